Source: an optimization exercise on an open RTL-to-GDS flow (aim: small area, a short achievable clock period and few clock cycles per item). Production flows keep margins and buffers that such runs may drop.
RTL that was checked went through simulation tests only; none was proved equivalent to the original.
The runs stand in the order in which they began. Some may have run side by side, so a run need not build on the results above it, and the first need not be the original design.
Some runs may be left out. An edit can pass the tests and still lose a function that they never use.
Function not checked in runs 2 to 6: the RTL went through the layout flow alone.
Power and IR drop assume default switching activity.

==> design.v <==
module PCinc(
	input 		      [3:0]  		PC_out,
	output		[3:0]					PC_next
);
assign PC_next = PC_out + 1;
endmodule
module mux_x(
	input 			[31:0]			in_1, 		 
	input 			[31:0]         in_2,			 
	input									select,
	output		[31:0]				Rd_data
);
assign Rd_data = select ? in_2 : in_1;  
endmodule
module mux_y(
	input 		      [3:0]   		in_1, 		 
	input 		      [3:0]    	in_2,			 
	input									select,
	output		[3:0]					out
);
assign out = select ? in_2 : in_1;  
endmodule
module mux_src1(
	input 		      [31:0]    	Rn, 				 
	input 		      [31:0]   	Rs, 				 
	input 		      [3:0]  		PC_out,			 
	input					[1:0]			select,
	output		reg	[31:0]		src1
);
always @(*)
begin
	case (select)
		2'b01 :  src1 = Rs;
		2'b10 :  src1 = {28'b0, PC_out};
		default: src1 = Rn;
	endcase
end
endmodule
module flags_register(
	input 		          			CLOCK_50,
	input									rst,
	input 		      [3:0]  		NZCV,
	input									CNTRL_update_en,
	output		reg	[3:0]			flags 		 
);
always @(posedge CLOCK_50)
	begin
		if (rst) flags <= 0;
		else if(CNTRL_update_en == 1) flags <= NZCV;
	end
endmodule
module data_memory(
	input 		          			CLOCK_50,
	input									rst,
	input 		      [3:0]    	Mem_addr,
	input 		      [31:0]   	RF_Rd_data,
	input 		        				CNTRL_write_en,
	output		[31:0]				Mem_data
);
logic [31:0] memory [15:0];
integer i;
always @(posedge CLOCK_50)
	begin
		if (rst) begin
			for (i=0; i<16; i=i+1) memory[i] <= 0;
		end
		else if(CNTRL_write_en == 1) memory[Mem_addr] <= RF_Rd_data;
	end
assign Mem_data = memory[Mem_addr];
endmodule
module reg_file(
	input 		          			CLOCK_50,
	input									rst,
	input					[2:0]			stage,
	input 		      [3:0]		   IR_ARn,
	input 		      [3:0]   		IR_ARs,
	input 		      [3:0]  		IR_ARm,
	input 		      [3:0]  		IR_ARd,				 
	input 		      [3:0]  		mux_ARd_or_15,
	input 		        				CNTRL_write_en_ARd,
	input 		      [3:0]  		PC_next,
	input 		      [31:0]  		mux_ALU_result_or_DMEM_data,
	output		reg	[31:0]		Rn,
	output		reg	[31:0]		Rs,
	output		reg	[31:0]		Rm,
	output		reg	[31:0]		Rd,
	output		reg	[3:0]			PC_out  
);
logic [31:0] memory [14:0];
integer i;
function [31:0] read_reg(input [3:0] a);
	read_reg = (a == 4'd15) ? {28'b0, PC_next} : memory[a];
endfunction
always @(posedge CLOCK_50)
	begin
		if (rst) begin
			for (i=0; i<15; i=i+1) memory[i] <= 0;
			PC_out <= 0;
			Rn <= 0;
			Rs <= 0;
			Rm <= 0;
			Rd <= 0;
		end
		else begin
			if (stage == 3'd1) begin
				Rn <= read_reg(IR_ARn);
				Rs <= read_reg(IR_ARs);
				Rm <= read_reg(IR_ARm);
				Rd <= read_reg(IR_ARd);
			end
			if (stage == 3'd4) begin
				if (CNTRL_write_en_ARd == 1 && mux_ARd_or_15 != 4'd15)
					memory[mux_ARd_or_15] <= mux_ALU_result_or_DMEM_data;
				if (CNTRL_write_en_ARd == 1 && mux_ARd_or_15 == 4'd15)
					PC_out <= mux_ALU_result_or_DMEM_data[3:0];
				else
					PC_out <= PC_next;
			end
		end
	end
endmodule
module src2shift(
	input 		          			CLOCK_50,
	input					[2:0]			stage,
	input					[2:0]			CTRL_select,  
	input 		      [4:0]  		IR_shamt5,			
	input					[1:0]			IR_sh,
	input									IR_4th,
	input					[23:0]		IR_imm,
	input					[31:0]		RF_Rm,
	input					[31:0]		RF_Rs,
	input									C_in,		 
	output 		reg   [31:0]  		src2,
	output 		reg			  		carryBit
);
logic [31:0] sh_out;
logic        sh_c;
logic [7:0]  amount;
logic [63:0] rot;
logic [32:0] wide;
always @(*)
	begin
		sh_out = RF_Rm;
		sh_c = C_in;
		rot = 64'b0;
		wide = 33'b0;
		if (amount != 0) begin
			case (IR_sh)
			2'b00: begin														 
				if (amount > 32) begin sh_out = 0; sh_c = 0; end
				else begin
					wide = {1'b0, RF_Rm} << amount;
					sh_out = wide[31:0];
					sh_c = wide[32];
				end
			end
			2'b01: begin														 
				if (amount > 32) begin sh_out = 0; sh_c = 0; end
				else begin
					wide = {RF_Rm, 1'b0} >> amount;
					sh_out = wide[32:1];
					sh_c = wide[0];
				end
			end
			2'b10: begin														 
				if (amount >= 32) begin sh_out = {32{RF_Rm[31]}}; sh_c = RF_Rm[31]; end
				else begin
					wide = $signed({RF_Rm, 1'b0}) >>> amount;
					sh_out = wide[32:1];
					sh_c = wide[0];
				end
			end
			2'b11: begin														 
				rot = {RF_Rm, RF_Rm} >> amount[4:0];
				sh_out = rot[31:0];
				sh_c = rot[31];
			end
			endcase
		end
	end
always @(*)
	begin
		if (CTRL_select == 3'b000 && IR_4th == 1)
			amount = RF_Rs[7:0];				 
		else
			amount = {3'b0, IR_shamt5};	 
	end
logic [63:0] imm_rot;
assign imm_rot = {24'b0, IR_imm[7:0], 24'b0, IR_imm[7:0]} >> {IR_imm[11:8], 1'b0};
always @(posedge CLOCK_50)
	begin
		if (stage == 3'd2) begin
			case (CTRL_select)
			3'b001 :								 
				begin
					src2 <= imm_rot[31:0];
					carryBit <= (IR_imm[11:8] != 0) ? imm_rot[31] : C_in;
				end
			3'b010 :								 
				begin
					src2 <= {20'b0, IR_imm[11:0]};
					carryBit <= C_in;
				end
			3'b100, 3'b101 :					 
				begin
					src2 <= {8'b0, IR_imm[23:0]};
					carryBit <= C_in;
				end
			default :							 
				begin
					src2 <= sh_out;
					carryBit <= sh_c;
				end
			endcase
		end
	end
endmodule
module ALU(
	input 		          			CLOCK_50,
	input					[2:0]			stage,
	input					[31:0]		src1,
	input 		      [31:0]  		src2,
	input									src2shift_carry,
	input					[3:0]			flags, 		 
	input					[4:0]			CTRL_cmd,
	output 		reg   [3:0]  		NZCV,
	output 		reg   [31:0]  		ALU_output
);
logic [31:0] a, b, out;
logic        cin, arith, logical_c;
logic [32:0] sum;
always @(*)
	begin
		a = src1;
		b = src2;
		cin = 0;
		arith = 1;
		case (CTRL_cmd[3:0])
		4'b0010, 4'b1010: begin b = ~src2; cin = 1; end				 
		4'b0011: begin a = src2; b = ~src1; cin = 1; end				 
		4'b0100, 4'b1011: ;														 
		4'b0101: cin = flags[1];												 
		4'b0110: begin b = ~src2; cin = flags[1]; end					 
		4'b0111: begin a = src2; b = ~src1; cin = flags[1]; end		 
		default: arith = 0;
		endcase
		if (CTRL_cmd[4]) arith = 0;
		sum = {1'b0, a} + {1'b0, b} + {32'b0, cin};
	end
always @(*)
	begin
		case(CTRL_cmd)
		5'b00000: out = src1 & src2; 						 
		5'b00001: out = src1 ^ src2; 						 
		5'b01000: out = src1 & src2;						 
		5'b01001: out = src1 ^ src2;						 
		5'b01100: out = src1 | src2;						 
		5'b01101: out = src2;								 
		5'b01110: out = src1 & ~src2;						 
		5'b01111: out = ~src2;								 
		5'b10000: out = src1 * src2;						 
		default:  out = sum[31:0];							 
		endcase
	end
always @(posedge CLOCK_50)
	begin
		if (stage == 3'd3) begin
			ALU_output <= out;
			NZCV[3] <= out[31];
			NZCV[2] <= (out == 0);
			if (arith) begin
				NZCV[1] <= sum[32];
				NZCV[0] <= (a[31] == b[31]) && (sum[31] != a[31]);
			end
			else begin
				NZCV[1] <= src2shift_carry;
				NZCV[0] <= flags[0];
			end
		end
	end
endmodule
module controller(
	input 		          			CLOCK_50,
	input									rst,
	input				[31:0]			IR_in,
	input				[3:0]				Flags_in,  
	output	reg	[31:0]			IR,
	output	reg	[2:0]				stage,
	output	reg						Wen_ARd,
	output	reg						Wen_Dmem,
	output	reg						Wen_Flags,
	output	reg	[4:0]				cmd,
	output	reg						select_X,
	output	reg						select_Y,
	output	reg	[1:0]				select_src1,
	output	reg	[2:0]				select_src2shift
);
logic [1:0] op;
logic [3:0] cond;
logic enable;
assign op = IR[27:26];
assign cond = IR[31:28];
always @(*)
	begin
		case(cond)
		4'b0000: enable = Flags_in[2];									 
		4'b0001: enable = !Flags_in[2];									 
		4'b0010: enable = Flags_in[1];									 
		4'b0011: enable = !Flags_in[1];									 
		4'b0100: enable = Flags_in[3];									 
		4'b0101: enable = !Flags_in[3];									 
		4'b0110: enable = Flags_in[0];									 
		4'b0111: enable = !Flags_in[0];									 
		4'b1000: enable = Flags_in[1] && !Flags_in[2];				 
		4'b1001: enable = !Flags_in[1] || Flags_in[2];				 
		4'b1010: enable = !(Flags_in[0] ^ Flags_in[1]);				 
		4'b1011: enable = Flags_in[0] ^ Flags_in[1];					 
		4'b1100: enable = !(Flags_in[0] ^ Flags_in[1]) && !Flags_in[2];	 
		4'b1101: enable = (Flags_in[0] ^ Flags_in[1]) || Flags_in[2];		 
		default: enable = 1;													 
		endcase
	end
always @(posedge CLOCK_50)
	begin
		if (rst) begin
			stage <= 0;
			IR <= 0;
			Wen_ARd <= 0;
			Wen_Dmem <= 0;
			Wen_Flags <= 0;
			cmd <= 0;
			select_X <= 0;
			select_Y <= 0;
			select_src1 <= 0;
			select_src2shift <= 0;
		end
		else begin
			stage <= (stage == 3'd4) ? 3'd0 : stage + 3'd1;
			if (stage == 3'd0) IR <= IR_in;	 
			if (stage == 3'd1) begin			 
				Wen_ARd <= 0;
				Wen_Dmem <= 0;
				Wen_Flags <= 0;
				select_X <= 0;
				select_Y <= 0;
				select_src1 <= 2'b00;
				cmd <= 5'b01101;
				select_src2shift <= IR[27:25];	 
				case (op)
				2'b00 :
					begin
						Wen_ARd <= enable && !(IR[24:23] == 2'b10);
						Wen_Flags <= enable && IR[20];
						if(IR[25:21] == 5'b00000 && IR[7:4] == 4'b1001)
							cmd <= 5'b10000;
						else
							cmd <= {1'b0, IR[24:21]};
					end
				2'b01 :
					begin
						Wen_ARd <= enable && IR[20];
						Wen_Dmem <= enable && !IR[20];
						select_X <= IR[20];		 
						cmd <= 5'b00100;			 
					end
				2'b10 :
					begin
						Wen_ARd <= enable;
						select_Y <= 1; 			 
						select_src1 <= 2'b10; 	 
						cmd <= 5'b00100;			 
					end
				default : ;
				endcase
			end
		end
	end
endmodule
module Processor(
	input 		          			CLOCK_50,
	input									rst,
	output		[3:0]					imem_addr,
	input			[31:0]				imem_data,
	output	reg						retire,
	output	reg	[3:0]				flags_out,
	output	reg	[31:0]			result_out
);
logic [3:0]  	PC_out;
logic [31:0] 	instruction;
logic [2:0]		stage;
logic [3:0] 	flags;
logic				Wen_ARd;
logic				Wen_Dmem;
logic				Wen_Flags;
logic	[4:0]		cmd;
logic				select_X;
logic				select_Y;
logic	[1:0]		select_src1;
logic	[2:0]		select_src2shift;
logic [3:0] 	mux_Y_out;
logic [3:0]  	PC_next;
logic	[31:0]	Rn;
logic	[31:0]	Rs;
logic	[31:0]	Rm;
logic	[31:0]	Rd;
logic [31:0]	mux_src1_out;
logic [31:0]  	src2shift_out;
logic		  		carryBit;
logic [3:0]		NZCV;
logic [31:0]  	ALU_output;
logic [31:0] 	DMEM_output;
logic [31:0] 	mux_X_out;
logic				wb;
logic [3:0]		ARd_decode;
logic				write_pc;
logic [31:0]	dest_after;
assign imem_addr = PC_out;
assign wb = (stage == 3'd4);
assign ARd_decode = (instruction[27:26] == 2'b10) ? 4'd15 : instruction[15:12];
controller inst1 (CLOCK_50, rst, imem_data, flags, instruction, stage, Wen_ARd, Wen_Dmem, Wen_Flags, cmd, select_X, select_Y, select_src1, select_src2shift);
mux_y inst2 (instruction[15:12], 4'b1111, select_Y, mux_Y_out);
PCinc inst3 (PC_out, PC_next);
reg_file inst4 (CLOCK_50, rst, stage, instruction[19:16], instruction[11:8], instruction[3:0], ARd_decode, mux_Y_out, Wen_ARd & wb, PC_next, mux_X_out, Rn, Rs, Rm, Rd, PC_out);
mux_src1 inst5 (Rn, Rs, PC_out, select_src1, mux_src1_out);
src2shift inst6 (CLOCK_50, stage, select_src2shift, instruction[11:7], instruction[6:5], instruction[4], instruction[23:0], Rm, Rs, flags[1], src2shift_out, carryBit);
ALU inst7 (CLOCK_50, stage, mux_src1_out, src2shift_out, carryBit, flags, cmd, NZCV, ALU_output);
flags_register inst8 (CLOCK_50, rst, NZCV, Wen_Flags & wb, flags);
data_memory inst9 (CLOCK_50, rst, ALU_output[3:0], Rd, Wen_Dmem & wb, DMEM_output);
mux_x inst10 (ALU_output, DMEM_output, select_X, mux_X_out);
assign write_pc = Wen_ARd && (mux_Y_out == 4'd15);
always @(*)
	begin
		if (mux_Y_out == 4'd15)
			dest_after = {28'b0, write_pc ? mux_X_out[3:0] : PC_next};
		else if (Wen_ARd)
			dest_after = mux_X_out;
		else
			dest_after = Rd;
	end
always @(posedge CLOCK_50)
	begin
		if (rst) begin
			retire <= 0;
			result_out <= 0;
			flags_out <= 0;
		end
		else begin
			retire <= wb;
			if (wb) begin
				result_out <= dest_after;
				flags_out <= Wen_Flags ? NZCV : flags;
			end
		end
	end
endmodule
==> run.sh <==
#!/bin/bash
# synth_recipe.tcl (not shown) runs the flow's synth.tcl, then flattens the netlist and writes it again
# the make line also repeats each setting of config.mk as NAME=value (left out here)
make -C /OpenROAD-flow-scripts/flow DESIGN_CONFIG=/design/flow/config.mk WORK_HOME=/design/flow/orfs CLKGATE_MAP_FILE= SYNTH_SCRIPT=/design/flow/synth_recipe.tcl finish
==> config.mk <==
export PLATFORM = sky130hd
export DESIGN_NAME = Processor
export DESIGN_NICKNAME = Processor
export VERILOG_FILES = /design/flow/design.v
export SDC_FILE = /design/flow/constraint.sdc
export NUM_CORES = 4
export LEC_CHECK = 0
export CAP_MARGIN = 20
export CORE_MARGIN = 2
export CORE_UTILIZATION = 30
export SLEW_MARGIN = 20
==> constraint.sdc <==
create_clock -name core_clock -period 11.0 [get_ports {CLOCK_50}]
set_input_delay 2.2000 -clock core_clock [delete_from_list [all_inputs] [get_ports {CLOCK_50}]]
set_output_delay 2.2000 -clock core_clock [all_outputs]
set_load 0.01 [all_outputs]
==> impl_metrics.csv, run 1 <==
group,metric,value,unit
cts,htreeDepth,4,
timing,finClkSkew,58.8,ps
worst_setup_path,end_kind,"flip-flop",
routing,vias,70100,
timing,finalSetupViolations,0,
cts,hold_buffers,0,
timing,hold_viol,0,
logic_synthesis,ys_warn_count,8,
pwr,leakagePower,37.0,nW
pwr,powerDensity,170,nW/µm²
routing,first_iter_violations,9769,
worst_setup_path,worst-path-buf-inv,7,
routing,via_per_inst,5.82,
die,fp-row-count,201,
cts,insertion_delay,840,ps
die,pin_count,75,
routing,wl_per_cell,29.8,µm
global_route,grt_overflow,0,
global_route,grt_antenna_before_repair,12,
cts,cts_buffer_depth,3,
place,hpwl,237000,µm
worst_setup_path,cp.arrival,10510,ps
global_route,grt_pass1_wl,511000,µm
logic_synthesis,synth_edf_count,1092,
global_route,grt_pass1_vias,69300,
place,place_congestion,0.982,
run,cap_violations,0,
routing,ant_nets,0,
cts,cts_sinks,1305,
worst_setup_path,critPathMaxFanout,40,
global_route,grtUsageTotal,0.229,
die,fp.dieArea,306000,µm²
worst_setup_path,slowest_stage,"clkinv_1",
timing,fmax,0.102,GHz
logic_synthesis,async_reset_ff_frac,0,
outcome,status,"timing/DRC/antenna clean",
cts,post-cts-setup-buffers,0,
die,fp.coreArea,300000,µm²
logic_synthesis,ys.flop_type,"edfxtp_1",
cts,numCtsBuffers,135,
worst_setup_path,slowest_delay,790,ps
pwr,p_total,17.1,mW
pwr,peakVddDrop,0.000174,V
worst_setup_path,rrSetupSlack,1200,ps
cts,path_clk_slew,70,ps
final_layout,fillers,29700,
logic_synthesis,ys_ff_latch,1305,
logic_synthesis,postSynthAreaPerCell,11.0,µm²
die,fp.dieW,554,µm
final_layout,drive_gt1_frac,0.149,
logic_synthesis,synth.yosys.seq_area_share,0.409,
global_route,grt_max_degree,151,
worst_setup_path,worstSetupPathType,"reg -> reg",
hold_path,hp-class,"reg -> reg",
worst_setup_path,crit_required,11710,ps
logic_synthesis,synth_cells,8213,
timing,slew_headroom,0.187,
logic_synthesis,synth_area,90600,µm²
timing,setup_tns,0,ps
routing,firstDrtPassIters,8,
cts,cts_tree,"built",
die,die_h,554,µm
timing,fin_crit,9800,ps
worst_setup_path,crit_top_cell,"fa_1",
worst_setup_path,critPathLaunchType,"flip-flop",
final_layout,syn2layout_area_growth,11.2,%
final_layout,final_nets,8624,
place,pre_cts_slack,1360,ps
timing,setup_ws,1200,ps
routing,drcViolationCount,0,
timing,worstMarginPinSlew,1190,ps
worst_setup_path,path_delay_family,"adder cells",
routing,routed_wl,359000,µm
timing,slew_violations,0,
timing,rsz0062_at_grt,"false",
logic_synthesis,ys_types,83,
cts,post_cts_resized,0,
place,portBuffers,74,
timing,final.period_utilization,0.891,
cts,cts_root_buffer,"clkbuf_16",
die,start_util,0.302,
-- final timing paths --
kind	from	cells past startpoint	endpoint
worst min register to register	result_out[23]$_SDFFE_PP0P_	2	result_out[23]$_SDFFE_PP0P_
worst min-delay path	result_out[23]$_SDFFE_PP0P_	2	result_out[23]$_SDFFE_PP0P_
worst max register to register	inst1.select_Y$_SDFFE_PP0N_	29	inst7.NZCV[2]$_DFFE_PN_
worst max-delay path	inst1.select_Y$_SDFFE_PP0N_	29	inst7.NZCV[2]$_DFFE_PN_
-- where the power goes --
group	internal, mW	switching, mW	total [mW]
clock	2.66	2.11	4.78
combinational	2.30	4.11	6.41
sequential	5.60	0.358	5.96
total	10.6	6.58	17.1
-- layout make-up --
cell class                      count  area (µm²)  area share
Clock inverter                     73         891     0.00884
Inverter                          505        1900      0.0188
Sequential cell                  1305       37100       0.368
Clock buffer                      177        3670      0.0364
Timing Repair Buffer              299        2490      0.0248
Tap cell                         3958        4950      0.0492
Multi-Input combinational cell   5722       49700       0.493
Antenna cell                        6        15.0    0.000149
-- logic make-up after synthesis --
group | after synthesis | share of synthesized area
buffers and inverters | 1217 | 0.0511
multiplexers | 920 | 0.181
AO/OA/AOI/OAI | 1281 | 0.0884
other | 1 | 0.0000414
adder cells (fa/ha/maj) | 622 | 0.120
AND/OR/NAND/NOR | 2757 | 0.139
XOR/XNOR | 110 | 0.0112
flip-flops | 1305 | 0.409
-- through the flow --
step                 util  cells  area [µm²]  hold WS, ps
floorplan               -   8244       90700          445
global placement    0.320  11800       96000          444
detailed placement  0.320  11800       96000          446
CTS                 0.335  12000      101000          461
global route        0.336  12000      101000          484
finish              0.336  12000      101000          455
-- cells in the final DEF (no fill, tap or decap), types with 46 or more instances in the layout --
master              n
edfxtp_1         1092
nand2_1           625
a21oi_1           314
a211oi_1           60
inv_1             488
nor2_1           1168
xnor2_1            82
clkdlybuf4s50_1    73
clkbuf_16         138
mux2i_1           271
and2_1            530
a22oi_1           125
nor3_1             88
o211ai_1           63
nor2b_1            46
mux4_2            574
o21ai_0           395
nand3_1            77
ha_1              211
buf_4             220
fa_1              410
dfxtp_1           193
-- tightest hold or removal path, stage by stage, from the launching register on --
cell and delay (ps):
dfxtp_1 330, nand2_1 50, o21ai_0 50
-- flip-flops by register name (all words and copies together), names as in the netlist, 4 cells and up, named ones only --
name              cells
flags_out             4
inst1.IR             32
inst1.cmd             5
inst4.PC_out          4
inst4.Rd             32
inst4.Rm             32
inst4.Rn             32
inst4.Rs              8
inst4.memory        512
inst6.src2           32
inst7.ALU_output     32
inst8.flags           4
inst9.memory        512
result_out           32
-- per-layer routing --
layer  vias up  GRT usage  part of all wire
met5         -          0           0.00020
met4        10      0.126             0.066
met3      1010     0.0598              0.12
met1     35400      0.288              0.36
li1      28800          -                 -
met2      4822      0.359              0.45
-- synth_stat cells, types with 40 or more instances --
library cell  number  area, µm²
a221oi_1          40        350
nand3_1           77        385
dfxtp_1          213       4260
and2_1           532       3330
o21ai_0          397       1990
buf_1             94        353
fa_1             410       8210
nor2_1          1186       4450
o211ai_1          63        473
nor3_1            94        470
xnor2_1           82        718
nor2b_1           50        313
a211oi_1          60        450
a22oi_1          125        938
a21oi_1          314       1570
mux2i_1          310       3100
inv_1            488       1830
edfxtp_1        1092      32800
nand2_1          642       2410
nand2b_1          45        282
mux4_2           574      12900
clkbuf_1         581       2180
ha_1             212       2650
Testbench counts, summed over its fixed seeds: cycles 15,552, instrs 3,072.
==> inputs of run 2 (changes only) <==
==> design.v (replaced) <==
module Processor(
	input					CLOCK_50,
	input					rst,
	output	[3:0]			imem_addr,
	input	[31:0]			imem_data,
	output	reg				retire,
	output	[3:0]			flags_out,
	output	reg	[31:0]		result_out
);
reg  [3:0]   pc;			 
reg  [31:0]  ir;			 
reg  [3:0]   ir_pc;			 
reg          ir_v;			 
reg          fN, fZ, fC, fV;
reg  [31:0]  rf [0:14];		 
reg  [14:0]  rf_v;			 
reg  [31:0]  dm [0:15];		 
reg  [15:0]  dm_v;			 
reg          mbusy;			 
reg  [30:0]  mplier;		 
reg  [5:0]   mamt;			 
reg          msc;			 
assign imem_addr = pc;
assign flags_out = {fN, fZ, fC, fV};
wire [3:0] cond = ir[31:28];
wire [1:0] op   = ir[27:26];
wire       I    = ir[25];
wire [3:0] cmd  = ir[24:21];
wire       S    = ir[20];
wire [3:0] a_n  = ir[19:16];
wire [3:0] a_d  = ir[15:12];
wire [3:0] a_s  = ir[11:8];
wire [3:0] a_m  = ir[3:0];
wire is_dp  = (op == 2'b00);
wire is_ls  = (op == 2'b01);
wire is_br  = (op == 2'b10);
wire is_mul = is_dp && ir[25:21] == 5'b00000 && ir[7:4] == 4'b1001;
reg pass;
always @(*) begin
	case (cond)
	4'h0: pass = fZ;
	4'h1: pass = !fZ;
	4'h2: pass = fC;
	4'h3: pass = !fC;
	4'h4: pass = fN;
	4'h5: pass = !fN;
	4'h6: pass = fV;
	4'h7: pass = !fV;
	4'h8: pass = fC && !fZ;
	4'h9: pass = !fC || fZ;
	4'ha: pass = fC == fV;
	4'hb: pass = fC != fV;
	4'hc: pass = (fC == fV) && !fZ;
	4'hd: pass = (fC != fV) || fZ;
	default: pass = 1'b1;
	endcase
end
wire [3:0] pc_inc = ir_pc + 4'd1;
reg [31:0] vn, vm, vs, vd;
always @(*) begin
	vn = (a_n == 4'd15) ? {28'b0, pc_inc} : (rf_v[a_n] ? rf[a_n] : 32'b0);
	vm = (a_m == 4'd15) ? {28'b0, pc_inc} : (rf_v[a_m] ? rf[a_m] : 32'b0);
	vs = (a_s == 4'd15) ? {28'b0, pc_inc} : (rf_v[a_s] ? rf[a_s] : 32'b0);
	vd = (a_d == 4'd15) ? {28'b0, pc_inc} : (rf_v[a_d] ? rf[a_d] : 32'b0);
end
wire       reg_amt = is_dp && !I && ir[4];
wire [7:0] amount  = mbusy ? {2'b0, mamt} : (reg_amt ? vs[7:0] : {3'b0, ir[11:7]});
wire [1:0] sh_type = ir[6:5];
reg [31:0] sh;
reg        shc;
always @(*) begin
	sh  = vm;
	shc = fC;
	if (amount != 8'd0) begin
		case (sh_type)
		2'b00: begin
			if (amount < 8'd32) begin sh = vm << amount[4:0]; shc = vm[6'd32 - {1'b0, amount[4:0]}]; end
			else if (amount == 8'd32) begin sh = 32'b0; shc = vm[0]; end
			else begin sh = 32'b0; shc = 1'b0; end
		end
		2'b01: begin
			if (amount < 8'd32) begin sh = vm >> amount[4:0]; shc = vm[amount[4:0] - 5'd1]; end
			else if (amount == 8'd32) begin sh = 32'b0; shc = vm[31]; end
			else begin sh = 32'b0; shc = 1'b0; end
		end
		2'b10: begin
			if (amount < 8'd32) begin sh = $signed(vm) >>> amount[4:0]; shc = vm[amount[4:0] - 5'd1]; end
			else begin sh = {32{vm[31]}}; shc = vm[31]; end
		end
		2'b11: begin
			sh  = (vm >> amount[4:0]) | (vm << (6'd32 - {1'b0, amount[4:0]}));
			shc = sh[31];
		end
		endcase
	end
end
wire [3:0]  rot     = ir[11:8];
wire [63:0] imm_dbl = {24'b0, ir[7:0], 24'b0, ir[7:0]} >> {rot, 1'b0};
wire [31:0] imm_rot = imm_dbl[31:0];
wire        imm_c   = (rot != 4'd0) ? imm_rot[31] : fC;
wire mul_term = mbusy ? mplier[0] : vn[0];	 
reg [31:0] op2;
reg        sc;
always @(*) begin
	if (is_dp && I) begin op2 = imm_rot; sc = imm_c; end
	else if (is_ls && !I) begin op2 = {20'b0, ir[11:0]}; sc = shc; end
	else if (is_mul) begin op2 = mul_term ? sh : 32'b0; sc = shc; end
	else begin op2 = sh; sc = shc; end
end
wire [31:0] src1 = is_mul ? (mbusy ? result_out : 32'b0) : vn;
reg  [31:0] x, y;
reg         cin, arith;
always @(*) begin
	x = src1;
	y = op2;
	cin = 1'b0;
	arith = 1'b1;
	if (is_mul) arith = 1'b0;
	else case (cmd)
	4'h2, 4'ha: begin y = ~op2; cin = 1'b1; end
	4'h3:       begin x = op2; y = ~src1; cin = 1'b1; end
	4'h4, 4'hb: ;
	4'h5:       cin = fC;
	4'h6:       begin y = ~op2; cin = fC; end
	4'h7:       begin x = op2; y = ~src1; cin = fC; end
	default:    arith = 1'b0;
	endcase
end
wire [32:0] sum = {1'b0, x} + {1'b0, y} + {32'b0, cin};
reg [31:0] res;
always @(*) begin
	if (is_mul) res = sum[31:0];
	else case (cmd)
	4'h0, 4'h8: res = src1 & op2;
	4'h1, 4'h9: res = src1 ^ op2;
	4'hc:       res = src1 | op2;
	4'hd:       res = op2;
	4'he:       res = src1 & ~op2;
	4'hf:       res = ~op2;
	default:    res = sum[31:0];
	endcase
end
wire newN = res[31];
wire newZ = (res == 32'b0);
wire newC = arith ? sum[32] : ((is_mul && mbusy) ? msc : sc);
wire newV = arith ? ((x[31] == y[31]) && (sum[31] != x[31])) : fV;
wire mul_last = mbusy ? ((mplier[30:1] == 30'b0) || (sh == 32'b0))
                      : ((vn[31:1] == 31'b0) || (sh == 32'b0));
wire mul_more = ir_v && is_mul && pass && !mul_last;	 
wire done     = ir_v && !mul_more;						 
wire [3:0]  maddr = vn[3:0] + op2[3:0];
wire [31:0] mdata = dm_v[maddr] ? dm[maddr] : 32'b0;
wire wr_rd   = pass && ((is_dp && cmd[3:2] != 2'b10) || is_mul || (is_ls && S));
wire wr_mem  = pass && is_ls && !S;
wire wr_flag = pass && is_dp && S;
wire [31:0] wdata = is_ls ? mdata : res;
wire [3:0]  br_tgt = ir_pc + ir[3:0];
reg  [3:0]  npc;
always @(*) begin
	if (is_br) npc = pass ? br_tgt : pc_inc;
	else if (wr_rd && a_d == 4'd15) npc = wdata[3:0];
	else npc = pc_inc;
end
wire [3:0] predicted = is_br ? br_tgt : pc_inc;
wire       redirect  = done && (npc != predicted);
wire        f_br   = (imem_data[27:26] == 2'b10);
wire [3:0]  f_next = f_br ? (pc + imem_data[3:0]) : (pc + 4'd1);
always @(posedge CLOCK_50) begin
	if (rst) begin
		pc     <= 4'd0;
		ir_v   <= 1'b0;
		retire <= 1'b0;
		mbusy  <= 1'b0;
		fN <= 1'b0; fZ <= 1'b0; fC <= 1'b0; fV <= 1'b0;
		rf_v   <= 15'b0;
		dm_v   <= 16'b0;
	end
	else begin
		retire <= done;
		if (!ir_v || done) begin
			if (redirect) begin
				pc   <= npc;
				ir_v <= 1'b0;
			end
			else begin
				pc    <= f_next;
				ir    <= imem_data;
				ir_pc <= pc;
				ir_v  <= 1'b1;
			end
		end
		if (done) begin
			if (wr_flag) begin fN <= newN; fZ <= newZ; fC <= newC; fV <= newV; end
			if (wr_rd && a_d != 4'd15) rf_v[a_d] <= 1'b1;
			if (wr_mem) dm_v[maddr] <= 1'b1;
			mbusy <= 1'b0;
		end
		else if (mul_more) begin
			mbusy <= 1'b1;
		end
	end
end
always @(posedge CLOCK_50) begin
	if (!rst && done) begin
		if (wr_rd && a_d != 4'd15) rf[a_d] <= wdata;
		if (wr_mem) dm[maddr] <= vd;
	end
end
always @(posedge CLOCK_50) begin
	if (done) begin
		if (is_br) result_out <= {28'b0, npc};
		else if (wr_rd) result_out <= (a_d == 4'd15) ? {28'b0, wdata[3:0]} : wdata;
		else result_out <= vd;
	end
	else if (mul_more) begin
		result_out <= sum[31:0];	 
	end
end
always @(posedge CLOCK_50) begin
	if (mul_more) begin
		mplier <= mbusy ? {1'b0, mplier[30:1]} : vn[31:1];
		mamt   <= amount[5:0] + 6'd1;
		if (!mbusy) msc <= shc;
	end
end
endmodule
==> impl_metrics.csv, run 2 <==
group,metric,value,unit
routing,vias,53700,
pwr,switchingPower,11.5,mW
worst_setup_path,crit_top_cell,"o21ai_0",
logic_synthesis,synthTopCellsByArea,"edfxtp_1 (48%), mux4_2 (18%), mux2i_1 (3.2%), o21ai_0 (2.3%), nand2_1 (2.3%)",
place,hpwl,215000,µm
global_route,grt_antenna_before_repair,17,
worst_setup_path,crit_required,11460,ps
run,cap_violations,0,
logic_synthesis,ys_types,114,
cts,cts_root_buffer,"clkbuf_16",
global_route,grtUsageTotal,0.254,
timing,slew_headroom,0.133,
cts,htreeDepth,3,
cts,cts_tree,"built",
logic_synthesis,ys.flop_type,"edfxtp_1",
outcome,status,"timing/DRC/antenna clean",
worst_setup_path,cp.arrival,10930,ps
die,pin_count,75,
pwr,leakagePower,26.5,nW
place,pre_cts_slack,915,ps
timing,fin_crit,10470,ps
routing,drcViolationCount,0,
final_layout,top_regs,"dm (512), rf (480)",
worst_setup_path,worstSetupPathType,"reg -> reg",
final_layout,layout_commonest_cell,"edfxtp_1",
logic_synthesis,synth_cells,5322,
pwr,swShare,0.466,
routing,ant_nets,0,
logic_synthesis,synth_top_area_share,0.481,
timing,rsz0062_at_grt,"false",
timing,finalSetupViolations,0,
logic_synthesis,synth.yosys.seq_area_share,0.498,
timing,worstMarginPinSlew,1290,ps
global_route,grt_max_degree,92,
place,portBuffers,74,
place,place_congestion,1.02,
cts,numCtsBuffers,117,
die,fp-row-count,175,
routing,routed_wl,303000,µm
timing,setup_tns,0,ps
worst_setup_path,slowest_delay,790,ps
final_layout,final_util,0.347,
pwr,peakVddDrop,0.000191,V
timing,finClkSkew,134,ps
global_route,grt_pass1_wl,416000,µm
logic_synthesis,yosysMostFrequentCell,"edfxtp_1",
cts,insertion_delay,840,ps
final_layout,fillers,22000,
logic_synthesis,async_reset_ff_frac,0,
cts,hold_buffers,0,
routing,via_per_inst,6.26,
final_layout,top_register,"dm",
timing,setup_ws,534,ps
timing,slew_violations,0,
logic_synthesis,postSynthAreaPerCell,12.9,µm²
logic_synthesis,ys_warn_count,1,
worst_setup_path,end_kind,"flip-flop",
worst_setup_path,slowest_stage,"or2_0",
place,dp.cells,8351,
routing,wl_per_cell,35.3,µm
global_route,grt_overflow,0,
final_layout,drive_gt1_frac,0.235,
pwr,p_int,13.2,mW
hold_path,hp-class,"reg -> reg",
pwr,powerDensity,313,nW/µm²
cts,cts_buffer_depth,3,
timing,holdWs,462,ps
routing,first_iter_violations,7953,
logic_synthesis,ys_ff_latch,1156,
pwr,p_comb_frac,0.581,
timing,final.period_utilization,0.951,
die,fp.coreArea,227000,µm²
worst_setup_path,critPathMaxFanout,25,
global_route,grt_pass1_vias,51500,
pwr,pwr-share-seq,0.250,
routing,firstDrtPassIters,6,
die,die_h,482,µm
cts,post-cts-setup-buffers,0,
final_layout,syn2layout_area_growth,15.3,%
timing,hold_viol,0,
worst_setup_path,critPathLaunchType,"flip-flop",
cts,post_cts_resized,0,
cts,path_clk_slew,70,ps
logic_synthesis,synth_area,68500,µm²
final_layout,stdcell_count,8580,
logic_synthesis,synth_common_cells,"edfxtp_1 (1098), mux4_2 (545), nand2_1 (412)",
pwr,clock_power_share,0.168,
logic_synthesis,yosysTopAreaCell,"edfxtp_1",
die,fp.dieW,482,µm
timing,fmax,0.0956,GHz
final_layout,final_nets,5590,
final_layout,largest_reg_flops,512,
logic_synthesis,synth_edf_count,1098,
die,fp.dieArea,232000,µm²
die,start_util,0.301,
cts,cts_sinks,1156,
final_layout,final_cell_mix,"edfxtp_1 (1098), mux4_2 (545), nand2_1 (412)",
==> run 2: cell type report <==
cell class	count	area, µm²	share of cell area
Clock inverter	77	948	0.0120
Sequential cell	1156	34200	0.433
Multi-Input combinational cell	3658	32700	0.415
Inverter	80	300	0.00380
Timing Repair Buffer	451	3960	0.0502
Clock buffer	143	3070	0.0388
Antenna cell	6	15.0	0.000190
Tap cell	3009	3760	0.0477
==> run 2: per-layer routing <==
| metal | vias to the layer above | global-route usage | part of all wire |
|---|---|---|---|
| li1 | 21800 | - | - |
| met1 | 27500 | 0.325 | 0.38 |
| met2 | 3556 | 0.391 | 0.45 |
| met3 | 822 | 0.0546 | 0.10 |
| met4 | 10 | 0.162 | 0.078 |
| met5 | - | 0 | 0.00019 |
==> run 2: final timing paths <==
check,startpoint,end,slack (ps),cells past startpoint
setup / recovery,flip-flop,rf[7][30]$_DFFE_PP_,530,37
hold / removal,dm_v[2]$_SDFFE_PP0P_,dm_v[2]$_SDFFE_PP0P_,460,2
setup reg to reg,flip-flop,rf[7][30]$_DFFE_PP_,530,37
hold reg to reg,dm_v[2]$_SDFFE_PP0P_,dm_v[2]$_SDFFE_PP0P_,460,2
==> run 2: cells by family (layout without fill, tap and decap cells) <==
logic type | count (synthesis) | in the layout | synth area share
multiplexers | 822 | 822 | 0.222
AO/OA/AOI/OAI | 1337 | 1337 | 0.129
XOR/XNOR | 63 | 63 | 0.00816
flip-flops | 1156 | 1156 | 0.498
adder cells (fa/ha/maj) | 92 | 92 | 0.0174
buffers and inverters | 508 | 751 | 0.0324
AND/OR/NAND/NOR | 1344 | 1344 | 0.0927
other | 0 | 6 | 0
==> run 2: power groups by stage <==
stage               clock (mW)  sequential, mW  combinational [mW]
finish                    4.17            6.19                14.4
detailed placement           0            6.27                14.0
floorplan                    0            5.85                8.47
global route              4.39            6.21                14.9
CTS                       4.22            6.18                14.0
global placement             0            6.27                14.0
==> run 2: critical path, delay by kind of cell, from the launching register on <==
family,cells,cell delay [ps]
compound gates,20,4900
xor+xnor,1,140
fa+ha+maj,2,940
buf+inv,4,920
flops,1,750
mux,1,520
simple gates,9,1900
==> run 2: stage by stage <==
stage	area, µm²	power, mW
global route	79000	25.5
floorplan	68500	14.3
finish	79000	24.7
CTS	78900	24.4
detailed placement	74900	20.3
global placement	74900	20.3
==> inputs of run 3 (changes only) <==
--- a/design.v
+++ b/design.v
@@ -11,6 +11,9 @@
 reg  [31:0]  ir;			 
 reg  [3:0]   ir_pc;			 
 reg          ir_v;			 
+reg  [31:0]  opn, opm, opd;	 
+reg  [7:0]   ops;
+reg          fwn, fwm, fws, fwd;	 
 reg          fN, fZ, fC, fV;
 reg  [31:0]  rf [0:14];		 
 reg  [14:0]  rf_v;			 
@@ -56,13 +59,23 @@
 	endcase
 end
 wire [3:0] pc_inc = ir_pc + 4'd1;
-reg [31:0] vn, vm, vs, vd;
-always @(*) begin
-	vn = (a_n == 4'd15) ? {28'b0, pc_inc} : (rf_v[a_n] ? rf[a_n] : 32'b0);
-	vm = (a_m == 4'd15) ? {28'b0, pc_inc} : (rf_v[a_m] ? rf[a_m] : 32'b0);
-	vs = (a_s == 4'd15) ? {28'b0, pc_inc} : (rf_v[a_s] ? rf[a_s] : 32'b0);
-	vd = (a_d == 4'd15) ? {28'b0, pc_inc} : (rf_v[a_d] ? rf[a_d] : 32'b0);
-end
+wire [3:0] f_n = imem_data[19:16];
+wire [3:0] f_m = imem_data[3:0];
+wire [3:0] f_s = imem_data[11:8];
+wire [3:0] f_d = imem_data[15:12];
+wire [3:0] f_pc_inc = pc + 4'd1;
+reg [31:0] rn_f, rm_f, rd_f;
+reg [7:0]  rs_f;
+always @(*) begin
+	rn_f = (f_n == 4'd15) ? {28'b0, f_pc_inc} : (rf_v[f_n] ? rf[f_n] : 32'b0);
+	rm_f = (f_m == 4'd15) ? {28'b0, f_pc_inc} : (rf_v[f_m] ? rf[f_m] : 32'b0);
+	rs_f = (f_s == 4'd15) ? {4'b0, f_pc_inc} : (rf_v[f_s] ? rf[f_s][7:0] : 8'b0);
+	rd_f = (f_d == 4'd15) ? {28'b0, f_pc_inc} : (rf_v[f_d] ? rf[f_d] : 32'b0);
+end
+wire [31:0] vn = fwn ? result_out : opn;
+wire [31:0] vm = fwm ? result_out : opm;
+wire [7:0]  vs = fws ? result_out[7:0] : ops;
+wire [31:0] vd = fwd ? result_out : opd;
 wire       reg_amt = is_dp && !I && ir[4];
 wire [7:0] amount  = mbusy ? {2'b0, mamt} : (reg_amt ? vs[7:0] : {3'b0, ir[11:7]});
 wire [1:0] sh_type = ir[6:5];
@@ -154,6 +167,7 @@
 wire wr_mem  = pass && is_ls && !S;
 wire wr_flag = pass && is_dp && S;
 wire [31:0] wdata = is_ls ? mdata : res;
+wire        wr_reg = done && wr_rd && a_d != 4'd15;	 
 wire [3:0]  br_tgt = ir_pc + ir[3:0];
 reg  [3:0]  npc;
 always @(*) begin
@@ -187,6 +201,14 @@
 				ir    <= imem_data;
 				ir_pc <= pc;
 				ir_v  <= 1'b1;
+				opn   <= rn_f;
+				opm   <= rm_f;
+				ops   <= rs_f;
+				opd   <= rd_f;
+				fwn   <= wr_reg && (f_n == a_d);
+				fwm   <= wr_reg && (f_m == a_d);
+				fws   <= wr_reg && (f_s == a_d);
+				fwd   <= wr_reg && (f_d == a_d);
 			end
 		end
 		if (done) begin
@@ -197,6 +219,8 @@
 		end
 		else if (mul_more) begin
 			mbusy <= 1'b1;
+			opm <= vm;
+			fwm <= 1'b0;
 		end
 	end
 end
--- a/config.mk
+++ b/config.mk
@@ -7,5 +7,6 @@
 export LEC_CHECK = 0
 export CAP_MARGIN = 20
 export CORE_MARGIN = 2
-export CORE_UTILIZATION = 30
+export CORE_UTILIZATION = 40
+export SETUP_SLACK_MARGIN = 3
 export SLEW_MARGIN = 20
==> impl_metrics.csv, run 3 <==
group,metric,value,unit
die,pin_count,75,
worst_setup_path,cp.arrival,8490,ps
cts,cts_buffer_depth,3,
global_route,grt_pass1_wl,466000,µm
cts,cts_tree,"built",
place,portBuffers,74,
final_layout,drive_gt1_frac,0.269,
timing,worstMarginPinSlew,1380,ps
cts,htreeDepth,4,
logic_synthesis,synthTopCellsByArea,"edfxtp_1 (48%), mux4_2 (17%), mux2i_1 (4.1%), o21ai_0 (2.3%), nand2_1 (2.1%)",
logic_synthesis,synth.yosys.seq_area_share,0.496,
final_layout,syn2layout_area_growth,16.9,%
routing,via_per_inst,7.09,
logic_synthesis,ys.flop_type,"edfxtp_1",
cts,cts_root_buffer,"clkbuf_16",
worst_setup_path,crit_top_cell,"buf_4",
timing,final.period_utilization,0.728,
pwr,powerDensity,216,nW/µm²
worst_setup_path,worstSetupPathType,"reg -> reg",
cts,numCtsBuffers,134,
worst_setup_path,slowest_delay,650,ps
place,hpwl,230000,µm
timing,fin_crit,8010,ps
logic_synthesis,synth_area,74500,µm²
global_route,grt_pass1_vias,56800,
logic_synthesis,ys_ff_latch,1244,
timing,finClkSkew,39.8,ps
die,fp.coreArea,185000,µm²
pwr,peakVddDrop,0.000142,V
routing,firstDrtPassIters,7,
die,start_util,0.402,
routing,vias,60900,
routing,routed_wl,342000,µm
cts,path_clk_slew,60,ps
run,cap_violations,0,
routing,wl_per_cell,39.8,µm
logic_synthesis,yosysTopAreaCell,"edfxtp_1",
cts,insertion_delay,810,ps
logic_synthesis,synth_edf_count,1202,
final_layout,final_cell_mix,"edfxtp_1 (1202), mux4_2 (559), nand2_1 (417)",
final_layout,top_register,"dm",
logic_synthesis,synth_cells,5834,
logic_synthesis,postSynthAreaPerCell,12.8,µm²
logic_synthesis,synth_top_area_share,0.485,
die,fp.dieW,435,µm
routing,drcViolationCount,0,
global_route,grtUsageTotal,0.349,
cts,hold_buffers,0,
timing,fmax,0.125,GHz
routing,ant_nets,0,
outcome,status,"timing/DRC/antenna clean",
logic_synthesis,yosysMostFrequentCell,"edfxtp_1",
logic_synthesis,synth_common_cells,"edfxtp_1 (1202), mux4_2 (559), nand2_1 (426)",
final_layout,layout_commonest_cell,"edfxtp_1",
global_route,grt_antenna_before_repair,26,
final_layout,largest_reg_flops,512,
pwr,leakagePower,28.8,nW
place,place_congestion,1.08,
cts,cts_sinks,1244,
worst_setup_path,slowest_stage,"nor3_1",
global_route,grt_overflow,0,
timing,setup_tns,0,ps
die,fp-row-count,158,
pwr,p_total,18.8,mW
timing,rsz0062_at_grt,"true",
timing,slew_violations,0,
logic_synthesis,async_reset_ff_frac,0,
routing,first_iter_violations,9050,
die,fp.dieArea,190000,µm²
final_layout,final_nets,6107,
timing,slew_headroom,0.0706,
hold_path,hp-class,"reg -> reg",
logic_synthesis,ys_warn_count,1,
final_layout,top_regs,"dm (512), rf (480)",
logic_synthesis,ys_types,103,
timing,hold_viol,0,
worst_setup_path,critPathMaxFanout,20,
worst_setup_path,critPathLaunchType,"flip-flop",
worst_setup_path,end_kind,"flip-flop",
die,die_h,435,µm
global_route,grt_max_degree,123,
worst_setup_path,crit_required,11490,ps
timing,finalSetupViolations,0,
-- run 3: cell types whose count changed after synthesis, moves of 35 or more --
cell	change
nand2b_1	-40
o211ai_1	+50
nor2b_1	+35
mux2_2	+49
o32ai_1	+35
clkbuf_1	+53
o22ai_1	+94
edfxtp_1	+104
mux2i_1	+84
-- run 3: worst paths after layout --
check	slack (ps)	from	endpoint	cells past startpoint
setup / recovery	2990	ir[27]$_DFFE_PP_	ops[6]$_SDFFCE_PP0P_	28
setup reg to reg	2990	ir[27]$_DFFE_PP_	ops[6]$_SDFFCE_PP0P_	28
hold / removal	470	dm_v[9]$_SDFFE_PP0P_	dm_v[9]$_SDFFE_PP0P_	2
hold reg to reg	470	dm_v[9]$_SDFFE_PP0P_	dm_v[9]$_SDFFE_PP0P_	2
-- run 3: timing repair --
item / 4_1_cts / 5_1_grt
pin swaps: 21 / 35
cloned: 13 / 9
endpoints found under the hold margin: 0 / 0
setup buffers: 59 / 34
gates resized for setup: 171 / 170
setup endpoints to repair: 1726 / 1176
-- run 3: cell families (layout without fill, tap and decap cells) --
kind of cell               Yosys count  after routing  share of synthesized area
and+or+nand+nor                   1313           1322                     0.0821
buffers and inverters              578            828                     0.0313
adders and majority gates           92             92                     0.0159
AOI/OAI and AO/OA                 1578           1578                      0.142
DFF                               1244           1244                      0.496
other                                0             12                          0
muxes                              952            952                      0.223
xor gates and xnor gates            77             77                    0.00906
-- run 3: through the flow --
| step | hold WS (ps) | setup slack, ps | util | std cells | cell area (µm²) |
|---|---|---|---|---|---|
| 2_1_floorplan | 427 | 3010 | - | 5834 | 74600 |
| 3_3_place_gp | 444 | 934 | 0.430 | 8212 | 79600 |
| 3_5_place_dp | 458 | 930 | 0.430 | 8212 | 79600 |
| 4_1_cts | 472 | 3000 | 0.463 | 8530 | 85800 |
| 5_1_grt | 486 | 2860 | 0.470 | 8574 | 87000 |
| 6_report | 470 | 2990 | 0.470 | 8585 | 87100 |
-- run 3: layout make-up --
cell class              count  area, µm²
well taps                2480       3100
fillers                 16300      98200
flip-flops and latches   1244      36900
repair buffers            500       4840
clock inverters            82       1080
inverters                  82        310
diodes                     12       30.0
multi-input cells        4021      37200
clock buffers             164       3530
-- run 3: power breakdown --
group	total [mW]	internal (mW)	switching, mW
combinational	7.98	2.71	5.27
clock	4.76	2.77	1.99
sequential	6.06	5.85	0.210
total	18.8	11.3	7.48
-- run 3: routing by layer --
layer / up-vias / share of wire / GRT usage
met2: 4576 / 0.43 / 0.517
met1: 31000 / 0.37 / 0.459
li1: 24100 / - / -
met3: 1147 / 0.12 / 0.0929
met5: - / 0.00048 / 0
met4: 26 / 0.076 / 0.214
-- run 3: worst max-delay path, delay by kind of cell (launching register included) --
family / cells / cell delay, ps
adders and majority gates: 1 / 330
buffers and inverters: 6 / 1090
DFF: 1 / 440
xor gates and xnor gates: 1 / 160
muxes: 2 / 600
and+or+nand+nor: 11 / 3510
AOI/OAI and AO/OA: 7 / 1510
==> inputs of run 4 (changes only) <==
==> design.v (replaced) <==
module Processor(
	input					CLOCK_50,
	input					rst,
	output	[3:0]			imem_addr,
	input	[31:0]			imem_data,
	output	reg				retire,
	output	[3:0]			flags_out,
	output	reg	[31:0]		result_out
);
reg  [31:0]  rf [0:14];		 
reg  [14:0]  rf_v;			 
reg  [31:0]  dm [0:15];		 
reg  [15:0]  dm_v;			 
reg          fN, fZ, fC, fV;
assign flags_out = {fN, fZ, fC, fV};
reg          ir_v;			 
reg  [3:0]   ir_pc;			 
reg  [3:0]   ir_cond;
reg  [3:0]   ir_rd;			 
reg  [3:0]   ir_off;		 
reg          k_dp;			 
reg          k_mul;			 
reg          k_ld, k_st, k_br;
reg          k_wr;			 
reg          k_fl;			 
reg          k_arith;		 
reg          k_acv;			 
reg          k_inva, k_invb;	 
reg          k_cinc;		 
reg          k_cin1;		 
reg  [3:0]   k_tt;			 
reg          k_lsl, k_asr, k_ror;	 
reg          k_immc;		 
reg          imm_cv;
reg  [31:0]  opn, opm, opd;	 
reg  [7:0]   ops;			 
reg          fwn, fwm, fws, fwd;	 
reg          mbusy;			 
reg  [30:0]  mplier;		 
reg          msc;			 
reg  [3:0]   pc_r;			 
reg pass;
always @(*) begin
	case (ir_cond)
	4'h0: pass = fZ;
	4'h1: pass = !fZ;
	4'h2: pass = fC;
	4'h3: pass = !fC;
	4'h4: pass = fN;
	4'h5: pass = !fN;
	4'h6: pass = fV;
	4'h7: pass = !fV;
	4'h8: pass = fC && !fZ;
	4'h9: pass = !fC || fZ;
	4'ha: pass = fC == fV;
	4'hb: pass = fC != fV;
	4'hc: pass = (fC == fV) && !fZ;
	4'hd: pass = (fC != fV) || fZ;
	default: pass = 1'b1;
	endcase
end
wire [3:0]  pc_inc = ir_pc + 4'd1;
wire [31:0] vn = fwn ? result_out : opn;
wire [31:0] vm = fwm ? result_out : opm;
wire [7:0]  vs = fws ? result_out[7:0] : ops;
wire [31:0] vd = fwd ? result_out : opd;
wire [4:0]  n5  = vs[4:0];
wire        big = |vs[7:5];					 
wire        nz  = |vs;						 
wire [31:0] r0 = k_lsl ? {vm[0], vm[31:1]} : vm;
wire [4:0]  rs = n5 ^ {5{k_lsl}};
wire [31:0] r1 = rs[0] ? {r0[0],     r0[31:1]}  : r0;
wire [31:0] r2 = rs[1] ? {r1[1:0],   r1[31:2]}  : r1;
wire [31:0] r3 = rs[2] ? {r2[3:0],   r2[31:4]}  : r2;
wire [31:0] r4 = rs[3] ? {r3[7:0],   r3[31:8]}  : r3;
wire [31:0] rot = rs[4] ? {r4[15:0], r4[31:16]} : r4;
reg  [31:0] therm;
integer k;
always @(*) for (k = 0; k < 32; k = k + 1) therm[k] = (n5 > k);
reg  [31:0] sh;
reg         shc;
wire        fill = k_asr & vm[31];
always @(*) begin
	for (k = 0; k < 32; k = k + 1) begin
		if (k_ror) sh[k] = rot[k];
		else if (big || (k_lsl ? therm[k] : therm[31 - k])) sh[k] = fill;
		else sh[k] = rot[k];
	end
	if (!nz) shc = fC;
	else if (k_lsl) shc = big ? (vs == 8'd32 ? vm[0] : 1'b0) : rot[0];
	else if (k_asr) shc = big ? vm[31] : rot[31];
	else if (k_ror) shc = rot[31];
	else shc = big ? (vs == 8'd32 ? vm[31] : 1'b0) : rot[31];
end
wire        sc = k_immc ? imm_cv : shc;
wire        mterm = mbusy ? mplier[0] : vn[0];		 
wire        selr  = k_mul ? mbusy : fwn;			 
wire        seln  = !k_mul && !fwn;					 
wire [31:0] src1  = ({32{selr}} & result_out) | ({32{seln}} & opn);
wire        en_b  = !(k_mul && !mterm);
wire [31:0] ax = src1 ^ {32{k_inva}};
wire [31:0] ay = (sh & {32{en_b}}) ^ {32{k_invb}};
wire        cin = k_cinc ? fC : k_cin1;
wire [31:0] p0 = ax ^ ay;
wire [31:0] g0 = {ax[31:1] & ay[31:1], (ax[0] & ay[0]) | (p0[0] & cin)};
wire [31:0] g1, p1, g2, p2, g3, p3, g4, p4, g5, p5;
genvar gi;
generate
	for (gi = 0; gi < 32; gi = gi + 1) begin : pfx
		if (gi >= 1)  begin assign g1[gi] = g0[gi] | (p0[gi] & g0[gi-1]);  assign p1[gi] = p0[gi] & ((gi == 1) ? 1'b0 : p0[gi-1]); end
		else          begin assign g1[gi] = g0[gi];                         assign p1[gi] = 1'b0; end
		if (gi >= 2)  begin assign g2[gi] = g1[gi] | (p1[gi] & g1[gi-2]);  assign p2[gi] = p1[gi] & p1[gi-2];  end
		else          begin assign g2[gi] = g1[gi];                         assign p2[gi] = 1'b0; end
		if (gi >= 4)  begin assign g3[gi] = g2[gi] | (p2[gi] & g2[gi-4]);  assign p3[gi] = p2[gi] & p2[gi-4];  end
		else          begin assign g3[gi] = g2[gi];                         assign p3[gi] = 1'b0; end
		if (gi >= 8)  begin assign g4[gi] = g3[gi] | (p3[gi] & g3[gi-8]);  assign p4[gi] = p3[gi] & p3[gi-8];  end
		else          begin assign g4[gi] = g3[gi];                         assign p4[gi] = 1'b0; end
		if (gi >= 16) begin assign g5[gi] = g4[gi] | (p4[gi] & g4[gi-16]); assign p5[gi] = p4[gi] & p4[gi-16]; end
		else          begin assign g5[gi] = g4[gi];                         assign p5[gi] = 1'b0; end
	end
endgenerate
wire [31:0] carries = {g5[30:0], cin};
wire [31:0] sum  = p0 ^ carries;
wire        cout = g5[31];
reg  [31:0] logic_r;
always @(*) for (k = 0; k < 32; k = k + 1) logic_r[k] = k_tt[{src1[k], sh[k]}];
wire [31:0] res = k_arith ? sum : logic_r;
wire newN = res[31];
wire newZ = (res == 32'b0);
wire newC = k_acv ? cout : (mbusy ? msc : sc);
wire newV = k_acv ? ((ax[31] == ay[31]) && (sum[31] != ax[31])) : fV;
wire mul_last = mbusy ? ((mplier[30:1] == 30'b0) || (sh == 32'b0))
                      : ((vn[31:1] == 31'b0) || (sh == 32'b0));
wire mul_more = ir_v && k_mul && pass && !mul_last;	 
wire done     = ir_v && !mul_more;					 
wire [3:0]  maddr = src1[3:0] + sh[3:0];
reg  [31:0] mdata;
always @(*) begin
	mdata = 32'b0;
	for (k = 0; k < 16; k = k + 1)
		if (maddr == k && dm_v[k]) mdata = mdata | dm[k];
end
wire [31:0] wdata = k_ld ? mdata : res;
wire wr_rd   = pass && k_wr;
wire wr_reg  = done && wr_rd && ir_rd != 4'd15;		 
wire wr_pc   = done && wr_rd && ir_rd == 4'd15;		 
wire wr_mem  = done && pass && k_st;
wire wr_flag = done && pass && k_fl;
wire [3:0]  br_tgt = ir_pc + ir_off;
wire [3:0]  npc_fast = (k_br && pass) ? br_tgt : pc_inc;
assign imem_addr = rst ? 4'd0 : (ir_v ? npc_fast : pc_r);
wire [31:0] f   = imem_data;
wire [3:0]  f_n = f[19:16];
wire [3:0]  f_d = f[15:12];
wire [3:0]  f_s = f[11:8];
wire [3:0]  f_m = f[3:0];
wire [3:0]  f_pc_inc = imem_addr + 4'd1;
wire        f_dp  = f[27:26] == 2'b00;
wire        f_ls  = f[27:26] == 2'b01;
wire        f_br  = f[27:26] == 2'b10;
wire        f_I   = f[25];
wire [3:0]  f_cmd = f[24:21];
wire        f_mul = f_dp && f[25:21] == 5'b00000 && f[7:4] == 4'b1001;
wire        f_ramt = f_dp && !f_I && f[4];		 
wire        f_immop = (f_dp && f_I) || (f_ls && !f_I);
wire [14:0] rv = rst ? 15'b0 : rf_v;
reg  [31:0] rn_f, rm_f, rd_f;
reg  [7:0]  rs_f;
always @(*) begin
	rn_f = (f_n == 4'd15) ? {28'b0, f_pc_inc} : 32'b0;
	rm_f = (f_m == 4'd15) ? {28'b0, f_pc_inc} : 32'b0;
	rd_f = (f_d == 4'd15) ? {28'b0, f_pc_inc} : 32'b0;
	rs_f = (f_s == 4'd15) ? {4'b0, f_pc_inc} : 8'b0;
	for (k = 0; k < 15; k = k + 1) begin
		if (f_n == k && rv[k]) rn_f = rn_f | rf[k];
		if (f_m == k && rv[k]) rm_f = rm_f | rf[k];
		if (f_d == k && rv[k]) rd_f = rd_f | rf[k];
		if (f_s == k && rv[k]) rs_f = rs_f | rf[k][7:0];
	end
end
wire [63:0] imm_dbl = {24'b0, f[7:0], 24'b0, f[7:0]} >> {f[11:8], 1'b0};
wire [31:0] imm_rot = imm_dbl[31:0];
reg [3:0] f_tt;
always @(*) begin
	case (f_cmd)
	4'h0, 4'h8: f_tt = 4'b1000;		 
	4'h1, 4'h9: f_tt = 4'b0110;		 
	4'hc:       f_tt = 4'b1110;		 
	4'hd:       f_tt = 4'b1010;		 
	4'he:       f_tt = 4'b0100;		 
	default:    f_tt = 4'b0101;		 
	endcase
end
wire f_arith = f_mul || (f_dp && (f_cmd[3:1] == 3'b001 || f_cmd[3:1] == 3'b010 || f_cmd[3:1] == 3'b011 || f_cmd[3:1] == 3'b101));
wire fwd_ok = !rst && wr_reg;	 
always @(posedge CLOCK_50) begin
	if (rst || !mul_more) begin
		ir_v    <= rst || !wr_pc;
		ir_pc   <= imem_addr;
		ir_cond <= f[31:28];
		ir_rd   <= f_d;
		ir_off  <= f[3:0];
		k_dp    <= f_dp;
		k_mul   <= f_mul;
		k_ld    <= f_ls && f[20];
		k_st    <= f_ls && !f[20];
		k_br    <= f_br;
		k_wr    <= f_mul || (f_dp && f_cmd[3:2] != 2'b10) || (f_ls && f[20]);
		k_fl    <= f_dp && f[20];
		k_arith <= f_arith;
		k_acv   <= f_arith && !f_mul;
		k_inva  <= !f_mul && (f_cmd == 4'h3 || f_cmd == 4'h7);
		k_invb  <= !f_mul && (f_cmd == 4'h2 || f_cmd == 4'h6 || f_cmd == 4'ha);
		k_cinc  <= !f_mul && (f_cmd == 4'h5 || f_cmd == 4'h6 || f_cmd == 4'h7);
		k_cin1  <= !f_mul && (f_cmd == 4'h2 || f_cmd == 4'h3 || f_cmd == 4'ha);
		k_tt    <= f_tt;
		k_lsl   <= !f_immop && f[6:5] == 2'b00;
		k_asr   <= !f_immop && f[6:5] == 2'b10;
		k_ror   <= !f_immop && f[6:5] == 2'b11;
		k_immc  <= f_dp && f_I && f[11:8] != 4'd0;
		imm_cv  <= imm_rot[31];
		opn     <= rn_f;
		opm     <= (f_dp && f_I) ? imm_rot : ((f_ls && !f_I) ? {20'b0, f[11:0]} : rm_f);
		ops     <= f_ramt ? rs_f : (f_immop ? 8'd0 : {3'b0, f[11:7]});
		opd     <= rd_f;
		fwn     <= fwd_ok && f_n == ir_rd;
		fwm     <= fwd_ok && !f_immop && f_m == ir_rd;
		fws     <= fwd_ok && f_ramt && f_s == ir_rd;
		fwd     <= fwd_ok && f_d == ir_rd;
	end
	else if (mul_more) begin
		opm <= vm;
		fwm <= 1'b0;
		ops <= vs + 8'd1;
		fws <= 1'b0;
	end
end
always @(posedge CLOCK_50) begin
	if (rst) begin
		retire <= 1'b0;
		mbusy  <= 1'b0;
		fN <= 1'b0; fZ <= 1'b0; fC <= 1'b0; fV <= 1'b0;
		rf_v   <= 15'b0;
		dm_v   <= 16'b0;
	end
	else begin
		retire <= done;
		mbusy  <= mul_more;
		if (wr_flag) begin fN <= newN; fZ <= newZ; fC <= newC; fV <= newV; end
		if (wr_reg) rf_v[ir_rd] <= 1'b1;
		if (wr_mem) dm_v[maddr] <= 1'b1;
	end
end
always @(posedge CLOCK_50) begin
	if (!rst && wr_reg) rf[ir_rd] <= wdata;
	if (!rst && wr_mem) dm[maddr] <= vd;
	if (wr_pc) pc_r <= wdata[3:0];
end
always @(posedge CLOCK_50) begin
	if (done) begin
		if (k_br) result_out <= {28'b0, npc_fast};
		else if (wr_rd) result_out <= (ir_rd == 4'd15) ? {28'b0, wdata[3:0]} : wdata;
		else result_out <= vd;
	end
	else if (mul_more) begin
		result_out <= sum;			 
	end
end
always @(posedge CLOCK_50) begin
	if (mul_more) begin
		mplier <= mbusy ? {1'b0, mplier[30:1]} : vn[31:1];
		if (!mbusy) msc <= shc;
	end
end
endmodule
--- a/config.mk
+++ b/config.mk
@@ -8,5 +8,5 @@
 export CAP_MARGIN = 20
 export CORE_MARGIN = 2
 export CORE_UTILIZATION = 40
-export SETUP_SLACK_MARGIN = 3
+export SETUP_SLACK_MARGIN = 4
 export SLEW_MARGIN = 20
==> impl_metrics.csv, run 4 <==
group,metric,value,unit
outcome,status,"timing/DRC/antenna clean",
logic_synthesis,synth_area,66800,µm²
final_layout,top_regs,"dm (512), rf (480)",
routing,drcViolationCount,0,
global_route,grt_overflow,0,
routing,routed_wl,322000,µm
timing,hold_viol,0,
global_route,grt_use_met3,0.143,
cts,cts_sinks,1243,
die,pin_count,75,
timing,slew_violations,0,
global_route,grt.busiest_layer,"met2",
place,portBuffers,74,
routing,ant_nets,0,
worst_setup_path,crit_top_cell,"a21o_1",
final_layout,largest_reg_flops,512,
logic_synthesis,async_reset_ff_frac,0,
routing,first_iter_violations,13900,
worst_setup_path,end_kind,"flip-flop",
logic_synthesis,ys.flop_type,"edfxtp_1",
pwr,powerDensity,161,nW/µm²
logic_synthesis,synth_cells,5511,
final_layout,final_cell_mix,"edfxtp_1 (1206), a22oi_1 (552), nand2_1 (312)",
die,die_h,413,µm
worst_setup_path,worst-path-buf-inv,1,
pwr,leakagePower,25.3,nW
worst_setup_path,slowest_stage,"edfxtp_1",
routing,firstDrtPassIters,13,
routing,wl_per_cell,40.5,µm
worst_setup_path,critPathMaxFanout,8,
cts,cts_buffer_depth,3,
global_route,grtUsageMet1,0.475,
worst_setup_path,cp.arrival,7800,ps
timing,finClkSkew,47.1,ps
worst_setup_path,path_delay_family,"compound AO/OA/AOI/OAI gates",
timing,slew_headroom,0.106,
logic_synthesis,ys_types,101,
global_route,grt_pass1_wl,436000,µm
worst_setup_path,critPathLaunchType,"flip-flop",
routing,vias,59500,
timing,finalSetupViolations,0,
logic_synthesis,synth_top_area_share,0.542,
logic_synthesis,synth_common_cells,"edfxtp_1 (1206), a22oi_1 (554), clkbuf_1 (323)",
logic_synthesis,yosysMostFrequentCell,"edfxtp_1",
die,start_util,0.404,
logic_synthesis,ys_warn_count,1,
worst_setup_path,cp_cell_sequence,"mux2i_2 > mux2i_1 > mux4_2 > mux4_2 > nor3b_1 > a211oi_2 > nor2_1 > xor2_1 > ha_1 > a21o_1 > a21o_1 > a21oi_2 > and3_2 > a21o_1 > buf_4 > a21oi_1 > o31a_1 > o31a_1 > or4b_2 > nand3_2 > a21o_4 > o32a_4",
place,pre_cts_slack,1850,ps
timing,setup_ws,3820,ps
global_route,met2_usage,0.511,
cts,htreeDepth,4,
global_route,grt_antenna_before_repair,25,
cts,cts_tree,"built",
die,fp.dieW,413,µm
timing,fmax,0.139,GHz
worst_setup_path,worstSetupPathType,"reg -> reg",
die,fp.coreArea,165000,µm²
final_layout,drive_gt1_frac,0.182,
cts,cts_root_buffer,"clkbuf_16",
die,fp.dieArea,170000,µm²
global_route,grtUsageTotal,0.365,
timing,fin_crit,7180,ps
logic_synthesis,synthTopCellsByArea,"edfxtp_1 (54%), a22oi_1 (6.2%), mux2i_1 (3.4%), mux4_2 (3.1%), a221oi_1 (2.1%)",
logic_synthesis,postSynthAreaPerCell,12.1,µm²
final_layout,syn2layout_area_growth,16.2,%
timing,rsz0062_at_grt,"true",
cts,hold_buffers,0,
logic_synthesis,ys_ff_latch,1243,
timing,worstMarginPinSlew,1330,ps
logic_synthesis,synth.yosys.seq_area_share,0.553,
cts,numCtsBuffers,135,
logic_synthesis,yosysTopAreaCell,"edfxtp_1",
logic_synthesis,synth_edf_count,1206,
place,hpwl,199000,µm
cts,insertion_delay,830,ps
place,place_congestion,1.01,
global_route,grt_pass1_vias,54000,
final_layout,final_nets,5740,
die,fp-row-count,149,
run,cap_violations,0,
final_layout,fillers,14600,
worst_setup_path,slowest_delay,730,ps
final_layout,layout_commonest_cell,"edfxtp_1",
global_route,grt_max_degree,89,
timing,setup_tns,0,ps
timing,final.period_utilization,0.653,
pwr,peakVddDrop,0.000184,V
routing,via_per_inst,7.48,
worst_setup_path,crit_required,11620,ps
hold_path,hp-class,"reg -> reg",
final_layout,top_register,"dm",
cts,path_clk_slew,60,ps
-- run 4: cell types whose count changed in the layout (fill, tap and decap cells not counted), sizes merged, moves of 112 or more --
cell	before	now
a221oi	20	161
a22oi	61	554
and3	16	134
mux4	559	91
nand2	429	317
o21ai	365	188
o22ai	166	32
-- run 4: repair_timing --
item	CTS	global route
endpoints found under the setup margin	1564	654
resized for setup	181	89
gates cloned	11	6
pin swaps	33	25
hold endpoints to repair	0	0
buffers inserted	65	46
-- run 4: area by class of cell --
class	count	area, µm²	area share
Inverter	57	253	0.00326
Tap cell	2189	2740	0.0353
Clock buffer	164	3560	0.0458
Timing Repair Buffer	405	3700	0.0476
Multi-Input combinational cell	3805	29700	0.382
Antenna cell	17	42.5	0.000548
Clock inverter	72	682	0.00878
Sequential cell	1243	37000	0.476
Timing Repair inverter	1	8.76	0.000113
-- run 4: per-stage QoR --
stage	cell area (µm²)	std cells	util	power (mW)	hold WS (ps)
after floorplan	67000	5552	-	6.76	435
final	77600	7953	0.470	12.5	471
after CTS	76600	7884	0.463	12.3	473
after global placement	70800	7572	0.428	7.68	452
after detailed placement	70800	7572	0.428	7.68	462
after global routing	77600	7938	0.469	12.7	490
-- run 4: worst paths after layout --
kind                             from                   end  slack [ps]  depth (start not counted)
max          result_out[27]$_DFFE_PP_  rf[11][28]$_DFFE_PP_        3820                         22
min              dm_v[3]$_SDFFE_PP0P_  dm_v[3]$_SDFFE_PP0P_         470                          2
max reg2reg  result_out[27]$_DFFE_PP_  rf[11][28]$_DFFE_PP_        3820                         22
min reg2reg      dm_v[3]$_SDFFE_PP0P_  dm_v[3]$_SDFFE_PP0P_         470                          2
-- run 4: worst reg2reg max path, cell delays in order, from the launching register on --
cell and delay, ps:
edfxtp_1 730, mux2i_2 530, mux2i_1 290, mux4_2 600, mux4_2 510, nor3b_1 160, a211oi_2 320, nor2_1 90
xor2_1 150, ha_1 350, a21o_1 210, a21o_1 210, a21oi_2 190, and3_2 250, a21o_1 210, buf_4 130
a21oi_1 80, o31a_1 300, o31a_1 300, or4b_2 630, nand3_2 140, a21o_4 250, o32a_4 330
-- run 4: kinds of logic (layout without fill, tap and decap cells) --
family                   count (synthesis)  after routing  synth area share
buffers and inverters                  513            699            0.0319
AO/OA/AOI/OAI                         1752           1754             0.196
adder cells (fa/ha/maj)                 59             59            0.0113
XOR/XNOR                               140            142            0.0190
other                                    1             59         0.0000561
AND/OR/NAND/NOR                       1368           1373             0.104
flip-flops                            1243           1243             0.553
multiplexers                           435            435            0.0845
-- run 4: per-layer routing --
metal	vias up	routed length, µm
met3	1493	52800
met4	20	25000
met1	29000	114000
met5	-	188
li1	22900	-
met2	6014	130000
-- run 4: power breakdown --
part	total (mW)	internal [mW]	switching, mW
Clock	4.50	2.49	2.01
Sequential	5.40	5.34	0.0572
Combinational	2.58	0.831	1.75
==> inputs of run 5 (changes only) <==
==> design.v (replaced) <==
module Processor(
	input					CLOCK_50,
	input					rst,
	output	[3:0]			imem_addr,
	input	[31:0]			imem_data,
	output	reg				retire,
	output	[3:0]			flags_out,
	output	reg	[31:0]		result_out
);
integer k;
reg  [31:0]  rf [0:14];		 
reg  [14:0]  rf_v;			 
reg  [31:0]  dm [0:15];		 
reg  [15:0]  dm_v;			 
reg          fN, fZ, fC, fV;
assign flags_out = {fN, fZ, fC, fV};
reg          ir_v;			 
reg  [3:0]   ir_pc;			 
reg  [3:0]   ir_cond;
reg  [3:0]   ir_rd;			 
reg  [3:0]   ir_off;		 
reg          k_mul;			 
reg          k_ld, k_st, k_br;
reg          k_wr;			 
reg          k_fl;			 
reg          k_arith;		 
reg          k_acv;			 
reg          k_inva, k_invb;	 
reg          k_cinc;		 
reg          k_cin1;		 
reg  [3:0]   k_tt;			 
reg  [31:0]  opn;			 
reg  [31:0]  op2;			 
reg  [31:0]  opd;			 
reg          sc_c;			 
reg          sc_v;			 
reg          mbusy;			 
reg  [30:0]  mplier;		 
reg  [3:0]   pc_r;			 
reg pass;
always @(*) begin
	case (ir_cond)
	4'h0: pass = fZ;
	4'h1: pass = !fZ;
	4'h2: pass = fC;
	4'h3: pass = !fC;
	4'h4: pass = fN;
	4'h5: pass = !fN;
	4'h6: pass = fV;
	4'h7: pass = !fV;
	4'h8: pass = fC && !fZ;
	4'h9: pass = !fC || fZ;
	4'ha: pass = fC == fV;
	4'hb: pass = fC != fV;
	4'hc: pass = (fC == fV) && !fZ;
	4'hd: pass = (fC != fV) || fZ;
	default: pass = 1'b1;
	endcase
end
wire [3:0]  pc_inc = ir_pc + 4'd1;
wire        sc = sc_c ? fC : sc_v;
wire        mterm = mbusy ? mplier[0] : opn[0];		 
wire        selr  = k_mul && mbusy;					 
wire        seln  = !k_mul;							 
wire [31:0] src1  = ({32{selr}} & result_out) | ({32{seln}} & opn);
wire        en_b  = !(k_mul && !mterm);
wire [31:0] ax = src1 ^ {32{k_inva}};
wire [31:0] ay = (op2 & {32{en_b}}) ^ {32{k_invb}};
wire        cin = k_cinc ? fC : k_cin1;
wire [31:0] p0 = ax ^ ay;
wire [31:0] g0 = {ax[31:1] & ay[31:1], (ax[0] & ay[0]) | (p0[0] & cin)};
wire [31:0] g1, p1, g2, p2, g3, p3, g4, p4, g5;
genvar gi;
generate
	for (gi = 0; gi < 32; gi = gi + 1) begin : pfx
		if (gi >= 1)  begin assign g1[gi] = g0[gi] | (p0[gi] & g0[gi-1]);  assign p1[gi] = p0[gi] & ((gi == 1) ? 1'b0 : p0[gi-1]); end
		else          begin assign g1[gi] = g0[gi];                         assign p1[gi] = 1'b0; end
		if (gi >= 2)  begin assign g2[gi] = g1[gi] | (p1[gi] & g1[gi-2]);  assign p2[gi] = p1[gi] & p1[gi-2];  end
		else          begin assign g2[gi] = g1[gi];                         assign p2[gi] = 1'b0; end
		if (gi >= 4)  begin assign g3[gi] = g2[gi] | (p2[gi] & g2[gi-4]);  assign p3[gi] = p2[gi] & p2[gi-4];  end
		else          begin assign g3[gi] = g2[gi];                         assign p3[gi] = 1'b0; end
		if (gi >= 8)  begin assign g4[gi] = g3[gi] | (p3[gi] & g3[gi-8]);  assign p4[gi] = p3[gi] & p3[gi-8];  end
		else          begin assign g4[gi] = g3[gi];                         assign p4[gi] = 1'b0; end
		if (gi >= 16) begin assign g5[gi] = g4[gi] | (p4[gi] & g4[gi-16]); end
		else          begin assign g5[gi] = g4[gi];                         end
	end
endgenerate
wire [31:0] carries = {g5[30:0], cin};
wire [31:0] sum  = p0 ^ carries;
wire        cout = g5[31];
reg  [31:0] logic_r;
always @(*) for (k = 0; k < 32; k = k + 1) logic_r[k] = k_tt[{src1[k], op2[k]}];
wire [31:0] res = k_arith ? sum : logic_r;
wire newN = res[31];
wire newZ = (res == 32'b0);
wire newC = k_acv ? cout : sc;
wire newV = k_acv ? ((ax[31] == ay[31]) && (sum[31] != ax[31])) : fV;
wire mul_last = ((mbusy ? mplier[30:1] : opn[31:1]) == 31'b0) || (op2[30:0] == 31'b0);
wire mul_more = ir_v && k_mul && pass && !mul_last;	 
wire done     = ir_v && !mul_more;					 
wire [3:0]  maddr = opn[3:0] + op2[3:0];
reg  [31:0] mdata;
always @(*) begin
	mdata = 32'b0;
	for (k = 0; k < 16; k = k + 1)
		if (maddr == k && dm_v[k]) mdata = mdata | dm[k];
end
wire [31:0] wdata = k_ld ? mdata : res;
wire wr_rd   = pass && k_wr;
wire wr_reg  = done && wr_rd && ir_rd != 4'd15;		 
wire wr_pc   = done && wr_rd && ir_rd == 4'd15;		 
wire wr_mem  = done && pass && k_st;
wire wr_flag = done && pass && k_fl;
wire [3:0]  br_tgt = ir_pc + ir_off;
wire [3:0]  npc_fast = (k_br && pass) ? br_tgt : pc_inc;
assign imem_addr = rst ? 4'd0 : (ir_v ? npc_fast : pc_r);
wire [31:0] f   = imem_data;
wire [3:0]  f_n = f[19:16];
wire [3:0]  f_d = f[15:12];
wire [3:0]  f_s = f[11:8];
wire [3:0]  f_m = f[3:0];
wire [3:0]  f_pc_inc = imem_addr + 4'd1;
wire        f_dp  = f[27:26] == 2'b00;
wire        f_ls  = f[27:26] == 2'b01;
wire        f_br  = f[27:26] == 2'b10;
wire        f_I   = f[25];
wire [3:0]  f_cmd = f[24:21];
wire        f_mul = f_dp && f[25:21] == 5'b00000 && f[7:4] == 4'b1001;
wire        f_ramt = f_dp && !f_I && f[4];		 
wire        f_dpi  = f_dp && f_I;				 
wire        f_lsi  = f_ls && !f_I;				 
wire        fwd_ok = !rst && wr_reg;
wire [14:0] rv = rst ? 15'b0 : rf_v;
reg  [31:0] rn_f, rm_f, rd_f;
reg  [7:0]  rs_f;
always @(*) begin
	rn_f = (f_n == 4'd15) ? {28'b0, f_pc_inc} : 32'b0;
	rm_f = (f_m == 4'd15) ? {28'b0, f_pc_inc} : 32'b0;
	rd_f = (f_d == 4'd15) ? {28'b0, f_pc_inc} : 32'b0;
	rs_f = (f_s == 4'd15) ? {4'b0, f_pc_inc} : 8'b0;
	for (k = 0; k < 15; k = k + 1) begin
		if (f_n == k && rv[k]) rn_f = rn_f | rf[k];
		if (f_m == k && rv[k]) rm_f = rm_f | rf[k];
		if (f_d == k && rv[k]) rd_f = rd_f | rf[k];
		if (f_s == k && rv[k]) rs_f = rs_f | rf[k][7:0];
	end
end
wire        fw_n = fwd_ok && f_n == ir_rd;
wire        fw_m = fwd_ok && f_m == ir_rd;
wire        fw_s = fwd_ok && f_s == ir_rd;
wire        fw_d = fwd_ok && f_d == ir_rd;
wire [31:0] vn_f = fw_n ? wdata : rn_f;
wire [31:0] vd_f = fw_d ? wdata : rd_f;
wire [7:0]  vs_f = fw_s ? wdata[7:0] : rs_f;
wire [63:0] imm_dbl = {24'b0, f[7:0], 24'b0, f[7:0]} >> {f[11:8], 1'b0};
wire [31:0] imm_rot = imm_dbl[31:0];
wire        sel_imm = f_dpi;
wire        sel_off = f_lsi;
wire        sel_fw  = !f_dpi && !f_lsi && fw_m;
wire        sel_rm  = !f_dpi && !f_lsi && !fw_m;
wire [31:0] vm = ({32{sel_imm}} & imm_rot) | ({32{sel_off}} & {20'b0, f[11:0]}) |
                 ({32{sel_fw}} & wdata) | ({32{sel_rm}} & rm_f);
wire [7:0]  vs = f_ramt ? vs_f : ((f_dpi || f_lsi) ? 8'd0 : {3'b0, f[11:7]});
wire        t_lsl = f[6:5] == 2'b00;
wire        t_asr = f[6:5] == 2'b10;
wire        t_ror = f[6:5] == 2'b11;
wire [4:0]  n5  = vs[4:0];
wire        big = |vs[7:5];					 
wire        nz  = |vs;						 
wire [31:0] r0 = t_lsl ? {vm[0], vm[31:1]} : vm;
wire [4:0]  rsel = n5 ^ {5{t_lsl}};
wire [31:0] r1 = rsel[0] ? {r0[0],     r0[31:1]}  : r0;
wire [31:0] r2 = rsel[1] ? {r1[1:0],   r1[31:2]}  : r1;
wire [31:0] r3 = rsel[2] ? {r2[3:0],   r2[31:4]}  : r2;
wire [31:0] r4 = rsel[3] ? {r3[7:0],   r3[31:8]}  : r3;
wire [31:0] rot = rsel[4] ? {r4[15:0], r4[31:16]} : r4;
reg  [31:0] therm;
always @(*) for (k = 0; k < 32; k = k + 1) therm[k] = (n5 > k);
reg  [31:0] sh;
reg         shc;
wire        fill = t_asr & vm[31];
always @(*) begin
	for (k = 0; k < 32; k = k + 1) begin
		if (t_ror) sh[k] = rot[k];
		else if (big || (t_lsl ? therm[k] : therm[31 - k])) sh[k] = fill;
		else sh[k] = rot[k];
	end
	if (t_lsl) shc = big ? (vs == 8'd32 ? vm[0] : 1'b0) : rot[0];
	else if (t_asr) shc = big ? vm[31] : rot[31];
	else if (t_ror) shc = rot[31];
	else shc = big ? (vs == 8'd32 ? vm[31] : 1'b0) : rot[31];
end
reg [3:0] f_tt;
always @(*) begin
	case (f_cmd)
	4'h0, 4'h8: f_tt = 4'b1000;		 
	4'h1, 4'h9: f_tt = 4'b0110;		 
	4'hc:       f_tt = 4'b1110;		 
	4'hd:       f_tt = 4'b1010;		 
	4'he:       f_tt = 4'b0100;		 
	default:    f_tt = 4'b0101;		 
	endcase
end
wire f_arith = f_mul || (f_dp && (f_cmd[3:1] == 3'b001 || f_cmd[3:1] == 3'b010 || f_cmd[3:1] == 3'b011 || f_cmd[3:1] == 3'b101));
wire f_immc  = f_dpi && f[11:8] != 4'd0;	 
always @(posedge CLOCK_50) begin
	if (rst || !mul_more) begin
		ir_v    <= rst || !wr_pc;
		ir_pc   <= imem_addr;
		ir_cond <= f[31:28];
		ir_rd   <= f_d;
		ir_off  <= f[3:0];
		k_mul   <= f_mul;
		k_ld    <= f_ls && f[20];
		k_st    <= f_ls && !f[20];
		k_br    <= f_br;
		k_wr    <= f_mul || (f_dp && f_cmd[3:2] != 2'b10) || (f_ls && f[20]);
		k_fl    <= f_dp && f[20];
		k_arith <= f_arith;
		k_acv   <= f_arith && !f_mul;
		k_inva  <= !f_mul && (f_cmd == 4'h3 || f_cmd == 4'h7);
		k_invb  <= !f_mul && (f_cmd == 4'h2 || f_cmd == 4'h6 || f_cmd == 4'ha);
		k_cinc  <= !f_mul && (f_cmd == 4'h5 || f_cmd == 4'h6 || f_cmd == 4'h7);
		k_cin1  <= !f_mul && (f_cmd == 4'h2 || f_cmd == 4'h3 || f_cmd == 4'ha);
		k_tt    <= f_tt;
		opn     <= vn_f;
		opd     <= vd_f;
		op2     <= sh;
		sc_c    <= !f_immc && !nz;
		sc_v    <= f_immc ? imm_rot[31] : shc;
	end
	else begin
		op2     <= {op2[30:0], 1'b0};
	end
end
always @(posedge CLOCK_50) begin
	if (rst) begin
		retire <= 1'b0;
		mbusy  <= 1'b0;
		fN <= 1'b0; fZ <= 1'b0; fC <= 1'b0; fV <= 1'b0;
		rf_v   <= 15'b0;
		dm_v   <= 16'b0;
	end
	else begin
		retire <= done;
		mbusy  <= mul_more;
		if (wr_flag) begin fN <= newN; fZ <= newZ; fC <= newC; fV <= newV; end
		if (wr_reg) rf_v[ir_rd] <= 1'b1;
		if (wr_mem) dm_v[maddr] <= 1'b1;
	end
end
always @(posedge CLOCK_50) begin
	if (!rst && wr_reg) rf[ir_rd] <= wdata;
	if (!rst && wr_mem) dm[maddr] <= opd;
	if (wr_pc) pc_r <= wdata[3:0];
end
always @(posedge CLOCK_50) begin
	if (done) begin
		if (k_br) result_out <= {28'b0, npc_fast};
		else if (wr_rd) result_out <= (ir_rd == 4'd15) ? {28'b0, wdata[3:0]} : wdata;
		else result_out <= opd;
	end
	else if (mul_more) begin
		result_out <= sum;			 
	end
end
always @(posedge CLOCK_50) begin
	if (mul_more) mplier <= mbusy ? {1'b0, mplier[30:1]} : opn[31:1];
end
endmodule
--- a/config.mk
+++ b/config.mk
@@ -7,6 +7,6 @@
 export LEC_CHECK = 0
 export CAP_MARGIN = 20
 export CORE_MARGIN = 2
-export CORE_UTILIZATION = 40
-export SETUP_SLACK_MARGIN = 4
+export CORE_UTILIZATION = 30
+export SETUP_SLACK_MARGIN = 5
 export SLEW_MARGIN = 20
==> impl_metrics.csv, run 5 <==
group,metric,value,unit
final_layout,top_regs,"dm (512), rf (480)",
logic_synthesis,ys_types,117,
final_layout,top_register,"dm",
place,hpwl,195000,µm
worst_setup_path,rr_endpoint,"sc_v$_DFFE_PN_",
worst_setup_path,r2r_start,"op2[2]$_DFF_P_",
hold_path,min_to,"dm_v[3]$_SDFFE_PP0P_",
worst_setup_path,critPathMaxFanout,31,
place,pre_cts_slack,2880,ps
worst_setup_path,critPathLaunchType,"input pin",
pwr,leakagePower,24.2,nW
place,dp.cells,8072,
logic_synthesis,synth_top_family_by_area,"compound AO/OA/AOI/OAI gates",
pwr,peakVddDrop,0.000167,V
routing,first_iter_violations,11200,
global_route,grt_max_degree,88,
global_route,grtUsageTotal,0.272,
die,pin_count,75,
logic_synthesis,synthTopCellsByArea,"edfxtp_1 (54%), a22oi_1 (7.0%), dfxtp_1 (2.2%), a21oi_1 (2.0%), a222oi_1 (1.9%)",
cts,numCtsBuffers,131,
timing,slew_headroom,0.100,
logic_synthesis,synth_edf_count,1158,
logic_synthesis,synth_area,63900,µm²
timing,rsz0062_at_grt,"true",
pwr,powerDensity,164,nW/µm²
place,place_congestion,1.03,
logic_synthesis,synth-compound-area-share,0.221,
timing,finClkSkew,46.6,ps
die,fp.dieW,466,µm
logic_synthesis,ys_warn_count,1,
logic_synthesis,synth.yosys.seq_area_share,0.566,
final_layout,largest_reg_flops,512,
logic_synthesis,async_reset_ff_frac,0,
final_layout,drive_gt1_frac,0.166,
logic_synthesis,synthAdderAreaFrac,0.0106,
routing,wl_per_cell,36.9,µm
final_layout,final_nets,5553,
cts,insertion_delay,810,ps
logic_synthesis,yosysTopAreaCell,"edfxtp_1",
logic_synthesis,synth_common_cells,"edfxtp_1 (1158), a22oi_1 (595), nand2_1 (313)",
cts,path_clk_slew,60,ps
die,start_util,0.302,
timing,final.period_utilization,0.567,
place,portBuffers,74,
worst_setup_path,rrSetupSlack,4860,ps
timing,fin_crit,6240,ps
worst_setup_path,cp_cell_sequence,"clkdlybuf4s50_1 > buf_8 > and3_1 > and2_1 > buf_4 > a222oi_1 > and3_1 > nand4_1 > a31oi_2 > o21ai_2 > or3_1 > o221ai_2 > a222oi_1 > buf_4 > mux2_2 > mux2_4 > a32oi_2 > a32oi_2",
worst_setup_path,crit_required,11520,ps
routing,routed_wl,310000,µm
cts,htreeDepth,4,
timing,worstMarginPinSlew,1340,ps
cts,cts_buffer_depth,3,
final_layout,syn2layout_area_growth,17.2,%
timing,setup_ws,4760,ps
worst_setup_path,cp.arrival,6760,ps
logic_synthesis,ys.flop_type,"edfxtp_1",
routing,drcViolationCount,0,
routing,vias,57000,
final_layout,multi_input_area,27600,µm²
timing,fmax,0.160,GHz
cts,cts_sinks,1227,
logic_synthesis,yosys.area_share.simple,0.120,
final_layout,final_cell_mix,"edfxtp_1 (1158), a22oi_1 (591), nand2_1 (305)",
routing,via_per_inst,6.79,
global_route,grt_overflow,0,
die,fp.coreArea,212000,µm²
timing,hold_viol,0,
logic_synthesis,synth_top_area_share,0.544,
die,fp-row-count,169,
global_route,grt_pass1_wl,422000,µm
hold_path,hp-class,"reg -> reg",
logic_synthesis,synthXorXnorAreaFrac,0.0170,
global_route,grt_pass1_vias,53500,
hold_path,holdCritStartpoint,"dm_v[3]$_SDFFE_PP0P_",
run,cap_violations,0,
worst_setup_path,worstSetupPathType,"in -> reg",
timing,setup_tns,0,ps
hold_path,min_path_cells,1,
logic_synthesis,yosysMostFrequentCell,"edfxtp_1",
outcome,status,"timing/DRC/antenna clean",
worst_setup_path,slowest_delay,440,ps
timing,slew_violations,0,
die,fp.dieArea,217000,µm²
cts,cts_tree,"built",
cts,cts_root_buffer,"clkbuf_16",
worst_setup_path,end_kind,"flip-flop",
global_route,grt_antenna_before_repair,16,
final_layout,seq_area,36200,µm²
routing,ant_nets,0,
logic_synthesis,yosys-mux-area-fraction,0.0325,
logic_synthesis,synth_cells,5452,
timing,finalSetupViolations,0,
final_layout,layout_commonest_cell,"edfxtp_1",
final_layout,stdcell_count,8397,
die,die_h,466,µm
worst_setup_path,slowest_stage,"clkdlybuf4s50_1",
logic_synthesis,ys_ff_latch,1227,
worst_setup_path,r2r_cells,17,
final_layout,fillers,20700,
logic_synthesis,postSynthAreaPerCell,11.7,µm²
pwr,p_total,12.3,mW
routing,firstDrtPassIters,11,
run 5: cell types whose count changed in the layout (fill, tap and decap cells not counted), moves of 44 or more:
cell / change
mux4_2: -62
nor3_1: +44
edfxtp_1: -48
mux2i_1: -124
a21oi_1: +51
mux2_2: -52
buf_4: -76
run 5: critical path: cells and delay by family:
| family | cells | cell delay (ps) |
|---|---|---|
| AOI/OAI and AO/OA | 7 | 1410 |
| and+or+nand+nor | 5 | 1330 |
| buffers and inverters | 4 | 1150 |
| muxes | 2 | 590 |
run 5: power breakdown:
part	switching, mW	internal, mW
logic	1.64	0.754
registers	0.153	5.30
clock network	1.94	2.52
run 5: layout make-up:
class,count,share of cell area
well taps,2821,0.0471
diodes,8,0.000267
clock buffers,165,0.0477
repair buffers,342,0.0421
inverters,47,0.00252
multi-input cells,3718,0.369
flip-flops and latches,1227,0.483
clock inverters,69,0.00870
run 5: worst max path at each step:
stage                                    start             end  cells after the start
after floorplan                            rst  sc_v$_DFFE_PN_                     20
after global placement           imem_data[10]  sc_v$_DFFE_PN_                     16
after detailed placement          imem_data[9]  sc_v$_DFFE_PN_                     15
after CTS                     opn[0]$_DFFE_PN_  sc_v$_DFFE_PN_                     23
after global routing      ir_cond[2]$_DFFE_PN_  sc_v$_DFFE_PN_                     26
final                             imem_data[0]  sc_v$_DFFE_PN_                     18
run 5: routing by layer:
layer	global-route usage	vias to the layer above	part of all wire
met4	0.169	10	0.078
met3	0.0910	1351	0.14
met5	0.00132	-	0.00089
met2	0.396	5176	0.42
met1	0.346	28100	0.36
li1	-	22400	-
run 5: cell families after synthesis:
group / Yosys count
buffers and inverters: 513
AO/OA/AOI/OAI: 1895
flip-flops: 1227
adder cells (fa/ha/maj): 52
multiplexers: 162
XOR/XNOR: 123
AND/OR/NAND/NOR: 1480
run 5: what timing repair did:
| action | 4_1_cts | 5_1_grt |
|---|---|---|
| buffers inserted | 35 | 39 |
| cloned | 4 | 4 |
| resized for setup | 231 | 180 |
| hold endpoints to repair | 0 | 0 |
| hold buffers | 0 | 0 |
| pin swaps | 33 | 48 |
| endpoints found under the setup margin | 44 | 35 |
run 5: per-stage QoR:
step,hold slack (ps),utilization,instance area [µm²]
6_report,514,0.353,74900
5_1_grt,538,0.353,74900
4_1_cts,500,0.348,73700
3_5_place_dp,486,0.322,68300
3_3_place_gp,479,0.322,68300
2_1_floorplan,452,-,63900
==> inputs of run 6 (changes only) <==
--- a/config.mk
+++ b/config.mk
@@ -7,6 +7,7 @@
 export LEC_CHECK = 0
 export CAP_MARGIN = 20
 export CORE_MARGIN = 2
-export CORE_UTILIZATION = 30
+export CORE_UTILIZATION = 25
 export SETUP_SLACK_MARGIN = 5
 export SLEW_MARGIN = 20
+export TNS_END_PERCENT = 100
==> impl_metrics.csv, run 6 <==
group,metric,value,unit
outcome,status,"timing/DRC/antenna clean",
timing,hold_viol,0,
final_layout,final_util,0.302,
global_route,met2_usage,0.339,
routing,vias,57500,
timing,slew_headroom,0.0782,
pwr,powerDensity,164,nW/µm²
timing,final.period_utilization,0.559,
routing,wl_per_cell,35.3,µm
worst_setup_path,crit_required,8800,ps
logic_synthesis,synth_edf_count,1158,
worst_setup_path,cp_cell_sequence,"nor2b_4 > mux2i_2 > mux2_4 > a32o_2 > buf_6 > and3_4 > ha_4 > a21o_1 > a21oi_2 > xor2_2 > nand4_1 > a31o_4 > nor2_4 > buf_6",
pwr,peakVddDrop,0.000182,V
timing,finClkSkew,53.5,ps
final_layout,design_area,76900,µm²
cts,cts_tree,"built",
pwr,leakagePower,24.7,nW
routing,drcViolationCount,0,
place,portBuffers,74,
place,postPlaceCellArea,69200,µm²
hold_path,hp-class,"reg -> reg",
worst_setup_path,crit_top_cell,"buf_6",
cts,htreeDepth,4,
place,place_congestion,1.00,
run,cap_violations,0,
worst_setup_path,slowest_stage,"edfxtp_1",
logic_synthesis,yosysTopAreaCell,"edfxtp_1",
timing,worstMarginPinSlew,1370,ps
logic_synthesis,synth.yosys.seq_area_share,0.566,
cts,insertion_delay,830,ps
timing,setup_tns,0,ps
routing,ant_nets,0,
logic_synthesis,yosysMostFrequentCell,"edfxtp_1",
cts,cts_sinks,1227,
die,fp.dieW,510,µm
timing,fin_crit,6150,ps
final_layout,syn2layout_area_growth,20.2,%
cts,cts_root_buffer,"clkbuf_16",
final_layout,layout_commonest_cell,"edfxtp_1",
worst_setup_path,end_kind,"output pin",
final_layout,final_cell_mix,"edfxtp_1 (1158), a22oi_1 (589), nand2_1 (299)",
routing,firstDrtPassIters,14,
global_route,grt_overflow,0,
logic_synthesis,synth_top_area_share,0.544,
die,fp.coreArea,254000,µm²
worst_setup_path,worstSetupPathType,"reg -> out",
logic_synthesis,synthTopCellsByArea,"edfxtp_1 (54%), a22oi_1 (7.0%), dfxtp_1 (2.2%), a21oi_1 (2.0%), a222oi_1 (1.9%)",
final_layout,final_nets,5636,
logic_synthesis,ys.flop_type,"edfxtp_1",
global_route,grt.busiest_layer,"met2",
die,start_util,0.251,
global_route,grt_pass1_wl,429000,µm
cts,path_clk_slew,60,ps
routing,first_iter_violations,12300,
routing,via_per_inst,6.38,
cts,numCtsBuffers,130,
global_route,grt_antenna_before_repair,19,
die,pin_count,75,
die,fp-row-count,185,
final_layout,top_regs,"dm (512), rf (480)",
routing,routed_wl,319000,µm
final_layout,top_register,"dm",
logic_synthesis,ys_warn_count,1,
cts,hold_buffers,0,
worst_setup_path,critPathLaunchType,"flip-flop",
worst_setup_path,critPathMaxFanout,4,
cts,cts_buffer_depth,3,
global_route,grt_max_degree,120,
timing,slew_violations,0,
global_route,grtUsageTotal,0.232,
worst_setup_path,slowest_delay,360,ps
worst_setup_path,cp.arrival,3950,ps
timing,finalSetupViolations,0,
final_layout,largest_reg_flops,512,
final_layout,fillers,25700,
die,die_h,510,µm
timing,rsz0062_at_grt,"true",
timing,fmax,0.163,GHz
logic_synthesis,postSynthAreaPerCell,11.7,µm²
logic_synthesis,ys_types,117,
die,fp.dieArea,260000,µm²
logic_synthesis,ys_ff_latch,1227,
logic_synthesis,synth_area,63900,µm²
timing,holdWs,500,ps
global_route,grt_use_met3,0.0880,
logic_synthesis,synth_common_cells,"edfxtp_1 (1158), a22oi_1 (595), nand2_1 (313)",
global_route,grt_pass1_vias,53500,
global_route,grtUsageMet1,0.288,
final_layout,drive_gt1_frac,0.190,
logic_synthesis,async_reset_ff_frac,0,
place,hpwl,198000,µm
logic_synthesis,synth_cells,5452,
-- run 6: metal layers --
metal  vias up  wire length, µm
li1      22600                -
met1     28200           114000
met2      5276           134000
met3      1445            45200
met4        20            25300
met5         -              436
-- run 6: what timing repair did --
action,CTS,global route
gates resized for setup,272,243
pin swaps,57,87
hold endpoints to repair,0,0
buffers inserted,64,61
endpoints found under the setup margin,39,37
gates cloned,1,14
-- run 6: worst max-delay path, delay by kind of cell, from the launching register on --
family                   cells  cell delay (ps)
AND/OR/NAND/NOR              4              620
XOR/XNOR                     1              190
adder cells (fa/ha/maj)      1              210
flip-flops                   1              360
buffers and inverters        2              290
AO/OA/AOI/OAI                4              890
multiplexers                 2              580
-- run 6: per-stage QoR --
stage | instances | total power [mW] | worst slack, ps
floorplan | 5452 | 6.69 | 4990
global placement | 8643 | 7.68 | 2640
detailed placement | 8643 | 7.68 | 2650
CTS | 8937 | 12.3 | 4830
global route | 9016 | 12.8 | 4740
finish | 9021 | 12.6 | 4850
-- run 6: kinds of logic after synthesis --
group | share of synthesized area
buf+inv | 0.0337
xor+xnor | 0.0170
fa+ha+maj | 0.0106
mux | 0.0325
compound gates | 0.221
flops | 0.566
simple gates | 0.120
-- run 6: power breakdown --
group / switching, mW / internal (mW)
Sequential: 0.172 / 5.29
Clock: 2.00 / 2.57
Combinational: 1.73 / 0.811
Total: 3.90 / 8.68
-- run 6: cell type report --
class,count,area (µm²),area share
inverters,47,189,0.00246
repair buffers,427,3950,0.0514
flip-flops and latches,1227,36200,0.471
clock buffers,159,3430,0.0446
diodes,8,20.0,0.000260
well taps,3366,4210,0.0548
multi-input cells,3717,28000,0.365
clock inverters,70,870,0.0113
-- run 6: final timing paths --
path | from | endpoint | slack [ps] | cells past startpoint
max | ir_cond[2]$_DFFE_PN_ | imem_addr[3] | 4850 | 14
min | dm_v[3]$_SDFFE_PP0P_ | dm_v[3]$_SDFFE_PP0P_ | 500 | 1
max reg2reg | opn[0]$_DFFE_PN_ | sc_v$_DFFE_PN_ | 4950 | 21
min reg2reg | dm_v[3]$_SDFFE_PP0P_ | dm_v[3]$_SDFFE_PP0P_ | 500 | 1
==> inputs of run 7 (changes only) <==
--- a/design.v
+++ b/design.v
@@ -14,7 +14,6 @@
 reg  [15:0]  dm_v;			 
 reg          fN, fZ, fC, fV;
 assign flags_out = {fN, fZ, fC, fV};
-reg          ir_v;			 
 reg  [3:0]   ir_pc;			 
 reg  [3:0]   ir_cond;
 reg  [3:0]   ir_rd;			 
@@ -35,8 +34,8 @@
 reg          sc_c;			 
 reg          sc_v;			 
 reg          mbusy;			 
-reg  [30:0]  mplier;		 
-reg  [3:0]   pc_r;			 
+reg  [31:0]  mplier;		 
+reg          mprev;			 
 reg pass;
 always @(*) begin
 	case (ir_cond)
@@ -59,14 +58,17 @@
 end
 wire [3:0]  pc_inc = ir_pc + 4'd1;
 wire        sc = sc_c ? fC : sc_v;
-wire        mterm = mbusy ? mplier[0] : opn[0];		 
+wire        mcur  = mbusy ? mplier[0] : opn[0];		 
+wire        mlow  = mbusy ? mprev : 1'b0;			 
+wire        mneg  = k_mul && !mlow && mcur;			 
 wire        selr  = k_mul && mbusy;					 
 wire        seln  = !k_mul;							 
 wire [31:0] src1  = ({32{selr}} & result_out) | ({32{seln}} & opn);
-wire        en_b  = !(k_mul && !mterm);
+wire        en_b  = !(k_mul && (mlow == mcur));		 
+wire        invb  = k_invb || mneg;
 wire [31:0] ax = src1 ^ {32{k_inva}};
-wire [31:0] ay = (op2 & {32{en_b}}) ^ {32{k_invb}};
-wire        cin = k_cinc ? fC : k_cin1;
+wire [31:0] ay = (op2 & {32{en_b}}) ^ {32{invb}};
+wire        cin = k_cinc ? fC : (k_cin1 || mneg);
 wire [31:0] p0 = ax ^ ay;
 wire [31:0] g0 = {ax[31:1] & ay[31:1], (ax[0] & ay[0]) | (p0[0] & cin)};
 wire [31:0] g1, p1, g2, p2, g3, p3, g4, p4, g5;
@@ -95,9 +97,10 @@
 wire newZ = (res == 32'b0);
 wire newC = k_acv ? cout : sc;
 wire newV = k_acv ? ((ax[31] == ay[31]) && (sum[31] != ax[31])) : fV;
-wire mul_last = ((mbusy ? mplier[30:1] : opn[31:1]) == 31'b0) || (op2[30:0] == 31'b0);
-wire mul_more = ir_v && k_mul && pass && !mul_last;	 
-wire done     = ir_v && !mul_more;					 
+wire [31:0] mrest = mbusy ? mplier : opn;
+wire mul_last = (mrest == 32'b0) || (mrest == 32'hffffffff) || (op2[30:0] == 31'b0);
+wire mul_more = k_mul && pass && !mul_last;	 
+wire done     = !mul_more;					 
 wire [3:0]  maddr = opn[3:0] + op2[3:0];
 reg  [31:0] mdata;
 always @(*) begin
@@ -108,12 +111,16 @@
 wire [31:0] wdata = k_ld ? mdata : res;
 wire wr_rd   = pass && k_wr;
 wire wr_reg  = done && wr_rd && ir_rd != 4'd15;		 
-wire wr_pc   = done && wr_rd && ir_rd == 4'd15;		 
 wire wr_mem  = done && pass && k_st;
 wire wr_flag = done && pass && k_fl;
 wire [3:0]  br_tgt = ir_pc + ir_off;
-wire [3:0]  npc_fast = (k_br && pass) ? br_tgt : pc_inc;
-assign imem_addr = rst ? 4'd0 : (ir_v ? npc_fast : pc_r);
+reg  [3:0]  npc;
+always @(*) begin
+	if (k_br) npc = pass ? br_tgt : pc_inc;
+	else if (wr_rd && ir_rd == 4'd15) npc = wdata[3:0];
+	else npc = pc_inc;
+end
+assign imem_addr = rst ? 4'd0 : npc;
 wire [31:0] f   = imem_data;
 wire [3:0]  f_n = f[19:16];
 wire [3:0]  f_d = f[15:12];
@@ -205,7 +212,6 @@
 wire f_immc  = f_dpi && f[11:8] != 4'd0;	 
 always @(posedge CLOCK_50) begin
 	if (rst || !mul_more) begin
-		ir_v    <= rst || !wr_pc;
 		ir_pc   <= imem_addr;
 		ir_cond <= f[31:28];
 		ir_rd   <= f_d;
@@ -252,11 +258,10 @@
 always @(posedge CLOCK_50) begin
 	if (!rst && wr_reg) rf[ir_rd] <= wdata;
 	if (!rst && wr_mem) dm[maddr] <= opd;
-	if (wr_pc) pc_r <= wdata[3:0];
 end
 always @(posedge CLOCK_50) begin
 	if (done) begin
-		if (k_br) result_out <= {28'b0, npc_fast};
+		if (k_br) result_out <= {28'b0, npc};
 		else if (wr_rd) result_out <= (ir_rd == 4'd15) ? {28'b0, wdata[3:0]} : wdata;
 		else result_out <= opd;
 	end
@@ -265,6 +270,9 @@
 	end
 end
 always @(posedge CLOCK_50) begin
-	if (mul_more) mplier <= mbusy ? {1'b0, mplier[30:1]} : opn[31:1];
+	if (mul_more) begin
+		mplier <= {mrest[31], mrest[31:1]};
+		mprev  <= mrest[0];
+	end
 end
 endmodule
--- a/config.mk
+++ b/config.mk
@@ -7,7 +7,6 @@
 export LEC_CHECK = 0
 export CAP_MARGIN = 20
 export CORE_MARGIN = 2
-export CORE_UTILIZATION = 25
+export CORE_UTILIZATION = 30
 export SETUP_SLACK_MARGIN = 5
 export SLEW_MARGIN = 20
-export TNS_END_PERCENT = 100
==> impl_metrics.csv, run 7 <==
group,metric,value,unit
routing,via_per_inst,6.79,
die,start_util,0.301,
cts,path_clk_slew,60,ps
place,portBuffers,74,
routing,routed_wl,324000,µm
global_route,grt_use_met3,0.0948,
timing,fmax,0.146,GHz
logic_synthesis,ys_ff_latch,1223,
worst_setup_path,critPathLaunchType,"flip-flop",
final_layout,drive_gt1_frac,0.184,
final_layout,syn2layout_area_growth,19.7,%
logic_synthesis,synth_common_cells,"edfxtp_1 (1122), a22oi_1 (507), clkbuf_1 (351)",
worst_setup_path,r2r_cells,33,
logic_synthesis,async_reset_ff_frac,0,
final_layout,final_nets,5775,
logic_synthesis,synthAdderAreaFrac,0.0109,
logic_synthesis,yosysMostFrequentCell,"edfxtp_1",
timing,worstMarginPinSlew,1190,ps
pwr,powerDensity,167,nW/µm²
logic_synthesis,yosysTopAreaCell,"edfxtp_1",
timing,fin_crit,6840,ps
die,pin_count,75,
logic_synthesis,synth.yosys.seq_area_share,0.555,
logic_synthesis,synth_cells,5559,
routing,firstDrtPassIters,13,
timing,finalSetupViolations,0,
pwr,peakVddDrop,0.000171,V
logic_synthesis,ys_warn_count,1,
final_layout,multi_input_area,28600,µm²
timing,rsz0062_at_grt,"true",
worst_setup_path,cp_cell_sequence,"ha_2 > fa_2 > buf_6 > ha_4 > and2_4 > buf_12 > buf_12 > a221oi_4 > nor2_2 > o31ai_4 > o32a_4 > clkinvlp_4 > a221oi_4 > nor2_4 > buf_6",
timing,final.period_utilization,0.622,
die,die_h,467,µm
logic_synthesis,ys.flop_type,"edfxtp_1",
global_route,grt_antenna_before_repair,6,
global_route,grt_overflow,0,
cts,cts_root_buffer,"clkbuf_16",
cts,cts_buffer_depth,3,
final_layout,fillers,20700,
global_route,grt_pass1_vias,55100,
global_route,grt.busiest_layer,"met2",
final_layout,top_regs,"dm (512), rf (480)",
worst_setup_path,worstSetupPathType,"reg -> out",
worst_setup_path,crit_required,8800,ps
logic_synthesis,yosys-mux-area-fraction,0.0340,
timing,hold_viol,0,
cts,htreeDepth,4,
logic_synthesis,synthTopCellsByArea,"edfxtp_1 (52%), a22oi_1 (5.9%), dfxtp_1 (3.1%), a221oi_1 (2.5%), clkbuf_1 (2.0%)",
global_route,grtUsageTotal,0.285,
logic_synthesis,synth_top_area_share,0.523,
worst_setup_path,end_kind,"output pin",
place,place_congestion,1.01,
place,dp.cells,8231,
die,fp-row-count,170,
routing,wl_per_cell,37.5,µm
die,fp.dieW,467,µm
global_route,grtUsageMet1,0.361,
cts,hold_buffers,0,
final_layout,stdcell_count,8635,
logic_synthesis,synth_edf_count,1122,
final_layout,seq_area,35700,µm²
worst_setup_path,cp.arrival,4640,ps
cts,numCtsBuffers,133,
worst_setup_path,slowest_delay,520,ps
timing,setup_tns,0,ps
outcome,status,"timing/DRC/antenna clean",
die,fp.dieArea,218000,µm²
logic_synthesis,postSynthAreaPerCell,11.6,µm²
logic_synthesis,synth_area,64400,µm²
hold_path,min_path_cells,1,
die,fp.coreArea,214000,µm²
logic_synthesis,synthXorXnorAreaFrac,0.0177,
global_route,met2_usage,0.417,
routing,ant_nets,0,
final_layout,layout_commonest_cell,"edfxtp_1",
cts,cts_tree,"built",
global_route,grt_pass1_wl,443000,µm
routing,first_iter_violations,12600,
timing,slew_violations,0,
timing,slew_headroom,0.201,
logic_synthesis,synth-compound-area-share,0.228,
logic_synthesis,synth_top_family_by_area,"compound AO/OA/AOI/OAI gates",
logic_synthesis,yosys.area_share.simple,0.120,
worst_setup_path,critPathMaxFanout,6,
global_route,grt_max_degree,89,
final_layout,final_cell_mix,"edfxtp_1 (1122), a22oi_1 (504), buf_4 (325)",
pwr,leakagePower,25.2,nW
routing,drcViolationCount,0,
hold_path,hp-class,"reg -> reg",
cts,cts_sinks,1223,
run,cap_violations,0,
final_layout,top_register,"dm",
final_layout,largest_reg_flops,512,
routing,vias,58600,
place,hpwl,202000,µm
cts,insertion_delay,830,ps
worst_setup_path,slowest_stage,"fa_2",
timing,finClkSkew,45.8,ps
logic_synthesis,ys_types,116,
[run 7: changes by cell type after synthesis, sizes merged, moves of 34 or more]
cell	previous run	this run
nor2	237	338
a221oi	135	188
mux2i	66	105
xor2	27	63
a21oi	256	214
edfxtp	1158	1122
buf	173	132
nand2	314	278
xnor2	96	62
a22oi	595	507
clkbuf	293	352
[run 7: power by group]
group | leakage (nW) | switching (mW) | internal (mW)
Clock | 2.21 | 2.03 | 2.70
Combinational | 11.6 | 1.87 | 0.911
Sequential | 11.4 | 0.130 | 5.27
Total | 25.2 | 4.02 | 8.87
[run 7: stage by stage]
stage / hold WS, ps / utilization / setup WS [ps] / instance area [µm²] / power (mW)
after floorplan: 448 / - / 4700 / 64700 / 6.82
after global placement: 474 / 0.324 / 2030 / 69200 / 7.84
after detailed placement: 471 / 0.324 / 1890 / 69200 / 7.85
after CTS: 492 / 0.356 / 4220 / 76300 / 12.7
after global routing: 530 / 0.360 / 4080 / 77100 / 13.2
final: 503 / 0.360 / 4160 / 77100 / 12.9
[run 7: final timing paths]
| path | endpoint | slack (ps) | from |
|---|---|---|---|
| worst max register to register | op2[14]$_DFF_P_ | 4210 | opn[0]$_DFFE_PN_ |
| worst min register to register | dm_v[6]$_SDFFE_PP0P_ | 500 | dm_v[6]$_SDFFE_PP0P_ |
| worst max-delay path | imem_addr[3] | 4160 | opn[0]$_DFFE_PN_ |
| worst min-delay path | dm_v[6]$_SDFFE_PP0P_ | 500 | dm_v[6]$_SDFFE_PP0P_ |
[run 7: final cells by class]
class,count,share of cell area
Antenna cell,3,0.0000974
Clock buffer,155,0.0455
Clock inverter,86,0.0132
Inverter,52,0.00273
Multi-Input combinational cell,3806,0.371
Sequential cell,1223,0.463
Tap cell,2838,0.0461
Timing Repair Buffer,471,0.0577
Timing Repair inverter,1,0.0000649
[run 7: kinds of logic (layout without fill, tap and decap cells)]
group | count (synthesis) | count (layout)
buf+inv | 536 | 765
other cells | 0 | 3
xor+xnor | 125 | 127
flops | 1223 | 1223
fa+ha+maj | 54 | 54
mux | 177 | 177
compound gates | 1930 | 1932
simple gates | 1514 | 1516
[run 7: critical path, delay by kind of cell (launching register included)]
kind / cells / cell delay, ps
DFF: 1 / 430
buffers and inverters: 5 / 730
and+or+nand+nor: 3 / 340
adders and majority gates: 3 / 920
AOI/OAI and AO/OA: 4 / 1380
[run 7: metal layers]
metal | wire length [µm] | vias up
met2 | 135000 | 5402
met3 | 46300 | 1460
met4 | 27200 | 6
li1 | - | 23100
met1 | 115000 | 28600
met5 | 55 | -
[run 7: timing repair]
item	4_1_cts	5_1_grt
endpoints found under the setup margin	95	38
gates cloned	17	2
pin swaps	92	61
buffers inserted	95	45
gates resized for setup	349	80
Testbench counts for the RTL of run 7, summed over its fixed seeds: cycles 3,358, instrs 3,072.
==> inputs of run 8 (changes only) <==
==> flow/run.sh (new file) <==
#!/bin/bash
set -euo pipefail
bash standard.sh SETUP_SLACK_MARGIN=6.5 finish > make_finish.log 2>&1
==> standard.sh (new file) <==
#!/bin/bash
# synth_recipe.tcl (not shown) runs the flow's synth.tcl, then flattens the netlist and writes it again
# the make line also repeats each setting of config.mk as NAME=value (left out here)
make -C /OpenROAD-flow-scripts/flow DESIGN_CONFIG=/design/flow/config.mk WORK_HOME=/design/flow/orfs CLKGATE_MAP_FILE= SYNTH_SCRIPT=/design/flow/synth_recipe.tcl "${@:-finish}"
--- a/config.mk
+++ b/config.mk
@@ -8,5 +8,4 @@
 export CAP_MARGIN = 20
 export CORE_MARGIN = 2
 export CORE_UTILIZATION = 30
-export SETUP_SLACK_MARGIN = 5
 export SLEW_MARGIN = 20
removed: run.sh
==> impl_metrics.csv, run 8 <==
group,metric,value,unit
logic_synthesis,synth_edf_count,1122,
cts,cts_sinks,1223,
final_layout,layout_commonest_cell,"edfxtp_1",
hold_path,hp-class,"reg -> reg",
logic_synthesis,yosysMostFrequentCell,"edfxtp_1",
logic_synthesis,ys_ff_latch,1223,
place,portBuffers,74,
worst_setup_path,worstSetupPathType,"reg -> out",
logic_synthesis,synth.yosys.seq_area_share,0.555,
routing,routed_wl,328000,µm
worst_setup_path,critPathLaunchType,"flip-flop",
place,hpwl,204000,µm
global_route,grt_overflow,0,
cts,path_clk_slew,60,ps
global_route,grtUsageTotal,0.287,
routing,vias,60100,
global_route,grt_pass1_vias,55200,
timing,fmax,0.145,GHz
logic_synthesis,synthTopCellsByArea,"edfxtp_1 (52%), a22oi_1 (5.9%), dfxtp_1 (3.1%), a221oi_1 (2.5%), clkbuf_1 (2.0%)",
logic_synthesis,ys_types,116,
global_route,grt_antenna_before_repair,15,
run,cap_violations,0,
logic_synthesis,ys.flop_type,"edfxtp_1",
logic_synthesis,yosys.area_share.simple,0.120,
timing,finalSetupViolations,0,
cts,htreeDepth,4,
routing,wl_per_cell,37.5,µm
pwr,powerDensity,165,nW/µm²
worst_setup_path,critPathMaxFanout,14,
logic_synthesis,synth_top_area_share,0.523,
final_layout,largest_reg_flops,512,
cts,numCtsBuffers,134,
logic_synthesis,postSynthAreaPerCell,11.6,µm²
die,fp.coreArea,214000,µm²
timing,setup_tns,0,ps
routing,firstDrtPassIters,13,
final_layout,top_regs,"dm (512), rf (480)",
cts,cts_buffer_depth,3,
die,fp-row-count,170,
die,die_h,467,µm
routing,drcViolationCount,0,
outcome,status,"timing/DRC/antenna clean",
final_layout,final_nets,5886,
routing,via_per_inst,6.86,
die,pin_count,75,
place,place_congestion,1.02,
final_layout,stdcell_count,8758,
logic_synthesis,synthAdderAreaFrac,0.0109,
timing,worstMarginPinSlew,1210,ps
cts,cts_tree,"built",
cts,cts_root_buffer,"clkbuf_16",
logic_synthesis,synth_cells,5559,
final_layout,final_cell_mix,"edfxtp_1 (1122), a22oi_1 (490), buf_4 (351)",
timing,finClkSkew,38.8,ps
die,fp.dieArea,218000,µm²
final_layout,syn2layout_area_growth,25.2,%
timing,slew_violations,0,
pwr,peakVddDrop,0.000160,V
logic_synthesis,yosys-mux-area-fraction,0.0340,
timing,rsz0062_at_grt,"true",
worst_setup_path,crit_required,8800,ps
logic_synthesis,synthXorXnorAreaFrac,0.0177,
logic_synthesis,yosysTopAreaCell,"edfxtp_1",
global_route,grt_max_degree,71,
place,dp.cells,8215,
logic_synthesis,synth_common_cells,"edfxtp_1 (1122), a22oi_1 (507), clkbuf_1 (351)",
final_layout,drive_gt1_frac,0.236,
logic_synthesis,synth_top_family_by_area,"compound AO/OA/AOI/OAI gates",
worst_setup_path,cp.arrival,4700,ps
final_layout,fillers,20500,
final_layout,top_register,"dm",
timing,hold_viol,0,
timing,slew_headroom,0.190,
pwr,leakagePower,26.3,nW
global_route,grt_pass1_wl,447000,µm
worst_setup_path,end_kind,"output pin",
logic_synthesis,ys_warn_count,1,
die,fp.dieW,467,µm
die,start_util,0.301,
cts,hold_buffers,0,
logic_synthesis,synth-compound-area-share,0.228,
timing,holdWs,493,ps
logic_synthesis,synth_area,64400,µm²
routing,ant_nets,0,
logic_synthesis,async_reset_ff_frac,0,
cts,insertion_delay,830,ps
routing,first_iter_violations,12200,
timing,fin_crit,6900,ps
timing,final.period_utilization,0.627,
[run 8: cell counts after synthesis]
Identical to the previous run, type by type.
[run 8: layout make-up]
class | count | area (µm²) | share of cell area
sequential | 1223 | 35700 | 0.443
multi-input combinational | 3806 | 30800 | 0.382
timing repair buffer | 581 | 5840 | 0.0724
tap | 2838 | 3550 | 0.0440
clock buffer | 167 | 3540 | 0.0439
clock inverter | 77 | 942 | 0.0117
inverter | 52 | 235 | 0.00292
antenna | 13 | 32.5 | 0.000403
timing repair inverter | 1 | 6.26 | 0.0000776
[run 8: final timing paths]
check | start | end | slack, ps | depth (start not counted)
setup / recovery | opn[0]$_DFFE_PN_ | imem_addr[3] | 4100 | 14
hold reg to reg | dm_v[6]$_SDFFE_PP0P_ | dm_v[6]$_SDFFE_PP0P_ | 490 | 1
hold / removal | dm_v[6]$_SDFFE_PP0P_ | dm_v[6]$_SDFFE_PP0P_ | 490 | 1
setup reg to reg | opn[0]$_DFFE_PN_ | sc_v$_DFFE_PN_ | 4150 | 31
[run 8: logic make-up after synthesis]
kind of cell             Yosys count
AO/OA/AOI/OAI                   1930
flip-flops                      1223
adder cells (fa/ha/maj)           54
multiplexers                     177
buffers and inverters            536
AND/OR/NAND/NOR                 1514
XOR/XNOR                         125
[run 8: stage by stage]
stage | setup slack (ps) | utilization | cell area (µm²) | power, mW
finish | 4100 | 0.377 | 80600 | 13.3
global route | 4050 | 0.377 | 80600 | 13.6
CTS | 4090 | 0.365 | 78100 | 12.9
detailed placement | 2340 | 0.324 | 69400 | 7.86
global placement | 2430 | 0.324 | 69400 | 7.86
floorplan | 4730 | - | 65200 | 6.86
[run 8: per-layer routing]
layer,vias to the layer above,track usage,routed length [µm]
met5,-,0,454
met4,20,0.168,26600
met3,1516,0.105,48500
met2,5774,0.415,135000
met1,29400,0.367,118000
li1,23400,-,-
[run 8: critical path: stages, from the launching register on]
cell        delay, ps
edfxtp_1          440
ha_4              200
fa_2              720
inv_4              80
ha_4              210
and2_4            160
buf_6             160
a221oi_2          310
nor2_4            100
a2111oi_4         470
o32a_4            350
clkinvlp_4        140
a221oi_4          310
nor2_2             90
buf_6             140
[run 8: repair_timing]
item | in CTS | in global routing
gates cloned | 19 | 5
endpoints found under the setup margin | 1685 | 698
buffers inserted | 149 | 113
resized for setup | 586 | 307
pin swaps | 130 | 76
[run 8: power breakdown]
part	switching, mW	total (mW)	internal, mW
Sequential	0.179	5.44	5.27
Clock	2.04	4.65	2.61
Combinational	2.04	3.23	1.20
Total	4.26	13.3	9.08
==> inputs of run 9 (changes only) <==
--- a/design.v
+++ b/design.v
@@ -14,7 +14,9 @@
 reg  [15:0]  dm_v;			 
 reg          fN, fZ, fC, fV;
 assign flags_out = {fN, fZ, fC, fV};
+reg          ir_v;			 
 reg  [3:0]   ir_pc;			 
+reg  [3:0]   pc_r;			 
 reg  [3:0]   ir_cond;
 reg  [3:0]   ir_rd;			 
 reg  [3:0]   ir_off;		 
@@ -58,16 +60,18 @@
 end
 wire [3:0]  pc_inc = ir_pc + 4'd1;
 wire        sc = sc_c ? fC : sc_v;
-wire        mcur  = mbusy ? mplier[0] : opn[0];		 
-wire        mlow  = mbusy ? mprev : 1'b0;			 
-wire        mneg  = k_mul && !mlow && mcur;			 
+wire [31:0] mrest = mbusy ? mplier : opn;			 
+wire        mlow  = mbusy && mprev;					 
+wire        m_one = k_mul && (mrest[0] ^ mlow);		 
+wire        m_two = k_mul && ((mrest[1] && !mrest[0] && !mlow) || (!mrest[1] && mrest[0] && mlow));	 
+wire        mneg  = k_mul && mrest[1];				 
 wire        selr  = k_mul && mbusy;					 
 wire        seln  = !k_mul;							 
 wire [31:0] src1  = ({32{selr}} & result_out) | ({32{seln}} & opn);
-wire        en_b  = !(k_mul && (mlow == mcur));		 
+wire        sel1  = !k_mul || m_one;
 wire        invb  = k_invb || mneg;
 wire [31:0] ax = src1 ^ {32{k_inva}};
-wire [31:0] ay = (op2 & {32{en_b}}) ^ {32{invb}};
+wire [31:0] ay = ((op2 & {32{sel1}}) | ({op2[30:0], 1'b0} & {32{m_two}})) ^ {32{invb}};
 wire        cin = k_cinc ? fC : (k_cin1 || mneg);
 wire [31:0] p0 = ax ^ ay;
 wire [31:0] g0 = {ax[31:1] & ay[31:1], (ax[0] & ay[0]) | (p0[0] & cin)};
@@ -97,10 +101,9 @@
 wire newZ = (res == 32'b0);
 wire newC = k_acv ? cout : sc;
 wire newV = k_acv ? ((ax[31] == ay[31]) && (sum[31] != ax[31])) : fV;
-wire [31:0] mrest = mbusy ? mplier : opn;
-wire mul_last = (mrest == 32'b0) || (mrest == 32'hffffffff) || (op2[30:0] == 31'b0);
-wire mul_more = k_mul && pass && !mul_last;	 
-wire done     = !mul_more;					 
+wire mul_last = (mrest[31:1] == 31'b0) || (mrest[31:1] == 31'h7fffffff) || (op2[29:0] == 30'b0);
+wire mul_more = ir_v && k_mul && pass && !mul_last;	 
+wire done     = ir_v && !mul_more;					 
 wire [3:0]  maddr = opn[3:0] + op2[3:0];
 reg  [31:0] mdata;
 always @(*) begin
@@ -114,19 +117,18 @@
 wire wr_mem  = done && pass && k_st;
 wire wr_flag = done && pass && k_fl;
 wire [3:0]  br_tgt = ir_pc + ir_off;
-reg  [3:0]  npc;
-always @(*) begin
-	if (k_br) npc = pass ? br_tgt : pc_inc;
-	else if (wr_rd && ir_rd == 4'd15) npc = wdata[3:0];
-	else npc = pc_inc;
-end
-assign imem_addr = rst ? 4'd0 : npc;
+wire wr_r15  = done && wr_rd && ir_rd == 4'd15;		 
+wire r15_dp  = wr_r15 && !k_ld;						 
+wire [3:0]  npc_fast = (k_br && pass) ? br_tgt : pc_inc;
+wire [3:0]  f_pc = rst ? 4'd0 : (ir_v ? npc_fast : pc_r);
+assign imem_addr = (r15_dp && !rst) ? wdata[3:0] : f_pc;
 wire [31:0] f   = imem_data;
 wire [3:0]  f_n = f[19:16];
 wire [3:0]  f_d = f[15:12];
 wire [3:0]  f_s = f[11:8];
 wire [3:0]  f_m = f[3:0];
-wire [3:0]  f_pc_inc = imem_addr + 4'd1;
+wire [3:0]  f_pc_inc = imem_addr + 4'd1;	 
+wire [3:0]  f_pc_inc_s = f_pc + 4'd1;		 
 wire        f_dp  = f[27:26] == 2'b00;
 wire        f_ls  = f[27:26] == 2'b01;
 wire        f_br  = f[27:26] == 2'b10;
@@ -142,9 +144,9 @@
 reg  [7:0]  rs_f;
 always @(*) begin
 	rn_f = (f_n == 4'd15) ? {28'b0, f_pc_inc} : 32'b0;
-	rm_f = (f_m == 4'd15) ? {28'b0, f_pc_inc} : 32'b0;
+	rm_f = (f_m == 4'd15) ? {28'b0, f_pc_inc_s} : 32'b0;
 	rd_f = (f_d == 4'd15) ? {28'b0, f_pc_inc} : 32'b0;
-	rs_f = (f_s == 4'd15) ? {4'b0, f_pc_inc} : 8'b0;
+	rs_f = (f_s == 4'd15) ? {4'b0, f_pc_inc_s} : 8'b0;
 	for (k = 0; k < 15; k = k + 1) begin
 		if (f_n == k && rv[k]) rn_f = rn_f | rf[k];
 		if (f_m == k && rv[k]) rm_f = rm_f | rf[k];
@@ -210,8 +212,11 @@
 end
 wire f_arith = f_mul || (f_dp && (f_cmd[3:1] == 3'b001 || f_cmd[3:1] == 3'b010 || f_cmd[3:1] == 3'b011 || f_cmd[3:1] == 3'b101));
 wire f_immc  = f_dpi && f[11:8] != 4'd0;	 
+wire f_r15   = !f_br && ((f_m == 4'd15 && !f_dpi && !f_lsi) || (f_s == 4'd15 && f_ramt));	 
+wire bubble  = !rst && wr_r15 && (k_ld || f_r15);
 always @(posedge CLOCK_50) begin
 	if (rst || !mul_more) begin
+		ir_v    <= !bubble;
 		ir_pc   <= imem_addr;
 		ir_cond <= f[31:28];
 		ir_rd   <= f_d;
@@ -236,7 +241,7 @@
 		sc_v    <= f_immc ? imm_rot[31] : shc;
 	end
 	else begin
-		op2     <= {op2[30:0], 1'b0};
+		op2     <= {op2[29:0], 2'b0};
 	end
 end
 always @(posedge CLOCK_50) begin
@@ -258,10 +263,11 @@
 always @(posedge CLOCK_50) begin
 	if (!rst && wr_reg) rf[ir_rd] <= wdata;
 	if (!rst && wr_mem) dm[maddr] <= opd;
+	if (wr_r15) pc_r <= wdata[3:0];
 end
 always @(posedge CLOCK_50) begin
 	if (done) begin
-		if (k_br) result_out <= {28'b0, npc};
+		if (k_br) result_out <= {28'b0, npc_fast};
 		else if (wr_rd) result_out <= (ir_rd == 4'd15) ? {28'b0, wdata[3:0]} : wdata;
 		else result_out <= opd;
 	end
@@ -271,8 +277,8 @@
 end
 always @(posedge CLOCK_50) begin
 	if (mul_more) begin
-		mplier <= {mrest[31], mrest[31:1]};
-		mprev  <= mrest[0];
+		mplier <= {{2{mrest[31]}}, mrest[31:2]};
+		mprev  <= mrest[1];
 	end
 end
 endmodule
==> run.sh (new file) <==
#!/bin/bash
# synth_recipe.tcl (not shown) runs the flow's synth.tcl, then flattens the netlist and writes it again
# the make line also repeats each setting of config.mk as NAME=value (left out here)
make -C /OpenROAD-flow-scripts/flow DESIGN_CONFIG=/design/flow/config.mk WORK_HOME=/design/flow/orfs CLKGATE_MAP_FILE= SYNTH_SCRIPT=/design/flow/synth_recipe.tcl finish
--- a/config.mk
+++ b/config.mk
@@ -5,7 +5,9 @@
 export SDC_FILE = /design/flow/constraint.sdc
 export NUM_CORES = 4
 export LEC_CHECK = 0
+export ABC_AREA = 1
 export CAP_MARGIN = 20
 export CORE_MARGIN = 2
 export CORE_UTILIZATION = 30
+export SETUP_SLACK_MARGIN = 5
 export SLEW_MARGIN = 20
removed: flow/run.sh
removed: standard.sh
==> impl_metrics.csv, run 9 <==
group,metric,value,unit
outcome,status,"timing/DRC/antenna clean",
place,postPlaceCellArea,70100,µm²
run,cap_violations,0,
timing,slew_headroom,0.184,
die,fp-row-count,171,
routing,wl_per_cell,32.4,µm
place,hpwl,213000,µm
routing,via_per_inst,6.05,
timing,slew_violations,0,
routing,ant_nets,0,
global_route,grt_overflow,0,
final_layout,syn2layout_area_growth,19.1,%
die,fp.dieArea,222000,µm²
routing,firstDrtPassIters,9,
logic_synthesis,synth_top_area_share,0.531,
die,fp.dieW,471,µm
pwr,peakVddDrop,0.000146,V
timing,fmax,0.160,GHz
logic_synthesis,synth_area,65500,µm²
timing,final.period_utilization,0.567,
final_layout,layout_commonest_cell,"nand2_1",
cts,path_clk_slew,60,ps
cts,hold_buffers,0,
timing,rsz0062_at_grt,"true",
final_layout,final_nets,7573,
logic_synthesis,yosysMostFrequentCell,"nand2_1",
pwr,p_comb_frac,0.164,
logic_synthesis,ys_warn_count,1,
cts,cts_sinks,1227,
cts,htreeDepth,4,
timing,finalSetupViolations,0,
timing,fin_crit,6240,ps
place,portBuffers,74,
pwr,leakagePower,30.2,nW
pwr,powerDensity,154,nW/µm²
pwr,pwr-share-seq,0.449,
place,place_congestion,1.02,
logic_synthesis,yosysTopAreaCell,"edfxtp_1",
die,fp.coreArea,217000,µm²
final_layout,top_register,"dm",
worst_setup_path,cp.arrival,4040,ps
routing,drcViolationCount,0,
die,pin_count,75,
timing,setup_tns,0,ps
worst_setup_path,worstSetupPathType,"reg -> out",
die,die_h,471,µm
logic_synthesis,ys_types,75,
pwr,p_int,8.41,mW
final_layout,drive_gt1_frac,0.125,
cts,cts_tree,"built",
die,start_util,0.302,
cts,numCtsBuffers,139,
pwr,swShare,0.300,
global_route,grt_pass1_vias,58200,
global_route,grtUsageTotal,0.294,
global_route,grt_max_degree,69,
pwr,switchingPower,3.61,mW
logic_synthesis,synthTopCellsByArea,"edfxtp_1 (53%), nand2_1 (11%), nand3_1 (4.4%), inv_1 (3.9%), nor2_1 (3.2%)",
worst_setup_path,crit_required,8800,ps
final_layout,final_cell_mix,"nand2_1 (1910), edfxtp_1 (1158), inv_1 (647)",
logic_synthesis,synth_common_cells,"nand2_1 (1954), edfxtp_1 (1158), inv_1 (684)",
global_route,grt_antenna_before_repair,32,
cts,insertion_delay,820,ps
timing,hold_viol,0,
logic_synthesis,ys.flop_type,"edfxtp_1",
logic_synthesis,synth.yosys.seq_area_share,0.552,
timing,worstMarginPinSlew,1220,ps
cts,cts_buffer_depth,3,
worst_setup_path,critPathMaxFanout,7,
hold_path,hp-class,"reg -> reg",
logic_synthesis,postSynthAreaPerCell,9.06,µm²
final_layout,top_regs,"dm (512), rf (480)",
routing,vias,63300,
worst_setup_path,end_kind,"output pin",
final_layout,largest_reg_flops,512,
logic_synthesis,synth_edf_count,1158,
timing,finClkSkew,48.0,ps
logic_synthesis,ys_ff_latch,1227,
pwr,clock_power_share,0.387,
logic_synthesis,synth_cells,7236,
worst_setup_path,critPathLaunchType,"flip-flop",
global_route,grt_pass1_wl,463000,µm
routing,first_iter_violations,11300,
logic_synthesis,async_reset_ff_frac,0,
cts,cts_root_buffer,"clkbuf_16",
final_layout,design_area,78000,µm²
routing,routed_wl,339000,µm
-- run 9: power by group through the flow --
| stage | combinational (mW) | sequential, mW | clock, mW |
|---|---|---|---|
| floorplan | 0.934 | 5.41 | 0 |
| global route | 2.05 | 5.39 | 4.87 |
| finish | 1.97 | 5.39 | 4.66 |
| global placement | 1.59 | 5.49 | 0 |
| detailed placement | 1.59 | 5.49 | 0 |
| CTS | 1.81 | 5.39 | 4.68 |
-- run 9: worst paths after layout --
check        slack [ps]                    to  cells past startpoint                 start
min                 490  dm_v[3]$_SDFFE_PP0P_                      2  dm_v[3]$_SDFFE_PP0P_
max reg2reg        4980        sc_v$_DFFE_PN_                     31      opn[0]$_DFFE_PN_
max                4760          imem_addr[3]                     17      opn[0]$_DFFE_PN_
min reg2reg         490  dm_v[3]$_SDFFE_PP0P_                      2  dm_v[3]$_SDFFE_PP0P_
-- run 9: area by class of cell --
type / count / area [µm²]
Inverter: 716 / 2830
Multi-Input combinational cell: 4939 / 26500
Antenna cell: 14 / 35.0
Timing Repair Buffer: 458 / 4440
Timing Repair inverter: 5 / 36.3
Sequential cell: 1227 / 36200
Clock buffer: 181 / 3690
Tap cell: 2854 / 3570
Fill cell: 21700 / 139000
Clock inverter: 69 / 798
-- run 9: per-layer routing --
layer  part of all wire  wire [µm]  up-vias  global-route usage
li1                   -          -    26100                   -
met1               0.37     126000    30600               0.378
met2               0.42     142000     5275               0.430
met3               0.14      47100     1302              0.0958
met4              0.071      24100       24               0.171
met5            0.00073        249        -             0.00281
-- run 9: through the flow --
stage / util / power (mW) / worst slack, ps / cells / hold WS [ps]
global route: 0.359 / 12.3 / 4730 / 10500 / 512
finish: 0.359 / 12.0 / 4760 / 10500 / 492
detailed placement: 0.323 / 7.08 / 2450 / 10000 / 451
floorplan: - / 6.34 / 5060 / 7236 / 431
CTS: 0.355 / 11.9 / 4720 / 10400 / 472
global placement: 0.323 / 7.08 / 2420 / 10000 / 454
-- run 9: cell families (layout without fill, tap and decap cells) --
kind of cell,Yosys count,in the layout,synth area share
fa+ha+maj,53,53,0.0106
simple gates,3430,3435,0.222
other cells,0,14,0
xor+xnor,100,100,0.0135
flops,1227,1227,0.552
buf+inv,1075,1429,0.0676
compound gates,1351,1351,0.135
-- run 9: worst max-delay path: stages, from the launching register on --
cell        delay (ps)
edfxtp_1           470
ha_2               240
fa_2               630
inv_4               80
ha_4               210
nand3_4            110
clkinvlp_4         220
buf_12             210
nand2_1             50
nand4_1            110
nor2_2             150
nand2_4            100
nand2_4            110
clkinvlp_4         120
buf_12             140
nand2_4             50
o21ai_4             70
buf_6              120
-- run 9: what timing repair did --
item	CTS	global route
pin swaps	52	73
endpoints found under the setup margin	481	41
resized for setup	279	140
setup buffers	109	51
gates cloned	24	6
Testbench counts for the RTL of run 9, summed over its fixed seeds: cycles 3,368, instrs 3,072.
==> inputs of run 10 (changes only) <==
--- a/config.mk
+++ b/config.mk
@@ -5,7 +5,6 @@
 export SDC_FILE = /design/flow/constraint.sdc
 export NUM_CORES = 4
 export LEC_CHECK = 0
-export ABC_AREA = 1
 export CAP_MARGIN = 20
 export CORE_MARGIN = 2
 export CORE_UTILIZATION = 30
==> impl_metrics.csv, run 10 <==
group,metric,value,unit
outcome,status,"timing/DRC/antenna clean",
routing,firstDrtPassIters,15,
worst_setup_path,worst-path-buf-inv,4,
logic_synthesis,synth.yosys.seq_area_share,0.565,
timing,slew_violations,0,
routing,first_iter_violations,13400,
routing,vias,59600,
timing,slew_headroom,0.168,
cts,cts_sinks,1227,
pwr,leakagePower,24.8,nW
final_layout,largest_reg_flops,512,
global_route,grt_pass1_wl,441000,µm
logic_synthesis,synthTopCellsByArea,"edfxtp_1 (54%), a22oi_1 (6.6%), a221oi_1 (2.8%), dfxtp_1 (2.2%), nor2_1 (2.2%)",
routing,drcViolationCount,0,
die,fp.coreArea,212000,µm²
hold_path,hp-class,"reg -> reg",
pwr,p_total,12.5,mW
final_layout,syn2layout_area_growth,21.5,%
cts,cts_tree,"built",
place,postPlaceCellArea,68500,µm²
cts,hold_buffers,0,
logic_synthesis,postSynthAreaPerCell,11.6,µm²
final_layout,design_area,77700,µm²
routing,ant_nets,0,
worst_setup_path,critPathMaxFanout,8,
pwr,powerDensity,161,nW/µm²
hold_path,min_path_cells,1,
worst_setup_path,path_delay_family,"adder cells",
logic_synthesis,ys_ff_latch,1227,
place,hpwl,200000,µm
logic_synthesis,yosysMostFrequentCell,"edfxtp_1",
die,pin_count,75,
logic_synthesis,synth_edf_count,1158,
worst_setup_path,slowest_delay,700,ps
routing,wl_per_cell,38.1,µm
die,fp-row-count,169,
worst_setup_path,rr_endpoint,"op2[13]$_DFF_P_",
timing,setup_tns,0,ps
timing,hold_viol,0,
die,start_util,0.302,
routing,routed_wl,327000,µm
cts,cts_buffer_depth,3,
final_layout,top_regs,"dm (512), rf (480)",
logic_synthesis,ys_types,108,
hold_path,holdCritStartpoint,"dm_v[10]$_SDFFE_PP0P_",
routing,via_per_inst,6.95,
worst_setup_path,rrSetupSlack,4760,ps
global_route,grt_antenna_before_repair,22,
cts,path_clk_slew,60,ps
cts,cts_root_buffer,"clkbuf_16",
logic_synthesis,ys_warn_count,1,
place,place_congestion,1.03,
timing,fmax,0.152,GHz
timing,finalSetupViolations,0,
logic_synthesis,synth_cells,5490,
logic_synthesis,async_reset_ff_frac,0,
final_layout,final_cell_mix,"edfxtp_1 (1158), a22oi_1 (551), buf_4 (317)",
logic_synthesis,ys.flop_type,"edfxtp_1",
timing,holdWs,462,ps
global_route,grtUsageTotal,0.285,
worst_setup_path,cp.arrival,4400,ps
hold_path,min_to,"dm_v[10]$_SDFFE_PP0P_",
die,fp.dieArea,217000,µm²
timing,finClkSkew,65.4,ps
final_layout,final_nets,5734,
worst_setup_path,r2r_start,"mbusy$_SDFF_PP0_",
timing,final.period_utilization,0.600,
worst_setup_path,cp_cell_sequence,"ha_4 > fa_2 > inv_4 > ha_4 > and2_4 > buf_12 > and2_4 > buf_12 > a222oi_1 > mux2i_4 > mux2_4 > nand2_4 > o41ai_4 > buf_2",
final_layout,drive_gt1_frac,0.204,
pwr,peakVddDrop,0.000167,V
worst_setup_path,end_kind,"output pin",
logic_synthesis,synth_common_cells,"edfxtp_1 (1158), a22oi_1 (565), nor2_1 (368)",
global_route,grt_overflow,0,
logic_synthesis,synth_area,63900,µm²
worst_setup_path,r2r_cells,24,
final_layout,layout_commonest_cell,"edfxtp_1",
timing,worstMarginPinSlew,1250,ps
worst_setup_path,crit_required,8800,ps
run,cap_violations,0,
timing,fin_crit,6600,ps
global_route,grt_max_degree,66,
cts,insertion_delay,840,ps
worst_setup_path,critPathLaunchType,"flip-flop",
cts,numCtsBuffers,131,
global_route,grt_pass1_vias,54800,
worst_setup_path,worstSetupPathType,"reg -> out",
logic_synthesis,yosysTopAreaCell,"edfxtp_1",
die,die_h,466,µm
die,fp.dieW,466,µm
logic_synthesis,synth_top_area_share,0.544,
worst_setup_path,slowest_stage,"fa_2",
cts,htreeDepth,4,
final_layout,top_register,"dm",
worst_setup_path,crit_cells,14,
place,portBuffers,74,
timing,rsz0062_at_grt,"true",
==> run 10: cell count changes after synthesis, moves of 51 or more <==
cell,change
a22oi_1,+549
a222oi_1,+114
nand3_1,-381
o22ai_1,-232
and3_1,+117
o21ai_0,-172
clkbuf_1,+113
nand2_1,-1690
inv_1,-636
a22o_1,+101
nor3_1,+51
a21oi_1,+70
nor2_1,-193
==> run 10: logic make-up (layout without fill, tap and decap cells) <==
kind of cell               Yosys count  in the layout  share of synthesized area
DFF                               1227           1227                      0.565
adders and majority gates           53             53                     0.0108
muxes                              117            118                     0.0253
other                                0             10                          0
and+or+nand+nor                   1442           1444                      0.113
AOI/OAI and AO/OA                 2007           2009                      0.234
buffers and inverters              513            766                     0.0331
xor gates and xnor gates           131            131                     0.0183
==> run 10: cell type report <==
type,instances,area (µm²)
timing repair inverter,1,5.00
tap,2821,3530
sequential,1227,36200
clock inverter,76,907
fill,20500,134000
clock buffer,158,3410
multi-input combinational,3755,28700
timing repair buffer,479,4760
antenna,10,25.0
inverter,52,210
==> run 10: power by group <==
part	internal, mW	total (mW)	leakage [nW]	switching (mW)
clock network	2.51	4.53	2.07	2.02
logic	0.835	2.55	11.2	1.72
registers	5.28	5.46	11.5	0.180
==> run 10: what timing repair did <==
| item | in CTS | in global routing |
|---|---|---|
| buffers inserted | 101 | 84 |
| cloned | 17 | 7 |
| pin swaps | 70 | 116 |
| setup endpoints to repair | 75 | 37 |
| resized for setup | 375 | 304 |
==> run 10: worst max path at each step <==
stage | from | end | slack, ps
2_1_floorplan | rst | op2[10]$_DFF_P_ | 4990
3_3_place_gp | imem_data[9] | op2[4]$_DFF_P_ | 2940
3_5_place_dp | imem_data[9] | op2[7]$_DFF_P_ | 2790
4_1_cts | opn[0]$_DFFE_PN_ | imem_addr[3] | 4290
5_1_grt | ir_cond[2]$_DFFE_PN_ | imem_addr[3] | 4310
6_report | opn[0]$_DFFE_PN_ | imem_addr[3] | 4400
==> run 10: stage by stage <==
step                setup WS [ps]  utilization  instances
detailed placement           2790        0.324       8125
floorplan                    4990            -       5490
finish                       4400        0.367       8579
CTS                          4290        0.357       8477
global route                 4310        0.367       8569
global placement             2940        0.323       8122
==> run 10: layer usage <==
metal  global-route usage  vias up  share of wire
li1                     -    23000              -
met1                0.353    29100           0.35
met2                0.407     5915           0.41
met3                0.105     1644           0.15
met4                0.205       18          0.093
met5              0.00154        -        0.00058
==> inputs of run 11 (changes only) <==
--- a/design.v
+++ b/design.v
@@ -160,7 +160,7 @@
 wire        fw_d = fwd_ok && f_d == ir_rd;
 wire [31:0] vn_f = fw_n ? wdata : rn_f;
 wire [31:0] vd_f = fw_d ? wdata : rd_f;
-wire [7:0]  vs_f = fw_s ? wdata[7:0] : rs_f;
+wire [7:0]  vs_f = fw_s ? res[7:0] : rs_f;	 
 wire [63:0] imm_dbl = {24'b0, f[7:0], 24'b0, f[7:0]} >> {f[11:8], 1'b0};
 wire [31:0] imm_rot = imm_dbl[31:0];
 wire        sel_imm = f_dpi;
@@ -168,7 +168,7 @@
 wire        sel_fw  = !f_dpi && !f_lsi && fw_m;
 wire        sel_rm  = !f_dpi && !f_lsi && !fw_m;
 wire [31:0] vm = ({32{sel_imm}} & imm_rot) | ({32{sel_off}} & {20'b0, f[11:0]}) |
-                 ({32{sel_fw}} & wdata) | ({32{sel_rm}} & rm_f);
+                 ({32{sel_fw}} & res) | ({32{sel_rm}} & rm_f);
 wire [7:0]  vs = f_ramt ? vs_f : ((f_dpi || f_lsi) ? 8'd0 : {3'b0, f[11:7]});
 wire        t_lsl = f[6:5] == 2'b00;
 wire        t_asr = f[6:5] == 2'b10;
@@ -213,7 +213,8 @@
 wire f_arith = f_mul || (f_dp && (f_cmd[3:1] == 3'b001 || f_cmd[3:1] == 3'b010 || f_cmd[3:1] == 3'b011 || f_cmd[3:1] == 3'b101));
 wire f_immc  = f_dpi && f[11:8] != 4'd0;	 
 wire f_r15   = !f_br && ((f_m == 4'd15 && !f_dpi && !f_lsi) || (f_s == 4'd15 && f_ramt));	 
-wire bubble  = !rst && wr_r15 && (k_ld || f_r15);
+wire f_lduse = k_ld && ((fw_m && !f_dpi && !f_lsi) || (fw_s && f_ramt));
+wire bubble  = !rst && ((wr_r15 && (k_ld || f_r15)) || f_lduse);
 always @(posedge CLOCK_50) begin
 	if (rst || !mul_more) begin
 		ir_v    <= !bubble;
@@ -263,7 +264,7 @@
 always @(posedge CLOCK_50) begin
 	if (!rst && wr_reg) rf[ir_rd] <= wdata;
 	if (!rst && wr_mem) dm[maddr] <= opd;
-	if (wr_r15) pc_r <= wdata[3:0];
+	if (bubble) pc_r <= wr_r15 ? wdata[3:0] : imem_addr;
 end
 always @(posedge CLOCK_50) begin
 	if (done) begin
--- a/config.mk
+++ b/config.mk
@@ -5,8 +5,10 @@
 export SDC_FILE = /design/flow/constraint.sdc
 export NUM_CORES = 4
 export LEC_CHECK = 0
+export ABC_AREA = 1
 export CAP_MARGIN = 20
 export CORE_MARGIN = 2
 export CORE_UTILIZATION = 30
+export CTS_BUF_LIST = sky130_fd_sc_hd__clkbuf_8
 export SETUP_SLACK_MARGIN = 5
 export SLEW_MARGIN = 20
==> impl_metrics.csv, run 11 <==
group,metric,value,unit
outcome,status,"timing/DRC/antenna clean",
logic_synthesis,synth_common_cells,"nand2_1 (1258), edfxtp_1 (1158), inv_1 (714)",
pwr,powerDensity,154,nW/µm²
worst_setup_path,rr_endpoint,"dm[0][8]$_DFFE_PP_",
routing,routed_wl,345000,µm
place,pre_cts_slack,2330,ps
worst_setup_path,worstSetupPathType,"reg -> out",
cts,cts_sinks,1227,
timing,worstMarginPinSlew,1410,ps
place,portBuffers,74,
pwr,p_int,7.98,mW
logic_synthesis,ys.flop_type,"edfxtp_1",
cts,insertion_delay,1070,ps
routing,firstDrtPassIters,8,
logic_synthesis,ys_warn_count,1,
global_route,grt_pass1_vias,56300,
final_layout,top_register,"dm",
global_route,grt_overflow,0,
timing,setup_tns,0,ps
logic_synthesis,synth_cells,6539,
final_layout,largest_reg_flops,512,
routing,drcViolationCount,0,
logic_synthesis,synth_area,63500,µm²
global_route,grt_max_degree,104,
final_layout,top_regs,"dm (512), rf (480)",
pwr,swShare,0.323,
final_layout,final_cell_mix,"nand2_1 (1202), edfxtp_1 (1158), inv_1 (739)",
timing,rsz0062_at_grt,"true",
worst_setup_path,r2r_cells,46,
logic_synthesis,ys_types,69,
timing,slew_headroom,0.0540,
routing,ant_nets,0,
final_layout,stdcell_count,9891,
worst_setup_path,critPathLaunchType,"flip-flop",
run,cap_violations,0,
final_layout,layout_commonest_cell,"nand2_1",
timing,fin_crit,7110,ps
final_layout,syn2layout_area_growth,20.5,%
routing,via_per_inst,6.26,
die,fp.dieArea,215000,µm²
cts,hold_buffers,0,
worst_setup_path,r2r_start,"opn[0]$_DFFE_PN_",
pwr,switchingPower,3.81,mW
cts,numCtsBuffers,208,
die,fp.coreArea,210000,µm²
pwr,p_comb_frac,0.186,
place,hpwl,220000,µm
timing,setup_ws,3890,ps
logic_synthesis,synth_edf_count,1158,
global_route,grt_antenna_before_repair,39,
cts,cts_buffer_depth,3,
global_route,grt_pass1_wl,461000,µm
hold_path,min_to,"rf_v[0]$_SDFFE_PP0P_",
timing,finClkSkew,112,ps
pwr,pwr-share-seq,0.460,
hold_path,hp-class,"reg -> reg",
timing,finalSetupViolations,0,
hold_path,min_path_cells,2,
cts,cts_root_buffer,"clkbuf_8",
worst_setup_path,cp.arrival,4910,ps
pwr,peakVddDrop,0.000121,V
routing,vias,61900,
die,fp-row-count,168,
die,pin_count,75,
timing,slew_violations,0,
logic_synthesis,synth_top_area_share,0.548,
global_route,grtUsageTotal,0.305,
worst_setup_path,crit_required,8800,ps
die,fp.dieW,464,µm
final_layout,final_nets,6980,
logic_synthesis,yosysMostFrequentCell,"nand2_1",
die,die_h,464,µm
cts,htreeDepth,4,
logic_synthesis,ys_ff_latch,1227,
logic_synthesis,synthTopCellsByArea,"edfxtp_1 (55%), nand2_1 (7.4%), inv_1 (4.2%), nand3_1 (4.1%), o22ai_1 (3.3%)",
logic_synthesis,postSynthAreaPerCell,9.70,µm²
logic_synthesis,yosysTopAreaCell,"edfxtp_1",
routing,first_iter_violations,11200,
timing,final.period_utilization,0.646,
routing,wl_per_cell,34.9,µm
pwr,clock_power_share,0.354,
worst_setup_path,rrSetupSlack,3950,ps
hold_path,holdCritStartpoint,"rf_v[0]$_SDFFE_PP0P_",
worst_setup_path,end_kind,"output pin",
final_layout,drive_gt1_frac,0.154,
cts,cts_tree,"built",
die,start_util,0.302,
place,place_congestion,1.03,
logic_synthesis,synth.yosys.seq_area_share,0.570,
cts,path_clk_slew,60,ps
worst_setup_path,critPathMaxFanout,6,
pwr,leakagePower,28.6,nW
timing,hold_viol,0,
logic_synthesis,async_reset_ff_frac,0,
timing,fmax,0.141,GHz
place,dp.cells,9295,
-- run 11: worst max-delay path, stage by stage, from the launching register on --
cell      delay (ps)
edfxtp_1         480
ha_4             220
fa_2             700
inv_4             80
ha_4             220
nand2_4           80
nor2_4            40
inv_2             70
nor2_4            50
buf_12           130
buf_12           140
nand2_2           50
nand4_1          160
nor2_1           130
nand4_1          610
o21a_4           400
nand2_2           80
o21ai_4          100
buf_2            160
-- run 11: logic make-up (layout without fill, tap and decap cells) --
group / after synthesis / count (layout) / share of synthesized area
other cells: 0 / 20 / 0
xor+xnor: 104 / 105 / 0.0148
fa+ha+maj: 53 / 53 / 0.0109
buf+inv: 1076 / 1600 / 0.0660
compound gates: 1652 / 1652 / 0.175
flops: 1227 / 1227 / 0.570
simple gates: 2427 / 2429 / 0.164
-- run 11: final cells by class --
class | instances | area, µm²
inverters | 742 | 2970
repair inverters | 3 | 21.3
flip-flops and latches | 1227 | 36200
well taps | 2805 | 3510
clock buffers | 214 | 2950
diodes | 20 | 50.0
multi-input cells | 4239 | 25300
fillers | 20800 | 134000
repair buffers | 472 | 4400
clock inverters | 169 | 1140
-- run 11: worst max path at each step --
stage                startpoint                   to  slack (ps)
2_1_floorplan               rst   rf[4][0]$_DFFE_PP_        4700
3_3_place_gp   mbusy$_SDFF_PP0_         imem_addr[2]        2350
3_5_place_dp   mbusy$_SDFF_PP0_         imem_addr[2]        2330
4_1_cts        opn[0]$_DFFE_PN_         imem_addr[0]        3940
5_1_grt        opn[0]$_DFFE_PN_  dm[0][13]$_DFFE_PP_        3930
6_report       opn[0]$_DFFE_PN_         imem_addr[3]        3890
-- run 11: what timing repair did --
item                                    4_1_cts  5_1_grt
endpoints found under the setup margin      353      110
gates resized for setup                     278      243
buffers inserted                            113       59
pin swaps                                    45       60
endpoints found under the hold margin         0        0
gates cloned                                 10       10
-- run 11: routing by layer --
layer / up-vias / routed length (µm) / global-route usage / share of wire
li1: 24800 / - / - / -
met1: 30200 / 126000 / 0.388 / 0.37
met2: 5516 / 142000 / 0.442 / 0.41
met3: 1438 / 48800 / 0.106 / 0.14
met4: 36 / 27300 / 0.185 / 0.079
met5: - / 446 / 0 / 0.0013
-- run 11: per-stage QoR --
stage | util | hold WS, ps | area (µm²) | total power, mW
floorplan | - | 429 | 63500 | 6.35
global placement | 0.326 | 448 | 68600 | 7.27
detailed placement | 0.327 | 461 | 68600 | 7.27
CTS | 0.356 | 476 | 74700 | 11.5
global route | 0.364 | 533 | 76400 | 12.1
finish | 0.364 | 490 | 76500 | 11.8
-- run 11: power groups by stage --
stage	registers [mW]	clock network [mW]	logic [mW]
after global routing	5.41	4.39	2.26
final	5.42	4.18	2.19
after floorplan	5.43	0	0.926
after detailed placement	5.51	0	1.76
after global placement	5.51	0	1.77
after CTS	5.41	4.18	1.94
Testbench counts for the RTL of run 11, summed over its fixed seeds: cycles 3,376, instrs 3,072.
==> inputs of run 12 (changes only) <==
--- a/design.v
+++ b/design.v
@@ -235,8 +235,6 @@
 		k_cinc  <= !f_mul && (f_cmd == 4'h5 || f_cmd == 4'h6 || f_cmd == 4'h7);
 		k_cin1  <= !f_mul && (f_cmd == 4'h2 || f_cmd == 4'h3 || f_cmd == 4'ha);
 		k_tt    <= f_tt;
-		opn     <= vn_f;
-		opd     <= vd_f;
 		op2     <= sh;
 		sc_c    <= !f_immc && !nz;
 		sc_v    <= f_immc ? imm_rot[31] : shc;
@@ -244,6 +242,10 @@
 	else begin
 		op2     <= {op2[29:0], 2'b0};
 	end
+end
+always @(posedge CLOCK_50) begin
+	opn <= vn_f;
+	opd <= vd_f;
 end
 always @(posedge CLOCK_50) begin
 	if (rst) begin
--- a/config.mk
+++ b/config.mk
@@ -9,6 +9,5 @@
 export CAP_MARGIN = 20
 export CORE_MARGIN = 2
 export CORE_UTILIZATION = 30
-export CTS_BUF_LIST = sky130_fd_sc_hd__clkbuf_8
 export SETUP_SLACK_MARGIN = 5
 export SLEW_MARGIN = 20
==> impl_metrics.csv, run 12 <==
group,metric,value,unit
logic_synthesis,synth_top_area_share,0.521,
logic_synthesis,postSynthAreaPerCell,9.56,µm²
routing,via_per_inst,6.26,
final_layout,stdcell_count,9765,
logic_synthesis,yosysMostFrequentCell,"nand2_1",
timing,fmax,0.154,GHz
timing,slew_violations,0,
logic_synthesis,ys_ff_latch,1227,
cts,path_clk_slew,60,ps
timing,setup_tns,0,ps
global_route,grt_pass1_wl,449000,µm
cts,cts_root_buffer,"clkbuf_16",
run,cap_violations,0,
cts,htreeDepth,4,
final_layout,seq_area,35500,µm²
logic_synthesis,synth_edf_count,1094,
worst_setup_path,end_kind,"output pin",
pwr,powerDensity,158,nW/µm²
final_layout,largest_reg_flops,512,
final_layout,syn2layout_area_growth,20.5,%
routing,firstDrtPassIters,9,
logic_synthesis,yosysTopAreaCell,"edfxtp_1",
final_layout,final_cell_mix,"nand2_1 (1264), edfxtp_1 (1094), inv_1 (659)",
worst_setup_path,cp.arrival,4300,ps
global_route,grt_max_degree,68,
cts,cts_buffer_depth,3,
cts,cts_tree,"built",
worst_setup_path,path_delay_family,"simple AND/OR/NAND/NOR gates",
global_route,grtUsageTotal,0.297,
final_layout,final_util,0.363,
routing,routed_wl,335000,µm
worst_setup_path,slowest_stage,"nand4_1",
pwr,p_total,12.0,mW
logic_synthesis,ys.flop_type,"edfxtp_1",
logic_synthesis,synth_cells,6593,
timing,finalSetupViolations,0,
final_layout,layout_commonest_cell,"nand2_1",
timing,fin_crit,6500,ps
die,fp-row-count,168,
die,fp.dieArea,214000,µm²
timing,hold_viol,0,
worst_setup_path,worst-path-buf-inv,3,
global_route,grt_antenna_before_repair,29,
die,die_h,462,µm
final_layout,design_area,75900,µm²
routing,ant_nets,0,
timing,rsz0062_at_grt,"true",
routing,first_iter_violations,11400,
timing,worstMarginPinSlew,1280,ps
die,start_util,0.301,
pwr,leakagePower,27.6,nW
final_layout,top_register,"dm",
cts,insertion_delay,810,ps
worst_setup_path,critPathMaxFanout,7,
die,fp.dieW,462,µm
worst_setup_path,rrSetupSlack,4880,ps
timing,holdWs,491,ps
worst_setup_path,critPathLaunchType,"flip-flop",
routing,wl_per_cell,34.3,µm
routing,vias,61200,
global_route,grt_pass1_vias,55600,
worst_setup_path,worstSetupPathType,"reg -> out",
place,pre_cts_slack,2840,ps
place,dp.cells,9337,
routing,drcViolationCount,0,
final_layout,top_regs,"dm (512), rf (480)",
worst_setup_path,crit_required,8800,ps
place,hpwl,214000,µm
logic_synthesis,ys_warn_count,1,
timing,finClkSkew,48.0,ps
timing,slew_headroom,0.139,
global_route,grt_overflow,0,
worst_setup_path,cp_cell_sequence,"ha_4 > fa_2 > or2_2 > nand2_4 > inv_1 > nor2_4 > nand3_1 > inv_2 > nand2_1 > o21ai_1 > a221oi_4 > nand4_1 > o21a_4 > nand2_2 > o21ai_4 > buf_6",
die,fp.coreArea,209000,µm²
logic_synthesis,synthTopCellsByArea,"edfxtp_1 (52%), nand2_1 (7.8%), nand3_1 (4.4%), dfxtp_1 (4.2%), inv_1 (4.2%)",
final_layout,drive_gt1_frac,0.135,
timing,final.period_utilization,0.591,
cts,numCtsBuffers,134,
logic_synthesis,synth_area,63000,µm²
logic_synthesis,synth.yosys.seq_area_share,0.564,
cts,hold_buffers,0,
cts,cts_sinks,1227,
final_layout,fillers,20800,
worst_setup_path,slowest_delay,420,ps
outcome,status,"timing/DRC/antenna clean",
pwr,peakVddDrop,0.000138,V
logic_synthesis,async_reset_ff_frac,0,
place,portBuffers,74,
die,pin_count,75,
logic_synthesis,synth_common_cells,"nand2_1 (1302), edfxtp_1 (1094), inv_1 (699)",
place,place_congestion,1.06,
timing,setup_ws,4500,ps
place,postPlaceCellArea,67900,µm²
hold_path,hp-class,"reg -> reg",
final_layout,final_nets,6928,
logic_synthesis,ys_types,71,
final_layout,multi_input_area,25100,µm²
[run 12: changes by cell type after synthesis, moves of 15 or more]
| cell | before | now |
|---|---|---|
| nor2_1 | 375 | 356 |
| inv_1 | 714 | 699 |
| a221oi_1 | 219 | 194 |
| nand2_1 | 1258 | 1302 |
| nand3_1 | 520 | 553 |
| dfxtp_1 | 69 | 133 |
| edfxtp_1 | 1158 | 1094 |
| a21oi_1 | 153 | 177 |
[run 12: layer usage]
layer | global-route usage | wire length (µm)
met3 | 0.101 | 47600
met4 | 0.214 | 31400
met1 | 0.370 | 120000
met5 | 0 | 345
met2 | 0.425 | 136000
[run 12: layout make-up]
| class | count | area share |
|---|---|---|
| diodes | 14 | 0.000462 |
| well taps | 2805 | 0.0462 |
| clock buffers | 173 | 0.0482 |
| multi-input cells | 4302 | 0.331 |
| inverters | 734 | 0.0385 |
| repair buffers | 439 | 0.0575 |
| flip-flops and latches | 1227 | 0.468 |
| repair inverters | 3 | 0.000346 |
| clock inverters | 68 | 0.00953 |
[run 12: cell families after synthesis]
group	Yosys count	share of synthesized area
AOI/OAI and AO/OA	1632	0.172
xor gates and xnor gates	108	0.0154
adders and majority gates	53	0.0110
buffers and inverters	1070	0.0663
DFF	1227	0.564
and+or+nand+nor	2503	0.172
[run 12: worst paths after layout]
check                         endpoint            startpoint  cells past startpoint
setup reg to reg       opn[17]$_DFF_P_       k_mul$_DFFE_PN_                     18
hold / removal    rf_v[0]$_SDFFE_PP0P_  rf_v[0]$_SDFFE_PP0P_                      2
setup / recovery          imem_addr[1]     op2[0]$_SDFF_PP0_                     16
hold reg to reg   rf_v[0]$_SDFFE_PP0P_  rf_v[0]$_SDFFE_PP0P_                      2
[run 12: worst register-to-register path, delay by kind of cell, from the launching register on]
| family | cells | cell delay, ps |
|---|---|---|
| flip-flops | 1 | 430 |
| XOR/XNOR | 2 | 850 |
| AND/OR/NAND/NOR | 5 | 860 |
| adder cells (fa/ha/maj) | 1 | 490 |
| buffers and inverters | 3 | 700 |
| AO/OA/AOI/OAI | 7 | 2630 |
[run 12: what timing repair did]
| item | CTS | global route |
|---|---|---|
| gates resized for setup | 287 | 172 |
| cloned | 18 | 8 |
| endpoints found under the setup margin | 331 | 62 |
| setup buffers | 92 | 55 |
| pin swaps | 40 | 62 |
[run 12: power breakdown]
group | internal (mW) | switching (mW) | leakage (nW) | total [mW]
Sequential | 5.24 | 0.129 | 10.8 | 5.37
Combinational | 0.543 | 1.49 | 14.7 | 2.03
Clock | 2.62 | 1.98 | 2.13 | 4.60
Testbench counts for the RTL of run 12, summed over its fixed seeds: cycles 3,376, instrs 3,072.
==> inputs of run 13 (changes only) <==
--- a/design.v
+++ b/design.v
@@ -121,7 +121,7 @@
 wire r15_dp  = wr_r15 && !k_ld;						 
 wire [3:0]  npc_fast = (k_br && pass) ? br_tgt : pc_inc;
 wire [3:0]  f_pc = rst ? 4'd0 : (ir_v ? npc_fast : pc_r);
-assign imem_addr = (r15_dp && !rst) ? wdata[3:0] : f_pc;
+assign imem_addr = (r15_dp && !rst) ? res[3:0] : f_pc;	 
 wire [31:0] f   = imem_data;
 wire [3:0]  f_n = f[19:16];
 wire [3:0]  f_d = f[15:12];
==> impl_metrics.csv, run 13 <==
group,metric,value,unit
final_layout,syn2layout_area_growth,18.4,%
worst_setup_path,crit_top_cell,"inv_2",
routing,maxUsedRoutingLayer,"met5",
final_layout,drive_gt1_frac,0.120,
routing,firstDrtPassIters,10,
logic_synthesis,postSynthAreaPerCell,9.38,µm²
logic_synthesis,synth.yosys.seq_area_share,0.559,
logic_synthesis,synthTopCellsByArea,"edfxtp_1 (52%), nand2_1 (8.9%), inv_1 (4.3%), dfxtp_1 (4.2%), nand3_1 (3.7%)",
final_layout,layout_commonest_cell,"nand2_1",
final_layout,final_util,0.358,
timing,finalSetupViolations,0,
timing,finClkSkew,70.5,ps
routing,dr_wl_met2,137000,µm
routing,ant_nets,0,
worst_setup_path,r2r_cells,34,
logic_synthesis,synth_area,63600,µm²
final_layout,fillers,21100,
place,portBuffers,74,
worst_setup_path,r2r_start,"ir_cond[1]$_DFFE_PN_",
worst_setup_path,rrSetupSlack,4890,ps
logic_synthesis,ys_warn_count,1,
hold_path,hp-class,"reg -> reg",
routing,via_per_inst,6.20,
logic_synthesis,synth_top_area_share,0.517,
final_layout,final_nets,7033,
logic_synthesis,synth_cells,6779,
logic_synthesis,synth_edf_count,1094,
worst_setup_path,end_kind,"output pin",
worst_setup_path,rr_endpoint,"op2[23]$_DFF_P_",
timing,slew_violations,0,
timing,hold_viol,0,
worst_setup_path,worst-path-buf-inv,7,
worst_setup_path,critPathLaunchType,"flip-flop",
final_layout,final_cell_mix,"nand2_1 (1470), edfxtp_1 (1094), inv_1 (696)",
worst_setup_path,critPathMaxFanout,4,
cts,path_clk_slew,60,ps
routing,met3_length,46700,µm
die,fp.dieW,464,µm
die,fp.coreArea,210000,µm²
place,place_congestion,1.03,
worst_setup_path,slowest_stage,"edfxtp_1",
global_route,grt_pass1_vias,55400,
worst_setup_path,path_delay_family,"simple AND/OR/NAND/NOR gates",
global_route,grt_antenna_before_repair,26,
cts,cts_tree,"built",
worst_setup_path,cp_cell_sequence,"inv_2 > nand2_1 > nor2_1 > nand3_2 > nand3_4 > inv_2 > nand2_4 > inv_2 > nor2_4 > inv_4 > nor2_4 > ha_4 > a21oi_4 > nand2_4 > xor2_4 > inv_1 > nand4_1 > nand2_1 > nand2_2 > nand2_2 > o21ai_2 > buf_6 > buf_6",
pwr,powerDensity,159,nW/µm²
final_layout,design_area,75300,µm²
cts,numCtsBuffers,137,
pwr,leakagePower,27.1,nW
global_route,grtUsageTotal,0.295,
cts,insertion_delay,840,ps
cts,hold_buffers,0,
die,fp.dieArea,216000,µm²
worst_setup_path,crit_required,8800,ps
worst_setup_path,worstSetupPathType,"reg -> out",
hold_path,min_path_cells,2,
timing,fmax,0.159,GHz
timing,slew_headroom,0.148,
outcome,status,"timing/DRC/antenna clean",
global_route,grt_max_degree,68,
logic_synthesis,yosysTopAreaCell,"edfxtp_1",
cts,cts_buffer_depth,3,
worst_setup_path,cp.arrival,4100,ps
routing,first_iter_violations,11800,
routing,wl_per_cell,33.6,µm
die,pin_count,75,
die,fp-row-count,168,
final_layout,top_regs,"dm (512), rf (480)",
pwr,peakVddDrop,0.000156,V
worst_setup_path,slowest_delay,460,ps
cts,htreeDepth,4,
place,hpwl,212000,µm
timing,setup_tns,0,ps
logic_synthesis,async_reset_ff_frac,0,
final_layout,largest_reg_flops,512,
final_layout,top_register,"dm",
timing,rsz0062_at_grt,"true",
routing,drcViolationCount,0,
routing,drt-met1-wl,123000,µm
logic_synthesis,ys_ff_latch,1227,
place,postPlaceCellArea,68500,µm²
logic_synthesis,synth_common_cells,"nand2_1 (1510), edfxtp_1 (1094), inv_1 (734)",
die,start_util,0.302,
hold_path,min_to,"dm_v[0]$_SDFFE_PP0P_",
worst_setup_path,crit_path_start,"ir_cond[1]$_DFFE_PN_",
routing,routed_wl,333000,µm
logic_synthesis,yosysMostFrequentCell,"nand2_1",
timing,final.period_utilization,0.572,
logic_synthesis,ys.flop_type,"edfxtp_1",
cts,cts_root_buffer,"clkbuf_16",
routing,vias,61300,
global_route,grt_pass1_wl,450000,µm
logic_synthesis,ys_types,66,
timing,fin_crit,6300,ps
hold_path,holdCritStartpoint,"dm_v[0]$_SDFFE_PP0P_",
global_route,grt_overflow,0,
timing,worstMarginPinSlew,1270,ps
die,die_h,464,µm
cts,cts_sinks,1227,
run,cap_violations,0,
==> run 13: kinds of logic after synthesis <==
group / share of synthesized area
compound gates: 0.170
xor+xnor: 0.0153
fa+ha+maj: 0.0109
buf+inv: 0.0681
flops: 0.559
simple gates: 0.177
==> run 13: timing repair <==
item,4_1_cts,5_1_grt
pin swaps,33,51
setup endpoints to repair,544,70
cloned,11,2
buffers inserted,62,24
gates resized for setup,195,163
==> run 13: power breakdown <==
| part | internal [mW] | leakage [nW] | switching [mW] |
|---|---|---|---|
| clock network | 2.71 | 2.21 | 2.02 |
| registers | 5.24 | 10.3 | 0.136 |
| logic | 0.487 | 14.6 | 1.38 |
==> run 13: final cells by class <==
class	instances	area [µm²]	area share
sequential	1227	35500	0.472
multi-input combinational	4441	25200	0.335
clock buffer	167	3640	0.0484
tap	2805	3510	0.0466
timing repair buffer	370	3310	0.0440
inverter	764	3010	0.0399
clock inverter	81	915	0.0122
antenna	27	67.6	0.000898
timing repair inverter	5	50.0	0.000665
==> run 13: through the flow <==
stage	setup slack (ps)	std cells	hold slack, ps	total power [mW]
after floorplan	5180	6779	418	6.27
after global placement	2700	9511	443	7.12
after detailed placement	2820	9511	466	7.12
after CTS	4830	9832	471	11.8
after global routing	4660	9861	484	12.2
final	4700	9887	465	12.0
==> run 13: metal layers <==
metal	global-route usage	up-vias
li1	-	24900
met1	0.378	29500
met2	0.424	5450
met3	0.100	1442
met4	0.187	16
met5	0	-
==> run 13: how the worst max path moves through the flow <==
stage | to | cells past startpoint | slack (ps)
finish | imem_addr[3] | 23 | 4700
global route | imem_addr[3] | 21 | 4660
CTS | imem_addr[3] | 20 | 4830
detailed placement | sc_v$_DFFE_PN_ | 23 | 2820
global placement | sc_v$_DFFE_PN_ | 26 | 2700
floorplan | imem_addr[2] | 13 | 5180
==> run 13: worst min-delay path: stages, from the launching register on <==
cell	delay, ps
dfxtp_1	310
inv_1	50
a21oi_1	60
Testbench counts for the RTL of run 13, summed over its fixed seeds: cycles 3,376, instrs 3,072.
==> inputs of run 14 (changes only) <==
--- a/config.mk
+++ b/config.mk
@@ -8,6 +8,6 @@
 export ABC_AREA = 1
 export CAP_MARGIN = 20
 export CORE_MARGIN = 2
-export CORE_UTILIZATION = 30
+export CORE_UTILIZATION = 35
 export SETUP_SLACK_MARGIN = 5
 export SLEW_MARGIN = 20
==> impl_metrics.csv, run 14 <==
group,metric,value,unit
timing,holdWs,449,ps
timing,slew_headroom,0.125,
routing,via_per_inst,6.43,
global_route,grt_pass1_wl,443000,µm
logic_synthesis,postSynthAreaPerCell,9.38,µm²
cts,cts_root_buffer,"clkbuf_16",
routing,ant_nets,0,
global_route,grt_pass1_vias,55400,
worst_setup_path,critPathMaxFanout,9,
place,pre_cts_slack,2120,ps
logic_synthesis,yosysTopAreaCell,"edfxtp_1",
pwr,swShare,0.299,
final_layout,drive_gt1_frac,0.121,
timing,slew_violations,0,
routing,firstDrtPassIters,13,
routing,vias,60800,
cts,cts_buffer_depth,3,
final_layout,seq_area,35500,µm²
run,cap_violations,0,
final_layout,final_cell_mix,"nand2_1 (1469), edfxtp_1 (1094), inv_1 (699)",
worst_setup_path,path_delay_family,"adder cells",
logic_synthesis,yosysMostFrequentCell,"nand2_1",
global_route,grtUsageTotal,0.340,
cts,numCtsBuffers,138,
worst_setup_path,slowest_delay,670,ps
logic_synthesis,synthTopCellsByArea,"edfxtp_1 (52%), nand2_1 (8.9%), inv_1 (4.3%), dfxtp_1 (4.2%), nand3_1 (3.7%)",
final_layout,syn2layout_area_growth,17.6,%
timing,fin_crit,6200,ps
worst_setup_path,worstSetupPathType,"reg -> out",
place,dp.cells,9062,
logic_synthesis,async_reset_ff_frac,0,
global_route,grt_max_degree,64,
routing,wl_per_cell,34.5,µm
global_route,grt_overflow,0,
worst_setup_path,crit_required,8800,ps
logic_synthesis,synth_top_area_share,0.517,
global_route,grt_antenna_before_repair,28,
pwr,p_int,8.32,mW
final_layout,final_nets,7050,
cts,path_clk_slew,60,ps
logic_synthesis,synth_cells,6779,
final_layout,final_util,0.414,
worst_setup_path,critPathLaunchType,"flip-flop",
pwr,powerDensity,159,nW/µm²
hold_path,hp-class,"reg -> reg",
pwr,pwr-share-seq,0.452,
cts,cts_sinks,1227,
timing,rsz0062_at_grt,"true",
worst_setup_path,cp.arrival,4000,ps
timing,final.period_utilization,0.564,
cts,cts_tree,"built",
worst_setup_path,rrSetupSlack,5010,ps
final_layout,layout_commonest_cell,"nand2_1",
worst_setup_path,cp_cell_sequence,"buf_4 > buf_8 > nand2_1 > nand2_1 > nand2_4 > a22o_1 > fa_2 > fa_2 > inv_1 > o21ai_2 > o21ai_2 > buf_6 > buf_6",
timing,setup_ws,4800,ps
timing,hold_viol,0,
final_layout,top_register,"dm",
die,fp.coreArea,181000,µm²
pwr,clock_power_share,0.393,
logic_synthesis,ys_warn_count,1,
logic_synthesis,ys_ff_latch,1227,
routing,drcViolationCount,0,
timing,setup_tns,0,ps
logic_synthesis,ys.flop_type,"edfxtp_1",
logic_synthesis,synth.yosys.seq_area_share,0.559,
die,pin_count,75,
die,die_h,430,µm
die,fp-row-count,156,
cts,htreeDepth,4,
worst_setup_path,end_kind,"output pin",
timing,finClkSkew,59.3,ps
die,start_util,0.352,
pwr,leakagePower,27.2,nW
cts,hold_buffers,0,
place,hpwl,210000,µm
worst_setup_path,worst-path-buf-inv,5,
final_layout,top_regs,"dm (512), rf (480)",
die,fp.dieW,430,µm
logic_synthesis,synth_area,63600,µm²
logic_synthesis,ys_types,66,
timing,fmax,0.161,GHz
timing,worstMarginPinSlew,1310,ps
logic_synthesis,synth_common_cells,"nand2_1 (1510), edfxtp_1 (1094), inv_1 (734)",
logic_synthesis,synth_edf_count,1094,
final_layout,multi_input_area,25200,µm²
final_layout,largest_reg_flops,512,
outcome,status,"timing/DRC/antenna clean",
cts,insertion_delay,840,ps
routing,first_iter_violations,11000,
die,fp.dieArea,185000,µm²
final_layout,stdcell_count,9457,
pwr,p_comb_frac,0.154,
pwr,peakVddDrop,0.000178,V
place,place_congestion,1.06,
worst_setup_path,slowest_stage,"fa_2",
routing,routed_wl,327000,µm
final_layout,fillers,17400,
pwr,switchingPower,3.55,mW
place,portBuffers,74,
timing,finalSetupViolations,0,
-- run 14: cell count changes in the layout (fill, tap and decap cells not counted), moves of 7 or more --
cell | previous run | this run
clkinv_1 | 38 | 29
diode_2 | 27 | 13
clkbuf_1 | 22 | 39
buf_4 | 259 | 268
o21ai_1 | 44 | 37
-- run 14: path summary, 6_finish.rpt --
| path | depth (start not counted) | startpoint | end |
|---|---|---|---|
| hold reg to reg | 2 | dm_v[0]$_SDFFE_PP0P_ | dm_v[0]$_SDFFE_PP0P_ |
| setup / recovery | 13 | mbusy$_SDFF_PP0_ | imem_addr[1] |
| hold / removal | 2 | dm_v[0]$_SDFFE_PP0P_ | dm_v[0]$_SDFFE_PP0P_ |
| setup reg to reg | 39 | ir_cond[1]$_DFFE_PN_ | sc_v$_DFFE_PN_ |
-- run 14: worst reg2reg max path, delay by kind of cell, from the launching register on --
| kind | cells | cell delay, ps |
|---|---|---|
| adder cells (fa/ha/maj) | 2 | 600 |
| buffers and inverters | 12 | 1490 |
| AND/OR/NAND/NOR | 21 | 2570 |
| XOR/XNOR | 3 | 520 |
| flip-flops | 1 | 450 |
| AO/OA/AOI/OAI | 1 | 130 |
-- run 14: cell type report --
class,count,share of cell area
Tap cell,2370,0.0397
Antenna cell,13,0.000435
Clock buffer,182,0.0492
Multi-Input combinational cell,4441,0.337
Timing Repair Buffer,384,0.0466
Inverter,764,0.0401
Timing Repair inverter,7,0.000703
Clock inverter,69,0.0107
Sequential cell,1227,0.475
-- run 14: power groups by stage --
stage	Sequential, mW	Clock (mW)	Combinational (mW)
floorplan	5.38	0	0.886
global placement	5.46	0	1.62
detailed placement	5.46	0	1.62
CTS	5.36	4.68	1.69
global route	5.36	4.86	1.89
finish	5.37	4.67	1.83
-- run 14: logic make-up after synthesis --
logic type | Yosys count | share of synthesized area
AND/OR/NAND/NOR | 2653 | 0.177
AO/OA/AOI/OAI | 1627 | 0.170
flip-flops | 1227 | 0.559
buffers and inverters | 1112 | 0.0681
XOR/XNOR | 107 | 0.0153
adder cells (fa/ha/maj) | 53 | 0.0109
-- run 14: per-layer routing --
metal	share of wire	routed length [µm]	up-vias	track usage
li1	-	-	24900	-
met1	0.36	119000	29400	0.429
met2	0.41	134000	5097	0.489
met3	0.14	45600	1441	0.119
met4	0.087	28400	34	0.232
met5	0.00072	235	-	0
-- run 14: timing repair --
action,CTS,global route
endpoints found under the setup margin,599,43
pin swaps,41,41
buffers inserted,90,24
resized for setup,204,134
gates cloned,14,2
-- run 14: per-stage QoR --
step	power (mW)	instance area (µm²)
2_1_floorplan	6.27	63600
3_3_place_gp	7.08	67900
3_5_place_dp	7.08	67900
4_1_cts	11.7	74000
5_1_grt	12.1	74800
6_report	11.9	74800

[what the ideal ports hide]
How much do the figures lean on ideal ports? The routed layouts below were timed once more, with nothing changed but the port constraints. Step 1, drivers: a clkbuf_16 drives CLOCK_50 and a buf_2 each remaining input, both assumed. Step 2, shift: input delay + t, output delay - t, t = (earliest + latest rising clock arrival at the registers) / 2. This alone moves slack from input paths to output paths. a / b / c = ideal / step 1 / step 2; a / b = the first two.
run | t (ns) | setup WS [ns] | worst setup path at the end
run 1 | 0.891 | 1.202 / 1.202 / 1.202 | register to register
run 2 | 0.861 | 0.534 / 0.534 / 0.534 | register to register
run 3 | 0.876 | 2.994 / 2.994 / 2.994 | register to register
run 4 | 0.883 | 3.816 / 3.816 / 3.816 | register to register
run 5 | 0.873 | 4.760 / 4.823 / 3.949 | input to register
run 6 | 0.895 | 4.847 / 4.760 / 4.026 | input to register
run 7 | 0.895 | 4.157 / 4.067 / 3.338 | input to register
run 8 | 0.895 | 4.104 / 4.019 / 3.315 | input to register
run 9 | 0.883 | 4.763 / 4.680 / 4.076 | input to register
run 10 | 0.886 | 4.400 / 4.317 / 3.712 | input to register
run 11 | 1.093 | 3.893 / 3.811 / 3.951 | register to register
run 12 | 0.874 | 4.498 / 4.413 / 4.205 | input to register
run 13 | 0.889 | 4.704 / 4.619 / 4.096 | input to register
run 14 | 0.893 | 4.801 / 4.716 / 4.082 | input to register
After both steps every run listed still meets setup and hold. The setup slack of run 6, which loses most, moves by -0.087 ns with the drivers and by -0.821 ns with both steps.
